This is an optimization exercise on Yosys and OpenROAD, whose aim is small area, a short achievable clock period and few clock cycles, not a production implementation.
Where RTL was checked, it was by simulation tests only, not by an equivalence proof against the original.
Order is by start time. A run may have started before the one above it ended, and the first run may already hold edits.
Some runs may be left out. An edit can pass the tests and still lose a function that they never use.
The RTL of run 2 was laid out without a check of its function.

===== flow/constraint.sdc =====
create_clock -name core_clock -period 11.0 [get_ports {clk}]
set_input_delay 2.2000 -clock core_clock [delete_from_list [all_inputs] [get_ports {clk}]]
set_output_delay 2.2000 -clock core_clock [all_outputs]
set_load 0.01 [all_outputs]

===== flow/design.v =====
`timescale 1ns/1ps
module muldiv_unit(
    input  logic clk,
    input  logic rst_n,
    input                muldiv_start, 
    input [2:0]          muldiv_op, 
    input [32-1:0]    muldiv_a, 
    input [32-1:0]    muldiv_b, 
    input [1-1:0] muldiv_hart_id, 
    input [4:0]          muldiv_rd,
    output                muldiv_busy, 
    output                muldiv_done, 
    output [32-1:0]    muldiv_result, 
    output [1-1:0] muldiv_done_hart_id, 
    output [4:0]          muldiv_done_rd
);
    localparam int NUM_PP = 17;
    localparam [32-1:0] ALL_ONES = {32{1'b1}};
    localparam [32-1:0] SIGN_MIN = {1'b1, {(32-1){1'b0}}};
    typedef enum logic [2:0] {
        S_IDLE      = 3'd0,
        S_MUL_TREE  = 3'd1,
        S_MUL_FINAL = 3'd2,
        S_DIV_RUN   = 3'd3
    } state_t;
    state_t state;
    logic [32-1:0] result_reg;
    logic [1-1:0] done_hart_id_reg;
    logic [5-1:0] done_rd_reg;
    logic done_reg;
    logic [32-1:0] mul_a_mag_reg;
    logic [32-1:0] mul_b_mag_reg;
    logic mul_sel_high;
    logic mul_signfix;
    logic mul_neg_reg;
    logic [63:0] mul_sum;
    logic [63:0] mul_carry;
    logic div_sel_rem;
    logic div_sign_q;
    logic div_sign_r;
    logic [32-1:0] div_quot;
    logic [63:0] div_rem_u;
    logic [63:0] div_divisor_u;
    logic [5:0] div_shift;
    logic [63:0] pp_comb [0:NUM_PP-1];
    logic [63:0] tree_sum_comb;
    logic [63:0] tree_carry_comb;
    logic [63:0] mul_product_add;
    logic [63:0] div_rem_next_u;
    logic [32-1:0] div_quot_next_u;
    logic [5:0] div_shift_next_u;
    logic div_done_next;
    logic [32-1:0] div_quot_final_next;
    logic [32-1:0] div_rem_final_next;
    wire op_is_mul = (muldiv_op == 3'd0) ||
                     (muldiv_op == 3'd1) ||
                     (muldiv_op == 3'd2) ||
                     (muldiv_op == 3'd3);
    wire op_is_div = (muldiv_op == 3'd4) ||
                     (muldiv_op == 3'd5) ||
                     (muldiv_op == 3'd6) ||
                     (muldiv_op == 3'd7);
    wire mul_a_zero = (muldiv_a == {32{1'b0}});
    wire mul_b_zero = (muldiv_b == {32{1'b0}});
    wire mul_a_one = (muldiv_a == 32'd1);
    wire mul_b_one = (muldiv_b == 32'd1);
    wire mul_a_neg_one = (muldiv_a == ALL_ONES);
    wire mul_b_neg_one = (muldiv_b == ALL_ONES);
    wire [32-1:0] mul_neg_a = ~muldiv_a + 32'd1;
    wire [32-1:0] mul_neg_b = ~muldiv_b + 32'd1;
    logic mul_fast_valid;
    logic [32-1:0] mul_fast_result;
    always_comb begin
        mul_fast_valid = 1'b0;
        mul_fast_result = {32{1'b0}};
        case (muldiv_op)
            3'd0: begin
                if (mul_a_zero || mul_b_zero) begin
                    mul_fast_valid = 1'b1;
                    mul_fast_result = {32{1'b0}};
                end else if (mul_a_one) begin
                    mul_fast_valid = 1'b1;
                    mul_fast_result = muldiv_b;
                end else if (mul_b_one) begin
                    mul_fast_valid = 1'b1;
                    mul_fast_result = muldiv_a;
                end else if (mul_a_neg_one) begin
                    mul_fast_valid = 1'b1;
                    mul_fast_result = mul_neg_b;
                end else if (mul_b_neg_one) begin
                    mul_fast_valid = 1'b1;
                    mul_fast_result = mul_neg_a;
                end
            end
            3'd1: begin
                if (mul_a_zero || mul_b_zero) begin
                    mul_fast_valid = 1'b1;
                    mul_fast_result = {32{1'b0}};
                end else if (mul_a_one) begin
                    mul_fast_valid = 1'b1;
                    mul_fast_result = muldiv_b[32-1] ? ALL_ONES : {32{1'b0}};
                end else if (mul_b_one) begin
                    mul_fast_valid = 1'b1;
                    mul_fast_result = muldiv_a[32-1] ? ALL_ONES : {32{1'b0}};
                end else if (mul_a_neg_one) begin
                    mul_fast_valid = 1'b1;
                    mul_fast_result = muldiv_b[32-1] ? {32{1'b0}} : ALL_ONES;
                end else if (mul_b_neg_one) begin
                    mul_fast_valid = 1'b1;
                    mul_fast_result = muldiv_a[32-1] ? {32{1'b0}} : ALL_ONES;
                end
            end
            3'd2: begin
                if (mul_a_zero || mul_b_zero) begin
                    mul_fast_valid = 1'b1;
                    mul_fast_result = {32{1'b0}};
                end else if (mul_a_one || mul_b_one) begin
                    mul_fast_valid = 1'b1;
                    mul_fast_result = {32{1'b0}};
                end else if (mul_a_neg_one) begin
                    mul_fast_valid = 1'b1;
                    mul_fast_result = (muldiv_b == {32{1'b0}}) ? {32{1'b0}} :
                                      (muldiv_b - 32'd1);
                end else if (mul_b_neg_one) begin
                    mul_fast_valid = 1'b1;
                    mul_fast_result = (muldiv_a == {32{1'b0}}) ? {32{1'b0}} :
                                      (muldiv_a - 32'd1);
                end
            end
            3'd3: begin
                if (mul_a_zero || mul_b_zero) begin
                    mul_fast_valid = 1'b1;
                    mul_fast_result = {32{1'b0}};
                end else if (mul_b_one) begin
                    mul_fast_valid = 1'b1;
                    mul_fast_result = muldiv_a[32-1] ? ALL_ONES : {32{1'b0}};
                end else if (mul_a_one) begin
                    mul_fast_valid = 1'b1;
                    mul_fast_result = {32{1'b0}};
                end else if (mul_a_neg_one) begin
                    mul_fast_valid = 1'b1;
                    mul_fast_result = (muldiv_b == {32{1'b0}}) ? {32{1'b0}} : ALL_ONES;
                end else if (mul_b_neg_one) begin
                    mul_fast_valid = 1'b1;
                    if (muldiv_a[32-1]) begin
                        mul_fast_result = muldiv_a;
                    end else if (muldiv_a == {32{1'b0}}) begin
                        mul_fast_result = {32{1'b0}};
                    end else begin
                        mul_fast_result = muldiv_a - 32'd1;
                    end
                end
            end
            default: begin
                mul_fast_valid = 1'b0;
                mul_fast_result = {32{1'b0}};
            end
        endcase
    end
    wire start_div_signed = (muldiv_op == 3'd4) ||
                            (muldiv_op == 3'd6);
    wire start_div_sel_rem = (muldiv_op == 3'd6) ||
                             (muldiv_op == 3'd7);
    wire start_div_zero = (muldiv_b == {32{1'b0}});
    wire start_div_overflow = start_div_signed &&
                              (muldiv_a == SIGN_MIN) &&
                              (muldiv_b == ALL_ONES);
    wire [32-1:0] start_dividend_abs =
        start_div_signed && muldiv_a[32-1] ? (~muldiv_a + 32'd1) : muldiv_a;
    wire [32-1:0] start_divisor_abs =
        start_div_signed && muldiv_b[32-1] ? (~muldiv_b + 32'd1) : muldiv_b;
    function automatic [5:0] msb_idx32;
        input [32-1:0] value;
        reg [32-1:0] x;
        reg [4:0] r;
        begin
            x = value;
            r = 5'd0;
            if (x[31:16] != 16'd0) begin r[4] = 1'b1; x = x >> 16; end
            if (x[15:8] != 8'd0) begin r[3] = 1'b1; x = x >> 8; end
            if (x[7:4] != 4'd0) begin r[2] = 1'b1; x = x >> 4; end
            if (x[3:2] != 2'd0) begin r[1] = 1'b1; x = x >> 2; end
            if (x[1]) r[0] = 1'b1;
            msb_idx32 = {1'b0, r};
        end
    endfunction
    function automatic [5:0] ctz32;
        input [32-1:0] value;
        begin
            ctz32 = msb_idx32(value);
        end
    endfunction
    function automatic [5:0] lzc32;
        input [32-1:0] value;
        begin
            lzc32 = (value == {32{1'b0}}) ? 6'd32 : (6'd31 - msb_idx32(value));
        end
    endfunction
    wire div_is_pow2 = (start_divisor_abs != {32{1'b0}}) &&
                       ((start_divisor_abs & (start_divisor_abs - 32'd1)) == {32{1'b0}});
    wire [5:0] div_pow2_k = ctz32(start_divisor_abs);
    wire [32-1:0] div_pow2_mask = (32'h1 << div_pow2_k) - 32'h1;
    wire [32-1:0] div_pow2_quot = start_dividend_abs >> div_pow2_k;
    wire [32-1:0] div_pow2_rem = start_dividend_abs & div_pow2_mask;
    wire div_pow2_sign_q = start_div_signed && (muldiv_a[32-1] ^ muldiv_b[32-1]);
    wire div_pow2_sign_r = start_div_signed && muldiv_a[32-1];
    wire [32-1:0] div_pow2_quot_signed =
        div_pow2_sign_q ? (~div_pow2_quot + 32'd1) : div_pow2_quot;
    wire [32-1:0] div_pow2_rem_signed =
        div_pow2_sign_r ? (~div_pow2_rem + 32'd1) : div_pow2_rem;
    wire [5:0] lzc_a = lzc32(start_dividend_abs);
    wire [5:0] lzc_b = lzc32(start_divisor_abs);
    wire [5:0] msb_a = (start_dividend_abs == {32{1'b0}}) ? 6'd0 : (6'd31 - lzc_a);
    wire [5:0] msb_b = (start_divisor_abs == {32{1'b0}}) ? 6'd0 : (6'd31 - lzc_b);
    wire div_a_lt_b = (start_dividend_abs < start_divisor_abs);
    wire [5:0] div_shift_init = msb_a - msb_b;
    function automatic signed [34:0] booth_partial;
        input [2:0] code;
        input signed [32:0] x;
        reg signed [34:0] x1;
        reg signed [34:0] x2;
        begin
            x1 = {{2{x[32]}}, x};
            x2 = {{1{x[32]}}, x, 1'b0};
            case (code)
                3'b000, 3'b111: booth_partial = 35'sd0;
                3'b001, 3'b010: booth_partial = x1;
                3'b011: booth_partial = x2;
                3'b100: booth_partial = -x2;
                3'b101, 3'b110: booth_partial = -x1;
                default: booth_partial = 35'sd0;
            endcase
        end
    endfunction
    function automatic [63:0] div_step_rem;
        input [63:0] rem_in;
        input [5:0] shift_in;
        input [63:0] divisor_in;
        reg [63:0] divisor_shifted;
        begin
            divisor_shifted = divisor_in << shift_in;
            div_step_rem = rem_in;
            if (rem_in >= divisor_shifted) begin
                div_step_rem = rem_in - divisor_shifted;
            end
        end
    endfunction
    function automatic [32-1:0] div_step_quot;
        input [63:0] rem_in;
        input [32-1:0] quot_in;
        input [5:0] shift_in;
        input [63:0] divisor_in;
        begin
            div_step_quot = quot_in;
            if (rem_in >= (divisor_in << shift_in)) begin
                div_step_quot = quot_in | (32'h1 << shift_in);
            end
        end
    endfunction
    always_comb begin
        int idx;
        logic [32:0] a_ext;
        logic [32:0] b_ext;
        logic [34:0] b_booth;
        logic [2:0] booth_bits;
        logic signed [34:0] pp_raw;
        logic signed [63:0] pp_ext;
        a_ext = {1'b0, mul_a_mag_reg};
        b_ext = {1'b0, mul_b_mag_reg};
        b_booth = {b_ext[32], b_ext, 1'b0};
        for (idx = 0; idx < NUM_PP; idx = idx + 1) begin
            booth_bits = b_booth[2*idx+2 -: 3];
            pp_raw = booth_partial(booth_bits, a_ext);
            pp_ext = {{(64-35){pp_raw[34]}}, pp_raw};
            pp_comb[idx] = pp_ext <<< (2*idx);
        end
    end
    always_comb begin
        logic [63:0] l0 [0:11];
        logic [63:0] l1 [0:7];
        logic [63:0] l2 [0:5];
        logic [63:0] l3 [0:3];
        logic [63:0] l4 [0:2];
        l0[0] = pp_comb[0] ^ pp_comb[1] ^ pp_comb[2];
        l0[1] = ((pp_comb[0] & pp_comb[1]) | (pp_comb[0] & pp_comb[2]) | (pp_comb[1] & pp_comb[2])) << 1;
        l0[2] = pp_comb[3] ^ pp_comb[4] ^ pp_comb[5];
        l0[3] = ((pp_comb[3] & pp_comb[4]) | (pp_comb[3] & pp_comb[5]) | (pp_comb[4] & pp_comb[5])) << 1;
        l0[4] = pp_comb[6] ^ pp_comb[7] ^ pp_comb[8];
        l0[5] = ((pp_comb[6] & pp_comb[7]) | (pp_comb[6] & pp_comb[8]) | (pp_comb[7] & pp_comb[8])) << 1;
        l0[6] = pp_comb[9] ^ pp_comb[10] ^ pp_comb[11];
        l0[7] = ((pp_comb[9] & pp_comb[10]) | (pp_comb[9] & pp_comb[11]) | (pp_comb[10] & pp_comb[11])) << 1;
        l0[8] = pp_comb[12] ^ pp_comb[13] ^ pp_comb[14];
        l0[9] = ((pp_comb[12] & pp_comb[13]) | (pp_comb[12] & pp_comb[14]) | (pp_comb[13] & pp_comb[14])) << 1;
        l0[10] = pp_comb[15];
        l0[11] = pp_comb[16];
        l1[0] = l0[0] ^ l0[1] ^ l0[2];
        l1[1] = ((l0[0] & l0[1]) | (l0[0] & l0[2]) | (l0[1] & l0[2])) << 1;
        l1[2] = l0[3] ^ l0[4] ^ l0[5];
        l1[3] = ((l0[3] & l0[4]) | (l0[3] & l0[5]) | (l0[4] & l0[5])) << 1;
        l1[4] = l0[6] ^ l0[7] ^ l0[8];
        l1[5] = ((l0[6] & l0[7]) | (l0[6] & l0[8]) | (l0[7] & l0[8])) << 1;
        l1[6] = l0[9] ^ l0[10] ^ l0[11];
        l1[7] = ((l0[9] & l0[10]) | (l0[9] & l0[11]) | (l0[10] & l0[11])) << 1;
        l2[0] = l1[0] ^ l1[1] ^ l1[2];
        l2[1] = ((l1[0] & l1[1]) | (l1[0] & l1[2]) | (l1[1] & l1[2])) << 1;
        l2[2] = l1[3] ^ l1[4] ^ l1[5];
        l2[3] = ((l1[3] & l1[4]) | (l1[3] & l1[5]) | (l1[4] & l1[5])) << 1;
        l2[4] = l1[6];
        l2[5] = l1[7];
        l3[0] = l2[0] ^ l2[1] ^ l2[2];
        l3[1] = ((l2[0] & l2[1]) | (l2[0] & l2[2]) | (l2[1] & l2[2])) << 1;
        l3[2] = l2[3] ^ l2[4] ^ l2[5];
        l3[3] = ((l2[3] & l2[4]) | (l2[3] & l2[5]) | (l2[4] & l2[5])) << 1;
        l4[0] = l3[0] ^ l3[1] ^ l3[2];
        l4[1] = ((l3[0] & l3[1]) | (l3[0] & l3[2]) | (l3[1] & l3[2])) << 1;
        l4[2] = l3[3];
        tree_sum_comb = l4[0] ^ l4[1] ^ l4[2];
        tree_carry_comb = ((l4[0] & l4[1]) | (l4[0] & l4[2]) | (l4[1] & l4[2])) << 1;
    end
    assign mul_product_add = mul_sum + mul_carry;
    always_comb begin
        logic [63:0] rem1;
        logic [32-1:0] quot1;
        logic [63:0] rem2;
        logic [32-1:0] quot2;
        div_rem_next_u = div_rem_u;
        div_quot_next_u = div_quot;
        div_shift_next_u = div_shift;
        div_done_next = 1'b0;
        rem2 = 64'd0;
        quot2 = {32{1'b0}};
        rem1 = div_step_rem(div_rem_u, div_shift, div_divisor_u);
        quot1 = div_step_quot(div_rem_u, div_quot, div_shift, div_divisor_u);
        if (div_shift == 6'd0) begin
            div_rem_next_u = rem1;
            div_quot_next_u = quot1;
            div_done_next = 1'b1;
        end else begin
            rem2 = div_step_rem(rem1, div_shift - 6'd1, div_divisor_u);
            quot2 = div_step_quot(rem1, quot1, div_shift - 6'd1, div_divisor_u);
            div_rem_next_u = rem2;
            div_quot_next_u = quot2;
            if (div_shift == 6'd1) begin
                div_done_next = 1'b1;
            end else begin
                div_shift_next_u = div_shift - 6'd2;
            end
        end
        div_quot_final_next = div_sign_q ? (~div_quot_next_u + 32'd1) : div_quot_next_u;
        div_rem_final_next = div_sign_r ?
                             (~div_rem_next_u[32-1:0] + 32'd1) :
                             div_rem_next_u[32-1:0];
    end
    always_ff @(posedge clk or negedge rst_n) begin
        if (!rst_n) begin
            state <= S_IDLE;
            result_reg <= {32{1'b0}};
            done_hart_id_reg <= {1{1'b0}};
            done_rd_reg <= {5{1'b0}};
            done_reg <= 1'b0;
            mul_a_mag_reg <= {32{1'b0}};
            mul_b_mag_reg <= {32{1'b0}};
            mul_sel_high <= 1'b0;
            mul_signfix <= 1'b0;
            mul_neg_reg <= 1'b0;
            mul_sum <= 64'b0;
            mul_carry <= 64'b0;
            div_sel_rem <= 1'b0;
            div_sign_q <= 1'b0;
            div_sign_r <= 1'b0;
            div_quot <= {32{1'b0}};
            div_rem_u <= 64'd0;
            div_divisor_u <= 64'd0;
            div_shift <= 6'd0;
        end else begin
            done_reg <= 1'b0;
            case (state)
                S_IDLE: begin
                    if (muldiv_start) begin
                        done_hart_id_reg <= muldiv_hart_id;
                        done_rd_reg <= muldiv_rd;
                        if (op_is_mul) begin
                            case (muldiv_op)
                                3'd0: begin
                                    mul_sel_high <= 1'b0;
                                    mul_signfix <= 1'b0;
                                    mul_neg_reg <= 1'b0;
                                    mul_a_mag_reg <= muldiv_a;
                                    mul_b_mag_reg <= muldiv_b;
                                end
                                3'd1: begin
                                    mul_sel_high <= 1'b1;
                                    mul_signfix <= 1'b1;
                                    mul_neg_reg <= muldiv_a[32-1] ^ muldiv_b[32-1];
                                    mul_a_mag_reg <= muldiv_a[32-1] ?
                                                     (~muldiv_a + 32'd1) : muldiv_a;
                                    mul_b_mag_reg <= muldiv_b[32-1] ?
                                                     (~muldiv_b + 32'd1) : muldiv_b;
                                end
                                3'd2: begin
                                    mul_sel_high <= 1'b1;
                                    mul_signfix <= 1'b0;
                                    mul_neg_reg <= 1'b0;
                                    mul_a_mag_reg <= muldiv_a;
                                    mul_b_mag_reg <= muldiv_b;
                                end
                                3'd3: begin
                                    mul_sel_high <= 1'b1;
                                    mul_signfix <= 1'b1;
                                    mul_neg_reg <= muldiv_a[32-1];
                                    mul_a_mag_reg <= muldiv_a[32-1] ?
                                                     (~muldiv_a + 32'd1) : muldiv_a;
                                    mul_b_mag_reg <= muldiv_b;
                                end
                                default: begin
                                    mul_sel_high <= 1'b0;
                                    mul_signfix <= 1'b0;
                                    mul_neg_reg <= 1'b0;
                                    mul_a_mag_reg <= muldiv_a;
                                    mul_b_mag_reg <= muldiv_b;
                                end
                            endcase
                            if (mul_fast_valid) begin
                                result_reg <= mul_fast_result;
                                done_reg <= 1'b1;
                                state <= S_IDLE;
                            end else begin
                                state <= S_MUL_TREE;
                            end
                        end else if (op_is_div) begin
                            if (start_div_zero) begin
                                result_reg <= start_div_sel_rem ? muldiv_a : ALL_ONES;
                                done_reg <= 1'b1;
                                state <= S_IDLE;
                            end else if (start_div_overflow) begin
                                result_reg <= start_div_sel_rem ? {32{1'b0}} : SIGN_MIN;
                                done_reg <= 1'b1;
                                state <= S_IDLE;
                            end else if (div_is_pow2) begin
                                result_reg <= start_div_sel_rem ?
                                              div_pow2_rem_signed :
                                              div_pow2_quot_signed;
                                done_reg <= 1'b1;
                                state <= S_IDLE;
                            end else begin
                                div_sel_rem <= start_div_sel_rem;
                                div_sign_q <= start_div_signed &&
                                              (muldiv_a[32-1] ^ muldiv_b[32-1]);
                                div_sign_r <= start_div_signed && muldiv_a[32-1];
                                if (div_a_lt_b) begin
                                    result_reg <= start_div_sel_rem ?
                                                  (start_div_signed && muldiv_a[32-1] ?
                                                   (~start_dividend_abs + 32'd1) :
                                                   start_dividend_abs) :
                                                  {32{1'b0}};
                                    done_reg <= 1'b1;
                                    state <= S_IDLE;
                                end else begin
                                    div_divisor_u <= {32'd0, start_divisor_abs};
                                    div_rem_u <= {32'd0, start_dividend_abs};
                                    div_quot <= {32{1'b0}};
                                    div_shift <= div_shift_init;
                                    state <= S_DIV_RUN;
                                end
                            end
                        end
                    end
                end
                S_MUL_TREE: begin
                    mul_sum <= tree_sum_comb;
                    mul_carry <= tree_carry_comb;
                    state <= S_MUL_FINAL;
                end
                S_MUL_FINAL: begin
                    logic [63:0] product_unsigned;
                    logic [63:0] product_final;
                    product_unsigned = mul_product_add;
                    if (mul_signfix && mul_neg_reg) begin
                        product_final = ~product_unsigned + 64'd1;
                    end else begin
                        product_final = product_unsigned;
                    end
                    result_reg <= mul_sel_high ? product_final[63:32] :
                                                product_final[31:0];
                    done_reg <= 1'b1;
                    state <= S_IDLE;
                end
                S_DIV_RUN: begin
                    div_rem_u <= div_rem_next_u;
                    div_quot <= div_quot_next_u;
                    div_shift <= div_shift_next_u;
                    if (div_done_next) begin
                        result_reg <= div_sel_rem ? div_rem_final_next :
                                                    div_quot_final_next;
                        done_reg <= 1'b1;
                        state <= S_IDLE;
                    end
                end
                default: begin
                    state <= S_IDLE;
                end
            endcase
        end
    end
    assign muldiv_busy         = (state != S_IDLE);
    assign muldiv_done         = done_reg;
    assign muldiv_result       = result_reg;
    assign muldiv_done_hart_id = done_hart_id_reg;
    assign muldiv_done_rd      = done_rd_reg;
endmodule

===== flow/config.mk =====
export PLATFORM = sky130hd
export DESIGN_NAME = muldiv_unit
export DESIGN_NICKNAME = muldiv_unit
export VERILOG_FILES = /design/flow/design.v
export SDC_FILE = /design/flow/constraint.sdc
export NUM_CORES = 4
export LEC_CHECK = 0
export CAP_MARGIN = 20
export CORE_MARGIN = 2
export CORE_UTILIZATION = 25
export PLACE_DENSITY = 0.5
export SLEW_MARGIN = 20

===== flow/run.sh =====
#!/bin/bash
# synth_recipe.tcl (not shown) runs the flow's synth.tcl, then flattens the netlist and writes it again
# the make line also repeats each setting of config.mk as NAME=value (left out here)
make -C /OpenROAD-flow-scripts/flow DESIGN_CONFIG=/design/flow/config.mk WORK_HOME=/design/flow/orfs CLKGATE_MAP_FILE= SYNTH_SCRIPT=/design/flow/synth_recipe.tcl finish

==> run notes, run 1 <==
vias in the first global route=roughly 93k; Post-Synthesis Cell Area=between 80000 and 90000 µm²; final non-filler cell total=between 15k and 20k; hold endpoint=mul_sum[37]; H-tree levels=2; CTS Hold Bufs=0; status=timing/DRC/antenna clean; Yosys top cell area share=0.133; Finished Cell Area=a little under 100000 µm²; Area Overhead vs Synth=14.7%; period utilization=0.973; CP Class=reg -> reg; Top FF cell, synth=dfrtp_1; reg2reg end=mul_sum[58]; drt total wl=between 500000 and 600000 µm; initial antenna violation count=81; gr ovfl total=0; Max Clock Skew=between 0.07 and 0.08 ns; Rel. slew slack=0.122; root buf cell=clkbuf_16; R2R cell count=30; WL/cell=approximately 34 µm; length of the first detailed-routing pass in iterations=10; vias post-DR=102k; fraction of layout cells with a size suffix above 1=0.114; Filler cells=between 30k and 40k; Starting Density=0.252; Hold Path Depth=2; post-synthesis instance total=roughly 12k; commonest cells in the netlist=1854 x nand2_1, 1093 x nor2_1, 1058 x a21oi_1; largest registers=div_rem_u x64, mul_sum x64, mul_carry x56; nets=about 13k; Starting DRT DRC Count=around 17k; area post-placement=between 90000 and 100000 µm²; RR Startpoint=mul_a_mag_reg[1]; mean post-synth cell area=6.99 µm²; DRC viols=0; TritonCTS Buffers=between 50 and 60; Crit path top cell by count=or3_1; pre-CTS WS=-0.0163 ns; Synth Register Bits=approximately 370; cell count after placement=about 17k; synth top area cells=fa_1 13%, dfrtp_1 11%, nand2_1 8.1%; maxcap violations=0; Distinct cells, synth=~110; Post-DP HPWL=around 440000 µm; crit path DAT=roughly 11 ns; leading area contributor after synthesis=fa_1; I/O Pins=around 120; max-slew violations=0; most common cell in the synthesized netlist=nand2_1; DRT antenna net count=0; Worst Path Required=~12 ns; syn nets=about 13k; r2r setup slk=between 0.2 and 0.3 ns; Setup-failing EPs final=0; final setup margin=0.298 ns; CTS tree=yes; critical path's slowest cell=or4b_4; die width=a little under 600 µm; Ys Warns=7; first-pass GRT wire length=roughly 790000 µm; Sum Neg Setup Slack=0 ns; hold_sp=mul_sum[37]; sequential element share of the synthesized area=0.107; clk slew on worst S/H paths=0.07 ns; final hold vios=0; crit-path max FO=11; Max Freq=93.4 MHz; worst hold path class=reg -> reg; Clock Latency Late Sink=around 0.75 ns; average vias per placed instance=around 6.1; crit end category=flop; Setup crit start kind=flop; Post-synth ARST share=1.00; Die Y-Extent=between 500 and 600 µm; worst-margin pin slew=roughly 1.3 ns; number of flops mapped to enable cells by yosys=0; CTS Sinks=about 370; FP Rows=roughly 210; largest net degree at the start of global routing=117; largest stage delay on the critical path=between 0.6 and 0.7 ns; die area=between 300000 and 400000 µm²; GP Congestion=about 1.1; Max Buffers Root-to-Sink=3; core area=around 340000 µm²; Period minus WS final=around 11 ns; PortBufs=~120; All-Layer GR Usage=0.319
placed cells by master (no fill, tap or decap), drive strengths merged, types with 83 or more instances in the layout:
cell type / count
dfrtp: 365
nand4: 110
a31oi: 168
xnor2: 480
a221oi: 290
inv: 723
buf: 918
nor4: 83
nand2: 1854
nand3: 201
nor3: 204
a21o: 163
ha: 321
o22ai: 135
a22oi: 107
o22a: 95
xor2: 347
mux2i: 174
nor2: 1095
o21ai: 1029
fa: 570
o221ai: 146
and2: 105
a211oi: 112
nand2b: 84
a21oi: 1061
o211ai: 114
clkdlybuf4s50: 114
how the worst max path moves through the flow:
stage | slack [ns] | from | endpoint
2_1_floorplan | 0.06 | mul_a_mag_reg[0] | mul_sum[52]
3_3_place_gp | -0.01 | div_shift[0] | result_reg[15]
3_5_place_dp | -0.02 | muldiv_b[7] | result_reg[31]
4_1_cts | 0.09 | div_shift[0] | result_reg[30]
5_1_grt | -0.06 | div_shift[0] | result_reg[16]
6_report | 0.30 | mul_a_mag_reg[1] | mul_sum[58]
area by class of cell:
cell class / instances / area, µm² / area share
antenna: 54 / 135 / 0.00138
clock buffer: 66 / 1440 / 0.0146
clock inverter: 29 / 403 / 0.00410
inverter: 736 / 2770 / 0.0282
multi-input combinational: 10000 / 70200 / 0.715
sequential: 365 / 9250 / 0.0942
tap: 4536 / 5680 / 0.0578
timing repair buffer: 1033 / 8290 / 0.0845
cells by family (layout without fill, tap and decap cells):
group / after synthesis / after routing / synth area share
xor gates and xnor gates: 827 / 827 / 0.0846
AOI/OAI and AO/OA: 3937 / 3937 / 0.295
DFF: 365 / 365 / 0.107
adders and majority gates: 892 / 892 / 0.180
other: 0 / 54 / 0
muxes: 277 / 277 / 0.0397
buffers and inverters: 1859 / 1864 / 0.0828
and+or+nand+nor: 4095 / 4096 / 0.211
stage by stage:
stage	hold WS, ns	util
final	0.479	0.289
after global routing	0.494	0.288
after CTS	0.482	0.287
after detailed placement	0.468	0.282
after global placement	0.465	0.282
after floorplan	0.450	-
metal layers:
layer | routed length (µm) | global-route usage
met2 | 226000 | 0.444
met4 | 44600 | 0.196
met3 | 74900 | 0.106
met1 | 232000 | 0.421
met5 | 180 | 0.000958
critical path, delay by kind of cell (launching register included):
family	cells	cell delay [ns]
buf+inv	7	1.09
simple gates	16	5.45
compound gates	1	0.54
fa+ha+maj	6	2.97
flops	1	0.58
timing repair:
| item | CTS | global route |
|---|---|---|
| setup buffers | 0 | 8 |
| setup endpoints to repair | 0 | 29 |
| gates resized for setup | 0 | 43 |
| endpoints found under the hold margin | 0 | 0 |
Testbench counts, summed over its fixed seeds: cycles 34,618.
Power of run 1 is not shown: default switching activity piles up to over one toggle a cycle in this logic, so the estimate is an artifact.
==> inputs of run 2 (changes only) <==
==> flow/design.v (replaced) <==
`timescale 1ns/1ps
module muldiv_unit(
    input  logic clk,
    input  logic rst_n,
    input                muldiv_start, 
    input [2:0]          muldiv_op, 
    input [32-1:0]    muldiv_a, 
    input [32-1:0]    muldiv_b, 
    input [1-1:0] muldiv_hart_id, 
    input [4:0]          muldiv_rd,
    output                muldiv_busy, 
    output                muldiv_done, 
    output [32-1:0]    muldiv_result, 
    output [1-1:0] muldiv_done_hart_id, 
    output [4:0]          muldiv_done_rd
);
    localparam [2:0] S_IDLE = 3'd0,
                     S_MUL  = 3'd1,
                     S_SWAP = 3'd2,
                     S_NEGB = 3'd3,
                     S_DIV  = 3'd4,
                     S_FIX1 = 3'd5,
                     S_FIX2 = 3'd6;
    logic [2:0]  state;
    logic        done_r;
    logic [32:0] x;       
    logic [34:0] h;       
    logic [33:0] l;       
    logic        bprev;   
    logic [5:0]  n;       
    logic [2:0]  op;
    logic        sa, sb;  
    logic        fixed;   
    logic [1-1:0]  tag_hid;
    logic [5-1:0] tag_rd;
    wire op_div  = op[2];
    wire op_rem  = op[1];
    logic [2:0] bcode;
    logic       d_zero, d_two, d_neg;
    always_comb begin
        bcode = {l[1], l[0], bprev};
        d_zero = (bcode == 3'b000) || (bcode == 3'b111);
        d_two  = (bcode == 3'b011) || (bcode == 3'b100);
        d_neg  = bcode[2];
        case (state)
            S_SWAP: begin d_zero = 1'b0; d_two = 1'b0; d_neg = sa;   end
            S_MUL:  ;
            default: begin d_zero = 1'b0; d_two = 1'b0; d_neg = 1'b1; end
        endcase
    end
    wire [34:0] x35 = {{2{x[32]}}, x};
    wire [34:0] ymag = d_zero ? 35'd0 : (d_two ? {x35[33:0], 1'b0} : x35);
    wire [34:0] y    = ymag ^ {35{d_neg}};
    wire [34:0] s    = h + y + {34'd0, d_neg};
    wire q = ~s[34];
    wire xnz = |x[31:0];
    logic [31:0] sm;
    always_comb begin
        sm = x[31:0];
        sm = sm | (sm >> 1);
        sm = sm | (sm >> 2);
        sm = sm | (sm >> 4);
        sm = sm | (sm >> 8);
        sm = sm | (sm >> 16);
    end
    wire [31:0] lm = sm >> 1;
    wire [47:0] v16 = {h[32:0], l[31:17]};
    wire [39:0] v8  = {h[32:0], l[31:25]};
    wire [35:0] v4  = {h[32:0], l[31:29]};
    wire [33:0] v2  = {h[32:0], l[31]};
    wire ok16 = xnz && (n >= 6'd16) && ((v16 & ~{16'd0, lm}) == 48'd0);
    wire ok8  = xnz && (n >= 6'd8)  && ((v8  & ~{8'd0,  lm}) == 40'd0);
    wire ok4  = xnz && (n >= 6'd4)  && ((v4  & ~{4'd0,  lm}) == 36'd0);
    wire ok2  = xnz && (n >= 6'd2)  && ((v2  & ~{2'd0,  lm}) == 34'd0);
    wire negres = op_rem ? sa : ((sa ^ sb) && xnz);
    logic last_div;
    always_comb begin
        if (ok16)      last_div = (n == 6'd16);
        else if (ok8)  last_div = (n == 6'd8);
        else if (ok4)  last_div = (n == 6'd4);
        else if (ok2)  last_div = (n == 6'd2);
        else           last_div = (n == 6'd1);
    end
    wire a_sext = (muldiv_op == 3'd1) || (muldiv_op == 3'd3);
    wire b_sext = (muldiv_op == 3'd1);
    always_ff @(posedge clk or negedge rst_n) begin
        if (!rst_n) begin
            state  <= S_IDLE;
            done_r <= 1'b0;
        end else begin
            done_r <= 1'b0;
            case (state)
                S_IDLE: if (muldiv_start) state <= muldiv_op[2] ? S_SWAP : S_MUL;
                S_MUL: if (n == 6'd1) begin
                    state  <= S_IDLE;
                    done_r <= 1'b1;
                end
                S_SWAP: state <= sb ? S_NEGB : S_DIV;
                S_NEGB: state <= S_DIV;
                S_DIV: if (last_div) begin
                    if (negres) state <= S_FIX1;
                    else begin
                        state  <= S_IDLE;
                        done_r <= 1'b1;
                    end
                end
                S_FIX1: state <= S_FIX2;
                S_FIX2: begin
                    state  <= S_IDLE;
                    done_r <= 1'b1;
                end
                default: state <= S_IDLE;
            endcase
        end
    end
    always_ff @(posedge clk) begin
        case (state)
            S_IDLE: begin
                x       <= {a_sext & muldiv_a[31], muldiv_a};
                l       <= {{2{b_sext & muldiv_b[31]}}, muldiv_b};
                h       <= 35'd0;
                bprev   <= 1'b0;
                n       <= muldiv_op[2] ? 6'd33 : 6'd17;
                op      <= muldiv_op;
                sa      <= ~muldiv_op[0] & muldiv_a[31];
                sb      <= ~muldiv_op[0] & muldiv_b[31];
                fixed   <= 1'b0;
                tag_hid <= muldiv_hart_id;
                tag_rd  <= muldiv_rd;
            end
            S_MUL: begin
                h     <= {{2{s[34]}}, s[34:2]};
                l     <= {s[1:0], l[33:2]};
                bprev <= l[1];
                n     <= n - 6'd1;
            end
            S_SWAP: begin
                l <= {2'b00, s[31:0]};
                x <= {1'b0, l[31:0]};
            end
            S_NEGB: begin
                x <= {1'b0, s[31:0]};
            end
            S_DIV: begin
                if (ok16) begin
                    h <= {2'b00, h[16:0], l[31:16]};
                    l <= {l[17:0], 16'd0};
                    n <= n - 6'd16;
                end else if (ok8) begin
                    h <= {2'b00, h[24:0], l[31:24]};
                    l <= {l[25:0], 8'd0};
                    n <= n - 6'd8;
                end else if (ok4) begin
                    h <= {2'b00, h[28:0], l[31:28]};
                    l <= {l[29:0], 4'd0};
                    n <= n - 6'd4;
                end else if (ok2) begin
                    h <= {2'b00, h[30:0], l[31:30]};
                    l <= {l[31:0], 2'd0};
                    n <= n - 6'd2;
                end else begin
                    h <= {2'b00, (q ? s[31:0] : h[31:0]), l[31]};
                    l <= {l[32:0], q};
                    n <= n - 6'd1;
                end
            end
            S_FIX1: begin
                x <= {1'b0, (op_rem ? h[32:1] : l[31:0])};
                h <= 35'd0;
            end
            S_FIX2: begin
                l     <= {2'b00, s[31:0]};
                fixed <= 1'b1;
            end
            default: ;
        endcase
    end
    assign muldiv_busy         = (state != S_IDLE);
    assign muldiv_done         = done_r;
    assign muldiv_result       = (op_div && op_rem && !fixed) ? h[32:1] :
                                 (!op_div && (op != 3'd0)) ? {h[29:0], l[33:32]} :
                                 l[31:0];
    assign muldiv_done_hart_id = tag_hid;
    assign muldiv_done_rd      = tag_rd;
endmodule
==> run 2 against run 1 <==
  * Flip-flop and latch count down 241
  * Critical path depth down 9
  * First-iteration DRC count down 85%
  * Non-clock buffer count down 861
  * Sequential share of layout area up 13 points
  * Utilization up 0.86 points
==> run notes, run 2 <==
Sum Neg Setup Slack=0 ns (unchanged); leading area contributor after synthesis=edfxtp_1; synth top area cells=edfxtp_1 26%, mux2i_1 5.7%, nand2_1 5.6%; RR Startpoint=state[2]; commonest cells in the netlist=208 x nand2_1, 192 x nor2_1, 146 x a21oi_1; nets=1917 (-85%); crit path capture=h[14]; die area=57300 µm² (-84%); average vias per placed instance=6.29 (+3.4%); Post-CTS Setup Bufs=0 (unchanged); GP Congestion=0.957 (-15%); largest registers=h x34, l x34, x x33; Area Overhead vs Synth=17.8%; TritonCTS Buffers=17 (-68%); DRC viols=0 (unchanged); max-slew violations=0 (unchanged); Synth Register Bits=124 (-66%); crit-path max FO=34 (+23); number of flops mapped to enable cells by yosys=120 (+120); syn nets=1895 (-86%); FP Rows=86 (-60%); Clock Latency Late Sink=0.50 ns (-0.25 ns); most common cell in the synthesized netlist=nand2_1; maxcap violations=0 (unchanged); met1 usage in global routing=0.341 (-0.0806); crit path DAT=6.69 ns (-4.63 ns); All-Layer GR Usage=0.258 (-0.0608); CTS Sinks=124 (-66%); vias in the first global route=15.0k (-84%); Hold Path Depth=2 (unchanged); Filler cells=5936 (-84%); final hold slack=0.718 ns (+0.239 ns); Worst Setup SP=state[2]; most common cell after layout, fill and taps aside=nand2_1; CTS Hold Bufs=0 (unchanged); Die Y-Extent=239 µm (-59%); r2r setup slk=4.57 ns (+4.27 ns); drt total wl=74800 µm (-87%); CTS tree=yes; cts repair resizes=0 (unchanged); GR Util met2=0.379 (-0.0647); Setup crit start kind=flop; I/O Pins=116 (unchanged); Post-Synthesis Cell Area=13800 µm² (-84%); largest net degree at the start of global routing=70 (-40%); Max Clock Skew=0.0144 ns (-0.0621 ns); length of the first detailed-routing pass in iterations=8 (-2); Most Crowded Layer GR=met2; Starting DRT DRC Count=2570 (-85%); CP Class=reg -> reg; status=timing/DRC/antenna clean; post-synthesis instance total=1771 (-86%); core area=54900 µm² (-84%); DRT antenna net count=0 (unchanged); Starting Density=0.252 (+0.000577); Period minus WS final=6.43 ns (-4.27 ns); Max Freq=155 MHz (+66%); Post-synth ARST share=0.0323 (-0.968); mean post-synth cell area=7.82 µm² (+12%); Max Buffers Root-to-Sink=2 (-1); unrepaired setup endpoints after global routing=false; gr ovfl total=0 (unchanged); Worst Path Required=11.25 ns (-0.37 ns); Setup-failing EPs final=0 (unchanged); die width=239 µm (-59%); root buf cell=clkbuf_16; most frequent cells in the layout=207 x nand2_1, 187 x nor2_1, 144 x a21oi_1, 120 x edfxtp_1, 115 x clkdlybuf4s50_1; clk slew on worst S/H paths=0.07 ns (about the same); vias post-DR=15.8k (-85%); WL/cell=29.8 µm (-13%); Post-DP HPWL=53700 µm (-88%); Distinct cells, synth=90 (-15%); PortBufs=115 (unchanged); met3 usage=0.0838 (-0.0221); period utilization=0.585 (-0.388); sequential element share of the synthesized area=0.268 (+0.161); Top FF cell, synth=edfxtp_1; Rel. slew slack=0.178 (+0.0561); H-tree levels=4 (+2); reg2reg end=h[14]; initial antenna violation count=4 (-95%); first-pass GRT wire length=107000 µm (-86%); Ys Warns=1 (-6); worst-margin pin slew=1.22 ns (-0.0835 ns); crit end category=flop; Yosys top cell area share=0.260 (+0.127); fraction of layout cells with a size suffix above 1=0.0836 (-0.0303); worst hold path class=reg -> reg; final hold vios=0 (unchanged); R2R cell count=21 (-30%)
==> run 2: cell count changes after synthesis, sizes merged, moves of 336 or more <==
cell,previous run,this run
xnor2,480,59
nand2,1854,209
clkbuf,944,130
xor2,347,11
fa,570,1
a21oi,1061,147
dfrtp,365,4
nor2,1094,193
inv,717,47
o21ai,1029,109
==> run 2: how the worst min path moves through the flow <==
stage,from,end,slack [ns]
after floorplan,l[33],l[31],0.59
after global placement,sb,state[1],0.71
after detailed placement,sb,state[1],0.70
after CTS,sb,state[1],0.71
after global routing,sb,state[1],0.74
final,sb,state[1],0.72
==> run 2: routing by layer <==
layer,routed length [µm],vias to the layer above,part of all wire
met4,3840,6,0.051
met5,30,-,0.00040
li1,-,6727,-
met1,30600,7619,0.41
met2,31500,1175,0.42
met3,8830,264,0.12
==> run 2: through the flow <==
stage,instances,util,area [µm²],setup slack (ns)
2_1_floorplan,1771,-,13800,5.97
3_3_place_gp,2478,0.286,15700,4.76
3_5_place_dp,2478,0.286,15700,4.72
4_1_cts,2510,0.297,16300,4.70
5_1_grt,2511,0.297,16300,4.29
6_report,2512,0.297,16300,4.57
==> run 2: logic make-up (layout without fill, tap and decap cells) <==
group	Yosys count	count (layout)	synth area share
fa+ha+maj	48	48	0.0439
mux	102	102	0.0758
simple gates	595	595	0.197
other cells	0	2	0
xor+xnor	70	70	0.0454
compound gates	616	616	0.308
flops	124	124	0.268
buf+inv	216	251	0.0624
==> run 2: worst max-delay path, cell delays in order (launching register included) <==
cell     delay (ns)
dfrtp_1        0.72
inv_1          0.19
nand2_1        0.40
nor2_1         0.13
nand2_2        0.08
buf_4          0.49
mux2i_1        0.26
nor2_1         0.07
xnor2_1        0.21
inv_1          0.08
fa_1           0.41
nor2b_1        0.16
o31a_1         0.23
o31ai_1        0.12
o31a_1         0.34
o21a_1         0.23
o31a_1         0.45
o21ai_4        0.19
buf_4          0.43
mux2_2         0.39
a211o_1        0.29
a22o_1         0.19
==> run 2: cell type report <==
| class | instances | area [µm²] | share of cell area |
|---|---|---|---|
| multi-input cells | 1431 | 9370 | 0.575 |
| flip-flops and latches | 124 | 3700 | 0.227 |
| repair buffers | 172 | 1580 | 0.0968 |
| well taps | 704 | 881 | 0.0540 |
| clock buffers | 20 | 447 | 0.0274 |
| inverters | 47 | 176 | 0.0108 |
| clock inverters | 12 | 146 | 0.00898 |
| diodes | 2 | 5.00 | 0.000307 |
Power of run 2 is left out for the same reason.
==> inputs of run 3 (changes only) <==
==> flow/design.v (replaced) <==
`timescale 1ns/1ps
module muldiv_unit(
    input  logic clk,
    input  logic rst_n,
    input                muldiv_start, 
    input [2:0]          muldiv_op, 
    input [32-1:0]    muldiv_a, 
    input [32-1:0]    muldiv_b, 
    input [1-1:0] muldiv_hart_id, 
    input [4:0]          muldiv_rd,
    output                muldiv_busy, 
    output                muldiv_done, 
    output [32-1:0]    muldiv_result, 
    output [1-1:0] muldiv_done_hart_id, 
    output [4:0]          muldiv_done_rd
);
    logic st_mul, st_div, st_sw1, st_sw2, st_fix1, st_fix2;
    logic busy_r, done_r;
    logic [32:0] x;       
    logic [36:0] h;       
    logic [35:0] l;       
    logic [5:0]  n;       
    logic        op_div, op_rem;
    logic        sa, sb;  
    logic        sel_rem, sel_mulh;
    logic [1-1:0]  tag_hid;
    logic [5-1:0] tag_rd;
    logic c0s1, c0s2, c0n, c1s1, c1s2, c1n;
    wire [36:0] x37 = {{4{x[32]}}, x};
    wire [36:0] y0  = (({37{c0s1}} & x37) | ({37{c0s2}} & {x37[35:0], 1'b0})) ^ {37{c0n}};
    wire [34:0] y1m = (({35{c1s1}} & x37[34:0]) | ({35{c1s2}} & {x37[33:0], 1'b0})) ^ {35{c1n}};
    wire [36:0] y1  = {y1m, c1n, c1n};
    wire [36:0] cs  = h ^ y0 ^ y1;
    wire [36:0] cc  = {((h[35:0] & y0[35:0]) | (h[35:0] & y1[35:0]) | (y0[35:0] & y1[35:0])), c1n};
    wire [36:0] s   = cs + cc + {36'd0, c0n};
    wire q   = ~s[36];
    wire xnz = |x[31:0];
    logic [31:0] sm;
    always_comb begin
        sm = x[32] ? ~x[31:0] : x[31:0];    
        sm = sm | (sm >> 1);
        sm = sm | (sm >> 2);
        sm = sm | (sm >> 4);
        sm = sm | (sm >> 8);
        sm = sm | (sm >> 16);
    end
    wire [31:0] lm = sm >> 1;    
    wire [47:0] v16 = {h[32:0], l[31:17]};
    wire [35:0] v4  = {h[32:0], l[31:29]};
    wire ok16 = (n >= 6'd16) && (!xnz || ((v16 & ~{16'd0, lm}) == 48'd0));
    wire ok4  = (n >= 6'd4)  && (!xnz || ((v4  & ~{4'd0,  lm}) == 36'd0));
    wire fill = !xnz;
    wire negres = op_rem ? sa : ((sa ^ sb) && xnz);
    wire last_div = ok16 ? (n == 6'd16) : ok4 ? (n == 6'd4) : (n == 6'd1);
    function automatic [2:0] bdec(input [2:0] b);    
        case (b)
            3'b001, 3'b010: bdec = 3'b100;
            3'b011:         bdec = 3'b010;
            3'b100:         bdec = 3'b011;
            3'b101, 3'b110: bdec = 3'b101;
            default:        bdec = 3'b000;
        endcase
    endfunction
    wire in_div  = muldiv_op[2];
    wire in_sa   = in_div & ~muldiv_op[0] & muldiv_a[31];
    wire in_sb   = in_div & ~muldiv_op[0] & muldiv_b[31];
    wire a_sext  = (muldiv_op == 3'd1) || (muldiv_op == 3'd3);
    wire b_sext  = (muldiv_op == 3'd1) || (in_div && !muldiv_op[0]);
    wire idle    = !busy_r;
    wire start   = idle && muldiv_start;
    wire mul_end = st_mul && (n == 6'd1);
    wire div_end = st_div && last_div;
    wire nx_mul  = (start && !in_div) || (st_mul && !mul_end);
    wire nx_sw1  = start && in_div && in_sa;
    wire nx_sw2  = st_sw1;
    wire nx_div  = (start && in_div && !in_sa) || st_sw2 ||
                   (st_div && !last_div);
    wire nx_fix1 = div_end && negres;
    wire nx_fix2 = st_fix1;
    wire nx_done = mul_end || (div_end && !negres) || st_fix2;
    always_ff @(posedge clk or negedge rst_n) begin
        if (!rst_n) begin
            st_mul <= 1'b0; st_div <= 1'b0; st_sw1 <= 1'b0; st_sw2 <= 1'b0;
            st_fix1 <= 1'b0; st_fix2 <= 1'b0;
            busy_r <= 1'b0;
            done_r <= 1'b0;
        end else begin
            st_mul  <= nx_mul;
            st_div  <= nx_div;
            st_sw1  <= nx_sw1;
            st_sw2  <= nx_sw2;
            st_fix1 <= nx_fix1;
            st_fix2 <= nx_fix2;
            busy_r  <= nx_mul | nx_div | nx_sw1 | nx_sw2 | nx_fix1 | nx_fix2;
            done_r  <= nx_done;
        end
    end
    always_ff @(posedge clk) begin
        if (idle) begin
            {c0s1, c0s2, c0n} <= in_div ? {2'b10, ~in_sa & ~in_sb} : bdec({muldiv_a[1:0], 1'b0});
            {c1s1, c1s2, c1n} <= in_div ? 3'b000 : bdec(muldiv_a[3:1]);
        end else if (st_mul) begin
            {c0s1, c0s2, c0n} <= bdec(l[5:3]);
            {c1s1, c1s2, c1n} <= bdec(l[7:5]);
        end else begin
            {c0s1, c0s2, c0n} <= {2'b10, (st_sw1 || st_fix1) ? 1'b1 : ~sb};
            {c1s1, c1s2, c1n} <= 3'b000;
        end
    end
    always_ff @(posedge clk) begin
        if (idle) begin
            x        <= {b_sext & muldiv_b[31], muldiv_b};
            l        <= {{4{a_sext & muldiv_a[31]}}, muldiv_a};
            h        <= 37'd0;
            n        <= in_div ? 6'd33 : 6'd9;
            op_div   <= in_div;
            op_rem   <= muldiv_op[1];
            sa       <= in_sa;
            sb       <= in_sb;
            sel_rem  <= in_div & muldiv_op[1];
            sel_mulh <= ~in_div & (muldiv_op[1:0] != 2'b00);
            tag_hid  <= muldiv_hart_id;
            tag_rd   <= muldiv_rd;
        end else begin
            if (st_mul) begin
                h <= {{4{s[36]}}, s[36:4]};
                l <= {s[3:0], l[35:4]};
                n <= n - 6'd1;
            end
            if (st_sw1 || st_sw2) begin
                l <= {4'd0, s[31:0]};
                x <= {st_sw2 & sb & l[31], l[31:0]};
            end
            if (st_div) begin
                if (ok16) begin
                    h <= {4'd0, h[16:0], l[31:16]};
                    l <= {l[19:0], {16{fill}}};
                    n <= n - 6'd16;
                end else if (ok4) begin
                    h <= {4'd0, h[28:0], l[31:28]};
                    l <= {l[31:0], {4{fill}}};
                    n <= n - 6'd4;
                end else begin
                    h <= {4'd0, (q ? s[31:0] : h[31:0]), l[31]};
                    l <= {l[34:0], q};
                    n <= n - 6'd1;
                end
            end
            if (st_fix1) begin
                x <= {1'b0, (op_rem ? h[32:1] : l[31:0])};
                h <= 37'd0;
            end
            if (st_fix2) begin
                l       <= {4'd0, s[31:0]};
                sel_rem <= 1'b0;
            end
        end
    end
    assign muldiv_busy         = busy_r;
    assign muldiv_done         = done_r;
    assign muldiv_result       = sel_rem  ? h[32:1] :
                                 sel_mulh ? {h[27:0], l[35:32]} :
                                 l[31:0];
    assign muldiv_done_hart_id = tag_hid;
    assign muldiv_done_rd      = tag_rd;
endmodule
==> flow/flow/run.sh (new file) <==
#!/bin/bash
cp standard.sh standard.sh.txt
export SETUP_SLACK_MARGIN=7
bash standard.sh > standard.log 2>&1
==> flow/standard.sh (new file) <==
#!/bin/bash
# synth_recipe.tcl (not shown) runs the flow's synth.tcl, then flattens the netlist and writes it again
# the make line also repeats each setting of config.mk as NAME=value (left out here)
make -C /OpenROAD-flow-scripts/flow DESIGN_CONFIG=/design/flow/config.mk WORK_HOME=/design/flow/orfs CLKGATE_MAP_FILE= SYNTH_SCRIPT=/design/flow/synth_recipe.tcl "${@:-finish}"
removed: flow/run.sh
==> run 3 against run 2 <==
  * Final cell count increased by 7.0%
  * Still clean on timing, DRC and antenna
  * Critical path type unchanged
  * Via count is 0.68% higher
  * Global-route usage is 2.0 points lower
  * Synthesized area up 4.0%
  * Hold slack worse by 0.27 ns
  * Die area up 3.9%
  * Utilization increased by 5.5 points
  * Maximum frequency up 42%
  * Cell area up 22%
  * Critical path depth down 4
==> run notes, run 3 <==
status=timing/DRC/antenna clean; average vias per placed instance=5.91 (-5.9%); leading area contributor after synthesis=edfxtp_1; Area Overhead vs Synth=38.4%; most common cell after layout, fill and taps aside=nand2_1; vias in the first global route=15.2k (+1.1%); syn nets=1914 (+1.0%); Hold Path Depth=0 (-2); Sum Neg Setup Slack=0 ns (unchanged); PortBufs=115 (unchanged); Clock Latency Late Sink=0.45 ns (-0.05 ns); core area=56600 µm² (+3.1%); hold endpoint=st_sw2; FP Rows=87 (+1.2%); hold_sp=st_sw1; CTS Hold Bufs=0 (unchanged); WL/cell=28.0 µm (-5.9%); Top reg by flops=l; r2r setup slk=6.46 ns (+1.90 ns); number of flops mapped to enable cells by yosys=86 (-28%); crit-path max FO=7 (-79%); Setup crit start kind=flop; Starting DRT DRC Count=1979 (-23%); post-synthesis instance total=1757 (-0.79%); CTS tree=yes; critical path, cell by cell=inv_1 > fa_1 > inv_1 > ha_4 > nand4_1 > nor4_2 > nor2_1 > buf_4 > a21o_4 > buf_12 > nand2_8 > a31oi_4 > o41ai_4 > xor2_2 > o21ai_0 > a21oi_1 > a22o_1; crit end category=flop; crit path DAT=4.86 ns (-1.83 ns); worst-margin pin slew=1.23 ns (+0.00934 ns); Worst Path Required=11.32 ns (+0.07 ns); Top FF cell, synth=edfxtp_1; length of the first detailed-routing pass in iterations=9 (+1); Yosys top cell area share=0.179 (-0.0809); root buf cell=clkbuf_16; max-slew violations=0 (unchanged); All-Layer GR Usage=0.238 (-0.0202); die area=59500 µm² (+3.9%); Die Y-Extent=244 µm (+1.9%); R2R cell count=17 (-19%); maxcap violations=0 (unchanged); largest net degree at the start of global routing=81 (+16%); Max Clock Skew=0.0141 ns (-0.000389 ns); Period minus WS final=4.54 ns (-1.90 ns); first-pass GRT wire length=105000 µm (-1.6%); Largest register FFs=36; most frequent cells in the layout=154 x nand2_1, 142 x buf_4, 118 x nor2_1, 117 x mux2i_1, 115 x inv_1; Post-DP HPWL=50500 µm (-6.0%); worst hold path class=reg -> reg; Rel. slew slack=0.171 (-0.00794); GP Congestion=0.949 (-0.91%); RR Startpoint=h[10]; initial antenna violation count=0 (-4); # diodes=0 (-2); Filler cells=5884 (-0.88%); DRC viols=0 (unchanged); TritonCTS Buffers=17 (unchanged); I/O Pins=116 (unchanged); drt total wl=75400 µm (+0.72%); Max Freq=220 MHz (+42%); final hold vios=0 (unchanged); Ys Warns=1 (unchanged); H-tree levels=4 (unchanged); CP Class=reg -> reg; largest registers=l x36, h x34, x x33; vias post-DR=15.9k (+0.68%); Starting Density=0.254 (+0.00205); clk slew on worst S/H paths=0.07 ns (about the same); unrepaired setup endpoints after global routing=true; reg2reg end=l[26]; CTS Sinks=134 (+8.1%); Post-Synthesis Cell Area=14400 µm² (+4.0%); Crit path top cell by count=inv_1; mean post-synth cell area=8.19 µm² (+4.8%); largest stage delay on the critical path=0.63 ns (-0.09 ns); commonest cells in the netlist=161 x nand2_1, 124 x nor2_1, 123 x clkbuf_1; fraction of layout cells with a size suffix above 1=0.267 (+0.183); die width=244 µm (+1.9%); critical path's slowest cell=dfxtp_1; Synth Register Bits=134 (+8.1%); DRT antenna net count=0 (unchanged); sequential element share of the synthesized area=0.249 (-0.0186); Setup-failing EPs final=0 (unchanged); period utilization=0.412 (-0.173); gr ovfl total=0 (unchanged); most common cell in the synthesized netlist=nand2_1; Post-synth ARST share=0.0597 (+0.0274); synth top area cells=edfxtp_1 18%, mux2i_1 8.3%, dfxtp_1 5.6%; Distinct cells, synth=86 (-4.4%); nets=2076 (+8.3%); Max Buffers Root-to-Sink=2 (unchanged)
[run 3: cell count changes after synthesis, sizes merged, moves of 40 or more]
cell,change
a21oi,-44
dfxtp,+40
inv,+73
mux2i,+42
nand2,-48
nor2,-67
[run 3: cell type report]
type | instances | area, µm² | area share
clock buffer | 18 | 429 | 0.0215
inverter | 121 | 467 | 0.0234
clock inverter | 14 | 175 | 0.00880
timing repair buffer | 306 | 2960 | 0.149
multi-input combinational | 1338 | 11300 | 0.568
sequential | 134 | 3610 | 0.181
tap | 756 | 946 | 0.0475
timing repair inverter | 1 | 11.3 | 0.000565
[run 3: critical path, delay by kind of cell (launching register included)]
family                   cells  cell delay (ns)
AO/OA/AOI/OAI                6             1.08
adder cells (fa/ha/maj)      2             0.89
buffers and inverters        4             0.70
AND/OR/NAND/NOR              4             0.65
flip-flops                   1             0.63
XOR/XNOR                     1             0.45
[run 3: how the worst max path moves through the flow]
| stage | cells after the start | start | end |
|---|---|---|---|
| 3_5_place_dp | 15 | c1n | h[22] |
| 2_1_floorplan | 20 | c1s1 | l[0] |
| 3_3_place_gp | 15 | c1n | h[22] |
| 5_1_grt | 19 | x[8] | l[20] |
| 6_report | 17 | h[10] | l[26] |
| 4_1_cts | 17 | x[20] | h[8] |
[run 3: per-stage QoR]
step | cells | hold slack [ns] | worst slack, ns | area, µm² | utilization
3_3_place_gp | 2503 | 0.430 | 5.56 | 16300 | 0.288
3_5_place_dp | 2503 | 0.427 | 5.49 | 16300 | 0.288
6_report | 2688 | 0.450 | 6.46 | 19900 | 0.352
2_1_floorplan | 1757 | 0.389 | 6.77 | 14700 | -
5_1_grt | 2688 | 0.458 | 6.37 | 19900 | 0.352
4_1_cts | 2640 | 0.446 | 6.64 | 18700 | 0.330
[run 3: cell families after synthesis]
group,count (synthesis),share of synthesized area
AO/OA/AOI/OAI,538,0.260
AND/OR/NAND/NOR,453,0.146
buffers and inverters,289,0.0804
multiplexers,144,0.103
flip-flops,134,0.249
XOR/XNOR,118,0.0718
adder cells (fa/ha/maj),81,0.0897
[run 3: per-layer routing]
layer / vias to the layer above / wire length (µm) / track usage
met5: - / 0 / 0
met1: 7866 / 30200 / 0.302
met3: 248 / 5980 / 0.0357
li1: 6805 / - / -
met2: 979 / 33700 / 0.383
met4: 0 / 5520 / 0.140
[run 3: timing repair]
| item | 4_1_cts | 5_1_grt |
|---|---|---|
| setup endpoints to repair | 144 | 93 |
| pin swaps | 44 | 93 |
| endpoints found under the hold margin | 0 | 0 |
| gates cloned | 8 | 4 |
| resized for setup | 216 | 191 |
| setup buffers | 97 | 44 |
Testbench counts for the RTL of run 3, summed over its fixed seeds: cycles 120,341.
Power of run 3 is left out for the same reason.
==> inputs of run 4 (changes only) <==
--- a/flow/design.v
+++ b/flow/design.v
@@ -25,10 +25,9 @@
     logic        sel_rem, sel_mulh;
     logic [1-1:0]  tag_hid;
     logic [5-1:0] tag_rd;
-    logic c0s1, c0s2, c0n, c1s1, c1s2, c1n;
-    wire [36:0] x37 = {{4{x[32]}}, x};
-    wire [36:0] y0  = (({37{c0s1}} & x37) | ({37{c0s2}} & {x37[35:0], 1'b0})) ^ {37{c0n}};
-    wire [34:0] y1m = (({35{c1s1}} & x37[34:0]) | ({35{c1s2}} & {x37[33:0], 1'b0})) ^ {35{c1n}};
+    logic c0n, c1n;
+    logic [36:0] y0;
+    logic [34:0] y1m;
     wire [36:0] y1  = {y1m, c1n, c1n};
     wire [36:0] cs  = h ^ y0 ^ y1;
     wire [36:0] cc  = {((h[35:0] & y0[35:0]) | (h[35:0] & y1[35:0]) | (y0[35:0] & y1[35:0])), c1n};
@@ -95,21 +94,36 @@
             done_r  <= nx_done;
         end
     end
+    logic [32:0] x_nx;
+    always_comb begin
+        if (idle)                     x_nx = {b_sext & muldiv_b[31], muldiv_b};
+        else if (st_sw1 || st_sw2)    x_nx = {st_sw2 & sb & l[31], l[31:0]};
+        else if (st_fix1)             x_nx = {1'b0, (op_rem ? h[32:1] : l[31:0])};
+        else                          x_nx = x;
+    end
+    logic [2:0] d0_nx, d1_nx;
+    always_comb begin
+        if (idle) begin
+            d0_nx = in_div ? {2'b10, ~in_sa & ~in_sb} : bdec({muldiv_a[1:0], 1'b0});
+            d1_nx = in_div ? 3'b000 : bdec(muldiv_a[3:1]);
+        end else if (st_mul) begin
+            d0_nx = bdec(l[5:3]);
+            d1_nx = bdec(l[7:5]);
+        end else begin
+            d0_nx = {2'b10, (st_sw1 || st_fix1) ? 1'b1 : ~sb};
+            d1_nx = 3'b000;
+        end
+    end
+    wire [36:0] xn37 = {{4{x_nx[32]}}, x_nx};
     always_ff @(posedge clk) begin
-        if (idle) begin
-            {c0s1, c0s2, c0n} <= in_div ? {2'b10, ~in_sa & ~in_sb} : bdec({muldiv_a[1:0], 1'b0});
-            {c1s1, c1s2, c1n} <= in_div ? 3'b000 : bdec(muldiv_a[3:1]);
-        end else if (st_mul) begin
-            {c0s1, c0s2, c0n} <= bdec(l[5:3]);
-            {c1s1, c1s2, c1n} <= bdec(l[7:5]);
-        end else begin
-            {c0s1, c0s2, c0n} <= {2'b10, (st_sw1 || st_fix1) ? 1'b1 : ~sb};
-            {c1s1, c1s2, c1n} <= 3'b000;
-        end
+        x   <= x_nx;
+        c0n <= d0_nx[0];
+        c1n <= d1_nx[0];
+        y0  <= (({37{d0_nx[2]}} & xn37) | ({37{d0_nx[1]}} & {xn37[35:0], 1'b0})) ^ {37{d0_nx[0]}};
+        y1m <= (({35{d1_nx[2]}} & xn37[34:0]) | ({35{d1_nx[1]}} & {xn37[33:0], 1'b0})) ^ {35{d1_nx[0]}};
     end
     always_ff @(posedge clk) begin
         if (idle) begin
-            x        <= {b_sext & muldiv_b[31], muldiv_b};
             l        <= {{4{a_sext & muldiv_a[31]}}, muldiv_a};
             h        <= 37'd0;
             n        <= in_div ? 6'd33 : 6'd9;
@@ -129,7 +143,7 @@
             end
             if (st_sw1 || st_sw2) begin
                 l <= {4'd0, s[31:0]};
-                x <= {st_sw2 & sb & l[31], l[31:0]};
+                h <= 37'd0;
             end
             if (st_div) begin
                 if (ok16) begin
@@ -147,10 +161,11 @@
                 end
             end
             if (st_fix1) begin
-                x <= {1'b0, (op_rem ? h[32:1] : l[31:0])};
                 h <= 37'd0;
+                l <= {4'd0, s[31:0]};
             end
             if (st_fix2) begin
+                h       <= 37'd0;
                 l       <= {4'd0, s[31:0]};
                 sel_rem <= 1'b0;
             end
==> run 4 against run 3 <==
  * Utilization decreased by 3.4 points
  * Global-route usage decreased by 1.0 points
  * Worst setup slack improved by 0.45 ns
  * Via count rose by 1.7%
  * Synthesized cell count up 6.3%
  * Maximum frequency increased by 11%
  * Critical path depth decreased by 3
  * Flip-flop and latch count rose by 64
  * Largest cell class unchanged
==> run notes, run 4 <==
status=timing/DRC/antenna clean; H-tree levels=4 (unchanged); Period minus WS final=4.09 ns (-0.446 ns); max-slew violations=0 (unchanged); Top reg by flops=l; CTS tree=yes; Yosys top cell area share=0.175 (-0.00406); TritonCTS Buffers=17 (unchanged); crit-path max FO=8 (+1); most common cell in the synthesized netlist=o21ai_0; most common cell after layout, fill and taps aside=nand2_1; Synth Register Bits=198 (+48%); post-synthesis instance total=1868 (+6.3%); CTS Sinks=198 (+48%); Worst Path Required=11.34 ns (+0.02 ns); Ys Warns=1 (unchanged); die width=254 µm (+4.2%); Starting DRT DRC Count=2070 (+4.6%); unrepaired setup endpoints after global routing=true; leading area contributor after synthesis=dfxtp_1; GP Congestion=0.936 (-1.4%); largest stage delay on the critical path=0.48 ns (-0.15 ns); Filler cells=6418 (+9.1%); syn nets=2025 (+5.8%); Setup-failing EPs final=0 (unchanged); Sum Neg Setup Slack=0 ns (unchanged); Distinct cells, synth=90 (+4.7%); Starting Density=0.253 (-0.00132); All-Layer GR Usage=0.228 (-0.0103); PortBufs=115 (unchanged); r2r setup slk=6.91 ns (+0.45 ns); WL/cell=26.4 µm (-5.9%); crit end category=flop; nets=2120 (+2.1%); CP Class=reg -> reg; FP Rows=91 (+4.6%); average vias per placed instance=5.75 (-2.9%); Clock Latency Late Sink=0.52 ns (+0.07 ns); Rel. slew slack=0.231 (+0.0605); Reg area=4590 µm² (+27%); sequential element share of the synthesized area=0.290 (+0.0410); synth top area cells=dfxtp_1 18%, edfxtp_1 10%, mux2i_1 8.8%; drt total wl=74200 µm (-1.5%); largest net degree at the start of global routing=65 (-20%); clk slew on worst S/H paths=0.09 ns (+0.02 ns); period utilization=0.372 (-0.0406); Post-DP HPWL=51100 µm (+1.1%); Most Crowded Layer GR=met2; met3 usage=0.0498 (+0.0141); critical path's slowest cell=fa_1; length of the first detailed-routing pass in iterations=8 (-1); worst hold path class=reg -> reg; Post-synth ARST share=0.0404 (-0.0193); first-pass GRT wire length=108000 µm (+2.5%); most frequent cells in the layout=154 x nand2_1, 143 x a21oi_1, 137 x o21ai_0, 128 x mux2i_1, 122 x dfxtp_1; # diodes=0 (unchanged); fraction of layout cells with a size suffix above 1=0.172 (-0.0950); die area=64600 µm² (+8.5%); initial antenna violation count=1 (+1); worst-margin pin slew=1.15 ns (-0.0822 ns); Max Clock Skew=0.0196 ns (+0.00556 ns); root buf cell=clkbuf_16; crit path DAT=4.43 ns (-0.43 ns); mean post-synth cell area=8.37 µm² (+2.2%); core area=61800 µm² (+9.2%); number of flops mapped to enable cells by yosys=53 (-38%); Post-Synthesis Cell Area=15600 µm² (+8.7%); Largest register FFs=36 (unchanged); Multi-input gate area=10900 µm² (-3.7%); commonest cells in the netlist=175 x o21ai_0, 156 x nand2_1, 154 x a21oi_1; maxcap violations=0 (unchanged); met1 usage in global routing=0.304 (+0.00155); DRC viols=0 (unchanged); Top FF cell, synth=dfxtp_1; GR Util met2=0.355 (-0.0280); Max Buffers Root-to-Sink=2 (unchanged); Area Overhead vs Synth=25.7%; Max Freq=245 MHz (+11%); critical path, cell by cell=fa_1 > ha_4 > nand4_1 > nor4b_4 > o21ai_2 > a311o_2 > a211o_4 > nor2_4 > buf_12 > buf_16 > buf_6 > mux2_4 > nand3_2 > a31oi_2; Die Y-Extent=254 µm (+4.2%); I/O Pins=116 (unchanged); vias in the first global route=15.4k (+1.4%); vias post-DR=16.2k (+1.7%); final hold vios=0 (unchanged); DRT antenna net count=0 (unchanged); Setup crit start kind=flop; gr ovfl total=0 (unchanged)
==> run 4: changes by cell type after synthesis, moves of 12 or more <==
| cell | previous run | this run |
|---|---|---|
| dfxtp_1 | 40 | 137 |
| o21ai_0 | 92 | 175 |
| a22oi_1 | 68 | 7 |
| a21oi_1 | 103 | 154 |
| o22ai_1 | 25 | 74 |
| inv_1 | 120 | 80 |
| edfxtp_1 | 86 | 53 |
| a211oi_1 | 39 | 10 |
| clkbuf_1 | 123 | 99 |
| nor2_1 | 124 | 100 |
| a221oi_1 | 43 | 25 |
| mux2i_1 | 120 | 138 |
| nand3_1 | 46 | 34 |
==> run 4: routing by layer <==
metal  routed length, µm  share of wire
met1               31600           0.43
met2               33100           0.45
met3                6500          0.088
met4                3040          0.041
met5                  13        0.00018
==> run 4: timing repair <==
item	4_1_cts	5_1_grt
endpoints found under the hold margin	0	0
buffers inserted	41	15
hold buffers	0	0
pin swaps	67	61
endpoints found under the setup margin	181	108
cloned	7	2
resized for setup	287	70
==> run 4: worst max-delay path, delay by kind of cell (launching register included) <==
kind / cells / cell delay [ns]
DFF: 1 / 0.46
buffers and inverters: 3 / 0.38
and+or+nand+nor: 4 / 0.97
muxes: 1 / 0.29
AOI/OAI and AO/OA: 4 / 1.00
adders and majority gates: 2 / 0.79
==> run 4: cells by family after synthesis <==
family                   after synthesis  share of synthesized area
flip-flops                           198                      0.290
AND/OR/NAND/NOR                      437                      0.132
XOR/XNOR                             109                     0.0610
multiplexers                         157                      0.103
adder cells (fa/ha/maj)               81                     0.0826
buffers and inverters                231                     0.0624
AO/OA/AOI/OAI                        655                      0.269
==> run 4: path summary, 6_finish.rpt <==
check                             from     end  cells past startpoint
worst min register to register  st_sw1  st_sw2                      0
max in group asynchronous        rst_n  busy_r                      1
worst min-delay path            st_sw1  st_sw2                      0
worst max-delay path              h[7]   h[29]                     14
worst max register to register    h[7]   h[29]                     14
min in group asynchronous        rst_n  st_sw2                      1
==> run 4: through the flow <==
step / utilization / instance area, µm² / hold slack, ns / cells / worst slack, ns
floorplan: - / 15600 / 0.372 / 1868 / 7.13
global placement: 0.285 / 17600 / 0.476 / 2715 / 6.00
detailed placement: 0.285 / 17600 / 0.501 / 2715 / 5.81
CTS: 0.311 / 19200 / 0.520 / 2795 / 6.87
global route: 0.318 / 19700 / 0.538 / 2813 / 6.85
finish: 0.318 / 19700 / 0.532 / 2813 / 6.91
==> run 4: final cells by class <==
type	instances	share of cell area
Multi-Input combinational cell	1439	0.555
Sequential cell	198	0.233
Timing Repair Buffer	226	0.114
Tap cell	837	0.0533
Clock buffer	21	0.0251
Inverter	81	0.0155
Clock inverter	11	0.00439
Testbench counts for the RTL of run 4, summed over its fixed seeds: cycles 120,341.
Power of run 4 is left out for the same reason.
==> inputs of run 5 (changes only) <==
==> flow/flow/run.sh (replaced) <==
#!/bin/bash
cp standard.sh standard.sh.txt
export SETUP_SLACK_MARGIN=8
bash standard.sh > standard.log 2>&1
==> run 5 against run 4 <==
  * Wire length rose by 21%
  * First-iteration DRC count up 12%
  * Count of clock-buffer cells in the layout fell by 3
  * Highest routed layer unchanged
  * Cell area up 20%
==> run notes, run 5 <==
R2R cell count=14 (unchanged); Setup crit start kind=flop; gr ovfl total=0 (unchanged); WL/cell=30.0 µm (+14%); Finished Cell Area=23500 µm² (+20%); nets=2296 (+8.3%); maxcap violations=0 (unchanged); H-tree levels=4 (unchanged); CTS tree=yes; Top reg by flops=l; Post-DP HPWL=52100 µm (+2.1%); max-slew violations=0 (unchanged); sequential element share of the synthesized area=0.290 (unchanged); root buf cell=clkbuf_16; critical path's slowest cell=nor4b_4; worst hold path class=reg -> reg; area post-placement=17900 µm² (+1.7%); Clock Latency Late Sink=0.52 ns (about the same); length of the first detailed-routing pass in iterations=7 (-1); FP Rows=91 (unchanged); Ys Warns=1 (unchanged); post-synthesis mux area share=0.103 (unchanged); average vias per placed instance=5.88 (+2.4%); Yosys top cell area share=0.175 (unchanged); Max Buffers Root-to-Sink=2 (unchanged); most common cell in the synthesized netlist=o21ai_0; Synth Register Bits=198 (unchanged); synth top area cells=dfxtp_1 18%, edfxtp_1 10%, mux2i_1 8.8%; first-pass GRT wire length=123000 µm (+14%); crit-path max FO=8 (unchanged); mean post-synth cell area=8.37 µm² (unchanged); unrepaired setup endpoints after global routing=true; largest net degree at the start of global routing=65 (unchanged); vias post-DR=17.6k (+8.8%); final setup margin=6.85 ns (-0.0595 ns); main combinational cell family by area after synthesis=compound AO/OA/AOI/OAI gates; pre-CTS WS=6.11 ns (+0.304 ns); number of flops mapped to enable cells by yosys=53 (unchanged); TritonCTS Buffers=17 (unchanged); crit path DAT=4.54 ns (+0.11 ns); Starting DRT DRC Count=2326 (+12%); Synth Area in Compound Gates=0.269 (unchanged); worst-margin pin slew=1.14 ns (-0.0128 ns); vias in the first global route=16.6k (+7.7%); core area=61800 µm² (unchanged); Max Clock Skew=0.0236 ns (+0.00400 ns); Setup-failing EPs final=0 (unchanged); largest stage delay on the critical path=0.48 ns (about the same); leading area contributor after synthesis=dfxtp_1; die width=254 µm (unchanged); Max Freq=241 MHz (-1.4%); Post-synth ARST share=0.0404 (unchanged); initial antenna violation count=2 (+1); die area=64600 µm² (unchanged); crit end category=flop; most common cell after layout, fill and taps aside=buf_4; I/O Pins=116 (unchanged); Period minus WS final=4.15 ns (+0.0595 ns); syn nets=2025 (unchanged); most frequent cells in the layout=148 x buf_4, 146 x nand2_1, 124 x a21oi_1, 113 x dfxtp_1, 112 x mux2i_1; Crit path top cell by count=mux2i_1; drt total wl=89500 µm (+21%); post-synthesis instance total=1868 (unchanged); Die Y-Extent=254 µm (unchanged); XOR/XNOR share of the synthesized area=0.0610 (unchanged); # diodes=0 (unchanged); RR Startpoint=h[8]; PortBufs=115 (unchanged); crit path capture=h[8]; Rel. slew slack=0.241 (+0.00957); final hold vios=0 (unchanged); DRT antenna net count=0 (unchanged); clk slew on worst S/H paths=0.09 ns (about the same); fraction of layout cells with a size suffix above 1=0.336 (+0.164); period utilization=0.377 (+0.00541); Area Overhead vs Synth=50.4%; Sum Neg Setup Slack=0 ns (unchanged); Top FF cell, synth=dfxtp_1; Distinct cells, synth=90 (unchanged); Starting Density=0.253 (unchanged); Largest register FFs=36 (unchanged); Worst Path Required=11.40 ns (+0.06 ns); CP Class=reg -> reg; CTS Sinks=198 (unchanged); Synth Area in Adders=0.0826 (unchanged); GP Congestion=0.943 (+0.78%); commonest cells in the netlist=175 x o21ai_0, 156 x nand2_1, 154 x a21oi_1; CTS Hold Bufs=0 (unchanged); Post-Synthesis Cell Area=15600 µm² (unchanged); critical path, cell by cell=fa_1 > ha_4 > nand4_1 > nor4b_4 > o21ai_2 > a311o_2 > a2111oi_4 > nor2_4 > buf_6 > buf_12 > buf_16 > mux2i_1 > mux2i_1 > o22ai_1; post-synthesis simple-gate area fraction=0.132 (unchanged); DRC viols=0 (unchanged); reg2reg end=h[8]; final hold slack=0.526 ns (-0.00613 ns); status=timing/DRC/antenna clean; Worst Setup SP=h[8]; All-Layer GR Usage=0.268 (+0.0406); r2r setup slk=6.85 ns (-0.06 ns)
==> run 5: cell counts after synthesis <==
No cell type changed its count.
==> run 5: worst min path at each step <==
stage / start / end / slack, ns / cells after the start
global placement: st_sw1 / st_sw2 / 0.48 / 0
CTS: st_sw1 / st_sw2 / 0.52 / 0
detailed placement: st_sw1 / st_sw2 / 0.50 / 0
finish: st_sw1 / st_sw2 / 0.53 / 0
floorplan: st_fix1 / st_fix2 / 0.37 / 0
global route: st_sw1 / st_sw2 / 0.53 / 0
==> run 5: critical path, delay by kind of cell (launching register included) <==
kind / cells / cell delay [ns]
buffers and inverters: 3 / 0.42
multiplexers: 2 / 0.33
adder cells (fa/ha/maj): 2 / 0.81
AND/OR/NAND/NOR: 3 / 0.84
AO/OA/AOI/OAI: 4 / 1.19
flip-flops: 1 / 0.41
==> run 5: repair_timing <==
| action | CTS | global route |
|---|---|---|
| gates cloned | 35 | 9 |
| endpoints found under the setup margin | 198 | 222 |
| pin swaps | 110 | 139 |
| setup buffers | 132 | 67 |
| resized for setup | 540 | 212 |
==> run 5: cell families (layout without fill, tap and decap cells) <==
family                     after synthesis  after routing
AOI/OAI and AO/OA                      655            660
and+or+nand+nor                        437            437
buffers and inverters                  231            510
DFF                                    198            198
muxes                                  157            157
xor gates and xnor gates               109            109
adders and majority gates               81             81
==> run 5: layer usage <==
metal | wire, µm | global-route usage | vias to the layer above
met2 | 38300 | 0.402 | 1096
met4 | 5290 | 0.135 | 4
li1 | - | - | 7476
met3 | 9560 | 0.0723 | 315
met1 | 36400 | 0.353 | 8694
met5 | 27 | 0.0120 | -
==> run 5: cell type report <==
type                       count  area (µm²)
clock buffer                  18         450
clock inverter                14         146
fill                        6082       38300
inverter                      81         320
multi-input combinational   1444       12400
sequential                   198        4610
tap                          837        1050
timing repair buffer         397        4540
==> run 5: stage by stage <==
stage / instances / util
final: 2989 / 0.380
after global routing: 2989 / 0.380
after CTS: 2913 / 0.352
after detailed placement: 2714 / 0.290
after global placement: 2714 / 0.290
after floorplan: 1868 / -
Power of run 5 is left out for the same reason.
==> inputs of run 6 (changes only) <==
==> flow/flow/run.sh (replaced) <==
#!/bin/bash
cp standard.sh standard.sh.txt
export SETUP_SLACK_MARGIN=7
bash standard.sh > standard.log 2>&1
--- a/flow/config.mk
+++ b/flow/config.mk
@@ -7,6 +7,6 @@
 export LEC_CHECK = 0
 export CAP_MARGIN = 20
 export CORE_MARGIN = 2
-export CORE_UTILIZATION = 25
-export PLACE_DENSITY = 0.5
+export CORE_UTILIZATION = 45
+export PLACE_DENSITY = 0.65
 export SLEW_MARGIN = 20
==> run 6 against run 5 <==
  * Register-to-register slack better by 0.03 ns
  * Final cell count is 18% lower
  * Cell area is 19% lower
  * Sequential share of layout area is 4.4 points higher
  * Flip-flop and latch count stayed put
  * Clock skew is 0.0054 ns lower
  * Non-clock buffer count is 160 lower
  * Hold slack worse by 0.013 ns
  * Count of clock-buffer cells in the layout is 3 higher
  * Via count is 5.4% lower
  * Global-route usage is 11 points higher
  * Synthesized area stayed put
  * Critical path type unchanged
  * Largest cell class unchanged
  * Highest routed layer unchanged
==> run notes, run 6 <==
Max Buffers Root-to-Sink=2 (unchanged); period utilization=0.374 (-0.00297); Clock Latency Late Sink=0.48 ns (-0.04 ns); average vias per placed instance=6.80 (+16%); CTS Hold Bufs=0 (unchanged); Max Freq=243 MHz (+0.79%); FP Rows=68 (-25%); crit end category=flop; All-Layer GR Usage=0.378 (+0.109); CTS tree=yes; post-synthesis instance total=1868 (unchanged); Max Clock Skew=0.0183 ns (-0.00536 ns); synth top area cells=dfxtp_1 18%, edfxtp_1 10%, mux2i_1 8.8%; commonest cells in the netlist=175 x o21ai_0, 156 x nand2_1, 154 x a21oi_1; most frequent cells in the layout=156 x nand2_1, 143 x a21oi_1, 138 x o21ai_0, 130 x mux2i_1, 120 x dfxtp_1; final hold vios=0 (unchanged); length of the first detailed-routing pass in iterations=7 (unchanged); Setup crit start kind=flop; Top FF cell, synth=dfxtp_1; Ys Warns=1 (unchanged); core area=34400 µm² (-44%); hold_sp=st_sw1; Hold Path Depth=0 (unchanged); WL/cell=28.5 µm (-5.0%); Largest register FFs=36 (unchanged); unrepaired setup endpoints after global routing=true; drt total wl=69600 µm (-22%); RR Startpoint=h[11]; Top reg by flops=l; Worst Path Required=11.22 ns (-0.18 ns); root buf cell=clkbuf_16; vias post-DR=16.6k (-5.4%); Starting Density=0.455 (+0.202); first-pass GRT wire length=101000 µm (-18%); sequential element share of the synthesized area=0.290 (unchanged); CP Class=reg -> reg; crit path DAT=4.34 ns (-0.20 ns); Crit path top cell by count=buf_4; Yosys top cell area share=0.175 (unchanged); critical path's slowest cell=or4b_4; Area Overhead vs Synth=22.3%; gr ovfl total=0 (unchanged); r2r setup slk=6.88 ns (+0.03 ns); R2R cell count=15 (+1); largest stage delay on the critical path=0.53 ns (+0.05 ns); DRC viols=0 (unchanged); Post-Synthesis Cell Area=15600 µm² (unchanged); Setup-failing EPs final=0 (unchanged); hold endpoint=st_sw2; die area=36300 µm² (-44%); largest net degree at the start of global routing=65 (unchanged); maxcap violations=0 (unchanged); most common cell after layout, fill and taps aside=nand2_1; Distinct cells, synth=90 (unchanged); fraction of layout cells with a size suffix above 1=0.159 (-0.177); Period minus WS final=4.12 ns (-0.0326 ns); CTS Sinks=198 (unchanged); H-tree levels=4 (unchanged); leading area contributor after synthesis=dfxtp_1; max-slew violations=0 (unchanged); I/O Pins=116 (unchanged); crit-path max FO=9 (+1); PortBufs=115 (unchanged); critical path, cell by cell=buf_6 > fa_1 > ha_4 > a211oi_1 > nor2_1 > a311o_1 > o21ai_2 > buf_4 > buf_4 > a31oi_4 > or4b_4 > o211ai_1 > buf_4 > nor2_1 > o21a_1; worst-margin pin slew=1.06 ns (-0.0736 ns); number of flops mapped to enable cells by yosys=53 (unchanged); worst hold path class=reg -> reg; status=timing/DRC/antenna clean; Post-DP HPWL=46100 µm (-12%); Synth Register Bits=198 (unchanged); initial antenna violation count=6 (+4); reg2reg end=l[30]; nets=2132 (-7.1%); most common cell in the synthesized netlist=o21ai_0; TritonCTS Buffers=17 (unchanged); Sum Neg Setup Slack=0 ns (unchanged); Starting DRT DRC Count=2638 (+13%); vias in the first global route=15.5k (-6.9%); DRT antenna net count=0 (unchanged); clk slew on worst S/H paths=0.08 ns (about the same); die width=190 µm (-25%); mean post-synth cell area=8.37 µm² (unchanged); Post-synth ARST share=0.0404 (unchanged); Filler cells=3234 (-47%); Rel. slew slack=0.284 (+0.0434); syn nets=2025 (unchanged); Die Y-Extent=190 µm (-25%); GP Congestion=0.993 (+5.3%)
[run 6: cell counts after synthesis]
No cell type changed its count.
[run 6: layout make-up]
cell class	instances	area, µm²	area share
multi-input cells	1440	10800	0.564
flip-flops and latches	198	4580	0.240
inverters	81	304	0.0159
well taps	455	569	0.0298
repair buffers	237	2250	0.118
clock inverters	11	139	0.00726
clock buffers	21	484	0.0253
diodes	2	5.00	0.000262
[run 6: timing repair]
| item | 4_1_cts | 5_1_grt |
|---|---|---|
| gates cloned | 6 | 1 |
| pin swaps | 56 | 44 |
| resized for setup | 207 | 78 |
| setup endpoints to repair | 175 | 113 |
| buffers inserted | 56 | 16 |
[run 6: worst max path at each step]
stage	startpoint	endpoint	slack, ns
2_1_floorplan	muldiv_op[2]	y0[25]	7.13
3_3_place_gp	h[2]	h[6]	5.53
3_5_place_dp	x[32]	l[33]	5.78
4_1_cts	sel_mulh	muldiv_result[19]	6.86
5_1_grt	h[8]	h[6]	6.85
6_report	h[11]	l[30]	6.88
[run 6: cells by family after synthesis]
kind of cell             count (synthesis)  share of synthesized area
buffers and inverters                  231                     0.0624
AND/OR/NAND/NOR                        437                      0.132
XOR/XNOR                               109                     0.0610
flip-flops                             198                      0.290
adder cells (fa/ha/maj)                 81                     0.0826
multiplexers                           157                      0.103
AO/OA/AOI/OAI                          655                      0.269
[run 6: per-stage QoR]
step	instance area (µm²)	util	hold slack (ns)	setup WS [ns]	std cells
6_report	19100	0.556	0.513	6.88	2445
2_1_floorplan	15600	-	0.372	7.13	1868
3_5_place_dp	17100	0.499	0.491	5.78	2332
5_1_grt	19100	0.556	0.542	6.85	2443
3_3_place_gp	17100	0.498	0.479	5.53	2331
4_1_cts	18800	0.547	0.507	6.86	2426
[run 6: layer usage]
layer	wire length, µm	GRT usage	up-vias
met5	85	0	-
met4	2970	0.149	6
met3	8830	0.109	241
met2	29600	0.562	1192
met1	28100	0.514	8057
li1	-	-	7131
[run 6: worst max-delay path, delay by kind of cell (launching register included)]
family / cells / cell delay, ns
AO/OA/AOI/OAI: 6 / 1.40
adder cells (fa/ha/maj): 2 / 0.77
buffers and inverters: 4 / 0.66
flip-flops: 1 / 0.33
AND/OR/NAND/NOR: 3 / 0.68
Power of run 6 is left out for the same reason.
==> inputs of run 7 (changes only) <==
--- a/flow/config.mk
+++ b/flow/config.mk
@@ -7,6 +7,6 @@
 export LEC_CHECK = 0
 export CAP_MARGIN = 20
 export CORE_MARGIN = 2
-export CORE_UTILIZATION = 45
-export PLACE_DENSITY = 0.65
+export CORE_UTILIZATION = 50
+export PLACE_DENSITY = 0.7
 export SLEW_MARGIN = 20
==> run 7 against run 6 <==
  * Flip-flop and latch count is the same
  * Global-route usage increased by 3.4 points
  * Maximum frequency up 0.19%
  * Still clean on timing, DRC and antenna
  * Non-clock buffer count fell by 17
  * First-iteration DRC count is 0.57% lower
  * Cell area shrank 1.5%
  * Clock skew up 0.0053 ns
  * Hold slack improved by 0.0058 ns
  * Worst setup slack better by 0.0077 ns
  * Die area fell by 9.8%
  * Utilization up 5.8 points
  * Wire length is 0.88% lower
==> run notes, run 7 <==
post-synthesis simple-gate area fraction=0.132 (unchanged); H-tree levels=4 (unchanged); final non-filler cell total=2371 (-3.0%); first-pass GRT wire length=101000 µm (-0.41%); drt total wl=69000 µm (-0.88%); Post-DP HPWL=45700 µm (-0.87%); DRC viols=0 (unchanged); Area Overhead vs Synth=20.5%; Largest register FFs=36 (unchanged); I/O Pins=116 (unchanged); post-synthesis mux area share=0.103 (unchanged); most common cell in the synthesized netlist=o21ai_0; number of flops mapped to enable cells by yosys=53 (unchanged); CTS Sinks=198 (unchanged); vias in the first global route=15.2k (-1.6%); fraction of layout cells with a size suffix above 1=0.154 (-0.00472); die width=181 µm (-5.0%); worst hold path class=reg -> reg; DRT antenna net count=0 (unchanged); XOR/XNOR share of the synthesized area=0.0610 (unchanged); Synth Area in Compound Gates=0.269 (unchanged); Clock Latency Late Sink=0.49 ns (about the same); final hold vios=0 (unchanged); Synth Register Bits=198 (unchanged); Post-synth ARST share=0.0404 (unchanged); Max Freq=243 MHz (+0.19%); Top FF cell, synth=dfxtp_1; core area=30700 µm² (-11%); Yosys top cell area share=0.175 (unchanged); crit end category=flop; largest net degree at the start of global routing=65 (unchanged); crit-path max FO=3 (-6); vias post-DR=16.6k (-0.18%); main combinational cell family by area after synthesis=compound AO/OA/AOI/OAI gates; Setup crit start kind=flop; FP Rows=64 (-5.9%); Sum Neg Setup Slack=0 ns (unchanged); leading area contributor after synthesis=dfxtp_1; root buf cell=clkbuf_16; Max Clock Skew=0.0236 ns (+0.00535 ns); period utilization=0.373 (-0.000703); commonest cells in the netlist=175 x o21ai_0, 156 x nand2_1, 154 x a21oi_1; die area=32700 µm² (-9.8%); Synth Area in Adders=0.0826 (unchanged); Period minus WS final=4.11 ns (-0.00773 ns); Starting DRT DRC Count=2623 (-0.57%); Max Buffers Root-to-Sink=2 (unchanged); CTS tree=yes; synth top area cells=dfxtp_1 18%, edfxtp_1 10%, mux2i_1 8.8%; WL/cell=29.1 µm (+2.2%); Top reg by flops=l; Post-Synthesis Cell Area=15600 µm² (unchanged); clk slew on worst S/H paths=0.10 ns (+0.02 ns); nets=2115 (-0.80%); Setup-failing EPs final=0 (unchanged); CP Class=reg -> reg; most common cell after layout, fill and taps aside=nand2_1; Rel. slew slack=0.259 (-0.0249); length of the first detailed-routing pass in iterations=8 (+1); Worst Path Required=11.37 ns (+0.15 ns); cell count after placement=2271 (-2.6%); initial antenna violation count=3 (-3); TritonCTS Buffers=17 (unchanged); post-synthesis instance total=1868 (unchanged); Filler cells=2677 (-17%); maxcap violations=0 (unchanged); sequential element share of the synthesized area=0.290 (unchanged); Ys Warns=1 (unchanged); mean post-synth cell area=8.37 µm² (unchanged); Starting Density=0.510 (+0.0549); unrepaired setup endpoints after global routing=true; gr ovfl total=0 (unchanged); Die Y-Extent=181 µm (-5.0%); worst-margin pin slew=1.10 ns (+0.0398 ns); status=timing/DRC/antenna clean; All-Layer GR Usage=0.412 (+0.0340); crit path DAT=4.48 ns (+0.14 ns); PortBufs=115 (unchanged); syn nets=2025 (unchanged); max-slew violations=0 (unchanged); Distinct cells, synth=90 (unchanged); GP Congestion=1.03 (+3.4%); most frequent cells in the layout=156 x nand2_1, 146 x a21oi_1, 142 x o21ai_0, 128 x mux2i_1, 122 x dfxtp_1; average vias per placed instance=7.00 (+2.9%)
==> run 7: final timing paths <==
path	startpoint	cells after the start	to	slack (ns)
max in group asynchronous	rst_n	1	busy_r	8.71
worst min-delay path	st_sw1	0	st_sw2	0.52
worst max-delay path	h[0]	16	h[26]	6.89
worst max register to register	h[0]	16	h[26]	6.89
min in group asynchronous	rst_n	1	busy_r	2.00
worst min register to register	st_sw1	0	st_sw2	0.52
==> run 7: cell type report <==
type	count	area, µm²	share of cell area
Inverter	81	307	0.0163
Multi-Input combinational cell	1440	10700	0.570
Antenna cell	4	10.0	0.000531
Tap cell	396	495	0.0263
Clock inverter	15	216	0.0115
Timing Repair Buffer	220	2080	0.110
Sequential cell	198	4580	0.243
Clock buffer	17	425	0.0226
==> run 7: what timing repair did <==
| action | in CTS | in global routing |
|---|---|---|
| gates resized for setup | 203 | 92 |
| setup endpoints to repair | 152 | 130 |
| hold buffers | 0 | 0 |
| setup buffers | 43 | 14 |
| pin swaps | 41 | 31 |
| gates cloned | 6 | 1 |
==> run 7: routing by layer <==
metal	wire length [µm]	up-vias	share of wire	GRT usage
met5	13	-	0.00019	0
met4	4410	2	0.064	0.232
met3	9980	303	0.14	0.132
met2	28300	1359	0.41	0.580
met1	26300	7849	0.38	0.553
li1	-	7084	-	-
==> run 7: critical path, cell delays in order, from the launching register on <==
cell and delay [ns]:
dfxtp_4 0.36, ha_1 0.30, mux2i_2 0.23, inv_1 0.09, fa_2 0.36, a21o_1 0.19
a311o_1 0.31, nor4b_4 0.17, o21ai_2 0.23, buf_4 0.17, a31oi_4 0.10, or4b_2 0.66
o211ai_1 0.22, buf_4 0.20, a21oi_1 0.09, a21oi_1 0.21, a21oi_1 0.09
==> run 7: logic make-up after synthesis <==
| logic type | Yosys count |
|---|---|
| AOI/OAI and AO/OA | 655 |
| xor gates and xnor gates | 109 |
| adders and majority gates | 81 |
| buffers and inverters | 231 |
| DFF | 198 |
| muxes | 157 |
| and+or+nand+nor | 437 |
==> run 7: through the flow <==
stage               setup WS, ns   util  hold WS [ns]  area (µm²)
floorplan                   7.13      -         0.372       15600
global route                6.84  0.614         0.521       18800
global placement            5.80  0.555         0.480       17000
CTS                         6.83  0.607         0.511       18600
finish                      6.89  0.614         0.519       18800
detailed placement          5.79  0.556         0.493       17000
Power of run 7 is left out for the same reason.
==> inputs of run 8 (changes only) <==
==> flow/flow/run.sh (replaced) <==
#!/bin/bash
cp standard.sh standard.sh.txt
export SETUP_SLACK_MARGIN=6.5
bash standard.sh > standard.log 2>&1
--- a/flow/config.mk
+++ b/flow/config.mk
@@ -7,6 +7,6 @@
 export LEC_CHECK = 0
 export CAP_MARGIN = 20
 export CORE_MARGIN = 2
-export CORE_UTILIZATION = 50
-export PLACE_DENSITY = 0.7
+export CORE_UTILIZATION = 45
+export PLACE_DENSITY = 0.65
 export SLEW_MARGIN = 20
==> run 8 against run 7 <==
  * Critical endpoint is now muldiv_result[6]
  * Wire length fell by 7.1%
  * Worst setup slack got worse by 0.38 ns
  * Still clean
  * Synthesized cell count unchanged
  * Cell area decreased by 4.7%
  * Largest cell class unchanged
  * Count of clock-buffer cells in the layout increased by 4
==> run notes, run 8 <==
gr ovfl total=0 (unchanged); most frequent cells in the layout=174 x o21ai_0, 156 x nand2_1, 151 x a21oi_1, 137 x mux2i_1, 129 x dfxtp_1; commonest cells in the netlist=175 x o21ai_0, 156 x nand2_1, 154 x a21oi_1; synth top area cells=dfxtp_1 18%, edfxtp_1 10%, mux2i_1 8.8%; leading area contributor after synthesis=dfxtp_1; Top FF cell, synth=dfxtp_1; largest delay contributor family on the critical path=flip-flops; DRT antenna net count=0 (unchanged); Crit path depth=3 (-13); Post-synth ARST share=0.0404 (unchanged); DRC viols=0 (unchanged); Ys Warns=1 (unchanged); die width=190 µm (+5.3%); WL/cell=27.0 µm (-7.1%); clk slew on worst S/H paths=0.08 ns (-0.02 ns); CP Class=reg -> out; All-Layer GR Usage=0.354 (-0.0580); Hold Path Depth=0 (unchanged); Distinct cells, synth=90 (unchanged); critical path's slowest cell=edfxtp_1; Max Clock Skew=0.0213 ns (-0.00230 ns); GP Congestion=0.995 (-3.1%); Largest register FFs=36 (unchanged); nets=2061 (-2.6%); Worst Path Required=8.80 ns (-2.57 ns); Max Freq=223 MHz (-8.5%); crit path DAT=2.29 ns (-2.19 ns); final hold vios=0 (unchanged); crit end category=output pin; Yosys top cell area share=0.175 (unchanged); unrepaired setup endpoints after global routing=true; R2R cell count=11 (-5); Die Y-Extent=190 µm (+5.3%); Filler cells=3255 (+22%); vias post-DR=15.8k (-5.1%); largest stage delay on the critical path=0.79 ns (+0.13 ns); Sum Neg Setup Slack=0 ns (unchanged); Rel. slew slack=0.259 (-0.000404); Area Overhead vs Synth=14.8%; Starting Density=0.455 (-0.0549); I/O Pins=116 (unchanged); Top reg by flops=l; root buf cell=clkbuf_16; RR Startpoint=h[15]; vias in the first global route=15.0k (-1.4%); Post-DP HPWL=45800 µm (+0.34%); hold_sp=st_sw1; core area=34400 µm² (+12%); crit-path max FO=10 (+7); Post-Synthesis Cell Area=15600 µm² (unchanged); die area=36300 µm² (+11%); critical path, cell by cell=mux2i_1 > o21ai_0 > clkdlybuf4s50_1; first-pass GRT wire length=96000 µm (-4.6%); FP Rows=68 (+6.3%); Starting DRT DRC Count=2381 (-9.2%); fraction of layout cells with a size suffix above 1=0.0861 (-0.0682); Clock Latency Late Sink=0.48 ns (about the same); sequential element share of the synthesized area=0.290 (unchanged); Synth Register Bits=198 (unchanged); drt total wl=64100 µm (-7.1%); hold endpoint=st_sw2; CTS tree=yes; TritonCTS Buffers=17 (unchanged); WP buf/inv=1 (-2); reg2reg end=h[32]; most common cell in the synthesized netlist=o21ai_0; number of flops mapped to enable cells by yosys=53 (unchanged); maxcap violations=0 (unchanged); worst hold path class=reg -> reg; most common cell after layout, fill and taps aside=o21ai_0; # diodes=0 (-4); worst-margin pin slew=1.10 ns (-0.00362 ns); Worst Setup SP=l[6]; r2r setup slk=6.59 ns (-0.30 ns); CTS Sinks=198 (unchanged); Setup crit start kind=flop; largest net degree at the start of global routing=65 (unchanged); status=timing/DRC/antenna clean; Max Buffers Root-to-Sink=2 (unchanged); post-synthesis instance total=1868 (unchanged); Setup-failing EPs final=0 (unchanged); H-tree levels=4 (unchanged); mean post-synth cell area=8.37 µm² (unchanged); length of the first detailed-routing pass in iterations=6 (-2); initial antenna violation count=0 (-3); average vias per placed instance=6.64 (-5.1%); max-slew violations=0 (unchanged); period utilization=0.408 (+0.0346); PortBufs=115 (unchanged); syn nets=2025 (unchanged); Period minus WS final=4.49 ns (+0.381 ns)
==> run 8: worst register-to-register path, stage by stage (launching register included) <==
cell	delay, ns
dfxtp_1	0.75
fa_1	0.53
ha_1	0.41
and4_1	0.31
nand4_1	0.21
a21oi_1	0.52
o31ai_4	0.21
o31a_1	0.36
xnor2_1	0.44
mux2i_1	0.15
a211o_1	0.31
a21oi_1	0.13
==> run 8: final cells by class <==
type / instances / area, µm² / area share
inverter: 81 / 304 / 0.0169
sequential: 198 / 4550 / 0.253
clock inverter: 11 / 90.1 / 0.00502
tap: 455 / 569 / 0.0317
multi-input combinational: 1439 / 10400 / 0.578
timing repair buffer: 167 / 1600 / 0.0892
clock buffer: 21 / 460 / 0.0256
==> run 8: how the worst max path moves through the flow <==
stage / endpoint / slack [ns]
finish: muldiv_result[6] / 6.51
global route: h[6] / 6.45
CTS: muldiv_result[6] / 6.52
detailed placement: h[6] / 5.90
global placement: h[6] / 5.76
floorplan: y0[10] / 6.93
==> run 8: cells by family after synthesis <==
logic type | count (synthesis) | synth area share
XOR/XNOR | 109 | 0.0610
multiplexers | 157 | 0.103
AND/OR/NAND/NOR | 437 | 0.132
buffers and inverters | 231 | 0.0624
adder cells (fa/ha/maj) | 81 | 0.0826
flip-flops | 198 | 0.290
AO/OA/AOI/OAI | 655 | 0.269
==> run 8: timing repair <==
| item | 4_1_cts | 5_1_grt |
|---|---|---|
| pin swaps | 2 | 4 |
| gates resized for setup | 17 | 24 |
| setup buffers | 5 | 3 |
| setup endpoints to repair | 84 | 57 |
| cloned | 0 | 0 |
| hold endpoints to repair | 0 | 0 |
| hold buffers | 0 | 0 |
==> run 8: routing by layer <==
metal  global-route usage  part of all wire  wire length, µm  vias to the layer above
li1                     -                 -                -                     6978
met1                0.491              0.42            26700                     7611
met2                0.530              0.43            27600                     1007
met3               0.0797              0.11             7360                      157
met4                0.144             0.039             2470                        0
met5                    0                 0                0                        -
==> run 8: per-stage QoR <==
| stage | utilization | hold WS (ns) | instance area [µm²] | cells | setup slack, ns |
|---|---|---|---|---|---|
| floorplan | - | 0.372 | 15600 | 1868 | 6.93 |
| global placement | 0.498 | 0.487 | 17100 | 2330 | 5.76 |
| detailed placement | 0.499 | 0.490 | 17100 | 2331 | 5.90 |
| CTS | 0.518 | 0.509 | 17800 | 2368 | 6.52 |
| global route | 0.522 | 0.537 | 18000 | 2372 | 6.45 |
| finish | 0.522 | 0.514 | 18000 | 2372 | 6.51 |
Power of run 8 is left out for the same reason.
==> inputs of run 9 (changes only) <==
--- a/flow/design.v
+++ b/flow/design.v
@@ -17,22 +17,20 @@
     logic st_mul, st_div, st_sw1, st_sw2, st_fix1, st_fix2;
     logic busy_r, done_r;
     logic [32:0] x;       
-    logic [36:0] h;       
+    logic [37:0] h;       
     logic [35:0] l;       
     logic [5:0]  n;       
-    logic        op_div, op_rem;
+    logic        op_rem;
     logic        sa, sb;  
-    logic        sel_rem, sel_mulh;
+    logic        sel_mul, sel_mulh, sel_rem;
     logic [1-1:0]  tag_hid;
     logic [5-1:0] tag_rd;
-    logic c0n, c1n;
-    logic [36:0] y0;
-    logic [34:0] y1m;
-    wire [36:0] y1  = {y1m, c1n, c1n};
-    wire [36:0] cs  = h ^ y0 ^ y1;
-    wire [36:0] cc  = {((h[35:0] & y0[35:0]) | (h[35:0] & y1[35:0]) | (y0[35:0] & y1[35:0])), c1n};
-    wire [36:0] s   = cs + cc + {36'd0, c0n};
-    wire q   = ~s[36];
+    logic [37:0] y0, y1;
+    logic        cc0, cin;
+    wire [37:0] cs  = h ^ y0 ^ y1;
+    wire [37:0] cc  = {((h[36:0] & y0[36:0]) | (h[36:0] & y1[36:0]) | (y0[36:0] & y1[36:0])), cc0};
+    wire [37:0] s   = cs + cc + {37'd0, cin};
+    wire q   = ~s[37];
     wire xnz = |x[31:0];
     logic [31:0] sm;
     always_comb begin
@@ -101,80 +99,83 @@
         else if (st_fix1)             x_nx = {1'b0, (op_rem ? h[32:1] : l[31:0])};
         else                          x_nx = x;
     end
+    logic       nx_is_mul, nx_neg;
     logic [2:0] d0_nx, d1_nx;
     always_comb begin
+        d0_nx = 3'b000;
+        d1_nx = 3'b000;
+        nx_is_mul = 1'b0;
+        nx_neg = 1'b1;
         if (idle) begin
-            d0_nx = in_div ? {2'b10, ~in_sa & ~in_sb} : bdec({muldiv_a[1:0], 1'b0});
-            d1_nx = in_div ? 3'b000 : bdec(muldiv_a[3:1]);
+            nx_is_mul = !in_div;
+            d0_nx = bdec({muldiv_a[2:1], 1'b0});
+            d1_nx = bdec(muldiv_a[4:2]);
+            nx_neg = !in_sa && !in_sb;
         end else if (st_mul) begin
-            d0_nx = bdec(l[5:3]);
-            d1_nx = bdec(l[7:5]);
+            nx_is_mul = 1'b1;
+            d0_nx = bdec(l[6:4]);
+            d1_nx = bdec(l[8:6]);
         end else begin
-            d0_nx = {2'b10, (st_sw1 || st_fix1) ? 1'b1 : ~sb};
-            d1_nx = 3'b000;
+            nx_neg = (st_sw1 || st_fix1) ? 1'b1 : ~sb;
         end
+        if (!nx_is_mul) d1_nx = 3'b000;
     end
-    wire [36:0] xn37 = {{4{x_nx[32]}}, x_nx};
+    wire [37:0] xn38 = {{5{x_nx[32]}}, x_nx};
+    wire        m1 = !nx_is_mul;                  
+    wire        m2 = nx_is_mul && d0_nx[2];       
+    wire        m4 = nx_is_mul && d0_nx[1];       
+    wire        n0 = nx_is_mul ? d0_nx[0] : nx_neg;
     always_ff @(posedge clk) begin
         x   <= x_nx;
-        c0n <= d0_nx[0];
-        c1n <= d1_nx[0];
-        y0  <= (({37{d0_nx[2]}} & xn37) | ({37{d0_nx[1]}} & {xn37[35:0], 1'b0})) ^ {37{d0_nx[0]}};
-        y1m <= (({35{d1_nx[2]}} & xn37[34:0]) | ({35{d1_nx[1]}} & {xn37[33:0], 1'b0})) ^ {35{d1_nx[0]}};
+        y0  <= {((({37{m1}} & xn38[37:1]) | ({37{m2}} & xn38[36:0]) | ({37{m4}} & {xn38[35:0], 1'b0})) ^ {37{n0}}),
+                (m1 ? (xn38[0] ^ n0) : d1_nx[0])};
+        y1  <= {(({35{d1_nx[2]}} & xn38[34:0]) | ({35{d1_nx[1]}} & {xn38[33:0], 1'b0})) ^ {35{d1_nx[0]}},
+                {3{d1_nx[0]}}};
+        cc0 <= nx_is_mul & d0_nx[0];
+        cin <= n0;
     end
     always_ff @(posedge clk) begin
         if (idle) begin
             l        <= {{4{a_sext & muldiv_a[31]}}, muldiv_a};
-            h        <= 37'd0;
-            n        <= in_div ? 6'd33 : 6'd9;
-            op_div   <= in_div;
+            h        <= (in_div || !muldiv_a[0]) ? 38'd0 : {{6{b_sext & muldiv_b[31]}}, muldiv_b};
+            n        <= in_div ? 6'd33 : 6'd8;
             op_rem   <= muldiv_op[1];
             sa       <= in_sa;
             sb       <= in_sb;
+            sel_mul  <= ~in_div & (muldiv_op[1:0] == 2'b00);
+            sel_mulh <= ~in_div & (muldiv_op[1:0] != 2'b00);
             sel_rem  <= in_div & muldiv_op[1];
-            sel_mulh <= ~in_div & (muldiv_op[1:0] != 2'b00);
             tag_hid  <= muldiv_hart_id;
             tag_rd   <= muldiv_rd;
-        end else begin
-            if (st_mul) begin
-                h <= {{4{s[36]}}, s[36:4]};
-                l <= {s[3:0], l[35:4]};
+        end else if (st_mul) begin
+            h <= {{4{s[37]}}, s[37:4]};
+            l <= {s[3:0], l[35:4]};
+            n <= n - 6'd1;
+        end else if (st_div) begin
+            if (ok16) begin
+                h <= {5'd0, h[16:0], l[31:16]};
+                l <= {l[19:0], {16{fill}}};
+                n <= n - 6'd16;
+            end else if (ok4) begin
+                h <= {5'd0, h[28:0], l[31:28]};
+                l <= {l[31:0], {4{fill}}};
+                n <= n - 6'd4;
+            end else begin
+                h <= {5'd0, (q ? s[31:0] : h[31:0]), l[31]};
+                l <= {l[34:0], q};
                 n <= n - 6'd1;
             end
-            if (st_sw1 || st_sw2) begin
-                l <= {4'd0, s[31:0]};
-                h <= 37'd0;
-            end
-            if (st_div) begin
-                if (ok16) begin
-                    h <= {4'd0, h[16:0], l[31:16]};
-                    l <= {l[19:0], {16{fill}}};
-                    n <= n - 6'd16;
-                end else if (ok4) begin
-                    h <= {4'd0, h[28:0], l[31:28]};
-                    l <= {l[31:0], {4{fill}}};
-                    n <= n - 6'd4;
-                end else begin
-                    h <= {4'd0, (q ? s[31:0] : h[31:0]), l[31]};
-                    l <= {l[34:0], q};
-                    n <= n - 6'd1;
-                end
-            end
-            if (st_fix1) begin
-                h <= 37'd0;
-                l <= {4'd0, s[31:0]};
-            end
-            if (st_fix2) begin
-                h       <= 37'd0;
-                l       <= {4'd0, s[31:0]};
-                sel_rem <= 1'b0;
-            end
+        end else begin
+            h <= 38'd0;
+            l <= {4'd0, s[31:0]};
+            if (st_fix2) sel_rem <= 1'b0;
         end
     end
     assign muldiv_busy         = busy_r;
     assign muldiv_done         = done_r;
-    assign muldiv_result       = sel_rem  ? h[32:1] :
-                                 sel_mulh ? {h[27:0], l[35:32]} :
+    assign muldiv_result       = sel_mul  ? l[35:4] :
+                                 sel_mulh ? h[31:0] :
+                                 sel_rem  ? h[32:1] :
                                  l[31:0];
     assign muldiv_done_hart_id = tag_hid;
     assign muldiv_done_rd      = tag_rd;
==> flow/flow/run.sh (replaced) <==
#!/bin/bash
cp standard.sh standard.sh.txt
export SETUP_SLACK_MARGIN=7
bash standard.sh > standard.log 2>&1
--- a/flow/config.mk
+++ b/flow/config.mk
@@ -7,6 +7,6 @@
 export LEC_CHECK = 0
 export CAP_MARGIN = 20
 export CORE_MARGIN = 2
-export CORE_UTILIZATION = 45
-export PLACE_DENSITY = 0.65
+export CORE_UTILIZATION = 25
+export PLACE_DENSITY = 0.5
 export SLEW_MARGIN = 20
==> run 9 against run 8 <==
  * Still clean on timing, DRC and antenna
  * Register-to-register slack better by 0.099 ns
  * Count of clock-buffer cells in the layout is 13 higher
  * Flip-flop and latch count is 3 higher
==> run notes, run 9 <==
Clock Latency Late Sink=0.57 ns (+0.09 ns); most frequent cells in the layout=179 x nand2_1, 146 x dfxtp_1, 140 x nor2_1, 117 x o21ai_0, 109 x a21oi_1; Distinct cells, synth=83 (-7.8%); Setup crit start kind=flop; post-synthesis instance total=1886 (+0.96%); worst hold path class=reg -> reg; crit path DAT=4.70 ns (+2.41 ns); Post-Synthesis Cell Area=15200 µm² (-2.6%); worst-margin pin slew=1.01 ns (-0.0931 ns); Sum Neg Setup Slack=0 ns (unchanged); clk slew on worst S/H paths=0.06 ns (-0.02 ns); hold_sp=st_sw1; largest registers=l x36, y0 x35, y1 x35; Max Freq=232 MHz (+4.1%); die area=62900 µm² (+73%); RR Startpoint=h[21]; crit-path max FO=8 (-2); CTS Hold Bufs=0 (unchanged); fraction of layout cells with a size suffix above 1=0.185 (+0.0988); CTS tree=yes; most common cell after layout, fill and taps aside=nand2_1; critical path, cell by cell=fa_1 > ha_1 > a21oi_1 > a21oi_1 > a211o_1 > o21a_1 > a211o_1 > a31o_4 > xnor2_4 > buf_12 > buf_12 > buf_16 > or3_1 > o211ai_1 > o221ai_1; Worst Path Required=11.39 ns (+2.59 ns); Area Overhead vs Synth=28.2%; mean post-synth cell area=8.07 µm² (-3.6%); syn nets=2045 (+0.99%); vias in the first global route=15.3k (+2.2%); Yosys top cell area share=0.230 (+0.0547); Post-DP HPWL=50800 µm (+11%); vias post-DR=16.1k (+2.4%); crit end category=flop; synth top area cells=dfxtp_1 23%, o21ai_0 5.7%, fa_1 5.1%; DRC viols=0 (unchanged); Top reg by flops=l; I/O Pins=116 (unchanged); WL/cell=26.7 µm (-1.1%); unrepaired setup endpoints after global routing=true; root buf cell=clkbuf_16; CTS Sinks=201 (+1.5%); Synth Register Bits=201 (+1.5%); PortBufs=115 (unchanged); leading area contributor after synthesis=dfxtp_1; largest stage delay on the critical path=0.52 ns (-0.27 ns); Worst Setup SP=h[21]; Max Buffers Root-to-Sink=3 (+1); All-Layer GR Usage=0.227 (-0.127); final non-filler cell total=2779 (+17%); GP Congestion=0.983 (-1.2%); cell count after placement=2662 (+14%); most common cell in the synthesized netlist=nand2_1; TritonCTS Buffers=25 (+8); Rel. slew slack=0.323 (+0.0646); largest net degree at the start of global routing=70 (+7.7%); status=timing/DRC/antenna clean; first-pass GRT wire length=107000 µm (+11%); number of flops mapped to enable cells by yosys=18 (-66%); post-layout util=0.324 (-0.198); Top FF cell, synth=dfxtp_1; DRT antenna net count=0 (unchanged); Setup-failing EPs final=0 (unchanged); period utilization=0.392 (-0.0162); final hold vios=0 (unchanged); length of the first detailed-routing pass in iterations=6 (unchanged); maxcap violations=0 (unchanged); sequential element share of the synthesized area=0.279 (-0.0112); Max Clock Skew=0.0184 ns (-0.00285 ns); nets=2138 (+3.7%); Starting DRT DRC Count=2215 (-7.0%); max-slew violations=0 (unchanged); commonest cells in the netlist=181 x nand2_1, 175 x dfxtp_1, 172 x o21ai_0; Period minus WS final=4.31 ns (-0.178 ns); gr ovfl total=0 (unchanged); core area=60200 µm² (+75%); Die Y-Extent=251 µm (+32%); die width=251 µm (+32%); initial antenna violation count=1 (+1); FP Rows=90 (+32%); average vias per placed instance=5.81 (-13%); CP Class=reg -> reg; critical path's slowest cell=dfxtp_2; Largest register FFs=36 (unchanged); Starting Density=0.253 (-0.202); r2r setup slk=6.69 ns (+0.10 ns); drt total wl=74300 µm (+16%); Post-synth ARST share=0.0398 (-0.000603); Ys Warns=1 (unchanged); H-tree levels=1 (-3)
## run 9: path summary, 6_finish.rpt
check	endpoint	depth (start not counted)
max in group asynchronous	busy_r	1
hold / removal	st_sw2	0
hold reg to reg	st_sw2	0
setup / recovery	h[31]	15
min in group asynchronous	done_r	1
setup reg to reg	h[31]	15
## run 9: stage by stage
| stage | area (µm²) | setup slack [ns] | hold WS, ns |
|---|---|---|---|
| 2_1_floorplan | 15200 | 7.03 | 0.352 |
| 3_3_place_gp | 17100 | 5.98 | 0.448 |
| 3_5_place_dp | 17100 | 5.94 | 0.450 |
| 4_1_cts | 19100 | 6.72 | 0.462 |
| 5_1_grt | 19500 | 6.61 | 0.480 |
| 6_report | 19500 | 6.69 | 0.473 |
## run 9: logic make-up after synthesis
group | after synthesis | synth area share
AOI/OAI and AO/OA | 625 | 0.276
xor gates and xnor gates | 109 | 0.0639
adders and majority gates | 83 | 0.0874
buffers and inverters | 233 | 0.0631
DFF | 201 | 0.279
muxes | 98 | 0.0661
and+or+nand+nor | 537 | 0.164
## run 9: per-layer routing
metal / wire length (µm) / share of wire / GRT usage / vias up
met2: 32200 / 0.43 / 0.352 / 979
li1: - / - / - / 7104
met1: 31300 / 0.42 / 0.308 / 7851
met3: 7150 / 0.096 / 0.0414 / 201
met5: 0 / 0 / 0 / -
met4: 3720 / 0.050 / 0.0984 / 0
## run 9: cell type report
| class | count | area [µm²] |
|---|---|---|
| antenna | 1 | 2.50 |
| clock buffer | 34 | 714 |
| clock inverter | 10 | 138 |
| fill | 6247 | 40700 |
| inverter | 68 | 255 |
| multi-input combinational | 1453 | 10800 |
| sequential | 201 | 4320 |
| tap | 782 | 978 |
| timing repair buffer | 230 | 2360 |
## run 9: critical path, delay by kind of cell (launching register included)
kind / cells / cell delay, ns
AO/OA/AOI/OAI: 8 / 1.79
XOR/XNOR: 1 / 0.18
adder cells (fa/ha/maj): 2 / 0.85
buffers and inverters: 3 / 0.44
flip-flops: 1 / 0.52
AND/OR/NAND/NOR: 1 / 0.36
## run 9: timing repair
action	4_1_cts	5_1_grt
gates resized for setup	344	67
setup endpoints to repair	183	161
buffers inserted	45	15
pin swaps	54	48
cloned	9	3
Testbench counts for the RTL of run 9, summed over its fixed seeds: cycles 114,349.
Power of run 9 is left out for the same reason.
==> inputs of run 10 (changes only) <==
--- a/flow/design.v
+++ b/flow/design.v
@@ -18,11 +18,12 @@
     logic busy_r, done_r;
     logic [32:0] x;       
     logic [37:0] h;       
-    logic [35:0] l;       
+    logic [31:0] l;       
+    logic        msign;   
     logic [5:0]  n;       
     logic        op_rem;
     logic        sa, sb;  
-    logic        sel_mul, sel_mulh, sel_rem;
+    logic        sel_mulh, sel_rem;
     logic [1-1:0]  tag_hid;
     logic [5-1:0] tag_rd;
     logic [37:0] y0, y1;
@@ -114,7 +115,7 @@
         end else if (st_mul) begin
             nx_is_mul = 1'b1;
             d0_nx = bdec(l[6:4]);
-            d1_nx = bdec(l[8:6]);
+            d1_nx = bdec({(n == 6'd2) ? msign : l[8], l[7:6]});
         end else begin
             nx_neg = (st_sw1 || st_fix1) ? 1'b1 : ~sb;
         end
@@ -136,45 +137,44 @@
     end
     always_ff @(posedge clk) begin
         if (idle) begin
-            l        <= {{4{a_sext & muldiv_a[31]}}, muldiv_a};
+            l        <= muldiv_a;
+            msign    <= a_sext & muldiv_a[31];
             h        <= (in_div || !muldiv_a[0]) ? 38'd0 : {{6{b_sext & muldiv_b[31]}}, muldiv_b};
             n        <= in_div ? 6'd33 : 6'd8;
             op_rem   <= muldiv_op[1];
             sa       <= in_sa;
             sb       <= in_sb;
-            sel_mul  <= ~in_div & (muldiv_op[1:0] == 2'b00);
             sel_mulh <= ~in_div & (muldiv_op[1:0] != 2'b00);
             sel_rem  <= in_div & muldiv_op[1];
             tag_hid  <= muldiv_hart_id;
             tag_rd   <= muldiv_rd;
         end else if (st_mul) begin
             h <= {{4{s[37]}}, s[37:4]};
-            l <= {s[3:0], l[35:4]};
+            l <= {s[3:0], l[31:4]};
             n <= n - 6'd1;
         end else if (st_div) begin
             if (ok16) begin
                 h <= {5'd0, h[16:0], l[31:16]};
-                l <= {l[19:0], {16{fill}}};
+                l <= {l[15:0], {16{fill}}};
                 n <= n - 6'd16;
             end else if (ok4) begin
                 h <= {5'd0, h[28:0], l[31:28]};
-                l <= {l[31:0], {4{fill}}};
+                l <= {l[27:0], {4{fill}}};
                 n <= n - 6'd4;
             end else begin
                 h <= {5'd0, (q ? s[31:0] : h[31:0]), l[31]};
-                l <= {l[34:0], q};
+                l <= {l[30:0], q};
                 n <= n - 6'd1;
             end
         end else begin
             h <= 38'd0;
-            l <= {4'd0, s[31:0]};
+            l <= s[31:0];
             if (st_fix2) sel_rem <= 1'b0;
         end
     end
     assign muldiv_busy         = busy_r;
     assign muldiv_done         = done_r;
-    assign muldiv_result       = sel_mul  ? l[35:4] :
-                                 sel_mulh ? h[31:0] :
+    assign muldiv_result       = sel_mulh ? h[31:0] :
                                  sel_rem  ? h[32:1] :
                                  l[31:0];
     assign muldiv_done_hart_id = tag_hid;
==> run 10 against run 9 <==
  * Still clean on timing, DRC and antenna
  * Synthesized cell count down 1.3%
  * Flip-flop and latch count shrank 4
  * Register-to-register slack improved by 0.18 ns
  * Non-clock buffer count fell by 22
  * Worst setup slack improved by 0.18 ns
  * Critical path depth is 3 lower
  * Final cell count decreased by 1.4%
  * First-iteration DRC count decreased by 10%
  * Clock skew about the same
  * Wire length grew 1.6%
  * Via count shrank 0.39%
  * Largest cell class unchanged
  * Highest routed layer is now met5
==> run notes, run 10 <==
status=timing/DRC/antenna clean; Max Freq=242 MHz (+4.4%); maxcap violations=0 (unchanged); Sum Neg Setup Slack=0 ns (unchanged); CP Class=reg -> reg; PortBufs=115 (unchanged); CTS Sinks=197 (-2.0%); root buf cell=clkbuf_16; Max Buffers Root-to-Sink=2 (-1); Starting Density=0.252 (-0.000285); average vias per placed instance=5.87 (+1.0%); hold_sp=st_sw1; post-synthesis instance total=1862 (-1.3%); Post-synth ARST share=0.0406 (+0.000808); initial antenna violation count=1 (unchanged); commonest cells in the netlist=190 x o21ai_0, 186 x nand2_1, 171 x dfxtp_1; first-pass GRT wire length=107000 µm (about the same); synth top area cells=dfxtp_1 22%, mux2i_1 6.4%, o21ai_0 6.2%; reg2reg end=h[28]; I/O Pins=116 (unchanged); CTS Hold Bufs=0 (unchanged); largest registers=y0 x35, y1 x35, h x34; largest net degree at the start of global routing=83 (+19%); Starting DRT DRC Count=1988 (-10%); Yosys top cell area share=0.225 (-0.00542); syn nets=2026 (-0.93%); WL/cell=27.6 µm (+3.0%); Post-Synthesis Cell Area=15200 µm² (about the same); unrepaired setup endpoints after global routing=true; Max Clock Skew=0.0189 ns (+0.000490 ns); worst hold path class=reg -> reg; die area=62900 µm² (about the same); Clock Latency Late Sink=0.49 ns (-0.08 ns); crit path DAT=4.51 ns (-0.19 ns); worst-margin pin slew=1.20 ns (+0.190 ns); Synth Register Bits=197 (-2.0%); H-tree levels=4 (+3); Period minus WS final=4.13 ns (-0.182 ns); Filler cells=6431 (+2.9%); Die Y-Extent=251 µm (about the same); Setup crit start kind=flop; leading area contributor after synthesis=dfxtp_1; most frequent cells in the layout=185 x nand2_1, 161 x o21ai_0, 138 x dfxtp_1, 121 x nor2_1, 95 x mux2i_1; final hold slack=0.434 ns (-0.0388 ns); period utilization=0.375 (-0.0165); hold endpoint=st_sw2; Top FF cell, synth=dfxtp_1; clk slew on worst S/H paths=0.08 ns (+0.02 ns); most common cell after layout, fill and taps aside=nand2_1; Finished Cell Area=18900 µm² (-3.0%); All-Layer GR Usage=0.230 (+0.00271); die width=251 µm (about the same); crit end category=flop; FP Rows=90 (unchanged); length of the first detailed-routing pass in iterations=6 (unchanged); Post-DP HPWL=51500 µm (+1.3%); most common cell in the synthesized netlist=o21ai_0; final non-filler cell total=2740 (-1.4%); fraction of layout cells with a size suffix above 1=0.153 (-0.0324); DRC viols=0 (unchanged); Rel. slew slack=0.199 (-0.125); Setup-failing EPs final=0 (unchanged); Worst Path Required=11.38 ns (about the same); cell count after placement=2644 (-0.68%); r2r setup slk=6.87 ns (+0.18 ns); DRT antenna net count=0 (unchanged); CTS tree=yes; drt total wl=75500 µm (+1.6%); R2R cell count=12 (-3); Area Overhead vs Synth=24.3%; crit-path max FO=9 (+1); Ys Warns=1 (unchanged); vias post-DR=16.1k (-0.39%); nets=2105 (-1.5%); Distinct cells, synth=81 (-2.4%); final hold vios=0 (unchanged); TritonCTS Buffers=17 (-32%); sequential element share of the synthesized area=0.273 (-0.00546); area post-placement=17000 µm² (about the same); RR Startpoint=h[6]; core area=60400 µm² (+0.19%); mean post-synth cell area=8.18 µm² (+1.4%); GP Congestion=0.978 (-0.47%); Hold Path Depth=0 (unchanged); max-slew violations=0 (unchanged); gr ovfl total=0 (unchanged); number of flops mapped to enable cells by yosys=18 (unchanged); vias in the first global route=15.1k (-1.7%)
-- run 10: cell types whose count changed after synthesis, sizes merged, moves of 37 or more --
cell,before,now
xor2,52,11
o221ai,71,3
a221o,14,54
o21ai,173,212
a22oi,24,61
xnor2,57,94
-- run 10: how the worst max path moves through the flow --
stage                     slack, ns    startpoint                 to  depth (start not counted)
after detailed placement       5.85          h[1]              h[28]                         13
after floorplan                7.02  muldiv_op[2]             y0[10]                          7
after CTS                      6.72       sel_rem  muldiv_result[30]                          4
after global placement         5.90  muldiv_op[2]             y1[28]                          8
final                          6.87          h[6]              h[28]                         12
after global routing           6.82          h[0]              h[23]                         14
-- run 10: cell families after synthesis --
group,after synthesis,synth area share
xor+xnor,105,0.0608
compound gates,648,0.285
buf+inv,201,0.0557
flops,197,0.273
fa+ha+maj,88,0.0915
mux,112,0.0748
simple gates,511,0.158
-- run 10: layer usage --
| metal | routed length (µm) | GRT usage |
|---|---|---|
| met3 | 6640 | 0.0471 |
| met1 | 31100 | 0.300 |
| met5 | 13 | 0 |
| met2 | 33500 | 0.361 |
| met4 | 4190 | 0.112 |
-- run 10: per-stage QoR --
| stage | setup slack, ns | util |
|---|---|---|
| after floorplan | 7.02 | - |
| after CTS | 6.72 | 0.305 |
| final | 6.87 | 0.314 |
| after global placement | 5.90 | 0.282 |
| after detailed placement | 5.85 | 0.282 |
| after global routing | 6.82 | 0.314 |
-- run 10: critical path, cell delays in order (launching register included) --
cell       delay [ns]
dfxtp_4          0.43
fa_1             0.54
ha_4             0.32
nand2_1          0.10
nor4_4           0.28
o31ai_4          0.17
a211oi_1         0.50
o31a_1           0.33
a31oi_1          0.13
xnor2_1          0.58
mux2_2           0.29
a2111oi_2        0.07
a221o_1          0.26
-- run 10: final cells by class --
type,count,area (µm²),area share
Antenna cell,4,10.0,0.000529
Clock buffer,19,475,0.0251
Clock inverter,13,93.8,0.00496
Inverter,51,193,0.0102
Multi-Input combinational cell,1466,10800,0.572
Sequential cell,197,4240,0.224
Tap cell,782,978,0.0517
Timing Repair Buffer,208,2110,0.112
-- run 10: what timing repair did --
action,in CTS,in global routing
setup endpoints to repair,177,101
setup buffers,22,26
gates cloned,7,5
pin swaps,25,50
resized for setup,178,113
Testbench counts for the RTL of run 10, summed over its fixed seeds: cycles 114,349.
Power of run 10 is left out for the same reason.
==> inputs of run 11 (changes only) <==
--- a/flow/config.mk
+++ b/flow/config.mk
@@ -8,5 +8,7 @@
 export CAP_MARGIN = 20
 export CORE_MARGIN = 2
 export CORE_UTILIZATION = 25
+export CTS_BUF_LIST = sky130_fd_sc_hd__clkbuf_4 sky130_fd_sc_hd__clkbuf_8
+export CTS_CLUSTER_SIZE = 30
 export PLACE_DENSITY = 0.5
 export SLEW_MARGIN = 20
==> run 11 against run 10 <==
  * Utilization is 0.17 points lower
  * Die area stayed put
  * Flip-flop and latch count unchanged
  * Critical path depth shrank 7
  * Maximum frequency is essentially flat
  * Register-to-register slack better by 0.02 ns
  * Sequential share of layout area is 0.059 points higher
  * Synthesized area unchanged
  * Critical endpoint is now muldiv_result[0]
==> run notes, run 11 <==
die area=62900 µm² (unchanged); cell count after placement=2644 (unchanged); Period minus WS final=4.13 ns (-0.00231 ns); CTS tree=yes; post-synthesis instance total=1862 (unchanged); largest stage delay on the critical path=0.47 ns (-0.11 ns); die width=251 µm (unchanged); worst hold path class=reg -> reg; Ys Warns=1 (unchanged); Max Buffers Root-to-Sink=2 (unchanged); Area Overhead vs Synth=23.6%; Worst Path Required=8.80 ns (-2.58 ns); Max Freq=242 MHz (about the same); critical path's slowest cell=edfxtp_1; first-pass GRT wire length=107000 µm (+0.74%); final hold vios=0 (unchanged); PortBufs=115 (unchanged); unrepaired setup endpoints after global routing=true; most common cell after layout, fill and taps aside=nand2_1; largest registers=y0 x35, y1 x35, h x34; period utilization=0.375 (about the same); initial antenna violation count=1 (unchanged); Die Y-Extent=251 µm (unchanged); gr ovfl total=0 (unchanged); maxcap violations=0 (unchanged); Rel. slew slack=0.167 (-0.0313); length of the first detailed-routing pass in iterations=5 (-1); Filler cells=6443 (+0.19%); mean post-synth cell area=8.18 µm² (unchanged); I/O Pins=116 (unchanged); nets=2112 (+0.33%); Post-Synthesis Cell Area=15200 µm² (unchanged); H-tree levels=4 (unchanged); FP Rows=90 (unchanged); All-Layer GR Usage=0.231 (+0.00180); final non-filler cell total=2746 (+0.22%); crit path DAT=1.93 ns (-2.58 ns); worst-margin pin slew=1.24 ns (+0.0467 ns); CP Class=reg -> out; Max Clock Skew=0.0231 ns (+0.00413 ns); largest net degree at the start of global routing=83 (unchanged); TritonCTS Buffers=17 (unchanged); status=timing/DRC/antenna clean; core area=60400 µm² (unchanged); DRT antenna net count=0 (unchanged); GP Congestion=0.978 (unchanged); Finished Cell Area=18800 µm² (-0.53%); fraction of layout cells with a size suffix above 1=0.158 (+0.00557); vias post-DR=16.1k (-0.12%); Sum Neg Setup Slack=0 ns (unchanged); critical path, cell by cell=buf_6 > buf_16 > mux2i_4 > o21ai_4 > buf_6; Post-synth ARST share=0.0406 (unchanged); Setup-failing EPs final=0 (unchanged); Yosys top cell area share=0.225 (unchanged); Starting DRT DRC Count=1941 (-2.4%); clk slew on worst S/H paths=0.12 ns (+0.04 ns); area post-placement=17000 µm² (unchanged); most frequent cells in the layout=185 x nand2_1, 153 x o21ai_0, 143 x dfxtp_1, 121 x nor2_1, 93 x mux2i_1; Distinct cells, synth=81 (unchanged); synth top area cells=dfxtp_1 22%, mux2i_1 6.4%, o21ai_0 6.2%; max-slew violations=0 (unchanged); syn nets=2026 (unchanged); drt total wl=75700 µm (+0.30%); CTS Sinks=197 (unchanged); average vias per placed instance=5.85 (-0.34%); crit end category=output pin; Setup crit start kind=flop; Starting Density=0.252 (unchanged); Synth Register Bits=197 (unchanged); number of flops mapped to enable cells by yosys=18 (unchanged); Crit path top cell by count=buf_6; crit-path max FO=8 (-1); WL/cell=27.6 µm (about the same); sequential element share of the synthesized area=0.273 (unchanged); root buf cell=clkbuf_8; Top FF cell, synth=dfxtp_1; Clock Latency Late Sink=0.56 ns (+0.07 ns); vias in the first global route=15.1k (+0.23%); DRC viols=0 (unchanged); leading area contributor after synthesis=dfxtp_1; final hold slack=0.442 ns (+0.00765 ns); Post-DP HPWL=51500 µm (unchanged); commonest cells in the netlist=190 x o21ai_0, 186 x nand2_1, 171 x dfxtp_1; most common cell in the synthesized netlist=o21ai_0
-- run 11: worst max-delay path: cells and delay by family (launching register included) --
kind / cells / cell delay [ns]
buf+inv: 3 / 0.49
flops: 1 / 0.47
mux: 1 / 0.19
compound gates: 1 / 0.22
-- run 11: per-stage QoR --
step	utilization	worst slack (ns)
after floorplan	-	7.02
after global placement	0.282	5.90
after detailed placement	0.282	5.85
after CTS	0.304	6.80
after global routing	0.312	6.80
final	0.312	6.87
-- run 11: cells by family after synthesis --
logic type	Yosys count	synth area share
mux	112	0.0748
xor+xnor	105	0.0608
simple gates	511	0.158
flops	197	0.273
fa+ha+maj	88	0.0915
compound gates	648	0.285
buf+inv	201	0.0557
-- run 11: layer usage --
layer / wire, µm / vias to the layer above / global-route usage
met5: 0 / - / 0
met2: 33700 / 917 / 0.367
met4: 3960 / 0 / 0.112
met3: 6430 / 193 / 0.0408
met1: 31600 / 7921 / 0.305
li1: - / 7022 / -
-- run 11: area by class of cell --
| class | count | area, µm² | share of cell area |
|---|---|---|---|
| antenna | 3 | 7.51 | 0.000399 |
| clock buffer | 17 | 234 | 0.0124 |
| clock inverter | 15 | 154 | 0.00817 |
| inverter | 51 | 191 | 0.0102 |
| multi-input combinational | 1466 | 10900 | 0.577 |
| sequential | 197 | 4220 | 0.224 |
| tap | 782 | 978 | 0.0519 |
| timing repair buffer | 215 | 2170 | 0.115 |
-- run 11: path summary, 6_finish.rpt --
| kind | start | end | slack, ns | cells past startpoint |
|---|---|---|---|---|
| setup / recovery | sel_rem | muldiv_result[0] | 6.87 | 5 |
| hold / removal | st_sw1 | st_sw2 | 0.44 | 0 |
| setup reg to reg | h[10] | h[28] | 6.89 | 13 |
| hold reg to reg | st_sw1 | st_sw2 | 0.44 | 0 |
| max in group asynchronous | rst_n | busy_r | 8.75 | 1 |
| min in group asynchronous | rst_n | busy_r | 1.92 | 1 |
-- run 11: timing repair --
item | CTS | global route
gates resized for setup | 300 | 50
hold buffers | 0 | 0
endpoints found under the setup margin | 177 | 100
endpoints found under the hold margin | 0 | 0
setup buffers | 35 | 21
pin swaps | 49 | 72
cloned | 8 | 3
Power of run 11 is left out for the same reason.
==> inputs of run 12 (changes only) <==
--- a/flow/config.mk
+++ b/flow/config.mk
@@ -8,7 +8,6 @@
 export CAP_MARGIN = 20
 export CORE_MARGIN = 2
 export CORE_UTILIZATION = 25
-export CTS_BUF_LIST = sky130_fd_sc_hd__clkbuf_4 sky130_fd_sc_hd__clkbuf_8
-export CTS_CLUSTER_SIZE = 30
+export CTS_BUF_LIST = sky130_fd_sc_hd__clkbuf_8
 export PLACE_DENSITY = 0.5
 export SLEW_MARGIN = 20
==> run 12 against run 11 <==
  * Critical endpoint unchanged
  * Non-clock buffer count unchanged
  * Flip-flop and latch count unchanged
  * Largest cell class unchanged
  * Critical path type unchanged
  * Count of clock-buffer cells in the layout unchanged
  * Worst setup slack unchanged
  * Synthesized cell count unchanged
==> run notes, run 12 <==
Area Overhead vs Synth=23.6% (unchanged); Clock Latency Late Sink=0.56 ns (about the same); crit-path max FO=8 (unchanged); FP Rows=90 (unchanged); average vias per placed instance=5.85 (unchanged); die width=251 µm (unchanged); status=timing/DRC/antenna clean; H-tree levels=4 (unchanged); Yosys top cell area share=0.225 (unchanged); PortBufs=115 (unchanged); most common cell after layout, fill and taps aside=nand2_1; CTS Sinks=197 (unchanged); Sum Neg Setup Slack=0 ns (unchanged); nets=2112 (unchanged); Starting DRT DRC Count=1941 (unchanged); Setup crit start kind=flop; Starting Density=0.252 (unchanged); Synth Register Bits=197 (unchanged); largest stage delay on the critical path=0.47 ns (about the same); Post-Synthesis Cell Area=15200 µm² (unchanged); All-Layer GR Usage=0.231 (unchanged); crit path DAT=1.93 ns (about the same); initial antenna violation count=1 (unchanged); root buf cell=clkbuf_8; critical path, cell by cell=buf_6 > buf_16 > mux2i_4 > o21ai_4 > buf_6; Top FF cell, synth=dfxtp_1; CTS Hold Bufs=0 (unchanged); Post-DP HPWL=51500 µm (unchanged); core area=60400 µm² (unchanged); DRT antenna net count=0 (unchanged); CP Class=reg -> out; final hold slack=0.442 ns (unchanged); Period minus WS final=4.13 ns (unchanged); Setup-failing EPs final=0 (unchanged); Worst Path Required=8.80 ns (about the same); Ys Warns=1 (unchanged); clk slew on worst S/H paths=0.12 ns (about the same); worst-margin pin slew=1.24 ns (unchanged); maxcap violations=0 (unchanged); syn nets=2026 (unchanged); GP Congestion=0.978 (unchanged); worst hold path class=reg -> reg; pre-CTS WS=5.85 ns (unchanged); unrepaired setup endpoints after global routing=true; Rel. slew slack=0.167 (unchanged); Die Y-Extent=251 µm (unchanged); Max Buffers Root-to-Sink=2 (unchanged); CTS tree=yes; max-slew violations=0 (unchanged); crit end category=output pin; TritonCTS Buffers=17 (unchanged); mean post-synth cell area=8.18 µm² (unchanged); period utilization=0.375 (unchanged); fraction of layout cells with a size suffix above 1=0.158 (unchanged); largest net degree at the start of global routing=83 (unchanged); Crit path top cell by count=buf_6; Max Clock Skew=0.0231 ns (unchanged); Post-synth ARST share=0.0406 (unchanged); WL/cell=27.6 µm (unchanged); Max Freq=242 MHz (unchanged); commonest cells in the netlist=190 x o21ai_0, 186 x nand2_1, 171 x dfxtp_1; length of the first detailed-routing pass in iterations=5 (unchanged); largest registers=y0 x35, y1 x35, h x34; die area=62900 µm² (unchanged); number of flops mapped to enable cells by yosys=18 (unchanged); vias post-DR=16.1k (unchanged); I/O Pins=116 (unchanged); largest delay contributor family on the critical path=buffers and inverters; most frequent cells in the layout=185 x nand2_1, 153 x o21ai_0, 143 x dfxtp_1, 121 x nor2_1, 93 x mux2i_1; first-pass GRT wire length=107000 µm (unchanged); leading area contributor after synthesis=dfxtp_1; post-synthesis instance total=1862 (unchanged); sequential element share of the synthesized area=0.273 (unchanged); final setup margin=6.87 ns (unchanged); Distinct cells, synth=81 (unchanged); synth top area cells=dfxtp_1 22%, mux2i_1 6.4%, o21ai_0 6.2%; WP buf/inv=3 (unchanged); drt total wl=75700 µm (unchanged); critical path's slowest cell=edfxtp_1; vias in the first global route=15.1k (unchanged); most common cell in the synthesized netlist=o21ai_0; final hold vios=0 (unchanged); DRC viols=0 (unchanged); gr ovfl total=0 (unchanged)
[run 12: cell counts after synthesis]
No cell type changed its count.
[run 12: final cells by class]
type                            instances  area, µm²
Multi-Input combinational cell       1466      10900
Clock inverter                         15        154
Tap cell                              782        978
Timing Repair Buffer                  215       2170
Clock buffer                           17        234
Antenna cell                            3       7.51
Fill cell                            6443      41500
Sequential cell                       197       4220
Inverter                               51        191
[run 12: logic make-up after synthesis]
group                    count (synthesis)  synth area share
adder cells (fa/ha/maj)                 88            0.0915
buffers and inverters                  201            0.0557
AND/OR/NAND/NOR                        511             0.158
XOR/XNOR                               105            0.0608
flip-flops                             197             0.273
multiplexers                           112            0.0748
AO/OA/AOI/OAI                          648             0.285
[run 12: metal layers]
metal	part of all wire	up-vias	wire [µm]	global-route usage
li1	-	7022	-	-
met2	0.44	917	33700	0.367
met4	0.052	0	3960	0.112
met5	0	-	0	0
met3	0.085	193	6430	0.0408
met1	0.42	7921	31600	0.305
[run 12: repair_timing]
action                     in CTS  in global routing
cloned                          8                  3
resized for setup             300                 50
setup buffers                  35                 21
pin swaps                      49                 72
setup endpoints to repair     177                100
[run 12: final timing paths]
kind	start	end	slack, ns	cells past startpoint
max	sel_rem	muldiv_result[0]	6.87	5
min	st_sw1	st_sw2	0.44	0
max reg2reg	h[10]	h[28]	6.89	13
min reg2reg	st_sw1	st_sw2	0.44	0
max in group asynchronous	rst_n	busy_r	8.75	1
min in group asynchronous	rst_n	busy_r	1.92	1
[run 12: worst register-to-register path, cell delays in order (launching register included)]
cell	delay [ns]
dfxtp_4	0.38
fa_1	0.53
ha_4	0.33
nand3_1	0.13
nor4_4	0.33
o31ai_4	0.11
buf_6	0.15
a211oi_2	0.35
o31a_1	0.34
a31oi_1	0.14
xnor2_1	0.56
mux2_2	0.32
a2111oi_4	0.07
a221o_1	0.26
[run 12: per-stage QoR]
stage          cell area (µm²)   util  instances
4_1_cts                  18300  0.304       2719
5_1_grt                  18800  0.312       2743
2_1_floorplan            15200      -       1862
3_5_place_dp             17000  0.282       2644
6_report                 18800  0.312       2746
3_3_place_gp             17000  0.282       2644
Power of run 12 is left out for the same reason.
==> inputs of run 13 (changes only) <==
==> flow/flow/run.sh (replaced) <==
#!/bin/bash
cp standard.sh standard.sh.txt
export SETUP_SLACK_MARGIN=7
export BUFFER_PORTS_ARGS="-buffer_cell sky130_fd_sc_hd__buf_1"
bash standard.sh > standard.log 2>&1
--- a/flow/config.mk
+++ b/flow/config.mk
@@ -8,6 +8,7 @@
 export CAP_MARGIN = 20
 export CORE_MARGIN = 2
 export CORE_UTILIZATION = 25
-export CTS_BUF_LIST = sky130_fd_sc_hd__clkbuf_8
+export CTS_BUF_LIST = sky130_fd_sc_hd__clkbuf_4 sky130_fd_sc_hd__clkbuf_8
+export CTS_CLUSTER_SIZE = 30
 export PLACE_DENSITY = 0.5
 export SLEW_MARGIN = 20
==> run 13 against run 12 <==
  * Flip-flop and latch count is the same
  * Die area is the same
  * Still clean on timing, DRC and antenna
  * Largest cell class unchanged
  * Critical path depth is the same
  * Cell area shrank 5.0%
==> run notes, run 13 <==
core area=60400 µm² (unchanged); largest registers=y0 x35, y1 x35, h x34; I/O Pins=116 (unchanged); GP Congestion=0.964 (-1.5%); Max Buffers Root-to-Sink=2 (unchanged); All-Layer GR Usage=0.227 (-0.00429); status=timing/DRC/antenna clean; DRC viols=0 (unchanged); largest net degree at the start of global routing=84 (+1.2%); CTS Sinks=197 (unchanged); Multi-input gate area=10900 µm² (-0.13%); Sum Neg Setup Slack=0 ns (unchanged); Reg area=4250 µm² (+0.53%); PortBufs=115 (unchanged); die width=251 µm (unchanged); syn nets=2026 (unchanged); most common cell after layout, fill and taps aside=nand2_1; Filler cells=6428 (-0.23%); Area Overhead vs Synth=17.4%; Starting Density=0.252 (unchanged); first-pass GRT wire length=106000 µm (-1.6%); Max Freq=244 MHz (+0.52%); vias post-DR=15.6k (-2.8%); Top FF cell, synth=dfxtp_1; Synth Register Bits=197 (unchanged); vias in the first global route=14.8k (-1.7%); period utilization=0.373 (-0.00195); die area=62900 µm² (unchanged); met3 wire len=6330 µm (-1.5%); crit path DAT=1.91 ns (-0.02 ns); average vias per placed instance=5.74 (-1.8%); # diodes=0 (-3); DRT antenna net count=0 (unchanged); Clock Latency Late Sink=0.56 ns (about the same); Setup crit start kind=flop; crit-path max FO=8 (unchanged); most frequent cells in the layout=185 x nand2_1, 153 x o21ai_0, 141 x dfxtp_1, 120 x nor2_1, 95 x mux2i_1; final hold slack=0.444 ns (+0.00285 ns); worst hold path class=reg -> reg; Post-Synthesis Cell Area=15200 µm² (unchanged); pre-CTS WS=5.90 ns (+0.0583 ns); Worst Path Required=8.80 ns (about the same); number of flops mapped to enable cells by yosys=18 (unchanged); CTS tree=yes; clk slew on worst S/H paths=0.11 ns (about the same); drt total wl=74000 µm (-2.3%); sequential element share of the synthesized area=0.273 (unchanged); crit end category=output pin; unrepaired setup endpoints after global routing=true; Die Y-Extent=251 µm (unchanged); FP Rows=90 (unchanged); top sig layer=met4; Max Clock Skew=0.0241 ns (+0.00107 ns); Period minus WS final=4.11 ns (-0.0215 ns); fraction of layout cells with a size suffix above 1=0.151 (-0.00682); Rel. slew slack=0.265 (+0.0974); leading area contributor after synthesis=dfxtp_1; H-tree levels=4 (unchanged); mean post-synth cell area=8.18 µm² (unchanged); post-layout util=0.296 (-0.0157); synth top area cells=dfxtp_1 22%, mux2i_1 6.4%, o21ai_0 6.2%; length of the first detailed-routing pass in iterations=6 (+1); most common cell in the synthesized netlist=o21ai_0; Distinct cells, synth=81 (unchanged); root buf cell=clkbuf_8; CP Class=reg -> out; Ys Warns=1 (unchanged); maxcap violations=0 (unchanged); Setup-failing EPs final=0 (unchanged); post-synthesis instance total=1862 (unchanged); Starting DRT DRC Count=1972 (+1.6%); Metal-1 WL=31100 µm (-1.8%); WL/cell=27.2 µm (-1.3%); commonest cells in the netlist=190 x o21ai_0, 186 x nand2_1, 171 x dfxtp_1; worst-margin pin slew=1.10 ns (-0.146 ns); TritonCTS Buffers=17 (unchanged); final hold vios=0 (unchanged); met2 wire length=33500 µm (-0.54%); nets=2088 (-1.1%); initial antenna violation count=0 (-1); gr ovfl total=0 (unchanged); final setup margin=6.89 ns (+0.0215 ns); Post-synth ARST share=0.0406 (unchanged); Post-DP HPWL=53100 µm (+3.1%); Yosys top cell area share=0.225 (unchanged); max-slew violations=0 (unchanged)
-- run 13: final cells by class --
cell class / count / area share
multi-input cells: 1464 / 0.607
flip-flops and latches: 197 / 0.237
repair buffers: 193 / 0.0705
well taps: 782 / 0.0547
clock buffers: 21 / 0.0155
inverters: 51 / 0.0107
clock inverters: 11 / 0.00406
-- run 13: path summary, 6_finish.rpt --
check                                          to     from  depth (start not counted)  slack (ns)
worst max-delay path            muldiv_result[12]  sel_rem                          5        6.89
worst min-delay path                       st_sw2   st_sw1                          0        0.44
worst max register to register              h[27]     h[0]                         14        6.93
worst min register to register             st_sw2   st_sw1                          0        0.44
max in group asynchronous                  busy_r    rst_n                          1        9.09
min in group asynchronous                  busy_r    rst_n                          1        1.55
-- run 13: cells by family (layout without fill, tap and decap cells) --
group	after synthesis	in the layout	synth area share
xor gates and xnor gates	105	105	0.0608
DFF	197	197	0.273
AOI/OAI and AO/OA	648	648	0.285
buffers and inverters	201	276	0.0557
adders and majority gates	88	88	0.0915
and+or+nand+nor	511	511	0.158
muxes	112	112	0.0748
-- run 13: per-stage QoR --
step           area [µm²]  instances
2_1_floorplan       15200       1862
5_1_grt             17900       2719
3_3_place_gp        16400       2649
3_5_place_dp        16400       2649
4_1_cts             17300       2693
6_report            17900       2719
-- run 13: repair_timing --
item                       4_1_cts  5_1_grt
hold buffers                     0        0
gates cloned                     2        3
pin swaps                       22       45
setup endpoints to repair      157       84
resized for setup              128      111
setup buffers                   10       23
-- run 13: critical path, cell delays in order, from the launching register on --
cell and delay (ns):
edfxtp_1 0.44, buf_6 0.17, clkbuf_16 0.19, mux2i_1 0.15
o21ai_2 0.23, buf_2 0.17
-- run 13: layer usage --
metal / global-route usage / vias to the layer above
li1: - / 6956
met1: 0.301 / 7743
met2: 0.359 / 773
met3: 0.0524 / 138
met4: 0.0849 / 0
met5: 0 / -
Power of run 13 is left out for the same reason.
==> inputs of run 14 (changes only) <==
--- a/flow/config.mk
+++ b/flow/config.mk
@@ -8,7 +8,5 @@
 export CAP_MARGIN = 20
 export CORE_MARGIN = 2
 export CORE_UTILIZATION = 25
-export CTS_BUF_LIST = sky130_fd_sc_hd__clkbuf_4 sky130_fd_sc_hd__clkbuf_8
-export CTS_CLUSTER_SIZE = 30
 export PLACE_DENSITY = 0.5
 export SLEW_MARGIN = 20
==> run 14 against run 13 <==
  * Count of clock-buffer cells in the layout unchanged
  * Non-clock buffer count is 3 lower
  * Synthesized area unchanged
  * Die area is the same
  * First-iteration DRC count increased by 9.0%
  * Global-route usage about the same
  * Clock skew fell by 0.0076 ns
  * Flip-flop and latch count unchanged
  * Maximum frequency fell by 0.60%
  * Cell area increased by 0.73%
  * Critical path depth is 1 lower
  * Hold slack worse by 0.0038 ns
==> run notes, run 14 <==
Top FF cell, synth=dfxtp_1; mean post-synth cell area=8.18 µm² (unchanged); Hold Path Depth=0 (unchanged); Synth Register Bits=197 (unchanged); synth top area cells=dfxtp_1 22%, mux2i_1 6.4%, o21ai_0 6.2%; crit-path max FO=8 (unchanged); Rel. slew slack=0.237 (-0.0275); crit end category=output pin; most common cell in the synthesized netlist=o21ai_0; DRT antenna net count=0 (unchanged); r2r setup slk=6.93 ns (about the same); Ys Warns=1 (unchanged); FP Rows=90 (unchanged); hold_sp=st_sw1; maxcap violations=0 (unchanged); Clock Latency Late Sink=0.49 ns (-0.07 ns); H-tree levels=4 (unchanged); number of flops mapped to enable cells by yosys=18 (unchanged); Area Overhead vs Synth=18.3%; Sum Neg Setup Slack=0 ns (unchanged); CTS Hold Bufs=0 (unchanged); WP buf/inv=2 (-1); critical path's slowest cell=edfxtp_1; Die Y-Extent=251 µm (unchanged); Post-Synthesis Cell Area=15200 µm² (unchanged); CTS tree=yes; post-synthesis instance total=1862 (unchanged); commonest cells in the netlist=190 x o21ai_0, 186 x nand2_1, 171 x dfxtp_1; sequential element share of the synthesized area=0.273 (unchanged); Starting DRT DRC Count=2149 (+9.0%); Period minus WS final=4.13 ns (+0.0248 ns); critical path, cell by cell=clkbuf_16 > mux2i_1 > o21ai_2 > buf_1; first-pass GRT wire length=106000 µm (about the same); leading area contributor after synthesis=dfxtp_1; unrepaired setup endpoints after global routing=true; final hold vios=0 (unchanged); # diodes=0 (unchanged); crit path DAT=1.93 ns (+0.02 ns); worst-margin pin slew=1.14 ns (+0.0411 ns); Max Buffers Root-to-Sink=2 (unchanged); status=timing/DRC/antenna clean; vias in the first global route=14.9k (+0.44%); core area=60400 µm² (unchanged); initial antenna violation count=1 (+1); Post-synth ARST share=0.0406 (unchanged); die area=62900 µm² (unchanged); largest net degree at the start of global routing=84 (unchanged); CTS Sinks=197 (unchanged); root buf cell=clkbuf_16; Distinct cells, synth=81 (unchanged); clk slew on worst S/H paths=0.08 ns (-0.03 ns); Setup-failing EPs final=0 (unchanged); I/O Pins=116 (unchanged); WL/cell=27.2 µm (-0.15%); max-slew violations=0 (unchanged); reg2reg end=h[27]; average vias per placed instance=5.80 (+0.94%); Worst Path Required=8.80 ns (about the same); fraction of layout cells with a size suffix above 1=0.135 (-0.0158); TritonCTS Buffers=17 (unchanged); All-Layer GR Usage=0.227 (about the same); vias post-DR=15.7k (+0.83%); Setup crit start kind=flop; length of the first detailed-routing pass in iterations=9 (+3); DRC viols=0 (unchanged); final hold slack=0.441 ns (-0.00381 ns); Starting Density=0.252 (unchanged); R2R cell count=14 (unchanged); Yosys top cell area share=0.225 (unchanged); largest stage delay on the critical path=0.56 ns (+0.12 ns); GP Congestion=0.964 (unchanged); period utilization=0.375 (+0.00225); most common cell after layout, fill and taps aside=nand2_1; syn nets=2026 (unchanged); Max Freq=242 MHz (-0.60%); PortBufs=115 (unchanged); gr ovfl total=0 (unchanged); RR Startpoint=h[0]; Max Clock Skew=0.0166 ns (-0.00757 ns); nets=2085 (-0.14%); largest registers=y0 x35, y1 x35, h x34; most frequent cells in the layout=185 x nand2_1, 169 x o21ai_0, 145 x dfxtp_1, 120 x nor2_1, 107 x buf_1; largest delay contributor family on the critical path=flip-flops; Post-DP HPWL=53100 µm (unchanged); die width=251 µm (unchanged); drt total wl=73800 µm (-0.26%); hold endpoint=st_sw2; worst hold path class=reg -> reg; CP Class=reg -> out
[run 14: changes by cell type in the layout (fill, tap and decap cells not counted), moves of 2 or more]
cell,previous run,this run
buf_12,5,3
buf_6,9,6
clkbuf_1,0,2
dfxtp_1,141,145
clkbuf_4,2,0
o21ai_1,43,33
clkbuf_2,20,6
clkbuf_8,20,3
buf_2,10,1
o21ai_0,153,169
dfxtp_2,14,10
clkbuf_16,2,21
buf_1,84,107
o21ai_2,14,8
[run 14: metrics by stage]
stage,std cells,utilization,instance area [µm²],setup slack (ns)
CTS,2691,0.289,17400,6.97
floorplan,1862,-,15200,7.02
global placement,2649,0.271,16400,6.05
global route,2716,0.299,18000,6.82
finish,2716,0.299,18000,6.87
detailed placement,2649,0.271,16400,5.90
[run 14: layout make-up]
type,count,area (µm²)
clock buffer,21,460
clock inverter,11,72.6
fill,6390,42300
inverter,51,191
multi-input combinational,1464,10900
sequential,197,4240
tap,782,978
timing repair buffer,190,1210
[run 14: worst max-delay path by stage]
stage,startpoint,endpoint,cells past startpoint
after floorplan,muldiv_op[2],y0[10],7
after global placement,h[7],h[28],13
after detailed placement,h[7],h[28],13
after CTS,h[8],h[28],12
after global routing,h[0],h[27],14
final,sel_rem,muldiv_result[19],4
[run 14: cell families after synthesis]
group	Yosys count	share of synthesized area
multiplexers	112	0.0748
buffers and inverters	201	0.0557
AND/OR/NAND/NOR	511	0.158
XOR/XNOR	105	0.0608
AO/OA/AOI/OAI	648	0.285
adder cells (fa/ha/maj)	88	0.0915
flip-flops	197	0.273
[run 14: worst register-to-register path, cell delays in order (launching register included)]
cell and delay (ns):
dfxtp_4 0.36, fa_1 0.51, inv_2 0.04, fa_2 0.39, fa_2 0.38, nor2b_2 0.14
o311a_1 0.21, o211ai_1 0.22, a211oi_2 0.39, nor3_2 0.09, or3_4 0.46, o21bai_4 0.18
xor2_4 0.24, a211oi_1 0.11, o31ai_1 0.25
[run 14: metal layers]
metal / GRT usage / vias up / part of all wire
met4: 0.0976 / 2 / 0.044
met2: 0.357 / 795 / 0.45
met1: 0.300 / 7835 / 0.42
li1: - / 6953 / -
met3: 0.0478 / 155 / 0.082
met5: 0 / - / 0.00016
[run 14: repair_timing]
item,in CTS,in global routing
cloned,2,4
buffers inserted,8,21
gates resized for setup,104,82
endpoints found under the setup margin,158,64
pin swaps,14,48
Power of run 14 is left out for the same reason.
==> inputs of run 15 (changes only) <==
==> flow/flow/run.sh (replaced) <==
#!/bin/bash
cp standard.sh standard.sh.txt
export SETUP_SLACK_MARGIN=7.5
export BUFFER_PORTS_ARGS="-buffer_cell sky130_fd_sc_hd__buf_1"
bash standard.sh > standard.log 2>&1
==> run 15 against run 14 <==
  * Worst setup slack improved by 0.10 ns
  * Flip-flop and latch count unchanged
  * Final cell count increased by 1.6%
  * Via count increased by 2.5%
  * Critical endpoint is now h[23]
  * Hold slack got worse by 0.0068 ns
  * Non-clock buffer count increased by 41
  * Clock skew decreased by 0.0057 ns
  * Maximum frequency increased by 2.5%
  * Utilization increased by 1.8 points
  * Register-to-register slack improved by 0.04 ns
==> run notes, run 15 <==
largest registers=y0 x35, y1 x35, h x34; unrepaired setup endpoints after global routing=true; H-tree levels=4 (unchanged); Max Clock Skew=0.0109 ns (-0.00568 ns); fraction of layout cells with a size suffix above 1=0.196 (+0.0603); Max Buffers Root-to-Sink=2 (unchanged); Synth Register Bits=197 (unchanged); Yosys top cell area share=0.225 (unchanged); worst hold path class=reg -> reg; Rel. slew slack=0.226 (-0.0117); gr ovfl total=0 (unchanged); CTS Sinks=197 (unchanged); post-synthesis instance total=1862 (unchanged); # diodes=0 (unchanged); CTS Hold Bufs=0 (unchanged); root buf cell=clkbuf_16; synth top area cells=dfxtp_1 22%, mux2i_1 6.4%, o21ai_0 6.2%; maxcap violations=0 (unchanged); crit path DAT=4.44 ns (+2.51 ns); GP Congestion=0.955 (-0.93%); Sum Neg Setup Slack=0 ns (unchanged); most common cell after layout, fill and taps aside=nand2_1; All-Layer GR Usage=0.231 (+0.00433); vias in the first global route=15.1k (+1.1%); length of the first detailed-routing pass in iterations=7 (-2); Post-DP HPWL=51900 µm (-2.2%); post-synthesis simple-gate area fraction=0.158 (unchanged); PortBufs=115 (unchanged); area post-placement=16400 µm² (+0.36%); Area Overhead vs Synth=25.6%; Post-Synthesis Cell Area=15200 µm² (unchanged); worst-margin pin slew=1.16 ns (+0.0175 ns); crit end category=flop; Finished Cell Area=19100 µm² (+6.2%); largest net degree at the start of global routing=65 (-23%); Clock Latency Late Sink=0.49 ns (about the same); WL/cell=28.1 µm (+3.5%); number of flops mapped to enable cells by yosys=18 (unchanged); core area=60400 µm² (unchanged); most common cell in the synthesized netlist=o21ai_0; average vias per placed instance=5.85 (+0.92%); period utilization=0.366 (-0.00913); Worst Path Required=11.41 ns (+2.61 ns); Top FF cell, synth=dfxtp_1; vias post-DR=16.1k (+2.5%); DRT antenna net count=0 (unchanged); clk slew on worst S/H paths=0.08 ns (about the same); status=timing/DRC/antenna clean; FP Rows=90 (unchanged); most frequent cells in the layout=178 x nand2_1, 137 x o21ai_0, 134 x dfxtp_1, 117 x nor2_1, 93 x mux2i_1; Synth Area in Adders=0.0915 (unchanged); final hold slack=0.434 ns (-0.00678 ns); Distinct cells, synth=81 (unchanged); syn nets=2026 (unchanged); final setup margin=6.97 ns (+0.100 ns); Setup-failing EPs final=0 (unchanged); Synth Area in Compound Gates=0.285 (unchanged); Ys Warns=1 (unchanged); post-synthesis mux area share=0.0748 (unchanged); nets=2128 (+2.1%); Setup crit start kind=flop; pre-CTS WS=6.19 ns (+0.289 ns); sequential element share of the synthesized area=0.273 (unchanged); commonest cells in the netlist=190 x o21ai_0, 186 x nand2_1, 171 x dfxtp_1; Period minus WS final=4.03 ns (-0.100 ns); first-pass GRT wire length=107000 µm (+1.5%); main combinational cell family by area after synthesis=compound AO/OA/AOI/OAI gates; drt total wl=77600 µm (+5.1%); TritonCTS Buffers=17 (unchanged); XOR/XNOR share of the synthesized area=0.0608 (unchanged); crit-path max FO=2 (-6); DRC viols=0 (unchanged); leading area contributor after synthesis=dfxtp_1; die width=251 µm (unchanged); CP Class=reg -> reg; final hold vios=0 (unchanged); I/O Pins=116 (unchanged); die area=62900 µm² (unchanged); Max Freq=248 MHz (+2.5%); Starting DRT DRC Count=2080 (-3.2%); Post-synth ARST share=0.0406 (unchanged); CTS tree=yes; max-slew violations=0 (unchanged); Die Y-Extent=251 µm (unchanged); initial antenna violation count=4 (+3); Starting Density=0.252 (unchanged); mean post-synth cell area=8.18 µm² (unchanged)
-- run 15: cell type report --
cell class	count	area, µm²
clock buffer	24	524
timing repair buffer	231	1860
inverter	51	191
multi-input combinational	1466	11300
tap	782	978
fill	6385	41200
sequential	197	4250
clock inverter	8	60.1
-- run 15: metrics by stage --
stage / utilization / instances
after floorplan: - / 1862
after global placement: 0.272 / 2644
after detailed placement: 0.272 / 2644
after CTS: 0.299 / 2711
after global routing: 0.317 / 2759
final: 0.317 / 2759
-- run 15: critical path, stage by stage, from the launching register on --
cell      delay [ns]
dfxtp_2         0.33
fa_1            0.54
inv_2           0.04
fa_2            0.40
fa_2            0.37
nor2b_2         0.15
o311a_1         0.26
o211ai_1        0.24
a211oi_2        0.35
nor3_2          0.09
or3_4           0.40
xnor2_4         0.18
mux2i_1         0.12
a221o_1         0.37
o221ai_2        0.13
-- run 15: worst paths after layout --
check / start / to / slack (ns) / depth (start not counted)
min reg2reg: st_sw1 / st_sw2 / 0.43 / 0
max reg2reg: y0[0] / h[23] / 6.97 / 14
min in group asynchronous: rst_n / st_sw2 / 1.64 / 1
max: y0[0] / h[23] / 6.97 / 14
min: st_sw1 / st_sw2 / 0.43 / 0
max in group asynchronous: rst_n / busy_r / 9.00 / 1
-- run 15: what timing repair did --
| action | in CTS | in global routing |
|---|---|---|
| gates cloned | 7 | 10 |
| setup buffers | 28 | 38 |
| setup endpoints to repair | 178 | 158 |
| gates resized for setup | 181 | 154 |
| pin swaps | 42 | 75 |
-- run 15: kinds of logic after synthesis --
logic type	count (synthesis)
flip-flops	197
multiplexers	112
XOR/XNOR	105
AND/OR/NAND/NOR	511
adder cells (fa/ha/maj)	88
AO/OA/AOI/OAI	648
buffers and inverters	201
-- run 15: metal layers --
| layer | routed length [µm] | GRT usage |
|---|---|---|
| met1 | 31600 | 0.304 |
| met2 | 35300 | 0.380 |
| met3 | 6940 | 0.0438 |
| met4 | 3610 | 0.0789 |
| met5 | 57 | 0 |
Power of run 15 is left out for the same reason.
==> inputs of run 16 (changes only) <==
--- a/flow/design.v
+++ b/flow/design.v
@@ -35,7 +35,7 @@
     wire xnz = |x[31:0];
     logic [31:0] sm;
     always_comb begin
-        sm = x[32] ? ~x[31:0] : x[31:0];    
+        sm = ~y0[31:0];
         sm = sm | (sm >> 1);
         sm = sm | (sm >> 2);
         sm = sm | (sm >> 4);
==> flow/flow/run.sh (replaced) <==
#!/bin/bash
cp standard.sh standard.sh.txt
export SETUP_SLACK_MARGIN=7
export BUFFER_PORTS_ARGS="-buffer_cell sky130_fd_sc_hd__buf_1"
bash standard.sh > standard.log 2>&1
==> run 16 against run 15 <==
  * Non-clock buffer count is 48 lower
  * Flip-flop and latch count unchanged
  * Clock skew is 0.0037 ns higher
  * Synthesized cell count fell by 8.0%
  * Utilization fell by 1.2 points
  * Critical path type unchanged
  * Critical endpoint is now h[28]
  * Largest cell class unchanged
==> run notes, run 16 <==
Distinct cells, synth=77 (-4.9%); drt total wl=68200 µm (-12%); Synth Register Bits=197 (unchanged); Max Buffers Root-to-Sink=2 (unchanged); number of flops mapped to enable cells by yosys=18 (unchanged); post-synthesis simple-gate area fraction=0.143 (-0.0156); leading area contributor after synthesis=dfxtp_1; Hold Path Depth=0 (unchanged); most common cell after layout, fill and taps aside=nand2_1; Setup-failing EPs final=0 (unchanged); period utilization=0.371 (+0.00456); root buf cell=clkbuf_16; gr ovfl total=0 (unchanged); Worst Path Required=11.39 ns (-0.02 ns); length of the first detailed-routing pass in iterations=9 (+2); Max Freq=245 MHz (-1.2%); CP Class=reg -> reg; largest registers=y0 x35, y1 x35, h x34; reg2reg end=h[28]; PortBufs=115 (unchanged); sequential element share of the synthesized area=0.290 (+0.0171); Sum Neg Setup Slack=0 ns (unchanged); unrepaired setup endpoints after global routing=true; synth top area cells=dfxtp_1 24%, o21ai_0 5.9%, xnor2_1 5.6%; R2R cell count=15 (+1); Post-Synthesis Cell Area=14300 µm² (-5.9%); GP Congestion=0.933 (-2.3%); vias in the first global route=14.2k (-5.9%); final hold vios=0 (unchanged); clk slew on worst S/H paths=0.08 ns (about the same); max-slew violations=0 (unchanged); core area=56600 µm² (-6.2%); Yosys top cell area share=0.239 (+0.0140); Setup crit start kind=flop; worst hold path class=reg -> reg; RR Startpoint=h[8]; final non-filler cell total=2552 (-7.5%); commonest cells in the netlist=178 x nand2_1, 171 x dfxtp_1, 169 x o21ai_0; syn nets=1877 (-7.4%); largest net degree at the start of global routing=84 (+29%); Starting Density=0.253 (+0.000915); crit path DAT=4.47 ns (+0.03 ns); mean post-synth cell area=8.37 µm² (+2.3%); Die Y-Extent=244 µm (-2.9%); Clock Latency Late Sink=0.48 ns (about the same); Area Overhead vs Synth=20.4%; most common cell in the synthesized netlist=nand2_1; area post-placement=15500 µm² (-5.7%); WL/cell=26.7 µm (-5.0%); CTS tree=yes; All-Layer GR Usage=0.223 (-0.00864); Rel. slew slack=0.277 (+0.0516); final hold slack=0.443 ns (+0.00925 ns); r2r setup slk=6.92 ns (-0.05 ns); Synth Area in Adders=0.0972 (+0.00571); Filler cells=6035 (-5.5%); I/O Pins=116 (unchanged); DRT antenna net count=0 (unchanged); Post-synth ARST share=0.0406 (unchanged); XOR/XNOR share of the synthesized area=0.0666 (+0.00581); vias post-DR=14.9k (-7.7%); FP Rows=87 (-3.3%); Synth Area in Compound Gates=0.295 (+0.00981); DRC viols=0 (unchanged); most frequent cells in the layout=176 x nand2_1, 140 x dfxtp_1, 131 x o21ai_0, 97 x buf_1, 89 x nor2_1; post-synthesis mux area share=0.0561 (-0.0187); fraction of layout cells with a size suffix above 1=0.152 (-0.0442); average vias per placed instance=5.84 (-0.22%); Ys Warns=1 (unchanged); Top FF cell, synth=dfxtp_1; first-pass GRT wire length=98000 µm (-8.7%); nets=1946 (-8.6%); CTS Sinks=197 (unchanged); TritonCTS Buffers=17 (unchanged); crit end category=flop; die area=59300 µm² (-5.8%); hold_sp=st_sw1; cell count after placement=2480 (-6.2%); Max Clock Skew=0.0146 ns (+0.00367 ns); post-synthesis instance total=1713 (-8.0%); CTS Hold Bufs=0 (unchanged); initial antenna violation count=4 (unchanged); worst-margin pin slew=1.08 ns (-0.0731 ns); Period minus WS final=4.08 ns (+0.0501 ns); Post-DP HPWL=48300 µm (-7.0%); crit-path max FO=9 (+7); maxcap violations=0 (unchanged); hold endpoint=st_sw2; H-tree levels=4 (unchanged); status=timing/DRC/antenna clean; Finished Cell Area=17300 µm² (-9.7%); Starting DRT DRC Count=1798 (-14%); die width=244 µm (-2.9%); main combinational cell family by area after synthesis=compound AO/OA/AOI/OAI gates
run 16: changes by cell type after synthesis, moves of 12 or more:
cell and change:
o221ai_1 +28, nor2_1 -27, a21oi_1 -24, o21ai_0 -21, mux2i_1 -20, nand3_1 -15, a221o_1 -13, mux2_2 -12
run 16: worst max-delay path, stage by stage (launching register included):
cell      delay (ns)
dfxtp_4         0.44
fa_1            0.48
ha_4            0.28
and3_4          0.18
and3_4          0.18
a211oi_4        0.37
a31oi_4         0.18
a31o_4          0.28
o41a_1          0.44
xnor2_4         0.18
buf_12          0.17
buf_12          0.12
buf_16          0.13
mux2i_2         0.14
a211o_1         0.32
o211ai_1        0.09
run 16: kinds of logic (layout without fill, tap and decap cells):
family,after synthesis,in the layout
AO/OA/AOI/OAI,617,617
XOR/XNOR,107,107
adder cells (fa/ha/maj),88,88
buffers and inverters,185,265
flip-flops,197,197
multiplexers,80,80
other,0,1
AND/OR/NAND/NOR,439,441
run 16: cell type report:
class	count	area (µm²)	share of cell area
Multi-Input combinational cell	1333	10000	0.581
Sequential cell	197	4230	0.245
Clock buffer	20	458	0.0265
Tap cell	756	946	0.0548
Clock inverter	12	115	0.00667
Antenna cell	1	2.50	0.000145
Timing Repair Buffer	183	1290	0.0748
Inverter	50	203	0.0117
run 16: layer usage:
layer,track usage,vias up,wire length (µm)
met1,0.307,7370,29300
met5,0,-,29
met3,0.0494,162,6680
met4,0.0769,4,2070
li1,-,6471,-
met2,0.341,886,30100
run 16: how the worst max path moves through the flow:
stage                      start     end  slack, ns  depth (start not counted)
finish                      h[8]   h[28]       6.92                         15
detailed placement  muldiv_op[2]  y0[23]       5.95                          7
global placement    muldiv_op[2]  y0[21]       6.03                          7
floorplan           muldiv_op[2]  y0[10]       6.95                          9
CTS                       y0[31]   h[20]       6.86                         10
global route                h[1]   h[31]       6.84                         15
run 16: through the flow:
stage	utilization	setup slack, ns
after floorplan	-	6.95
after global placement	0.274	6.03
after detailed placement	0.274	5.95
after CTS	0.297	6.86
after global routing	0.305	6.84
final	0.305	6.92
run 16: repair_timing:
item,CTS,global route
buffers inserted,19,9
setup endpoints to repair,149,149
pin swaps,41,44
gates resized for setup,141,96
cloned,8,3
Testbench counts for the RTL of run 16, summed over its fixed seeds: cycles 114,349.
Power of run 16 is left out for the same reason.
==> inputs of run 17 (changes only) <==
--- a/flow/design.v
+++ b/flow/design.v
@@ -23,7 +23,7 @@
     logic [5:0]  n;       
     logic        op_rem;
     logic        sa, sb;  
-    logic        sel_mulh, sel_rem;
+    logic        sel_mulh, sel_rem, sel_l;
     logic [1-1:0]  tag_hid;
     logic [5-1:0] tag_rd;
     logic [37:0] y0, y1;
@@ -146,6 +146,7 @@
             sb       <= in_sb;
             sel_mulh <= ~in_div & (muldiv_op[1:0] != 2'b00);
             sel_rem  <= in_div & muldiv_op[1];
+            sel_l    <= ~(in_div & muldiv_op[1]) & ~(~in_div & (muldiv_op[1:0] != 2'b00));
             tag_hid  <= muldiv_hart_id;
             tag_rd   <= muldiv_rd;
         end else if (st_mul) begin
@@ -169,14 +170,17 @@
         end else begin
             h <= 38'd0;
             l <= s[31:0];
-            if (st_fix2) sel_rem <= 1'b0;
+            if (st_fix2) begin
+                sel_rem <= 1'b0;
+                sel_l   <= 1'b1;
+            end
         end
     end
     assign muldiv_busy         = busy_r;
     assign muldiv_done         = done_r;
-    assign muldiv_result       = sel_mulh ? h[31:0] :
-                                 sel_rem  ? h[32:1] :
-                                 l[31:0];
+    assign muldiv_result       = ({32{sel_mulh}} & h[31:0]) |
+                                 ({32{sel_rem}}  & h[32:1]) |
+                                 ({32{sel_l}}    & l[31:0]);
     assign muldiv_done_hart_id = tag_hid;
     assign muldiv_done_rd      = tag_rd;
 endmodule
==> run 17 against run 16 <==
  * Die area is 1.4% lower
  * Cell area is 4.3% lower
  * Hold slack worse by 0.037 ns
  * Critical endpoint is now muldiv_result[0]
  * Worst setup slack worse by 0.16 ns
  * First-iteration DRC count is 4.1% higher
  * Critical path type is now reg -> out
  * Via count is 3.3% lower
  * Critical path depth is 10 lower
  * Count of clock-buffer cells in the layout is 3 lower
  * Flip-flop and latch count is 1 higher
==> run notes, run 17 <==
commonest cells in the netlist=171 x dfxtp_1, 152 x o21ai_0, 142 x nand2_1; status=timing/DRC/antenna clean; Post-DP HPWL=46700 µm (-3.4%); Post-Synthesis Cell Area=14100 µm² (-1.5%); Max Freq=236 MHz (-3.8%); Top FF cell, synth=dfxtp_1; fraction of layout cells with a size suffix above 1=0.118 (-0.0337); GP Congestion=0.943 (+1.1%); Area Overhead vs Synth=16.9%; critical path's slowest cell=a222oi_1; Period minus WS final=4.24 ns (+0.162 ns); post-synthesis instance total=1656 (-3.3%); root buf cell=clkbuf_16; largest net degree at the start of global routing=87 (+3.6%); first-pass GRT wire length=94400 µm (-3.6%); core area=56200 µm² (-0.77%); max-slew violations=0 (unchanged); worst hold path class=reg -> reg; synth top area cells=dfxtp_1 24%, xnor2_1 5.9%, fa_1 5.5%; All-Layer GR Usage=0.214 (-0.00859); crit end category=output pin; DRC viols=0 (unchanged); WP buf/inv=4 (+1); CP Class=reg -> out; Setup-failing EPs final=0 (unchanged); TritonCTS Buffers=17 (unchanged); Filler cells=6041 (+0.099%); worst-margin pin slew=1.18 ns (+0.0912 ns); Sum Neg Setup Slack=0 ns (unchanged); die area=58500 µm² (-1.4%); Die Y-Extent=242 µm (-0.72%); mean post-synth cell area=8.53 µm² (+1.9%); H-tree levels=4 (unchanged); unrepaired setup endpoints after global routing=true; crit-path max FO=16 (+7); PortBufs=115 (unchanged); period utilization=0.386 (+0.0147); initial antenna violation count=2 (-2); # diodes=0 (-1); Setup crit start kind=flop; final hold vios=0 (unchanged); Synth Register Bits=198 (+0.51%); clk slew on worst S/H paths=0.08 ns (about the same); sequential element share of the synthesized area=0.297 (+0.00642); critical path, cell by cell=buf_4 > clkbuf_16 > a222oi_1 > inv_1 > buf_1; largest registers=y0 x35, y1 x35, h x34; Worst Path Required=8.80 ns (-2.59 ns); vias in the first global route=13.7k (-3.7%); leading area contributor after synthesis=dfxtp_1; Rel. slew slack=0.213 (-0.0637); CTS tree=yes; FP Rows=87 (unchanged); vias post-DR=14.4k (-3.3%); syn nets=1820 (-3.0%); I/O Pins=116 (unchanged); Max Buffers Root-to-Sink=2 (unchanged); WL/cell=26.2 µm (-2.0%); largest delay contributor family on the critical path=buffers and inverters; most frequent cells in the layout=147 x o21ai_0, 141 x nand2_1, 139 x dfxtp_1, 110 x buf_1, 93 x a21oi_1; gr ovfl total=0 (unchanged); length of the first detailed-routing pass in iterations=6 (-3); crit path DAT=2.04 ns (-2.43 ns); largest stage delay on the critical path=0.50 ns (+0.02 ns); maxcap violations=0 (unchanged); Yosys top cell area share=0.242 (+0.00353); Starting Density=0.252 (-0.00176); CTS Sinks=198 (+0.51%); drt total wl=65200 µm (-4.5%); Post-synth ARST share=0.0404 (-0.000205); most common cell after layout, fill and taps aside=o21ai_0; most common cell in the synthesized netlist=dfxtp_1; Distinct cells, synth=76 (-1.3%); average vias per placed instance=5.79 (-0.73%); Ys Warns=1 (unchanged); die width=242 µm (-0.72%); nets=1882 (-3.3%); Max Clock Skew=0.0171 ns (+0.00251 ns); DRT antenna net count=0 (unchanged); number of flops mapped to enable cells by yosys=19 (+1); Clock Latency Late Sink=0.48 ns (about the same); Starting DRT DRC Count=1872 (+4.1%)
## run 17: changes by cell type after synthesis, moves of 12 or more
cell      delta
mux2i_1     -21
a22oi_1     -12
inv_1       +15
a222oi_1    +27
o21ai_1     -21
nor2_1      -26
nand2_1     -36
o21ai_0     -17
a221o_1     +19
a21oi_1     +24
## run 17: area by class of cell
class | instances | area, µm² | share of cell area
inverters | 65 | 253 | 0.0153
well taps | 756 | 946 | 0.0572
clock buffers | 17 | 425 | 0.0257
clock inverters | 15 | 141 | 0.00856
repair buffers | 174 | 1050 | 0.0634
multi-input cells | 1262 | 9470 | 0.573
flip-flops and latches | 198 | 4240 | 0.257
## run 17: kinds of logic after synthesis
group | count (synthesis) | share of synthesized area
multiplexers | 67 | 0.0484
flip-flops | 198 | 0.297
buffers and inverters | 196 | 0.0549
AO/OA/AOI/OAI | 597 | 0.296
AND/OR/NAND/NOR | 403 | 0.139
adder cells (fa/ha/maj) | 88 | 0.0986
XOR/XNOR | 107 | 0.0663
## run 17: stage by stage
stage / std cells / util / setup slack [ns] / cell area (µm²) / hold slack (ns)
3_5_place_dp: 2435 / 0.273 / 6.24 / 15300 / 0.384
5_1_grt: 2487 / 0.294 / 6.77 / 16500 / 0.419
4_1_cts: 2477 / 0.289 / 6.77 / 16200 / 0.413
3_3_place_gp: 2435 / 0.273 / 6.28 / 15300 / 0.390
6_report: 2487 / 0.294 / 6.76 / 16500 / 0.406
2_1_floorplan: 1656 / - / 7.08 / 14100 / 0.352
## run 17: what timing repair did
| item | 4_1_cts | 5_1_grt |
|---|---|---|
| hold buffers | 0 | 0 |
| endpoints found under the setup margin | 113 | 106 |
| setup buffers | 8 | 8 |
| pin swaps | 27 | 22 |
| hold endpoints to repair | 0 | 0 |
| resized for setup | 52 | 58 |
| gates cloned | 2 | 2 |
## run 17: metal layers
layer,vias to the layer above,GRT usage,wire [µm]
met3,146,0.0315,5050
met4,4,0.0920,2830
met2,769,0.346,29800
met1,7157,0.284,27500
met5,-,0,18
li1,6331,-,-
## run 17: final timing paths
kind	slack, ns	endpoint	startpoint	cells past startpoint
min	0.41	st_sw2	st_sw1	0
max in group asynchronous	9.03	busy_r	rst_n	1
min in group asynchronous	1.63	done_r	rst_n	1
min reg2reg	0.41	st_sw2	st_sw1	0
max reg2reg	7.04	h[32]	h[0]	16
max	6.76	muldiv_result[0]	sel_mulh	5
Testbench counts for the RTL of run 17, summed over its fixed seeds: cycles 114,349.
Power of run 17 is left out for the same reason.
==> inputs of run 18 (changes only) <==
--- a/flow/design.v
+++ b/flow/design.v
@@ -23,7 +23,7 @@
     logic [5:0]  n;       
     logic        op_rem;
     logic        sa, sb;  
-    logic        sel_mulh, sel_rem, sel_l;
+    logic        sel_mulh, sel_rem;
     logic [1-1:0]  tag_hid;
     logic [5-1:0] tag_rd;
     logic [37:0] y0, y1;
@@ -146,12 +146,11 @@
             sb       <= in_sb;
             sel_mulh <= ~in_div & (muldiv_op[1:0] != 2'b00);
             sel_rem  <= in_div & muldiv_op[1];
-            sel_l    <= ~(in_div & muldiv_op[1]) & ~(~in_div & (muldiv_op[1:0] != 2'b00));
             tag_hid  <= muldiv_hart_id;
             tag_rd   <= muldiv_rd;
         end else if (st_mul) begin
             h <= {{4{s[37]}}, s[37:4]};
-            l <= {s[3:0], l[31:4]};
+            l <= (sel_mulh && n == 6'd1) ? s[35:4] : {s[3:0], l[31:4]};
             n <= n - 6'd1;
         end else if (st_div) begin
             if (ok16) begin
@@ -172,15 +171,12 @@
             l <= s[31:0];
             if (st_fix2) begin
                 sel_rem <= 1'b0;
-                sel_l   <= 1'b1;
             end
         end
     end
     assign muldiv_busy         = busy_r;
     assign muldiv_done         = done_r;
-    assign muldiv_result       = ({32{sel_mulh}} & h[31:0]) |
-                                 ({32{sel_rem}}  & h[32:1]) |
-                                 ({32{sel_l}}    & l[31:0]);
+    assign muldiv_result       = sel_rem ? h[32:1] : l[31:0];
     assign muldiv_done_hart_id = tag_hid;
     assign muldiv_done_rd      = tag_rd;
 endmodule
==> run 18 against run 17 <==
  * Still clean
  * Critical endpoint is now muldiv_result[20]
  * Global-route usage increased by 1.2 points
  * Register-to-register slack gained 0.03 ns
  * Die area rose by 3.4%
  * First-iteration DRC count increased by 6.3%
  * Largest cell class unchanged
  * Cell area is 2.2% higher
  * Critical path type unchanged
  * Final cell count grew 3.0%
  * Count of clock-buffer cells in the layout up 4
  * Synthesized cell count rose by 4.5%
==> run notes, run 18 <==
Sum Neg Setup Slack=0 ns (unchanged); Area Overhead vs Synth=15.5%; critical path, cell by cell=inv_1 > o21ai_0 > buf_1; hold endpoint=st_sw2; average vias per placed instance=5.94 (+2.6%); Yosys top cell area share=0.234 (-0.00802); nets=1947 (+3.5%); area post-placement=15800 µm² (+3.3%); final hold slack=0.441 ns (+0.0351 ns); Starting DRT DRC Count=1990 (+6.3%); die area=60400 µm² (+3.4%); Distinct cells, synth=77 (+1.3%); Synth Register Bits=197 (-0.51%); mean post-synth cell area=8.44 µm² (-1.1%); Max Freq=250 MHz (+5.9%); H-tree levels=4 (unchanged); CTS tree=yes; status=timing/DRC/antenna clean; drt total wl=69900 µm (+7.3%); Post-synth ARST share=0.0406 (+0.000205); Max Clock Skew=0.0190 ns (+0.00195 ns); final hold vios=0 (unchanged); worst-margin pin slew=1.08 ns (-0.0920 ns); period utilization=0.364 (-0.0216); initial antenna violation count=1 (-1); RR Startpoint=x[25]; WL/cell=27.3 µm (+4.1%); All-Layer GR Usage=0.227 (+0.0125); post-synthesis instance total=1731 (+4.5%); Ys Warns=1 (unchanged); core area=57800 µm² (+2.9%); root buf cell=clkbuf_16; Worst Path Required=8.80 ns (about the same); sequential element share of the synthesized area=0.285 (-0.0119); WP buf/inv=2 (-2); Post-DP HPWL=52200 µm (+12%); Top FF cell, synth=dfxtp_1; commonest cells in the netlist=171 x dfxtp_1, 148 x o21ai_0, 144 x nand2_1; met2 wire length=31000 µm (+4.2%); DRC viols=0 (unchanged); largest delay contributor family on the critical path=flip-flops; max-slew violations=0 (unchanged); vias in the first global route=14.5k (+6.0%); Starting Density=0.253 (+0.00125); GP Congestion=0.976 (+3.5%); vias post-DR=15.2k (+5.7%); Metal-1 WL=29400 µm (+7.0%); Setup crit start kind=flop; CP Class=reg -> out; fraction of layout cells with a size suffix above 1=0.122 (+0.00409); Clock Latency Late Sink=0.49 ns (about the same); R2R cell count=9 (-7); first-pass GRT wire length=101000 µm (+7.2%); largest net degree at the start of global routing=64 (-26%); largest stage delay on the critical path=0.53 ns (+0.03 ns); clk slew on worst S/H paths=0.08 ns (about the same); synth top area cells=dfxtp_1 23%, xnor2_1 5.4%, fa_1 5.3%; gr ovfl total=0 (unchanged); crit path DAT=1.80 ns (-0.24 ns); I/O Pins=116 (unchanged); r2r setup slk=7.07 ns (+0.03 ns); unrepaired setup endpoints after global routing=true; Rel. slew slack=0.278 (+0.0643); leading area contributor after synthesis=dfxtp_1; most frequent cells in the layout=145 x o21ai_0, 144 x dfxtp_1, 141 x nand2_1, 114 x buf_1, 86 x xnor2_1; number of flops mapped to enable cells by yosys=18 (-1); CTS Sinks=197 (-0.51%); reg2reg end=l[31]; Die Y-Extent=246 µm (+1.7%); largest registers=y0 x35, y1 x35, h x34; met3 wire len=6540 µm (+29%); FP Rows=88 (+1.1%); hold_sp=st_sw1; DRT antenna net count=0 (unchanged); length of the first detailed-routing pass in iterations=6 (unchanged); Setup-failing EPs final=0 (unchanged); TritonCTS Buffers=17 (unchanged); Period minus WS final=4.00 ns (-0.238 ns); top sig layer=met4; Post-Synthesis Cell Area=14600 µm² (+3.4%); worst hold path class=reg -> reg; Hold Path Depth=0 (unchanged); maxcap violations=0 (unchanged); critical path's slowest cell=dfxtp_2; Max Buffers Root-to-Sink=2 (unchanged); most common cell after layout, fill and taps aside=o21ai_0; Worst Setup SP=l[20]; crit end category=output pin; die width=246 µm (+1.7%); syn nets=1895 (+4.1%); most common cell in the synthesized netlist=dfxtp_1; PortBufs=115 (unchanged); crit-path max FO=5 (-11); Finished Cell Area=16900 µm² (+2.2%)
-- run 18: changes by cell type in the layout (fill, tap and decap cells not counted), moves of 14 or more --
| cell | previous run | this run |
|---|---|---|
| a211oi_1 | 13 | 28 |
| a21oi_1 | 93 | 69 |
| a221o_1 | 60 | 37 |
| a222oi_1 | 40 | 1 |
| a22oi_1 | 38 | 66 |
| inv_1 | 62 | 44 |
| mux2_2 | 11 | 33 |
| nor2_1 | 64 | 78 |
| nor3_1 | 13 | 28 |
| o221ai_1 | 32 | 47 |
-- run 18: cell families (layout without fill, tap and decap cells) --
family	after synthesis	count (layout)	share of synthesized area
and+or+nand+nor	448	448	0.150
AOI/OAI and AO/OA	640	640	0.305
DFF	197	197	0.285
buffers and inverters	179	244	0.0474
muxes	79	79	0.0569
adders and majority gates	88	88	0.0954
other	0	1	0
xor gates and xnor gates	100	100	0.0599
-- run 18: per-layer routing --
layer | GRT usage | vias to the layer above
li1 | - | 6645
met1 | 0.305 | 7537
met2 | 0.351 | 868
met3 | 0.0490 | 179
met4 | 0.0895 | 0
met5 | 0 | -
-- run 18: worst max-delay path by stage --
stage	end	cells after the start
floorplan	y0[26]	8
global placement	h[15]	11
detailed placement	h[30]	11
CTS	h[4]	11
global route	h[5]	12
finish	muldiv_result[20]	3
-- run 18: stage by stage --
step	worst slack, ns	cells	util
floorplan	7.01	1731	-
global placement	6.11	2510	0.273
detailed placement	6.16	2511	0.274
CTS	6.95	2550	0.288
global route	6.96	2561	0.292
finish	7.00	2562	0.292
-- run 18: layout make-up --
class	instances	area, µm²
repair buffers	166	873
well taps	765	957
diodes	1	2.50
multi-input cells	1355	10100
inverters	46	173
flip-flops and latches	197	4220
fillers	6176	40900
clock buffers	21	470
clock inverters	11	101
-- run 18: timing repair --
action | CTS | global route
setup endpoints to repair | 133 | 63
pin swaps | 7 | 10
setup buffers | 7 | 11
hold buffers | 0 | 0
gates resized for setup | 48 | 48
Testbench counts for the RTL of run 18, summed over its fixed seeds: cycles 114,349.
Power of run 18 is left out for the same reason.
==> inputs of run 19 (changes only) <==
==> flow/flow/run.sh (replaced) <==
#!/bin/bash
cp standard.sh standard.sh.txt
export SETUP_SLACK_MARGIN=6.75
export BUFFER_PORTS_ARGS="-buffer_cell sky130_fd_sc_hd__buf_1"
bash standard.sh > standard.log 2>&1
==> run 19 against run 18 <==
  * Wire length fell by 0.23%
  * Critical path type is now reg -> reg
  * Flip-flop and latch count is the same
  * Synthesized cell count unchanged
  * Sequential share of layout area rose by 0.17 points
  * Synthesized area unchanged
  * Die area unchanged
  * Count of clock-buffer cells in the layout fell by 1
==> run notes, run 19 <==
WL/cell=27.3 µm (+0.23%); mean post-synth cell area=8.44 µm² (unchanged); Worst Setup SP=h[0]; Setup-failing EPs final=0 (unchanged); final hold vios=0 (unchanged); Post-Synthesis Cell Area=14600 µm² (unchanged); DRC viols=0 (unchanged); crit path DAT=4.65 ns (+2.85 ns); All-Layer GR Usage=0.228 (+0.000906); vias in the first global route=14.6k (+0.88%); Post-DP HPWL=52100 µm (-0.23%); synth top area cells=dfxtp_1 23%, xnor2_1 5.4%, fa_1 5.3%; Synth Register Bits=197 (unchanged); CTS tree=yes; Area Overhead vs Synth=13.9%; unrepaired setup endpoints after global routing=true; Max Buffers Root-to-Sink=2 (unchanged); post-synthesis simple-gate area fraction=0.150 (unchanged); vias post-DR=15.1k (-0.65%); maxcap violations=0 (unchanged); die width=246 µm (unchanged); Sum Neg Setup Slack=0 ns (unchanged); DRT antenna net count=0 (unchanged); Die Y-Extent=246 µm (unchanged); length of the first detailed-routing pass in iterations=6 (unchanged); largest net degree at the start of global routing=64 (unchanged); R2R cell count=14 (+5); Worst Path Required=11.41 ns (+2.61 ns); Rel. slew slack=0.283 (+0.00570); drt total wl=69700 µm (-0.23%); XOR/XNOR share of the synthesized area=0.0599 (unchanged); Starting Density=0.253 (unchanged); post-synthesis mux area share=0.0569 (unchanged); status=timing/DRC/antenna clean; main combinational cell family by area after synthesis=compound AO/OA/AOI/OAI gates; post-synthesis instance total=1731 (unchanged); Starting DRT DRC Count=2075 (+4.3%); first-pass GRT wire length=101000 µm (+0.16%); worst-margin pin slew=1.07 ns (-0.0126 ns); period utilization=0.385 (+0.0215); fraction of layout cells with a size suffix above 1=0.0942 (-0.0278); reg2reg end=h[32]; most common cell after layout, fill and taps aside=dfxtp_1; gr ovfl total=0 (unchanged); pre-CTS WS=6.11 ns (-0.0544 ns); Finished Cell Area=16600 µm² (-1.4%); Max Clock Skew=0.0238 ns (+0.00481 ns); area post-placement=15800 µm² (unchanged); TritonCTS Buffers=17 (unchanged); root buf cell=clkbuf_16; PortBufs=115 (unchanged); Top FF cell, synth=dfxtp_1; Yosys top cell area share=0.234 (unchanged); final setup margin=6.76 ns (-0.237 ns); GP Congestion=0.958 (-1.9%); sequential element share of the synthesized area=0.285 (unchanged); die area=60400 µm² (unchanged); most frequent cells in the layout=162 x dfxtp_1, 146 x o21ai_0, 141 x nand2_1, 115 x buf_1, 86 x xnor2_1; Clock Latency Late Sink=0.49 ns (about the same); Synth Area in Adders=0.0954 (unchanged); Synth Area in Compound Gates=0.305 (unchanged); Max Freq=236 MHz (-5.6%); commonest cells in the netlist=171 x dfxtp_1, 148 x o21ai_0, 144 x nand2_1; Post-synth ARST share=0.0406 (unchanged); largest registers=y0 x35, y1 x35, h x34; crit-path max FO=6 (+1); Ys Warns=1 (unchanged); CTS Sinks=197 (unchanged); max-slew violations=0 (unchanged); worst hold path class=reg -> reg; most common cell in the synthesized netlist=dfxtp_1; syn nets=1895 (unchanged); clk slew on worst S/H paths=0.09 ns (about the same); crit end category=flop; RR Startpoint=h[0]; H-tree levels=4 (unchanged); initial antenna violation count=1 (unchanged); CP Class=reg -> reg; Period minus WS final=4.24 ns (+0.237 ns); Setup crit start kind=flop; I/O Pins=116 (unchanged); average vias per placed instance=5.93 (-0.18%); number of flops mapped to enable cells by yosys=18 (unchanged); crit path capture=h[32]; r2r setup slk=6.76 ns (-0.31 ns); nets=1936 (-0.56%); FP Rows=88 (unchanged); Distinct cells, synth=77 (unchanged); leading area contributor after synthesis=dfxtp_1; core area=57800 µm² (unchanged)
## run 19: cell counts after synthesis
No cell type changed its count.
## run 19: final cells by class
| class | instances | area, µm² |
|---|---|---|
| antenna | 1 | 2.50 |
| tap | 765 | 957 |
| clock inverter | 11 | 151 |
| multi-input combinational | 1355 | 9970 |
| fill | 6219 | 41200 |
| sequential | 197 | 4180 |
| timing repair buffer | 155 | 761 |
| clock buffer | 20 | 447 |
| inverter | 46 | 173 |
## run 19: metrics by stage
stage                     hold slack, ns  utilization  instances
after floorplan                    0.352            -       1731
after global routing               0.494        0.288       2550
after global placement             0.459        0.273       2510
after CTS                          0.476        0.286       2546
after detailed placement           0.458        0.274       2511
final                              0.479        0.288       2550
## run 19: logic make-up (layout without fill, tap and decap cells)
family          Yosys count  after routing
flops                   197            197
simple gates            448            448
xor+xnor                100            100
fa+ha+maj                88             88
other cells               0              1
compound gates          640            640
buf+inv                 179            232
mux                      79             79
## run 19: timing repair
action,in CTS,in global routing
pin swaps,2,4
resized for setup,20,19
buffers inserted,4,3
gates cloned,0,0
endpoints found under the setup margin,48,70
hold buffers,0,0
## run 19: worst min-delay path by stage
stage | start | endpoint | slack (ns) | cells past startpoint
4_1_cts | st_fix2 | done_r | 0.48 | 2
3_3_place_gp | st_fix2 | done_r | 0.46 | 2
5_1_grt | st_fix2 | done_r | 0.49 | 2
6_report | st_fix2 | done_r | 0.48 | 2
3_5_place_dp | st_fix2 | done_r | 0.46 | 2
2_1_floorplan | st_fix1 | st_fix2 | 0.35 | 0
## run 19: critical path, cell delays in order (launching register included)
cell and delay [ns]:
dfxtp_2 0.40, fa_1 0.54, inv_1 0.05, fa_2 0.37
fa_2 0.42, nor2b_2 0.16, o2111ai_2 0.18, a211oi_2 0.23
buf_4 0.16, o21ba_2 0.21, a21oi_2 0.12, o211ai_1 0.37
a21oi_2 0.12, or4b_2 0.63, a41oi_1 0.19
## run 19: routing by layer
metal	wire (µm)	vias to the layer above	global-route usage	share of wire
met5	0	-	0	0
met4	3050	0	0.103	0.044
met3	6140	177	0.0415	0.088
met2	30600	850	0.352	0.44
met1	29900	7500	0.306	0.43
li1	-	6603	-	-
Power of run 19 is left out for the same reason.
==> inputs of run 20 (changes only) <==
==> flow/flow/run.sh (replaced) <==
#!/bin/bash
cp standard.sh standard.sh.txt
export SETUP_SLACK_MARGIN=7
export BUFFER_PORTS_ARGS="-buffer_cell sky130_fd_sc_hd__buf_1"
bash standard.sh > standard.log 2>&1
--- a/flow/config.mk
+++ b/flow/config.mk
@@ -7,6 +7,6 @@
 export LEC_CHECK = 0
 export CAP_MARGIN = 20
 export CORE_MARGIN = 2
-export CORE_UTILIZATION = 25
-export PLACE_DENSITY = 0.5
+export CORE_UTILIZATION = 40
+export PLACE_DENSITY = 0.65
 export SLEW_MARGIN = 20
==> run 20 against run 19 <==
  * Die area is 37% lower
  * Global-route usage is 9.9 points higher
  * Register-to-register slack better by 0.26 ns
  * Sequential share of layout area is 0.54 points higher
  * Synthesized cell count stayed put
  * Maximum frequency is 6.5% higher
  * Clock skew is 0.0064 ns lower
  * Largest cell class unchanged
  * Highest routed layer unchanged
==> run notes, run 20 <==
Die Y-Extent=195 µm (-21%); WP buf/inv=0 (-2); I/O Pins=116 (unchanged); Worst Setup SP=h[9]; Setup-failing EPs final=0 (unchanged); most common cell in the synthesized netlist=dfxtp_1; unrepaired setup endpoints after global routing=true; Filler cells=3642 (-41%); status=timing/DRC/antenna clean; post-synthesis instance total=1731 (unchanged); largest registers=y0 x35, y1 x35, h x34; largest stage delay on the critical path=0.75 ns (+0.12 ns); fraction of layout cells with a size suffix above 1=0.113 (+0.0188); crit-path max FO=8 (+2); Post-synth ARST share=0.0406 (unchanged); H-tree levels=4 (unchanged); average vias per placed instance=6.80 (+15%); largest delay contributor family on the critical path=compound AO/OA/AOI/OAI gates; # diodes=0 (-1); initial antenna violation count=0 (-1); Distinct cells, synth=77 (unchanged); crit end category=flop; Post-Synthesis Cell Area=14600 µm² (unchanged); Max Clock Skew=0.0174 ns (-0.00643 ns); worst-margin pin slew=1.08 ns (+0.0117 ns); PortBufs=115 (unchanged); number of flops mapped to enable cells by yosys=18 (unchanged); clk slew on worst S/H paths=0.08 ns (about the same); critical path, cell by cell=fa_1 > ha_1 > a21oi_1 > nor2_1 > a2111o_1 > o21ba_4 > a21oi_2 > a21boi_1 > and3_1 > a211oi_1 > o221ai_1; vias in the first global route=14.5k (-1.0%); Setup crit start kind=flop; hold_sp=st_sw1; final hold vios=0 (unchanged); die width=195 µm (-21%); most frequent cells in the layout=146 x o21ai_0, 145 x dfxtp_1, 140 x nand2_1, 114 x buf_1, 85 x xnor2_1; DRT antenna net count=0 (unchanged); maxcap violations=0 (unchanged); die area=38100 µm² (-37%); critical path's slowest cell=dfxtp_1; Post-DP HPWL=45800 µm (-12%); Synth Register Bits=197 (unchanged); commonest cells in the netlist=171 x dfxtp_1, 148 x o21ai_0, 144 x nand2_1; core area=36300 µm² (-37%); max-slew violations=0 (unchanged); period utilization=0.362 (-0.0235); TritonCTS Buffers=17 (unchanged); CTS tree=yes; Max Freq=251 MHz (+6.5%); Clock Latency Late Sink=0.46 ns (-0.03 ns); most common cell after layout, fill and taps aside=o21ai_0; reg2reg end=h[27]; mean post-synth cell area=8.44 µm² (unchanged); Max Buffers Root-to-Sink=2 (unchanged); WL/cell=28.1 µm (+2.6%); leading area contributor after synthesis=dfxtp_1; vias post-DR=15.3k (+1.4%); DRC viols=0 (unchanged); R2R cell count=11 (-3); Worst Path Required=11.37 ns (-0.04 ns); RR Startpoint=h[9]; CP Class=reg -> reg; Sum Neg Setup Slack=0 ns (unchanged); first-pass GRT wire length=93600 µm (-7.6%); root buf cell=clkbuf_16; synth top area cells=dfxtp_1 23%, xnor2_1 5.4%, fa_1 5.3%; r2r setup slk=7.02 ns (+0.26 ns); crit path capture=h[27]; All-Layer GR Usage=0.327 (+0.0991); Rel. slew slack=0.278 (-0.00518); largest net degree at the start of global routing=64 (unchanged); CTS Sinks=197 (unchanged); gr ovfl total=0 (unchanged); drt total wl=63300 µm (-9.2%); syn nets=1895 (unchanged); Starting DRT DRC Count=2211 (+6.6%); nets=1939 (+0.15%); worst hold path class=reg -> reg; crit path DAT=4.35 ns (-0.30 ns); Area Overhead vs Synth=12.3%; sequential element share of the synthesized area=0.285 (unchanged); FP Rows=70 (-20%); CTS Hold Bufs=0 (unchanged); Top FF cell, synth=dfxtp_1; Period minus WS final=3.98 ns (-0.259 ns); Yosys top cell area share=0.234 (unchanged); Crit path depth=11 (-3); GP Congestion=0.992 (+3.5%); length of the first detailed-routing pass in iterations=7 (+1); Starting Density=0.403 (+0.150); Ys Warns=1 (unchanged)
run 20: what timing repair did:
action,4_1_cts,5_1_grt
resized for setup,43,53
endpoints found under the setup margin,143,68
pin swaps,6,10
cloned,1,0
setup buffers,7,5
run 20: through the flow:
step	std cells	instance area, µm²	utilization	hold WS [ns]	setup slack, ns
2_1_floorplan	1731	14600	-	0.352	7.01
3_3_place_gp	2211	15400	0.425	0.440	6.32
3_5_place_dp	2211	15400	0.425	0.444	6.24
4_1_cts	2251	16200	0.447	0.463	6.92
5_1_grt	2256	16400	0.453	0.493	6.94
6_report	2256	16400	0.453	0.469	7.02
run 20: cell type report:
cell class | instances | area (µm²) | area share
Clock inverter | 14 | 145 | 0.00884
Clock buffer | 18 | 429 | 0.0261
Timing Repair Buffer | 157 | 788 | 0.0480
Inverter | 46 | 175 | 0.0107
Multi-Input combinational cell | 1356 | 10100 | 0.614
Sequential cell | 197 | 4210 | 0.257
Tap cell | 468 | 586 | 0.0357
run 20: worst min path at each step:
stage / depth (start not counted) / to / slack, ns
floorplan: 0 / st_fix2 / 0.35
global placement: 0 / st_sw2 / 0.44
detailed placement: 0 / st_sw2 / 0.44
CTS: 0 / st_sw2 / 0.46
global route: 0 / st_sw2 / 0.49
finish: 0 / st_sw2 / 0.47
run 20: cells by family (layout without fill, tap and decap cells):
family,after synthesis,after routing,share of synthesized area
AO/OA/AOI/OAI,640,641,0.305
AND/OR/NAND/NOR,448,448,0.150
flip-flops,197,197,0.285
buffers and inverters,179,235,0.0474
XOR/XNOR,100,100,0.0599
adder cells (fa/ha/maj),88,88,0.0954
multiplexers,79,79,0.0569
run 20: worst reg2reg max path, delay by kind of cell (launching register included):
kind / cells / cell delay [ns]
AOI/OAI and AO/OA: 7 / 1.89
adders and majority gates: 2 / 0.95
DFF: 1 / 0.75
and+or+nand+nor: 2 / 0.30
run 20: layer usage:
layer / share of wire / vias up / GRT usage / routed length, µm
met2: 0.43 / 1111 / 0.490 / 27000
li1: - / 6608 / - / -
met5: 0 / - / 0 / 0
met1: 0.39 / 7390 / 0.431 / 24700
met4: 0.060 / 0 / 0.176 / 3800
met3: 0.12 / 240 / 0.0834 / 7750
Power of run 20 is left out for the same reason.
==> inputs of run 21 (changes only) <==
--- a/flow/config.mk
+++ b/flow/config.mk
@@ -7,6 +7,7 @@
 export LEC_CHECK = 0
 export CAP_MARGIN = 20
 export CORE_MARGIN = 2
-export CORE_UTILIZATION = 40
-export PLACE_DENSITY = 0.65
+export CORE_UTILIZATION = 25
+export CTS_BUF_LIST = sky130_fd_sc_hd__clkbuf_4 sky130_fd_sc_hd__clkbuf_8 sky130_fd_sc_hd__clkbuf_16
+export PLACE_DENSITY = 0.5
 export SLEW_MARGIN = 20
==> run 21 against run 20 <==
  * Utilization is 16 points lower
  * Die area is 59% higher
  * Still clean
  * First-iteration DRC count is 7.2% lower
  * Final cell count is 14% higher
==> run notes, run 21 <==
status=timing/DRC/antenna clean; post-synthesis mux area share=0.0569 (unchanged); final setup margin=6.97 ns (-0.0467 ns); H-tree levels=4 (unchanged); post-synthesis instance total=1731 (unchanged); final hold vios=0 (unchanged); initial antenna violation count=1 (+1); CTS Hold Bufs=0 (unchanged); Post-synth ARST share=0.0406 (unchanged); pre-CTS WS=6.16 ns (-0.0736 ns); mean post-synth cell area=8.44 µm² (unchanged); crit path capture=l[31]; number of flops mapped to enable cells by yosys=18 (unchanged); vias post-DR=15.1k (-1.6%); Max Clock Skew=0.0149 ns (-0.00251 ns); WL/cell=27.3 µm (-2.8%); All-Layer GR Usage=0.227 (-0.0999); most common cell in the synthesized netlist=dfxtp_1; Area Overhead vs Synth=15.6%; leading area contributor after synthesis=dfxtp_1; DRT antenna net count=0 (unchanged); Die Y-Extent=246 µm (+26%); Period minus WS final=4.03 ns (+0.0467 ns); root buf cell=clkbuf_16; CP Class=reg -> reg; gr ovfl total=0 (unchanged); sequential element share of the synthesized area=0.285 (unchanged); core area=57800 µm² (+59%); unrepaired setup endpoints after global routing=true; die area=60400 µm² (+59%); Setup-failing EPs final=0 (unchanged); Post-Synthesis Cell Area=14600 µm² (unchanged); synth top area cells=dfxtp_1 23%, xnor2_1 5.4%, fa_1 5.3%; WP buf/inv=1 (+1); clk slew on worst S/H paths=0.08 ns (about the same); CTS Sinks=197 (unchanged); most frequent cells in the layout=145 x o21ai_0, 144 x dfxtp_1, 141 x nand2_1, 114 x buf_1, 86 x xnor2_1; largest delay contributor family on the critical path=simple AND/OR/NAND/NOR gates; syn nets=1895 (unchanged); Clock Latency Late Sink=0.49 ns (+0.03 ns); vias in the first global route=14.5k (+0.15%); nets=1947 (+0.41%); drt total wl=69900 µm (+10%); commonest cells in the netlist=171 x dfxtp_1, 148 x o21ai_0, 144 x nand2_1; Ys Warns=1 (unchanged); period utilization=0.366 (+0.00425); length of the first detailed-routing pass in iterations=8 (+1); Synth Area in Compound Gates=0.305 (unchanged); Crit path depth=9 (-2); I/O Pins=116 (unchanged); hold_sp=st_sw1; Starting DRT DRC Count=2052 (-7.2%); GP Congestion=0.976 (-1.6%); first-pass GRT wire length=101000 µm (+8.1%); post-layout util=0.292 (-0.161); critical path, cell by cell=nor4_1 > nand4_1 > nor3_2 > nor2b_1 > a21o_1 > buf_4 > mux2_2 > o311ai_0 > o221ai_1; RR Startpoint=x[25]; PortBufs=115 (unchanged); fraction of layout cells with a size suffix above 1=0.122 (+0.00952); Rel. slew slack=0.277 (-0.00165); Max Freq=248 MHz (-1.2%); Starting Density=0.253 (-0.150); largest net degree at the start of global routing=64 (unchanged); crit path DAT=4.38 ns (+0.03 ns); Post-DP HPWL=52200 µm (+14%); most common cell after layout, fill and taps aside=o21ai_0; Yosys top cell area share=0.234 (unchanged); CTS tree=yes; Worst Path Required=11.35 ns (-0.02 ns); Sum Neg Setup Slack=0 ns (unchanged); Setup crit start kind=flop; critical path's slowest cell=nor4_1; r2r setup slk=6.97 ns (-0.05 ns); crit-path max FO=31 (+23); Synth Area in Adders=0.0954 (unchanged); XOR/XNOR share of the synthesized area=0.0599 (unchanged); Worst Setup SP=x[25]; main combinational cell family by area after synthesis=compound AO/OA/AOI/OAI gates; reg2reg end=l[31]; final hold slack=0.448 ns (-0.0208 ns); Distinct cells, synth=77 (unchanged); die width=246 µm (+26%); worst hold path class=reg -> reg; TritonCTS Buffers=17 (unchanged); largest registers=y0 x35, y1 x35, h x34; Top FF cell, synth=dfxtp_1; largest stage delay on the critical path=0.73 ns (-0.02 ns); max-slew violations=0 (unchanged); maxcap violations=0 (unchanged); FP Rows=88 (+26%); R2R cell count=9 (-2); DRC viols=0 (unchanged); average vias per placed instance=5.90 (-13%); crit end category=flop; Max Buffers Root-to-Sink=2 (unchanged); Hold Path Depth=0 (unchanged); post-synthesis simple-gate area fraction=0.150 (unchanged); Synth Register Bits=197 (unchanged); worst-margin pin slew=1.09 ns (+0.00261 ns)
-- run 21: cell counts after synthesis --
No cell type changed its count.
-- run 21: layout make-up --
type	count	area [µm²]
Timing Repair Buffer	166	873
Antenna cell	1	2.50
Tap cell	765	957
Fill cell	6177	40900
Clock buffer	21	474
Multi-Input combinational cell	1355	10100
Clock inverter	11	101
Sequential cell	197	4220
Inverter	46	173
-- run 21: worst min-delay path by stage --
stage | end | slack [ns]
after floorplan | st_fix2 | 0.35
after global placement | st_sw2 | 0.43
after detailed placement | st_sw2 | 0.43
after CTS | st_sw2 | 0.45
after global routing | st_sw2 | 0.47
final | st_sw2 | 0.45
-- run 21: worst reg2reg max path: cells and delay by family (launching register included) --
| family | cells | cell delay, ns |
|---|---|---|
| AOI/OAI and AO/OA | 3 | 0.72 |
| buffers and inverters | 1 | 0.40 |
| DFF | 1 | 0.32 |
| muxes | 1 | 0.40 |
| and+or+nand+nor | 4 | 2.06 |
-- run 21: per-layer routing --
layer  share of wire  vias to the layer above  GRT usage  wire length [µm]
li1                -                     6633          -                 -
met4           0.039                        0     0.0906              2690
met3           0.093                      151     0.0483              6510
met1            0.42                     7474      0.305             29500
met2            0.45                      846      0.352             31200
met5               0                        -          0                 0
-- run 21: metrics by stage --
stage               cells  area (µm²)
global route         2561       16900
floorplan            1731       14600
global placement     2510       15800
finish               2562       16900
CTS                  2550       16600
detailed placement   2511       15800
-- run 21: timing repair --
action,in CTS,in global routing
buffers inserted,7,11
endpoints found under the setup margin,133,63
resized for setup,48,48
cloned,0,0
pin swaps,7,10
-- run 21: cell families after synthesis --
group	after synthesis
compound gates	640
simple gates	448
flops	197
buf+inv	179
xor+xnor	100
fa+ha+maj	88
mux	79
Power of run 21 is left out for the same reason.
==> inputs of run 22 (changes only) <==
--- a/flow/config.mk
+++ b/flow/config.mk
@@ -8,6 +8,7 @@
 export CAP_MARGIN = 20
 export CORE_MARGIN = 2
 export CORE_UTILIZATION = 25
-export CTS_BUF_LIST = sky130_fd_sc_hd__clkbuf_4 sky130_fd_sc_hd__clkbuf_8 sky130_fd_sc_hd__clkbuf_16
+export CTS_BUF_LIST = sky130_fd_sc_hd__clkbuf_8
+export CTS_CLUSTER_SIZE = 12
 export PLACE_DENSITY = 0.5
 export SLEW_MARGIN = 20
==> run 22 against run 21 <==
  * Still clean
  * Flip-flop and latch count stayed put
  * Critical path depth is 7 lower
  * Worst setup slack worse by 0.023 ns
  * Synthesized area stayed put
  * Count of clock-buffer cells in the layout is 1 lower
  * Cell area is 1.2% lower
  * Die area stayed put
  * Critical endpoint is now muldiv_result[19]
==> run notes, run 22 <==
status=timing/DRC/antenna clean; Worst Path Required=8.80 ns (-2.55 ns); most frequent cells in the layout=144 x o21ai_0, 143 x dfxtp_1, 141 x nand2_1, 115 x buf_1, 86 x xnor2_1; core area=57800 µm² (unchanged); Setup-failing EPs final=0 (unchanged); Worst Setup SP=l[19]; die area=60400 µm² (unchanged); GP Congestion=0.976 (unchanged); RR Startpoint=h[0]; Period minus WS final=4.05 ns (+0.0227 ns); DRT antenna net count=0 (unchanged); syn nets=1895 (unchanged); drt total wl=69600 µm (-0.44%); Distinct cells, synth=77 (unchanged); Post-Synthesis Cell Area=14600 µm² (unchanged); WP buf/inv=1 (unchanged); final hold vios=0 (unchanged); largest stage delay on the critical path=0.78 ns (+0.05 ns); DRC viols=0 (unchanged); All-Layer GR Usage=0.226 (-0.000767); FP Rows=88 (unchanged); commonest cells in the netlist=171 x dfxtp_1, 148 x o21ai_0, 144 x nand2_1; Filler cells=6189 (+0.19%); R2R cell count=14 (+5); unrepaired setup endpoints after global routing=true; Crit path depth=2 (-7); crit path DAT=1.85 ns (-2.53 ns); nets=1945 (-0.10%); mean post-synth cell area=8.44 µm² (unchanged); Yosys top cell area share=0.234 (unchanged); Max Clock Skew=0.0242 ns (+0.00928 ns); crit end category=output pin; average vias per placed instance=5.92 (+0.49%); period utilization=0.368 (+0.00207); Area Overhead vs Synth=14.2%; post-synthesis instance total=1731 (unchanged); most common cell in the synthesized netlist=dfxtp_1; Clock Latency Late Sink=0.56 ns (+0.07 ns); reg2reg end=h[32]; Hold Path Depth=0 (unchanged); synth top area cells=dfxtp_1 23%, xnor2_1 5.4%, fa_1 5.3%; Starting Density=0.253 (unchanged); sequential element share of the synthesized area=0.285 (unchanged); CTS tree=yes; largest registers=y0 x35, y1 x35, h x34; leading area contributor after synthesis=dfxtp_1; crit path capture=muldiv_result[19]; H-tree levels=4 (unchanged); Top FF cell, synth=dfxtp_1; critical path's slowest cell=dfxtp_1; Starting DRT DRC Count=2100 (+2.3%); I/O Pins=116 (unchanged); PortBufs=115 (unchanged); most common cell after layout, fill and taps aside=o21ai_0; initial antenna violation count=1 (unchanged); CTS Hold Bufs=0 (unchanged); max-slew violations=0 (unchanged); Post-DP HPWL=52200 µm (unchanged); worst-margin pin slew=1.07 ns (-0.0148 ns); Max Buffers Root-to-Sink=2 (unchanged); number of flops mapped to enable cells by yosys=18 (unchanged); length of the first detailed-routing pass in iterations=7 (-1); vias post-DR=15.2k (+0.49%); first-pass GRT wire length=101000 µm (-0.27%); TritonCTS Buffers=17 (unchanged); Rel. slew slack=0.284 (+0.00714); vias in the first global route=14.5k (+0.13%); maxcap violations=0 (unchanged); Post-synth ARST share=0.0406 (unchanged); root buf cell=clkbuf_8; Ys Warns=1 (unchanged); clk slew on worst S/H paths=0.12 ns (+0.04 ns); worst hold path class=reg -> reg; r2r setup slk=6.96 ns (about the same); CP Class=reg -> out; largest net degree at the start of global routing=64 (unchanged); Max Freq=247 MHz (-0.56%); WL/cell=27.2 µm (-0.44%); Sum Neg Setup Slack=0 ns (unchanged); die width=246 µm (unchanged); critical path, cell by cell=mux2_2 > buf_1; Setup crit start kind=flop; fraction of layout cells with a size suffix above 1=0.122 (-0.000421); Die Y-Extent=246 µm (unchanged); crit-path max FO=7 (-77%); largest delay contributor family on the critical path=flip-flops; gr ovfl total=0 (unchanged); Synth Register Bits=197 (unchanged); CTS Sinks=197 (unchanged)
-- run 22: cell counts after synthesis --
Identical to the previous run, type by type.
-- run 22: per-layer routing --
| metal | share of wire | GRT usage | routed length [µm] | vias up |
|---|---|---|---|---|
| met2 | 0.44 | 0.349 | 30900 | 863 |
| met4 | 0.043 | 0.0948 | 2960 | 0 |
| met5 | 0 | 0 | 0 | - |
| met1 | 0.42 | 0.303 | 29300 | 7513 |
| li1 | - | - | - | 6622 |
| met3 | 0.092 | 0.0482 | 6410 | 180 |
-- run 22: kinds of logic (layout without fill, tap and decap cells) --
logic type | after synthesis | in the layout | share of synthesized area
other cells | 0 | 3 | 0
flops | 197 | 197 | 0.285
buf+inv | 179 | 242 | 0.0474
simple gates | 448 | 448 | 0.150
mux | 79 | 79 | 0.0569
xor+xnor | 100 | 100 | 0.0599
compound gates | 640 | 640 | 0.305
fa+ha+maj | 88 | 88 | 0.0954
-- run 22: final cells by class --
class	instances	area [µm²]	area share
multi-input combinational	1355	10100	0.606
tap	765	957	0.0573
inverter	46	173	0.0103
timing repair buffer	164	845	0.0506
clock buffer	20	275	0.0165
clock inverter	12	105	0.00630
sequential	197	4220	0.253
antenna	3	7.51	0.000450
-- run 22: worst min path at each step --
stage	startpoint	end	slack, ns
after detailed placement	st_sw1	st_sw2	0.43
after global routing	st_sw1	st_sw2	0.48
after floorplan	st_fix1	st_fix2	0.35
after CTS	st_sw1	st_sw2	0.45
after global placement	st_sw1	st_sw2	0.43
final	st_sw1	st_sw2	0.46
-- run 22: through the flow --
stage / area [µm²] / utilization / cells / hold WS (ns) / worst slack (ns)
global route: 16700 / 0.289 / 2559 / 0.481 / 6.90
finish: 16700 / 0.289 / 2562 / 0.456 / 6.95
detailed placement: 15800 / 0.274 / 2511 / 0.432 / 6.16
CTS: 16400 / 0.284 / 2551 / 0.453 / 6.96
global placement: 15800 / 0.273 / 2510 / 0.429 / 6.11
floorplan: 14600 / - / 1731 / 0.352 / 7.01
-- run 22: repair_timing --
action                                 4_1_cts  5_1_grt
cloned                                       0        0
setup endpoints to repair                  134       85
setup buffers                                8        8
endpoints found under the hold margin        0        0
resized for setup                           56       45
pin swaps                                    7        8
Power of run 22 is left out for the same reason.
==> inputs of run 23 (changes only) <==
==> flow/config.mk (replaced) <==
export PLATFORM = sky130hd
export DESIGN_NAME = muldiv_unit
export DESIGN_NICKNAME = muldiv_unit
export VERILOG_FILES = /design/flow/design.v
export SDC_FILE = /design/flow/constraint.sdc
export NUM_CORES = 4
export LEC_CHECK = 0
export ABC_AREA = 1
export CAP_MARGIN = 20
export CORE_MARGIN = 2
export CORE_UTILIZATION = 25
export PLACE_DENSITY = 0.5
export SLEW_MARGIN = 20
==> run 23 against run 22 <==
  * Synthesized cell count increased by 33%
  * Cell area up 5.8%
  * Clock skew is 0.0052 ns lower
  * Count of clock-buffer cells in the layout fell by 1
  * Hold slack better by 0.031 ns
  * Register-to-register slack better by 0.26 ns
  * Critical path type unchanged
  * Critical endpoint is now muldiv_result[27]
==> run notes, run 23 <==
status=timing/DRC/antenna clean; largest stage delay on the critical path=0.67 ns (-0.11 ns); area post-placement=16700 µm² (+5.2%); Setup-failing EPs final=0 (unchanged); Hold Path Depth=2 (+2); CTS Hold Bufs=0 (unchanged); worst-margin pin slew=1.07 ns (-0.000467 ns); CTS tree=yes; reg2reg end=l[26]; root buf cell=clkbuf_16; mean post-synth cell area=6.79 µm² (-20%); I/O Pins=116 (unchanged); post-layout util=0.286 (-0.00247); r2r setup slk=7.22 ns (+0.26 ns); Filler cells=6862 (+11%); PortBufs=115 (unchanged); length of the first detailed-routing pass in iterations=6 (-1); final hold vios=0 (unchanged); Post-DP HPWL=59500 µm (+14%); most frequent cells in the layout=535 x nand2_1, 244 x inv_1, 194 x nand3_1, 165 x dfxtp_1, 153 x nor2_1; Synth Register Bits=197 (unchanged); RR Startpoint=h[0]; hold endpoint=done_r; final non-filler cell total=3201 (+25%); synth top area cells=dfxtp_1 22%, nand2_1 13%, nand3_1 6.2%; Setup crit start kind=flop; Max Clock Skew=0.0190 ns (-0.00523 ns); Reg area=4170 µm² (-1.2%); critical path's slowest cell=dfxtp_1; H-tree levels=4 (unchanged); clk slew on worst S/H paths=0.09 ns (-0.03 ns); WL/cell=24.3 µm (-11%); crit path DAT=1.83 ns (-0.02 ns); largest net degree at the start of global routing=83 (+30%); CP Class=reg -> out; largest delay contributor family on the critical path=flip-flops; gr ovfl total=0 (unchanged); All-Layer GR Usage=0.237 (+0.0114); first-pass GRT wire length=112000 µm (+11%); nets=2514 (+29%); crit-path max FO=5 (-2); critical path, cell by cell=inv_1 > o21ai_0 > buf_1; drt total wl=77700 µm (+12%); period utilization=0.366 (-0.00195); vias in the first global route=16.5k (+14%); unrepaired setup endpoints after global routing=false; worst hold path class=reg -> reg; crit end category=output pin; Finished Cell Area=17700 µm² (+5.8%); max-slew violations=0 (unchanged); vias post-DR=17.3k (+14%); Synth Area in Compound Gates=0.210 (-0.0958); Multi-input gate area=10100 µm² (-0.57%); Worst Path Required=8.80 ns (about the same); Max Buffers Root-to-Sink=2 (unchanged); TritonCTS Buffers=17 (unchanged); Area Overhead vs Synth=13.4%; commonest cells in the netlist=538 x nand2_1, 248 x inv_1, 194 x nand3_1; die area=64400 µm² (+6.5%); number of flops mapped to enable cells by yosys=18 (unchanged); Starting DRT DRC Count=1908 (-9.1%); most common cell in the synthesized netlist=nand2_1; main combinational cell family by area after synthesis=simple AND/OR/NAND/NOR gates; Rel. slew slack=0.287 (+0.00301); fraction of layout cells with a size suffix above 1=0.0664 (-0.0556); hold_sp=st_fix2; XOR/XNOR share of the synthesized area=0.0584 (-0.00148); Clock Latency Late Sink=0.48 ns (-0.08 ns); Ys Warns=1 (unchanged); Post-Synthesis Cell Area=15600 µm² (+6.6%); DRC viols=0 (unchanged); CTS Sinks=197 (unchanged); leading area contributor after synthesis=dfxtp_1; R2R cell count=18 (+4); Distinct cells, synth=50 (-35%); FP Rows=91 (+3.4%); core area=61700 µm² (+6.8%); Post-synth ARST share=0.0406 (unchanged); post-synthesis mux area share=0.000722 (-0.0562); initial antenna violation count=2 (+1); GP Congestion=0.984 (+0.79%); largest registers=y0 x35, y1 x35, h x34; die width=254 µm (+3.2%); post-synthesis instance total=2295 (+33%); Period minus WS final=4.03 ns (-0.0214 ns); Sum Neg Setup Slack=0 ns (unchanged); sequential element share of the synthesized area=0.267 (-0.0177); most common cell after layout, fill and taps aside=nand2_1; Max Freq=248 MHz (+0.53%); WP buf/inv=2 (+1); Yosys top cell area share=0.220 (-0.0146); Synth Area in Adders=0.0894 (-0.00592); DRT antenna net count=0 (unchanged); Die Y-Extent=254 µm (+3.2%); post-synthesis simple-gate area fraction=0.270 (+0.120); Top FF cell, synth=dfxtp_1; average vias per placed instance=5.39 (-9.0%); Starting Density=0.253 (-0.000314); syn nets=2459 (+30%); maxcap violations=0 (unchanged); cell count after placement=3151 (+25%)
run 23: cells by family after synthesis:
logic type	count (synthesis)
and+or+nand+nor	979
AOI/OAI and AO/OA	541
buffers and inverters	385
DFF	197
xor gates and xnor gates	104
adders and majority gates	88
muxes	1
run 23: area by class of cell:
class | count | share of cell area
multi-input cells | 1713 | 0.569
flip-flops and latches | 197 | 0.236
well taps | 837 | 0.0593
inverters | 267 | 0.0583
repair buffers | 151 | 0.0426
clock buffers | 19 | 0.0256
clock inverters | 13 | 0.00786
repair inverters | 3 | 0.00120
diodes | 1 | 0.000142
run 23: how the worst max path moves through the flow:
stage | end | from | cells after the start | slack [ns]
2_1_floorplan | y0[32] | muldiv_op[2] | 11 | 7.39
3_3_place_gp | y0[0] | muldiv_op[2] | 13 | 5.97
3_5_place_dp | y0[0] | muldiv_op[2] | 13 | 5.99
4_1_cts | y0[0] | muldiv_op[2] | 13 | 6.92
5_1_grt | muldiv_result[27] | l[27] | 3 | 7.00
6_report | muldiv_result[27] | l[27] | 3 | 6.97
run 23: repair_timing:
action	in CTS	in global routing
buffers inserted	6	8
pin swaps	0	3
cloned	2	1
resized for setup	28	39
endpoints found under the setup margin	110	101
run 23: worst register-to-register path, stage by stage (launching register included):
cell and delay (ns):
dfxtp_2 0.37, fa_1 0.54, inv_1 0.05, fa_1 0.41, fa_2 0.42, inv_1 0.10
nand3_1 0.08, nand2_2 0.12, nand2_1 0.06, nand2_1 0.12, nand2_1 0.07, nand2_1 0.13
nand2_1 0.07, nand2_1 0.18, a21oi_1 0.14, xnor2_2 0.34, inv_1 0.18, o21ai_0 0.23
nand3b_1 0.14
run 23: stage by stage:
| stage | hold slack [ns] | setup WS, ns |
|---|---|---|
| final | 0.487 | 6.97 |
| after global routing | 0.529 | 7.00 |
| after CTS | 0.482 | 6.92 |
| after detailed placement | 0.462 | 5.99 |
| after global placement | 0.462 | 5.97 |
| after floorplan | 0.349 | 7.39 |
run 23: per-layer routing:
metal	track usage	wire, µm
met5	0	0
met4	0.107	3510
met3	0.0421	6710
met2	0.367	34300
met1	0.322	33200
Power of run 23 is left out for the same reason.
==> inputs of run 24 (changes only) <==
--- a/flow/design.v
+++ b/flow/design.v
@@ -43,13 +43,13 @@
         sm = sm | (sm >> 16);
     end
     wire [31:0] lm = sm >> 1;    
-    wire [47:0] v16 = {h[32:0], l[31:17]};
-    wire [35:0] v4  = {h[32:0], l[31:29]};
-    wire ok16 = (n >= 6'd16) && (!xnz || ((v16 & ~{16'd0, lm}) == 48'd0));
-    wire ok4  = (n >= 6'd4)  && (!xnz || ((v4  & ~{4'd0,  lm}) == 36'd0));
+    wire [61:0] va = {h[32:0], l[31:3]};
+    wire [34:0] vb = {h[32:0], l[31:30]};
+    wire oka = (n >= 6'd30) && (!xnz || ((va & ~{30'd0, lm}) == 62'd0));
+    wire okb = (n >= 6'd3) && (!xnz || ((vb & ~{3'd0, lm}) == 35'd0));
     wire fill = !xnz;
     wire negres = op_rem ? sa : ((sa ^ sb) && xnz);
-    wire last_div = ok16 ? (n == 6'd16) : ok4 ? (n == 6'd4) : (n == 6'd1);
+    wire last_div = oka ? (n == 6'd30) : okb ? (n == 6'd3) : (n == 6'd1);
     function automatic [2:0] bdec(input [2:0] b);    
         case (b)
             3'b001, 3'b010: bdec = 3'b100;
@@ -153,14 +153,14 @@
             l <= (sel_mulh && n == 6'd1) ? s[35:4] : {s[3:0], l[31:4]};
             n <= n - 6'd1;
         end else if (st_div) begin
-            if (ok16) begin
-                h <= {5'd0, h[16:0], l[31:16]};
-                l <= {l[15:0], {16{fill}}};
-                n <= n - 6'd16;
-            end else if (ok4) begin
-                h <= {5'd0, h[28:0], l[31:28]};
-                l <= {l[27:0], {4{fill}}};
-                n <= n - 6'd4;
+            if (oka) begin
+                h <= {5'd0, h[2:0], l[31:2]};
+                l <= {l[1:0], {30{fill}}};
+                n <= n - 6'd30;
+            end else if (okb) begin
+                h <= {5'd0, h[29:0], l[31:29]};
+                l <= {l[28:0], {3{fill}}};
+                n <= n - 6'd3;
             end else begin
                 h <= {5'd0, (q ? s[31:0] : h[31:0]), l[31]};
                 l <= {l[30:0], q};
--- a/flow/config.mk
+++ b/flow/config.mk
@@ -5,7 +5,6 @@
 export SDC_FILE = /design/flow/constraint.sdc
 export NUM_CORES = 4
 export LEC_CHECK = 0
-export ABC_AREA = 1
 export CAP_MARGIN = 20
 export CORE_MARGIN = 2
 export CORE_UTILIZATION = 25
==> run 24 against run 23 <==
  * Via count down 13%
  * Sequential share of layout area up 0.99 points
  * Synthesized cell count down 25%
  * Count of clock-buffer cells in the layout up 1
  * Highest routed layer is now met5
  * Synthesized area down 5.6%
  * Die area down 5.5%
  * Register-to-register slack worse by 0.23 ns
==> run notes, run 24 <==
crit-path max FO=5 (unchanged); critical path, cell by cell=fa_1 > inv_2 > fa_2 > fa_2 > nor2b_4 > o211ai_1 > a211oi_2 > o211ai_1 > buf_4 > buf_4 > a2111oi_4 > nor3_2 > o41ai_2 > mux2i_1 > o211ai_1; mean post-synth cell area=8.56 µm² (+26%); R2R cell count=15 (-3); Period minus WS final=4.01 ns (-0.0150 ns); Hold Path Depth=0 (-2); synth top area cells=dfxtp_1 23%, mux2i_1 7.1%, fa_1 5.3%; Starting DRT DRC Count=1736 (-9.0%); leading area contributor after synthesis=dfxtp_1; FP Rows=88 (-3.3%); largest net degree at the start of global routing=69 (-17%); hold endpoint=st_sw2; top sig layer=met5; nets=1962 (-22%); RR Startpoint=h[0]; reg2reg end=h[32]; CTS Sinks=197 (unchanged); drt total wl=68600 µm (-12%); Distinct cells, synth=81 (+62%); main combinational cell family by area after synthesis=compound AO/OA/AOI/OAI gates; Sum Neg Setup Slack=0 ns (unchanged); Ys Warns=1 (unchanged); average vias per placed instance=5.83 (+8.2%); Worst Path Required=11.37 ns (+2.57 ns); CTS Hold Bufs=0 (unchanged); initial antenna violation count=1 (-1); Die Y-Extent=247 µm (-2.8%); r2r setup slk=6.99 ns (-0.23 ns); Post-DP HPWL=48200 µm (-19%); sequential element share of the synthesized area=0.283 (+0.0157); clk slew on worst S/H paths=0.08 ns (about the same); die area=60800 µm² (-5.5%); worst hold path class=reg -> reg; most frequent cells in the layout=149 x nand2_1, 143 x o21ai_0, 140 x dfxtp_1, 120 x a21oi_1, 115 x buf_1; Synth Area in Compound Gates=0.255 (+0.0458); vias post-DR=15.0k (-13%); most common cell in the synthesized netlist=dfxtp_1; Post-Synthesis Cell Area=14700 µm² (-5.6%); Top FF cell, synth=dfxtp_1; hold_sp=st_sw1; post-synthesis mux area share=0.120 (+0.119); Rel. slew slack=0.238 (-0.0483); fraction of layout cells with a size suffix above 1=0.142 (+0.0760); H-tree levels=4 (unchanged); Synth Area in Adders=0.0938 (+0.00442); vias in the first global route=14.5k (-12%); CP Class=reg -> reg; Clock Latency Late Sink=0.51 ns (+0.03 ns); All-Layer GR Usage=0.219 (-0.0180); Max Clock Skew=0.0197 ns (+0.000734 ns); crit end category=flop; root buf cell=clkbuf_16; XOR/XNOR share of the synthesized area=0.0607 (+0.00225); maxcap violations=0 (unchanged); final hold vios=0 (unchanged); unrepaired setup endpoints after global routing=true; I/O Pins=116 (unchanged); critical path's slowest cell=fa_1; period utilization=0.365 (-0.00137); status=timing/DRC/antenna clean; Post-synth ARST share=0.0406 (unchanged); Area Overhead vs Synth=16.3%; Starting Density=0.254 (+0.00158); syn nets=1883 (-23%); DRT antenna net count=0 (unchanged); max-slew violations=0 (unchanged); Synth Register Bits=197 (unchanged); number of flops mapped to enable cells by yosys=18 (unchanged); Crit path top cell by count=o211ai_1; Worst Setup SP=h[0]; DRC viols=0 (unchanged); largest delay contributor family on the critical path=compound AO/OA/AOI/OAI gates; post-synthesis instance total=1720 (-25%); length of the first detailed-routing pass in iterations=6 (unchanged); crit path DAT=4.39 ns (+2.56 ns); PortBufs=115 (unchanged); CTS tree=yes; TritonCTS Buffers=17 (unchanged); met2 wire length=30700 µm (-10%); gr ovfl total=0 (unchanged); commonest cells in the netlist=171 x dfxtp_1, 150 x nand2_1, 148 x o21ai_0; GP Congestion=0.927 (-5.7%); first-pass GRT wire length=98600 µm (-12%); Yosys top cell area share=0.233 (+0.0129); worst-margin pin slew=1.11 ns (+0.0436 ns); Max Freq=249 MHz (+0.37%); Setup-failing EPs final=0 (unchanged); Filler cells=6195 (-9.7%); largest stage delay on the critical path=0.54 ns (-0.13 ns); core area=57900 µm² (-6.2%); Max Buffers Root-to-Sink=2 (unchanged); WP buf/inv=3 (+1); largest registers=y0 x35, y1 x35, h x34; area post-placement=15900 µm² (-4.5%); Setup crit start kind=flop; # diodes=0 (-1); met3 wire len=6110 µm (-8.9%); WL/cell=26.6 µm (+9.7%); post-synthesis simple-gate area fraction=0.136 (-0.134); Metal-1 WL=29300 µm (-12%); die width=247 µm (-2.8%); Finished Cell Area=17100 µm² (-3.2%); most common cell after layout, fill and taps aside=nand2_1
## run 24: cell count changes in the layout (fill, tap and decap cells not counted), sizes merged, moves of 36 or more
cell,previous run,this run
nand3,195,38
xnor2,16,84
nor2,166,64
mux2i,0,104
and3,0,36
inv,271,69
o211ai,113,28
xor2,88,18
mux2,1,64
nand2,544,150
## run 24: worst max path at each step
stage | depth (start not counted) | to | slack [ns]
3_5_place_dp | 13 | l[30] | 6.22
6_report | 15 | h[32] | 6.99
2_1_floorplan | 13 | h[32] | 6.99
4_1_cts | 15 | l[30] | 6.95
5_1_grt | 15 | l[30] | 6.85
3_3_place_gp | 13 | h[32] | 6.29
## run 24: kinds of logic (layout without fill, tap and decap cells)
kind of cell    count (synthesis)  after routing
compound gates                575            575
simple gates                  407            409
flops                         197            197
buf+inv                       184            273
mux                           168            168
xor+xnor                      102            102
fa+ha+maj                      87             87
## run 24: final cells by class
| cell class | instances | area [µm²] | area share |
|---|---|---|---|
| clock inverter | 11 | 126 | 0.00739 |
| multi-input combinational | 1341 | 10100 | 0.593 |
| inverter | 67 | 251 | 0.0147 |
| clock buffer | 20 | 447 | 0.0261 |
| timing repair buffer | 175 | 973 | 0.0569 |
| tap | 765 | 957 | 0.0559 |
| sequential | 197 | 4210 | 0.246 |
## run 24: stage by stage
step | hold slack, ns | setup slack (ns) | cells | utilization
after CTS | 0.413 | 6.95 | 2561 | 0.290
after floorplan | 0.352 | 6.99 | 1720 | -
after detailed placement | 0.395 | 6.22 | 2509 | 0.275
after global placement | 0.402 | 6.29 | 2509 | 0.275
final | 0.415 | 6.99 | 2576 | 0.295
after global routing | 0.434 | 6.85 | 2576 | 0.295
## run 24: routing by layer
layer  GRT usage  up-vias
met1       0.289     7438
met4      0.0801        2
met3      0.0524      157
met2       0.347      841
met5           0        -
li1            -     6589
## run 24: repair_timing
action | in CTS | in global routing
buffers inserted | 20 | 12
pin swaps | 7 | 22
setup endpoints to repair | 103 | 111
cloned | 1 | 3
resized for setup | 43 | 49
Testbench counts for the RTL of run 24, summed over its fixed seeds: cycles 112,157.
Power of run 24 is left out for the same reason.
==> inputs of run 25 (changes only) <==
--- a/flow/design.v
+++ b/flow/design.v
@@ -43,13 +43,13 @@
         sm = sm | (sm >> 16);
     end
     wire [31:0] lm = sm >> 1;    
-    wire [61:0] va = {h[32:0], l[31:3]};
-    wire [34:0] vb = {h[32:0], l[31:30]};
-    wire oka = (n >= 6'd30) && (!xnz || ((va & ~{30'd0, lm}) == 62'd0));
-    wire okb = (n >= 6'd3) && (!xnz || ((vb & ~{3'd0, lm}) == 35'd0));
+    wire [59:0] va = {h[32:0], l[31:5]};
+    wire [35:0] vb = {h[32:0], l[31:29]};
+    wire oka = (n >= 6'd28) && (!xnz || ((va & ~{28'd0, lm}) == 60'd0));
+    wire okb = (n >= 6'd4) && (!xnz || ((vb & ~{4'd0, lm}) == 36'd0));
     wire fill = !xnz;
     wire negres = op_rem ? sa : ((sa ^ sb) && xnz);
-    wire last_div = oka ? (n == 6'd30) : okb ? (n == 6'd3) : (n == 6'd1);
+    wire last_div = oka ? (n == 6'd28) : okb ? (n == 6'd4) : (n == 6'd1);
     function automatic [2:0] bdec(input [2:0] b);    
         case (b)
             3'b001, 3'b010: bdec = 3'b100;
@@ -154,13 +154,13 @@
             n <= n - 6'd1;
         end else if (st_div) begin
             if (oka) begin
-                h <= {5'd0, h[2:0], l[31:2]};
-                l <= {l[1:0], {30{fill}}};
-                n <= n - 6'd30;
+                h <= {5'd0, h[4:0], l[31:4]};
+                l <= {l[3:0], {28{fill}}};
+                n <= n - 6'd28;
             end else if (okb) begin
-                h <= {5'd0, h[29:0], l[31:29]};
-                l <= {l[28:0], {3{fill}}};
-                n <= n - 6'd3;
+                h <= {5'd0, h[28:0], l[31:28]};
+                l <= {l[27:0], {4{fill}}};
+                n <= n - 6'd4;
             end else begin
                 h <= {5'd0, (q ? s[31:0] : h[31:0]), l[31]};
                 l <= {l[30:0], q};
==> run 25 against run 24 <==
  * Synthesized area is 4.2% lower
  * Wire length shrank 1.8%
  * Critical endpoint is now h[25]
  * Highest routed layer is now met4
  * Register-to-register slack got worse by 0.03 ns
  * Global-route usage is 0.72 points higher
  * Final cell count down 3.7%
==> run notes, run 25 <==
# diodes=0 (unchanged); CTS tree=yes; core area=56100 µm² (-3.2%); status=timing/DRC/antenna clean; Filler cells=5945 (-4.0%); GP Congestion=0.914 (-1.4%); Synth Area in Compound Gates=0.261 (+0.00545); length of the first detailed-routing pass in iterations=6 (unchanged); max-slew violations=0 (unchanged); most frequent cells in the layout=165 x nand2_1, 155 x dfxtp_1, 125 x a21oi_1, 114 x buf_1, 97 x mux2i_1; Worst Path Required=11.33 ns (-0.04 ns); vias post-DR=14.6k (-3.1%); Period minus WS final=4.04 ns (+0.0300 ns); largest net degree at the start of global routing=68 (-1.4%); final hold slack=0.520 ns (+0.106 ns); clk slew on worst S/H paths=0.08 ns (about the same); Post-synth ARST share=0.0406 (unchanged); met1 usage in global routing=0.310 (+0.0214); Max Freq=247 MHz (-0.74%); DRT antenna net count=0 (unchanged); Setup-failing EPs final=0 (unchanged); most common cell in the synthesized netlist=dfxtp_1; CP Class=reg -> reg; H-tree levels=4 (unchanged); fraction of layout cells with a size suffix above 1=0.118 (-0.0242); Max Buffers Root-to-Sink=2 (unchanged); Rel. slew slack=0.369 (+0.131); synth top area cells=dfxtp_1 24%, mux2i_1 7.1%, xnor2_1 5.7%; critical path's slowest cell=a2111o_1; Die Y-Extent=241 µm (-2.1%); main combinational cell family by area after synthesis=compound AO/OA/AOI/OAI gates; vias in the first global route=14.0k (-3.5%); Clock Latency Late Sink=0.48 ns (-0.03 ns); FP Rows=87 (-1.1%); most common cell after layout, fill and taps aside=nand2_1; initial antenna violation count=0 (-1); maxcap violations=0 (unchanged); R2R cell count=14 (-1); Top FF cell, synth=dfxtp_1; first-pass GRT wire length=96500 µm (-2.2%); drt total wl=67400 µm (-1.8%); period utilization=0.368 (+0.00272); gr ovfl total=0 (unchanged); Yosys top cell area share=0.243 (+0.0103); die area=58300 µm² (-4.2%); Post-DP HPWL=46800 µm (-2.8%); Sum Neg Setup Slack=0 ns (unchanged); Starting DRT DRC Count=1879 (+8.2%); crit end category=flop; Max Clock Skew=0.0149 ns (-0.00482 ns); syn nets=1799 (-4.5%); Post-Synthesis Cell Area=14100 µm² (-4.2%); commonest cells in the netlist=171 x dfxtp_1, 167 x nand2_1, 130 x a21oi_1; TritonCTS Buffers=17 (unchanged); crit path DAT=4.38 ns (about the same); PortBufs=115 (unchanged); crit-path max FO=5 (unchanged); post-synthesis instance total=1638 (-4.8%); Starting Density=0.251 (-0.00273); DRC viols=0 (unchanged); Most Crowded Layer GR=met2; XOR/XNOR share of the synthesized area=0.0659 (+0.00517); sequential element share of the synthesized area=0.295 (+0.0125); root buf cell=clkbuf_16; post-synthesis simple-gate area fraction=0.136 (-0.000792); CTS Hold Bufs=0 (unchanged); largest registers=y0 x35, y1 x35, h x34; I/O Pins=116 (unchanged); Synth Register Bits=197 (unchanged); Setup crit start kind=flop; worst-margin pin slew=0.946 ns (-0.167 ns); Area Overhead vs Synth=17.8%; Hold Path Depth=2 (+2); Ys Warns=1 (unchanged); GR Util met2=0.338 (-0.00921); WL/cell=27.2 µm (+2.0%); post-synthesis mux area share=0.103 (-0.0167); r2r setup slk=6.96 ns (-0.03 ns); CTS Sinks=197 (unchanged); post-layout util=0.296 (+0.000784); mean post-synth cell area=8.60 µm² (+0.55%); critical path, cell by cell=fa_1 > inv_2 > fa_2 > nor2b_2 > o2111ai_2 > a2111o_1 > nand3_4 > a21oi_4 > o41ai_4 > xnor2_4 > buf_6 > buf_12 > mux2i_2 > o221ai_1; largest stage delay on the critical path=0.56 ns (+0.02 ns); All-Layer GR Usage=0.227 (+0.00723); Synth Area in Adders=0.0962 (+0.00238); die width=241 µm (-2.1%); nets=1873 (-4.5%); met3 usage=0.0476 (-0.00477); final hold vios=0 (unchanged); unrepaired setup endpoints after global routing=true; leading area contributor after synthesis=dfxtp_1; number of flops mapped to enable cells by yosys=18 (unchanged); average vias per placed instance=5.87 (+0.57%); worst hold path class=reg -> reg; Distinct cells, synth=73 (-9.9%)
## run 25: logic make-up (layout without fill, tap and decap cells)
group           Yosys count  count (layout)
compound gates          538             539
simple gates            416             416
flops                   197             197
buf+inv                 156             242
mux                     140             140
xor+xnor                106             106
fa+ha+maj                85              85
## run 25: path summary, 6_finish.rpt
path | startpoint | endpoint
min in group asynchronous | rst_n | done_r
hold / removal | st_fix2 | done_r
max in group asynchronous | rst_n | busy_r
hold reg to reg | st_fix2 | done_r
setup reg to reg | h[0] | h[25]
setup / recovery | h[0] | h[25]
## run 25: area by class of cell
type                       instances  area [µm²]  share of cell area
inverter                          44         168              0.0101
sequential                       197        4190               0.252
timing repair buffer             166         973              0.0586
clock buffer                      22         487              0.0293
multi-input combinational       1286        9710               0.585
tap                              756         946              0.0570
clock inverter                    10         131             0.00791
## run 25: per-stage QoR
step	area (µm²)	std cells	worst slack, ns
after global placement	15400	2431	5.74
final	16600	2481	6.96
after floorplan	14100	1638	6.82
after global routing	16600	2481	6.89
after detailed placement	15400	2432	6.02
after CTS	16300	2471	6.99
## run 25: worst max-delay path, delay by kind of cell (launching register included)
family / cells / cell delay, ns
compound gates: 5 / 1.44
fa+ha+maj: 2 / 0.92
flops: 1 / 0.39
buf+inv: 3 / 0.39
simple gates: 2 / 0.31
xor+xnor: 1 / 0.22
mux: 1 / 0.22
## run 25: timing repair
| item | CTS | global route |
|---|---|---|
| pin swaps | 6 | 13 |
| setup buffers | 4 | 6 |
| gates resized for setup | 46 | 52 |
| gates cloned | 3 | 3 |
| setup endpoints to repair | 166 | 118 |
## run 25: per-layer routing
layer  vias to the layer above  part of all wire
li1                       6274                 -
met1                      7084              0.42
met2                      1015              0.43
met3                       182              0.11
met4                         0             0.042
met5                         -                 0
Testbench counts for the RTL of run 25, summed over its fixed seeds: cycles 112,852.
Power of run 25 is left out for the same reason.
==> inputs of run 26 (changes only) <==
--- a/flow/design.v
+++ b/flow/design.v
@@ -14,7 +14,7 @@
     output [1-1:0] muldiv_done_hart_id, 
     output [4:0]          muldiv_done_rd
 );
-    logic st_mul, st_div, st_sw1, st_sw2, st_fix1, st_fix2;
+    logic st_mul, st_div, st_sw, st_fix1, st_fix2;
     logic busy_r, done_r;
     logic [32:0] x;       
     logic [37:0] h;       
@@ -69,34 +69,31 @@
     wire mul_end = st_mul && (n == 6'd1);
     wire div_end = st_div && last_div;
     wire nx_mul  = (start && !in_div) || (st_mul && !mul_end);
-    wire nx_sw1  = start && in_div && in_sa;
-    wire nx_sw2  = st_sw1;
-    wire nx_div  = (start && in_div && !in_sa) || st_sw2 ||
+    wire nx_sw   = start && in_div && in_sa;
+    wire nx_div  = (start && in_div && !in_sa) || st_sw ||
                    (st_div && !last_div);
     wire nx_fix1 = div_end && negres;
     wire nx_fix2 = st_fix1;
     wire nx_done = mul_end || (div_end && !negres) || st_fix2;
     always_ff @(posedge clk or negedge rst_n) begin
         if (!rst_n) begin
-            st_mul <= 1'b0; st_div <= 1'b0; st_sw1 <= 1'b0; st_sw2 <= 1'b0;
+            st_mul <= 1'b0; st_div <= 1'b0; st_sw <= 1'b0;
             st_fix1 <= 1'b0; st_fix2 <= 1'b0;
             busy_r <= 1'b0;
             done_r <= 1'b0;
         end else begin
             st_mul  <= nx_mul;
             st_div  <= nx_div;
-            st_sw1  <= nx_sw1;
-            st_sw2  <= nx_sw2;
+            st_sw   <= nx_sw;
             st_fix1 <= nx_fix1;
             st_fix2 <= nx_fix2;
-            busy_r  <= nx_mul | nx_div | nx_sw1 | nx_sw2 | nx_fix1 | nx_fix2;
+            busy_r  <= nx_mul | nx_div | nx_sw | nx_fix1 | nx_fix2;
             done_r  <= nx_done;
         end
     end
     logic [32:0] x_nx;
     always_comb begin
         if (idle)                     x_nx = {b_sext & muldiv_b[31], muldiv_b};
-        else if (st_sw1 || st_sw2)    x_nx = {st_sw2 & sb & l[31], l[31:0]};
         else if (st_fix1)             x_nx = {1'b0, (op_rem ? h[32:1] : l[31:0])};
         else                          x_nx = x;
     end
@@ -111,21 +108,22 @@
             nx_is_mul = !in_div;
             d0_nx = bdec({muldiv_a[2:1], 1'b0});
             d1_nx = bdec(muldiv_a[4:2]);
-            nx_neg = !in_sa && !in_sb;
+            nx_neg = !in_sb;
         end else if (st_mul) begin
             nx_is_mul = 1'b1;
             d0_nx = bdec(l[6:4]);
             d1_nx = bdec({(n == 6'd2) ? msign : l[8], l[7:6]});
         end else begin
-            nx_neg = (st_sw1 || st_fix1) ? 1'b1 : ~sb;
+            nx_neg = st_fix1 ? 1'b1 : ~sb;
         end
         if (!nx_is_mul) d1_nx = 3'b000;
     end
     wire [37:0] xn38 = {{5{x_nx[32]}}, x_nx};
-    wire        m1 = !nx_is_mul;                  
+    wire        neg_a = idle && in_sa;            
+    wire        m1 = !nx_is_mul && !neg_a;        
     wire        m2 = nx_is_mul && d0_nx[2];       
     wire        m4 = nx_is_mul && d0_nx[1];       
-    wire        n0 = nx_is_mul ? d0_nx[0] : nx_neg;
+    wire        n0 = nx_is_mul ? d0_nx[0] : (nx_neg && !neg_a);
     always_ff @(posedge clk) begin
         x   <= x_nx;
         y0  <= {((({37{m1}} & xn38[37:1]) | ({37{m2}} & xn38[36:0]) | ({37{m4}} & {xn38[35:0], 1'b0})) ^ {37{n0}}),
@@ -133,13 +131,14 @@
         y1  <= {(({35{d1_nx[2]}} & xn38[34:0]) | ({35{d1_nx[1]}} & {xn38[33:0], 1'b0})) ^ {35{d1_nx[0]}},
                 {3{d1_nx[0]}}};
         cc0 <= nx_is_mul & d0_nx[0];
-        cin <= n0;
+        cin <= n0 | neg_a;
     end
     always_ff @(posedge clk) begin
         if (idle) begin
             l        <= muldiv_a;
             msign    <= a_sext & muldiv_a[31];
-            h        <= (in_div || !muldiv_a[0]) ? 38'd0 : {{6{b_sext & muldiv_b[31]}}, muldiv_b};
+            h        <= in_sa ? {6'h3f, ~muldiv_a} :
+                        (in_div || !muldiv_a[0]) ? 38'd0 : {{6{b_sext & muldiv_b[31]}}, muldiv_b};
             n        <= in_div ? 6'd33 : 6'd8;
             op_rem   <= muldiv_op[1];
             sa       <= in_sa;
==> run 26 against run 25 <==
  * Register-to-register slack improved by 0.09 ns
  * Via count increased by 3.9%
  * Wire length increased by 0.84%
  * Still clean on timing, DRC and antenna
  * Critical path type unchanged
==> run notes, run 26 <==
Setup crit start kind=flop; largest net degree at the start of global routing=68 (unchanged); root buf cell=clkbuf_16; Synth Register Bits=196 (-0.51%); length of the first detailed-routing pass in iterations=8 (+2); CP Class=reg -> reg; nets=1979 (+5.7%); most common cell after layout, fill and taps aside=dfxtp_1; most common cell in the synthesized netlist=dfxtp_1; Clock Latency Late Sink=0.47 ns (about the same); status=timing/DRC/antenna clean; die width=247 µm (+2.3%); fraction of layout cells with a size suffix above 1=0.108 (-0.0101); mean post-synth cell area=8.35 µm² (-3.0%); Top FF cell, synth=dfxtp_1; maxcap violations=0 (unchanged); Max Clock Skew=0.0202 ns (+0.00536 ns); number of flops mapped to enable cells by yosys=18 (unchanged); Die Y-Extent=247 µm (+2.3%); Ys Warns=1 (unchanged); average vias per placed instance=5.81 (-0.98%); RR Startpoint=y0[16]; CTS Sinks=196 (-0.51%); Worst Path Required=11.33 ns (about the same); crit end category=flop; Period minus WS final=3.95 ns (-0.0893 ns); Max Freq=253 MHz (+2.3%); drt total wl=68000 µm (+0.84%); Rel. slew slack=0.259 (-0.110); crit-path max FO=7 (+2); leading area contributor after synthesis=dfxtp_1; Post-DP HPWL=48300 µm (+3.2%); syn nets=1928 (+7.2%); vias post-DR=15.1k (+3.9%); WL/cell=26.1 µm (-3.9%); Yosys top cell area share=0.232 (-0.0109); Max Buffers Root-to-Sink=2 (unchanged); clk slew on worst S/H paths=0.08 ns (about the same); reg2reg end=h[14]; Worst Setup SP=y0[16]; unrepaired setup endpoints after global routing=true; CTS tree=yes; die area=61000 µm² (+4.6%); initial antenna violation count=0 (unchanged); DRT antenna net count=0 (unchanged); core area=58700 µm² (+4.7%); vias in the first global route=14.6k (+4.0%); final hold vios=0 (unchanged); GP Congestion=0.957 (+4.7%); Starting DRT DRC Count=1939 (+3.2%); period utilization=0.360 (-0.00812); final setup margin=7.05 ns (+0.0893 ns); Distinct cells, synth=87 (+19%); Area Overhead vs Synth=14.5%; worst-margin pin slew=1.11 ns (+0.162 ns); FP Rows=89 (+2.3%); pre-CTS WS=5.53 ns (-0.493 ns); crit path capture=h[14]; commonest cells in the netlist=171 x dfxtp_1, 146 x a21oi_1, 130 x nor2_1; crit path DAT=4.29 ns (-0.09 ns); worst hold path class=reg -> reg; R2R cell count=13 (-1); post-synthesis instance total=1767 (+7.9%); Setup-failing EPs final=0 (unchanged); Post-synth ARST share=0.0357 (-0.00489); H-tree levels=4 (unchanged); All-Layer GR Usage=0.220 (-0.00646); max-slew violations=0 (unchanged); first-pass GRT wire length=99700 µm (+3.3%); most frequent cells in the layout=149 x dfxtp_1, 140 x a21oi_1, 126 x nor2_1, 114 x buf_1, 111 x nand2_1; sequential element share of the synthesized area=0.281 (-0.0149); Sum Neg Setup Slack=0 ns (unchanged); CTS Hold Bufs=0 (unchanged); r2r setup slk=7.05 ns (+0.09 ns); gr ovfl total=0 (unchanged); DRC viols=0 (unchanged); PortBufs=115 (unchanged); Post-Synthesis Cell Area=14800 µm² (+4.7%); TritonCTS Buffers=17 (unchanged); Starting Density=0.251 (about the same); # diodes=0 (unchanged); largest registers=y0 x35, y1 x35, h x34; I/O Pins=116 (unchanged); synth top area cells=dfxtp_1 23%, mux2i_1 6.7%, fa_1 5.3%
[run 26: routing by layer]
| metal | track usage | share of wire | wire (µm) | up-vias |
|---|---|---|---|---|
| li1 | - | - | - | 6647 |
| met1 | 0.296 | 0.42 | 28800 | 7383 |
| met2 | 0.345 | 0.45 | 30300 | 923 |
| met3 | 0.0385 | 0.088 | 5960 | 174 |
| met4 | 0.0927 | 0.043 | 2920 | 0 |
| met5 | 0 | 0 | 0 | - |
[run 26: critical path: stages, from the launching register on]
cell	delay, ns
dfxtp_1	0.45
fa_1	0.49
ha_1	0.45
and3_1	0.28
and2_1	0.20
o211ai_1	0.14
nand3_2	0.20
o2111ai_4	0.32
a211oi_2	0.13
buf_4	0.17
o21ai_4	0.30
a21boi_1	0.17
o31ai_2	0.37
o211ai_1	0.14
[run 26: per-stage QoR]
step	cells	hold slack [ns]	instance area (µm²)	util
final	2604	0.480	16900	0.288
after global routing	2604	0.519	16900	0.288
after CTS	2600	0.478	16700	0.285
after detailed placement	2559	0.462	15900	0.272
after global placement	2559	0.453	15900	0.272
after floorplan	1767	0.389	14800	-
[run 26: final cells by class]
class                      instances  area (µm²)
sequential                       196        4180
clock inverter                    12         114
timing repair buffer             156         777
inverter                          83         315
clock buffer                      20         437
multi-input combinational       1364       10100
fill                            6269       41800
tap                              773         967
[run 26: worst min path at each step]
stage	start	endpoint	slack (ns)	cells after the start
global route	st_sw	st_div	0.52	2
CTS	st_sw	st_div	0.48	2
finish	st_sw	st_div	0.48	2
detailed placement	st_sw	st_div	0.46	2
floorplan	st_fix1	st_fix2	0.39	0
global placement	st_sw	st_div	0.45	2
[run 26: repair_timing]
item / in CTS / in global routing
setup endpoints to repair: 120 / 122
pin swaps: 6 / 11
gates resized for setup: 41 / 46
setup buffers: 9 / 4
gates cloned: 0 / 0
[run 26: cells by family (layout without fill, tap and decap cells)]
| group | Yosys count | in the layout | synth area share |
|---|---|---|---|
| compound gates | 649 | 649 | 0.291 |
| simple gates | 389 | 389 | 0.124 |
| buf+inv | 207 | 271 | 0.0561 |
| flops | 196 | 196 | 0.281 |
| mux | 129 | 129 | 0.0901 |
| xor+xnor | 112 | 112 | 0.0665 |
| fa+ha+maj | 85 | 85 | 0.0919 |
Testbench counts for the RTL of run 26, summed over its fixed seeds: cycles 111,551.
Power of run 26 is left out for the same reason.

[static timing again, ports no longer ideal]
The flow's constraints put no driver on any port. The routed layouts listed below were extracted and timed again, unchanged, in two steps.
Step 1 assumes that a clkbuf_16 drives the clock port and a buf_2 every other input.
Step 2 moves the port delays by t, midway between the first and last clock arrival at a register: inputs arrive t later, outputs are due t later. That takes back most of the time a late clock gives input paths.
Slacks: ideal / step 1 / step 2; pairs: ideal / step 1.
| run | shift t [ns] | slack for setup (ns) | hold slack, ns | worst data-port slew with drivers (ns) | cell pins on the clock port's net |
|---|---|---|---|---|---|
| run 1 | 0.807 | 0.298 / 0.298 / -0.193 | 0.479 / 0.479 / 0.479 | 0.55 | 1 |
| run 2 | 0.553 | 4.566 / 4.566 / 4.566 | 0.718 / 0.718 / 0.718 | 0.06 | 1 |
| run 3 | 0.501 | 6.465 / 6.465 / 6.465 | 0.450 / 0.450 / 0.450 | 0.05 | 1 |
| run 4 | 0.566 | 6.911 / 6.884 / 6.535 | 0.532 / 0.532 / 0.532 | 0.05 | 1 |
| run 5 | 0.565 | 6.851 / 6.851 / 6.851 | 0.526 / 0.526 / 0.526 | 0.06 | 1 |
| run 6 | 0.524 | 6.884 / 6.884 / 6.560 | 0.513 / 0.513 / 0.513 | 0.05 | 1 |
| run 7 | 0.537 | 6.892 / 6.885 / 6.491 | 0.519 / 0.519 / 0.519 | 0.06 | 1 |
| run 8 | 0.528 | 6.511 / 6.456 / 6.159 | 0.514 / 0.514 / 0.514 | 0.05 | 1 |
| run 9 | 0.617 | 6.689 / 6.689 / 6.531 | 0.473 / 0.473 / 0.473 | 0.05 | 1 |
| run 10 | 0.539 | 6.871 / 6.871 / 6.678 | 0.434 / 0.434 / 0.434 | 0.06 | 1 |
| run 11 | 0.601 | 6.873 / 6.820 / 6.490 | 0.442 / 0.442 / 0.442 | 0.06 | 1 |
| run 12 | 0.601 | 6.873 / 6.820 / 6.490 | 0.442 / 0.442 / 0.442 | 0.06 | 1 |
| run 13 | 0.603 | 6.894 / 6.841 / 6.554 | 0.444 / 0.444 / 0.444 | 0.05 | 1 |
| run 14 | 0.534 | 6.870 / 6.814 / 6.562 | 0.441 / 0.441 / 0.441 | 0.05 | 1 |
| run 15 | 0.546 | 6.970 / 6.928 / 6.970 | 0.434 / 0.434 / 0.434 | 0.06 | 1 |
| run 16 | 0.526 | 6.920 / 6.866 / 6.451 | 0.443 / 0.443 / 0.443 | 0.05 | 1 |
| run 17 | 0.532 | 6.758 / 6.702 / 6.646 | 0.406 / 0.406 / 0.406 | 0.05 | 1 |
| run 18 | 0.536 | 6.996 / 6.944 / 6.748 | 0.441 / 0.441 / 0.441 | 0.05 | 1 |
| run 19 | 0.538 | 6.760 / 6.760 / 6.398 | 0.479 / 0.479 / 0.479 | 0.05 | 1 |
| run 20 | 0.509 | 7.019 / 6.966 / 6.608 | 0.469 / 0.469 / 0.469 | 0.06 | 1 |
| run 21 | 0.538 | 6.972 / 6.955 / 6.736 | 0.448 / 0.448 / 0.448 | 0.05 | 1 |
| run 22 | 0.599 | 6.949 / 6.901 / 6.490 | 0.456 / 0.456 / 0.456 | 0.05 | 1 |
| run 23 | 0.520 | 6.971 / 6.919 / 6.634 | 0.487 / 0.487 / 0.487 | 0.07 | 1 |
| run 24 | 0.555 | 6.986 / 6.964 / 6.659 | 0.415 / 0.415 / 0.415 | 0.06 | 1 |
| run 25 | 0.530 | 6.956 / 6.956 / 6.577 | 0.520 / 0.520 / 0.520 | 0.04 | 1 |
| run 26 | 0.518 | 7.045 / 7.020 / 6.577 | 0.480 / 0.480 / 0.480 | 0.05 | 1 |
Met with ideal ports but missed after step 2: setup timing in run 1. The setup slack of run 1, which loses most, moves by 0.000 ns with the drivers and by -0.491 ns with both steps.
